From an optimization exercise on the open Yosys and OpenROAD flow, aimed at small area; shortcuts taken in it are not production practice.
Only simulation tests tie the RTL to the original design; equivalence was not proved.
Runs are listed by start time; runs that overlapped did not see each other's results, and the first one shown may already differ from the original design.
The series may have gaps, and a smaller design here may also do less where the tests do not look.
The clock cells of runs 11 to 17 come from the design's own scripts or RTL, not from TritonCTS.
No driver is modelled on the clock port, so clock power and skew are understated where the tree is cut down; a real chip needs a root buffer or a tree.
Power and IR drop assume default switching activity.

--- run.sh ---
#!/bin/bash
# synth_recipe.tcl (not shown) runs the flow's synth.tcl, then flattens the netlist and writes it again
# the make line also repeats each setting of config.mk as NAME=value (left out here)
make -C /OpenROAD-flow-scripts/flow DESIGN_CONFIG=/design/flow/config.mk WORK_HOME=/design/flow/orfs CLKGATE_MAP_FILE= SYNTH_SCRIPT=/design/flow/synth_recipe.tcl finish
--- config.mk ---
export PLATFORM = sky130hd
export DESIGN_NAME = finalDesign
export DESIGN_NICKNAME = finalDesign
export VERILOG_FILES = /design/flow/design.v
export SDC_FILE = /design/flow/constraint.sdc
export NUM_CORES = 4
export LEC_CHECK = 0
export CAP_MARGIN = 20
export CORE_MARGIN = 2
export CORE_UTILIZATION = 40
export SLEW_MARGIN = 20
--- constraint.sdc ---
create_clock -name core_clock -period 13.0 [get_ports {clk}]
set_input_delay 2.6000 -clock core_clock [delete_from_list [all_inputs] [get_ports {clk}]]
set_output_delay 2.6000 -clock core_clock [all_outputs]
set_load 0.01 [all_outputs]
--- design.v ---
module splittor(
	input clk_in,
	input rst,
	output reg clk_out,
	output tick
);
reg [15:0] counter;
assign tick = (counter >= 1) && !clk_out;
always @(posedge clk_in) begin
	if( rst ) begin
		counter <= 0;
		clk_out <= 0;
	end
	else begin
		counter <= counter + 1'b1;
		if( counter >= 1 ) begin  
			counter <= 0;
			clk_out <= ~clk_out;
		end
	end
end
endmodule
module counter(
	input clk,
	input rst,
	input ce,
	input en,
	input clear,
	output reg [15:0] digits
);
always @(posedge clk) begin
	if( rst ) digits <= 0;
	else if( ce ) begin
		if( en ) digits <= digits + 1'b1;
		else digits <= digits;
		if( clear ) digits <= 0;
	end
end
endmodule
module mapping(
	input clk,
	input rst,
	input wire [15:0] num,
	output reg [6:0] codeout
);
	always@(posedge clk) begin
		if( rst ) codeout <= 7'b0000000;
		else
		case(num)
			4'b0000:codeout<=7'b1111110;
			4'b0001:codeout<=7'b0110000;
			4'b0010:codeout<=7'b1101101;
			4'b0011:codeout<=7'b1111001;
			4'b0100:codeout<=7'b0110011;
			4'b0101:codeout<=7'b1011011;
			4'b0110:codeout<=7'b1011111;
			4'b0111:codeout<=7'b1110000;
			4'b1000:codeout<=7'b1111111;
			4'b1001:codeout<=7'b1111011;
		endcase
	end
endmodule
module display(
	input clk,
	input rst,
	input wire [15:0] count,
	output reg [2:0] seg,
	output reg [6:0] codeout
);
wire [6:0] codeout1;
wire [6:0] codeout2;
wire [6:0] codeout3;
mapping m1(
	.clk (clk),
	.rst (rst),
	.num (count % 10),
	.codeout (codeout1) 
);
mapping m2(
	.clk (clk),
	.rst (rst),
	.num (count/10 % 10),
	.codeout (codeout2) 
);
mapping m3(
	.clk (clk),
	.rst (rst),
	.num (count/100 % 10),
	.codeout (codeout3) 
);
always @(posedge clk) begin
	if( rst ) begin
		seg <= 3'b001;
		codeout <= 7'b0000000;
	end
	else begin
		seg <= 3'b000;
		codeout <= codeout3;
	end
end
endmodule
module finalDesign(
	input clk,
	input rst,
	input start_in,
	input end_in,
	input clear_in,
	input en,
	input wire [2:0] check,
	output wire led,
	output wire [2:0] seg,
	output wire [6:0] digits,
	output reg [1:0] winner
);
wire clk_inner;
wire tick;
wire [15:0] counter_inside;
reg [15:0] counter_storage;
reg [15:0] max;
reg [15:0] min;
reg [15:0] average;
reg [15:0] rand_num;
reg clear_logic;
reg start_flag;
reg en_logic;
reg clear_next;
reg start_next;
reg en_next;
reg start_mid;
assign led = 1'b0;
splittor sp1(
	.clk_in (clk),
	.rst (rst),
	.clk_out (clk_inner),
	.tick (tick)
);
counter c1(
	.clk (clk),
	.rst (rst),
	.ce (tick),
	.en (en_logic),
	.clear (clear_logic),
	.digits (counter_inside)
);
display dp1(
	.clk (clk),
	.rst (rst),
	.count (counter_storage),
	.seg (seg),
	.codeout (digits)
);
always @* begin
	clear_next = clear_logic;
	en_next = en_logic;
	start_next = start_flag;
	if( clear_in ) begin
		en_next = 0;
		clear_next = 1;
	end
	else clear_next = 0;
	if( en && start_in && rand_num == 0 ) begin
		start_next = 1;
		en_next = 1;
	end
	start_mid = start_next;
	if( en && end_in && start_mid ) begin
		start_next = 0;
		en_next = 0;
	end
end
always @(posedge clk) begin
	if( rst ) begin
		counter_storage <= 0;
		rand_num <= 0;
		clear_logic <= 0;
		start_flag <= 0;
		en_logic <= 0;
		max <= 0;
		min <= 999;
		average <= 0;
		winner <= 2'b00;
	end
	else if( tick ) begin
		counter_storage <= counter_inside;
		clear_logic <= clear_next;
		en_logic <= en_next;
		start_flag <= start_next;
		if( rand_num > 0 ) rand_num <= rand_num - 1;
		if( en ) begin
			if( start_in ) begin
				rand_num <= 2000;
			end
			if( end_in ) begin
				if( start_mid ) begin
					if( counter_inside > max ) max <= counter_inside;
					if( counter_inside < min ) min <= counter_inside;
					average <= (max + min)/2;
					if( max > counter_inside ) winner <= 2'b10;
					else winner <= 2'b01;
				end
				else begin
					counter_storage <= 999;
				end
			end
		end
		else begin
			if( check[0] )  counter_storage <= max;
			if( check[1] )  counter_storage <= min;
			if( check[2] )  counter_storage <= average;
		end
	end
end
endmodule
==> results_tabular.tex, run 1 <==
\begin{tabular}{lr}
\hline
Metric & Value \\
\hline
\multicolumn{2}{l}{\textbf{Worst setup path}} \\
Count of buffer and inverter cells on the critical path & 1 \\
Delay of the slowest cell on the worst path & roughly 0.84 ns \\
Required time of the worst setup path & 13.30 ns \\
Type of the worst setup path & register to register \\
CP max-delay cell & a311oi\_4 \\
Arrival @ worst endpoint & 10.82 ns \\
CP Launch Type & register \\
Element type at the critical path end & register \\
Delay-heaviest family, CP & compound AO/OA/AOI/OAI gates \\
Largest fanout on the critical path & 23 \\
\multicolumn{2}{l}{\textbf{Timing}} \\
Number of endpoints failing setup at the final stage & 0 \\
Worst rel slew slack & about 35\% \\
Unrepaired setup endpoints after global routing & false \\
Final hold violations & 0 \\
Transition at the pin with the smallest max-transition slack & about 0.97 ns \\
Max Freq & approximately 95 MHz \\
Fin crit share & 80.9\% \\
Pins Over Slew Limit & 0 \\
Final worst path period need & about 11 ns \\
Total negative slack & 0 ns \\
Clock tree skew after final layout & between 0.008 and 0.009 ns \\
\multicolumn{2}{l}{\textbf{Routing}} \\
\# DRC & 0 \\
Post-Route WL & roughly 30 mm \\
DR vias & about 11000 \\
Number of detailed-routing iterations run before antenna repair & 5 \\
Antenna viol nets, final & 0 \\
Average via count per standard cell & just under 6 \\
Drt first-iter violations & 950 \\
WL/cell & $\sim$17 um \\
\multicolumn{2}{l}{\textbf{Synthesis}} \\
Arithmetic-cell share of the synthesized area counting full adders, half adders and majority gates & approximately 7.3\% \\
Proportion of synthesized area in mux cells & a little over 4\% \\
Combinational family with the most area after synthesis & compound AO/OA/AOI/OAI gates \\
Basic-gate share of the synthesized area counting and, or, nand and nor cells & 23.5\% \\
Cell area after synthesis & roughly 11000 um2 \\
Yosys synthesis warning count & 8 \\
EDFF count, synth & 0 \\
Commonest register cell after synthesis & dfxtp\_1 \\
Compound-gate portion of the synthesized area & 30.3\% \\
Async SR Flop Fraction & 0\% \\
Xor/xnor cell area share of the yosys netlist & around 5\% \\
Mean area per synthesized cell & $\sim$7.6 um2 \\
Portion of the post-synthesis area used by sequential elements & between 20\% and 30\% \\
Proportion of netlist area held by the largest area contributor & 24.2\% \\
Post-synthesis cell type with the largest combined area & dfxtp\_1 \\
Distinct cells, synth & between 100 and 150 \\
Cells taking the most area after synthesis & dfxtp\_1 (24\%), ha\_1 (6.5\%), nor2\_1 (5.8\%) \\
Count of mapped cells out of synthesis & between 1000 and 1500 \\
Flip-flop and latch count after synthesis & 133 \\
\multicolumn{2}{l}{\textbf{Hold path}} \\
Class of the worst hold path & register to register \\
\multicolumn{2}{l}{\textbf{Clocking}} \\
Worst-case clock buffer depth & 2 \\
CTS Hold Buffers Added & 0 \\
TritonCTS clock tree & yes \\
Clock transition time at the flip-flop clock pins of the worst setup and hold paths & 0.06 ns \\
Cell chosen for the clock root & clkbuf\_16 \\
Total number of H-tree levels & 4 \\
Number of buffers added by the clock tree synthesis step & 17 \\
Total clock sinks & roughly 130 \\
Worst-Skew Late Latency & roughly 0.42 ns \\
Post-CTS sizing & 0 \\
Number of setup buffers added after CTS & 0 \\
\multicolumn{2}{l}{\textbf{Placement}} \\
Detailed placement HPWL & around 21 mm \\
Final weighted congestion of routability-driven global placement & $\sim$0.89 \\
Number of buffer cells added on primary ports & 18 \\
Placed cells & about 1700 \\
\multicolumn{2}{l}{\textbf{Floorplan}} \\
Num ports & 22 \\
Chip height & 170 um \\
Initial core utilization & between 40\% and 50\% \\
Cell row count & 60 \\
Die X-Extent & approximately 170 um \\
Core Footprint & between 20000 and 30000 um2 \\
Die Footprint & just under 30000 um2 \\
\multicolumn{2}{l}{\textbf{Flow run}} \\
Maxcap violations & 0 \\
\multicolumn{2}{l}{\textbf{Final layout}} \\
Area taken by flip-flops and latches & roughly 2700 um2 \\
Count of antenna diodes in the layout & 0 \\
Final cell count without fillers & 1776 \\
Net count, final & $\sim$1500 \\
Area of the multi-input gates & 7780 um2 \\
Number of filler instances in the final layout & 2666 \\
Share of final-layout standard cells stronger than drive strength 1 & under 10\% \\
Synthesis-to-layout area growth & 8.74\% \\
\multicolumn{2}{l}{\textbf{Global routing}} \\
Number of global-route vias before repair & 9691 \\
Number of antenna violations at the first check in global routing & 0 \\
Pin count of the biggest net entering global routing & between 80 and 90 \\
Total routing usage reported by global routing & a little over a fifth \\
First-pass GRT wire length & $\sim$50 mm \\
Remaining Overflow, GRT & 0 \\
\multicolumn{2}{l}{\textbf{Run status}} \\
Outcome & finished clean \\
\hline
\end{tabular}
==> layer usage <==
layer / global-route usage (%) / wire (um) / vias to the layer above / share of wire, %
met5: 0 / 0 / - / 0
met4: 7.17 / 665 / 0 / 2.2
met3: 2.75 / 1490 / 54 / 5.0
met2: 34.4 / 13700 / 317 / 46
met1: 28.0 / 13900 / 4913 / 47
li1: - / - / 5257 / -
==> layout make-up <==
class	instances	share of cell area [%]
flip-flops and latches	133	22.3
inverters	66	2.07
clock inverters	14	1.18
multi-input cells	1175	65.1
repair buffers	29	2.16
well taps	341	3.57
clock buffers	18	3.59
==> sequential cells by signal, indices dropped and copies added (netlist names) <==
signal and count:
sp1.counter 16, average 16, dp1.codeout 7, clear_logic 1, dp1.seg 1, c1.digits 16
dp1.m3.codeout 7, en_logic 1, counter_storage 16, start_flag 1, winner 2, rand_num 16
sp1.clk_out 1, max 16, min 16
==> cell families (layout without fill, tap and decap cells) <==
group	Yosys count	after routing
XOR/XNOR	60	60
buffers and inverters	145	127
AND/OR/NAND/NOR	532	532
flip-flops	133	133
multiplexers	41	41
other	1	16
AO/OA/AOI/OAI	461	461
adder cells (fa/ha/maj)	65	65
==> worst register-to-register path, delay by kind of cell (launching register included) <==
kind | cells | cell delay (ns)
compound gates | 14 | 4.86
xor+xnor | 3 | 0.80
fa+ha+maj | 2 | 0.54
buf+inv | 1 | 0.09
flops | 1 | 0.46
mux | 2 | 0.84
simple gates | 12 | 2.81
==> cell usage after synthesis (8+ instances only) <==
| cell type | number |
|---|---|
| nand3_1 | 34 |
| and3_1 | 11 |
| nor4_1 | 21 |
| buf_4 | 8 |
| a22oi_1 | 8 |
| nand4_1 | 17 |
| ha_1 | 57 |
| buf_2 | 10 |
| o31ai_1 | 8 |
| a21oi_1 | 119 |
| xor2_1 | 13 |
| a211oi_1 | 47 |
| xnor2_1 | 43 |
| o21ai_1 | 9 |
| and2_1 | 14 |
| a21o_1 | 18 |
| o221ai_1 | 13 |
| nand2_1 | 133 |
| nor3_1 | 33 |
| a31oi_1 | 15 |
| mux2i_1 | 33 |
| nand2b_1 | 22 |
| o21a_1 | 8 |
| dfxtp_1 | 133 |
| nor2_1 | 169 |
| o21ai_0 | 64 |
| clkbuf_1 | 55 |
| or3_1 | 15 |
| o21bai_1 | 14 |
| o211ai_1 | 12 |
| inv_1 | 58 |
| nor2b_1 | 21 |
==> metrics by stage <==
| stage | worst slack [ns] | utilization [%] | hold slack, ns | area, um2 |
|---|---|---|---|---|
| 2_1_floorplan | 4.66 | - | 0.405 | 11000 |
| 3_3_place_gp | 2.96 | 42.2 | 0.439 | 11400 |
| 3_5_place_dp | 2.63 | 42.2 | 0.448 | 11400 |
| 4_1_cts | 2.59 | 44.3 | 0.456 | 11900 |
| 5_1_grt | 1.76 | 44.3 | 0.469 | 11900 |
| 6_report | 2.49 | 44.3 | 0.454 | 11900 |
==> worst paths after layout <==
| kind | start | to | slack, ns | cells after the start |
|---|---|---|---|---|
| worst max-delay path | counter_storage[12]$_SDFFE_PP0P_ | dp1.m3.codeout[5]$_SDFFE_PP0P_ | 2.49 | 34 |
| worst min-delay path | average[13]$_SDFFE_PP0P_ | average[13]$_SDFFE_PP0P_ | 0.45 | 2 |
| worst max register to register | counter_storage[12]$_SDFFE_PP0P_ | dp1.m3.codeout[5]$_SDFFE_PP0P_ | 2.49 | 34 |
| worst min register to register | average[13]$_SDFFE_PP0P_ | average[13]$_SDFFE_PP0P_ | 0.45 | 2 |
==> cell usage in the layout, fill, tap and decap left out, types with 16 or more instances in the layout <==
cell,synthesis,final
nand4_1,17,17
nor2_1,169,169
nand2b_1,22,22
xnor2_1,43,43
nand3_1,34,34
inv_1,58,58
dfxtp_1,133,133
clkdlybuf4s50_1,0,17
a21oi_1,119,119
mux2i_1,33,33
nor4_1,21,21
nor3_1,33,33
conb_1,1,16
a21o_1,18,18
a211oi_1,47,47
ha_1,57,57
nand2_1,133,133
o21ai_0,64,63
nor2b_1,21,21
clkbuf_16,0,17
Power of run 1 is not shown: the default activity estimate is doubtful for this run.
==> inputs of run 2 (changes only) <==
==> design.v (replaced) <==
module splittor(
	input clk_in,
	input rst,
	output reg c,
	output tick
);
reg o;
assign tick = c & ~o;
always @(posedge clk_in) begin
	if( rst ) begin
		c <= 1'b0;
		o <= 1'b0;
	end
	else begin
		c <= ~c;
		o <= o ^ c;
	end
end
endmodule
module counter(
	input clk,
	input rst,
	input ce,
	input en,
	input clear,
	output reg [6:0] th,
	output reg [3:0] h,
	output reg [6:0] lo
);
wire inc = ce & en & ~clear;
wire wrap = th[6] & th[0] & h[2] & h[0] & lo[5] & lo[1] & lo[0];
wire zero = rst | (ce & clear) | (inc & wrap);
wire c_lo = inc & lo[6] & lo[5] & lo[1] & lo[0];
wire c_h = c_lo & h[3] & h[0];
reg [7:0] k_lo;
reg [4:0] k_h;
reg [7:0] k_th;
integer i;
always @* begin
	k_lo[0] = inc;
	for( i = 0; i < 7; i = i + 1 ) k_lo[i+1] = k_lo[i] & lo[i];
	k_h[0] = c_lo;
	for( i = 0; i < 4; i = i + 1 ) k_h[i+1] = k_h[i] & h[i];
	k_th[0] = c_h;
	for( i = 0; i < 7; i = i + 1 ) k_th[i+1] = k_th[i] & th[i];
end
always @(posedge clk) begin
	lo <= {7{~(zero | c_lo)}} & (lo ^ k_lo[6:0]);
	h <= {4{~(zero | c_h)}} & (h ^ k_h[3:0]);
	th <= {7{~zero}} & (th ^ k_th[6:0]);
end
endmodule
module mapping(
	input wire [3:0] num,
	output wire [6:0] codeout
);
	localparam [111:0] TABLE = {
		7'b0000000, 7'b0000000, 7'b0000000, 7'b0000000, 7'b0000000, 7'b0000000,
		7'b1111011, 7'b1111111, 7'b1110000, 7'b1011111, 7'b1011011,
		7'b0110011, 7'b1111001, 7'b1101101, 7'b0110000, 7'b1111110 };
	assign codeout = TABLE[num*7 +: 7];
endmodule
module display(
	input clk,
	input rst,
	input c,
	input wire [3:0] digit,
	output wire [2:0] seg,
	output wire [6:0] codeout
);
reg [3:0] shown;
reg seg0;
assign seg = {2'b00, seg0};
mapping m1(
	.num (shown),
	.codeout (codeout)
);
always @(posedge clk) begin
	seg0 <= rst;
	if( rst ) shown <= 4'b1111;
	else if( c ) shown <= digit;
end
endmodule
module finalDesign(
	input clk,
	input rst,
	input start_in,
	input end_in,
	input clear_in,
	input en,
	input wire [2:0] check,
	output wire led,
	output wire [2:0] seg,
	output wire [6:0] digits,
	output reg [1:0] winner
);
wire c;
wire tick;
wire [6:0] cnt_th;
wire [3:0] cnt_h;
wire [6:0] cnt_lo;
reg [6:0] max_th;
reg [3:0] max_h;
reg [6:0] max_lo;
reg [3:0] min_h;    
reg [6:0] min_lo;
reg [3:0] avg_h;
reg [3:0] stor_h;
reg clear_logic;
reg start_flag;
reg en_logic;
reg [12:0] lfsr;
reg rnd_zero;
assign led = 1'b0;
splittor sp1(
	.clk_in (clk),
	.rst (rst),
	.c (c),
	.tick (tick)
);
counter c1(
	.clk (clk),
	.rst (rst),
	.ce (tick),
	.en (en_logic),
	.clear (clear_logic),
	.th (cnt_th),
	.h (cnt_h),
	.lo (cnt_lo)
);
display dp1(
	.clk (clk),
	.rst (rst),
	.c (c),
	.digit (stor_h),
	.seg (seg),
	.codeout (digits)
);
wire arm = en & start_in & rnd_zero;
wire start_mid = start_flag | arm;
wire stop = en & end_in & start_mid;
wire en_next = ((en_logic & ~clear_in) | arm) & ~stop;
wire start_next = start_mid & ~stop;
wire [17:0] cnt_all = {cnt_th, cnt_h, cnt_lo};
wire [17:0] max_all = {max_th, max_h, max_lo};
wire [10:0] cnt_low = {cnt_h, cnt_lo};
wire [10:0] min_all = {min_h, min_lo};
reg [18:0] ge;    
reg [11:0] gm;    
reg [7:0] k0;     
reg [7:0] s0;
reg [4:0] k1;
reg [4:0] t;
integer i;
always @* begin
	ge[0] = 1'b1;
	for( i = 0; i < 18; i = i + 1 )
		ge[i+1] = (cnt_all[i] & ~max_all[i]) | ((cnt_all[i] | ~max_all[i]) & ge[i]);
	gm[0] = 1'b1;
	for( i = 0; i < 11; i = i + 1 )
		gm[i+1] = (cnt_low[i] & ~min_all[i]) | ((cnt_low[i] | ~min_all[i]) & gm[i]);
	k0[0] = 1'b0;
	for( i = 0; i < 7; i = i + 1 ) begin
		s0[i] = max_lo[i] ^ min_lo[i] ^ k0[i];
		k0[i+1] = (max_lo[i] & min_lo[i]) | ((max_lo[i] ^ min_lo[i]) & k0[i]);
	end
	s0[7] = k0[7];
	k1[0] = s0[7] | (s0[6] & s0[5] & (s0[4] | s0[3] | s0[2]));    
	for( i = 0; i < 4; i = i + 1 ) begin
		t[i] = max_h[i] ^ min_h[i] ^ k1[i];
		k1[i+1] = (max_h[i] & min_h[i]) | ((max_h[i] ^ min_h[i]) & k1[i]);
	end
	t[4] = k1[4];
end
wire cnt_ge_max = ge[18];
wire cnt_lt_min = (cnt_th == 7'd0) & ~gm[11];
wire [3:0] u = t[4:1];
reg [3:0] avg_next;
always @* begin
	if( !max_th[0] ) avg_next = u;
	else case( u )
		4'd0: avg_next = 4'd5;
		4'd1: avg_next = 4'd6;
		4'd2: avg_next = 4'd7;
		4'd3: avg_next = 4'd8;
		4'd4: avg_next = 4'd9;
		4'd5: avg_next = 4'd0;
		4'd6: avg_next = 4'd1;
		4'd7: avg_next = 4'd2;
		4'd8: avg_next = 4'd3;
		default: avg_next = 4'd4;
	endcase
end
wire load = tick & en & start_in;
wire fb = ~(lfsr[12] ^ lfsr[2]);
wire hit = lfsr[12] & ~|lfsr[10:0];
always @(posedge clk) begin
	lfsr <= {13{~load}} & {lfsr[11:0], fb};
	rnd_zero <= rst | (~load & (rnd_zero | hit));
end
always @(posedge clk) begin
	if( rst ) begin
		stor_h <= 0;
		clear_logic <= 0;
		start_flag <= 0;
		en_logic <= 0;
		max_th <= 0;
		max_h <= 0;
		max_lo <= 0;
		min_h <= 4'd9;
		min_lo <= 7'd99;
		avg_h <= 0;
		winner <= 2'b00;
	end
	else if( tick ) begin
		clear_logic <= clear_in;
		en_logic <= en_next;
		start_flag <= start_next;
		if( !en ) begin
			if( check[2] ) stor_h <= avg_h;
			else if( check[1] ) stor_h <= min_h;
			else if( check[0] ) stor_h <= max_h;
			else stor_h <= cnt_h;
		end
		else if( end_in && !start_mid ) stor_h <= 4'd9;
		else stor_h <= cnt_h;
		if( stop ) begin
			if( cnt_ge_max ) begin
				max_th <= cnt_th;
				max_h <= cnt_h;
				max_lo <= cnt_lo;
			end
			if( cnt_lt_min ) begin
				min_h <= cnt_h;
				min_lo <= cnt_lo;
			end
			avg_h <= avg_next;
			winner <= cnt_ge_max ? 2'b01 : 2'b10;
		end
	end
end
endmodule
--- a/config.mk
+++ b/config.mk
@@ -7,2 +7,3 @@
 export LEC_CHECK = 0
+export ABC_AREA = 1
 export CAP_MARGIN = 20
==> run 2 against run 1 <==
Against the previous run:
- worst setup slack gained 5.5 ns
- sequential share of layout area grew 12 points
- largest cell class unchanged
- non-clock buffer count shrank 9
- synthesized cell count shrank 59%
- first-iteration DRC count shrank 84%
- area after synthesis shrank 61%
- clock-buffer cell count shrank 8
- cell area shrank 60%
- highest routed layer unchanged
- clock skew grew 0.0038 ns
- register-to-register slack gained 5.5 ns
- worst hold slack lost 0.029 ns
==> results_tabular.tex, run 2 <==
\begin{tabular}{lr}
\hline
Metric & Value \\
\hline
\multicolumn{2}{l}{\textbf{Pwr}} \\
Power density over cell area & about 120 nW/um2 \\
Leakage dissipation & around 2.2 nW \\
Max IR drop VDD & roughly 0.048 mV \\
Overall power consumption & approximately 560 uW \\
\multicolumn{2}{l}{\textbf{Clocking}} \\
TritonCTS clock tree & yes \\
Worst-Skew Late Latency & between 0.3 and 0.4 ns \\
Worst-case clock buffer depth & 2 \\
CTS Hold Buffers Added & 0 \\
Total number of H-tree levels & 3 \\
Number of setup buffers added after CTS & 0 \\
Post-CTS sizing & 0 \\
Number of buffers added by the clock tree synthesis step & 9 \\
Cell chosen for the clock root & clkbuf\_8 \\
Clock transition time at the flip-flop clock pins of the worst setup and hold paths & 0.09 ns \\
Total clock sinks & 81 \\
\multicolumn{2}{l}{\textbf{Global routing}} \\
Remaining Overflow, GRT & 0 \\
Number of global-route vias before repair & approximately 3400 \\
Pin count of the biggest net entering global routing & 39 \\
Total routing usage reported by global routing & around 17\% \\
First-pass GRT wire length & about 15 mm \\
Number of antenna violations at the first check in global routing & 0 \\
\multicolumn{2}{l}{\textbf{Floorplan}} \\
Core Footprint & around 10000 um2 \\
Chip height & roughly 110 um \\
Die Footprint & 11600 um2 \\
Die X-Extent & 108 um \\
Num ports & 22 \\
Cell row count & 37 \\
Initial core utilization & between 40\% and 50\% \\
\multicolumn{2}{l}{\textbf{Final layout}} \\
Register containing the most flip-flops in the final layout & lfsr \\
Net count, final & 650 \\
Synthesis-to-layout area growth & 10.8\% \\
Share of final-layout standard cells stronger than drive strength 1 & approximately 5.7\% \\
Most frequent cells in the layout & nand2\_1 (123), inv\_1 (99), dfxtp\_1 (81) \\
Count of antenna diodes in the layout & 0 \\
Max reg flops & 13 \\
Most common cell after layout, fill and taps aside & nand2\_1 \\
\multicolumn{2}{l}{\textbf{Synthesis}} \\
Proportion of netlist area held by the largest area contributor & between 30\% and 40\% \\
Yosys synthesis warning count & 4 \\
Cells taking the most area after synthesis & dfxtp\_1 (38\%), nand2\_1 (11\%), inv\_1 (8.7\%) \\
Commonest register cell after synthesis & dfxtp\_1 \\
Flip-flop and latch count after synthesis & just over 80 \\
Distinct cells, synth & 38 \\
Count of mapped cells out of synthesis & 595 \\
List of most frequent post-synthesis cells & nand2\_1 (123), inv\_1 (99), dfxtp\_1 (81) \\
Async SR Flop Fraction & 0\% \\
Cell area after synthesis & around 4300 um2 \\
Post-synthesis cell type with the largest combined area & dfxtp\_1 \\
Library cell with the highest instance count after synthesis & nand2\_1 \\
Mean area per synthesized cell & 7.21 um2 \\
Portion of the post-synthesis area used by sequential elements & between 30\% and 40\% \\
EDFF count, synth & 0 \\
\multicolumn{2}{l}{\textbf{Timing}} \\
Final hold violations & 0 \\
Number of endpoints failing setup at the final stage & 0 \\
Total negative slack & 0 ns \\
Final worst path period need & 5.00 ns \\
Clock tree skew after final layout & $\sim$0.013 ns \\
Pins Over Slew Limit & 0 \\
Fin crit share & slightly below 40\% \\
Transition at the pin with the smallest max-transition slack & approximately 0.92 ns \\
Unrepaired setup endpoints after global routing & false \\
PnR worst setup slack & 8.00 ns \\
Max Freq & about 200 MHz \\
Worst rel slew slack & about two fifths \\
\multicolumn{2}{l}{\textbf{Routing}} \\
Average via count per standard cell & about 4.8 \\
Post-Route WL & approximately 9 mm \\
DR vias & $\sim$3600 \\
Drt first-iter violations & 154 \\
\# DRC & 0 \\
Antenna viol nets, final & 0 \\
Number of detailed-routing iterations run before antenna repair & 5 \\
WL/cell & about 12 um \\
\multicolumn{2}{l}{\textbf{Worst setup path}} \\
Required time of the worst setup path & between 10 and 15 ns \\
Largest fanout on the critical path & 4 \\
CP Launch Type & register \\
Type of the worst setup path & register to register \\
Element type at the critical path end & register \\
Arrival @ worst endpoint & about 5.3 ns \\
\multicolumn{2}{l}{\textbf{Placement}} \\
Final weighted congestion of routability-driven global placement & 0.903 \\
Worst slack after detailed placement & a little under 8 ns \\
Number of buffer cells added on primary ports & 18 \\
Detailed placement HPWL & around 6.5 mm \\
\multicolumn{2}{l}{\textbf{Run status}} \\
Outcome & finished clean \\
\multicolumn{2}{l}{\textbf{Hold path}} \\
Class of the worst hold path & register to register \\
\multicolumn{2}{l}{\textbf{Flow run}} \\
Maxcap violations & 0 \\
\hline
\end{tabular}
run 2: cell count changes after synthesis, sizes merged, moves of 30 or more:
cell | before | now
nor3 | 35 | 4
dfxtp | 133 | 81
a211oi | 52 | 0
inv | 63 | 102
ha | 57 | 26
clkbuf | 56 | 8
xnor2 | 46 | 3
o21ai | 77 | 47
a21oi | 124 | 49
nor2 | 169 | 58
mux2i | 35 | 0
run 2: logic make-up (layout without fill, tap and decap cells):
kind of cell	after synthesis	in the layout	share of synthesized area, %
adders and majority gates	34	34	11.3
other	1	3	0.0874
buffers and inverters	123	138	11.8
xor gates and xnor gates	4	4	0.816
AOI/OAI and AO/OA	114	114	14.7
and+or+nand+nor	238	238	23.5
DFF	81	81	37.8
run 2: power breakdown:
group | total [mW] | internal (mW) | switching [mW]
Combinational | 0.0793 | 0.0305 | 0.0488
Clock | 0.196 | 0.0966 | 0.0996
Sequential | 0.286 | 0.272 | 0.0139
Total | 0.561 | 0.399 | 0.162
run 2: metal layers:
metal  GRT usage (%)  wire, um
met1            22.1      4510
met2            25.9      3980
met3            3.63       408
met4            7.69       165
met5               0         0
run 2: final cells by class:
cell class | count | area, um2
Inverter | 102 | 385
Fill cell | 1076 | 5610
Clock buffer | 10 | 138
Sequential cell | 81 | 1620
Tap cell | 136 | 170
Timing Repair Buffer | 20 | 195
Multi-Input combinational cell | 393 | 2170
Clock inverter | 6 | 75.1
run 2: path summary, 6_finish.rpt:
kind / startpoint / to / slack, ns / cells after the start
setup / recovery: min_lo[1]$_SDFFE_PP1P_ / avg_h[2]$_SDFFE_PP0P_ / 8.00 / 19
hold / removal: lfsr[11]$_DFF_P_ / lfsr[12]$_DFF_P_ / 0.42 / 2
hold reg to reg: lfsr[11]$_DFF_P_ / lfsr[12]$_DFF_P_ / 0.42 / 2
setup reg to reg: min_lo[1]$_SDFFE_PP1P_ / avg_h[2]$_SDFFE_PP0P_ / 8.00 / 19
run 2: stage by stage:
stage,utilization (%),hold WS [ns],instance area (um2),cells
after floorplan,-,0.390,4300,597
after global placement,43.8,0.396,4540,732
after detailed placement,43.8,0.406,4540,732
after CTS,45.9,0.426,4760,748
after global routing,45.9,0.441,4760,748
final,45.9,0.425,4760,748
run 2: worst max-delay path: stages (launching register included):
cell and delay, ns:
dfxtp_1 0.40, ha_1 0.25, a31o_2 0.26, fa_1 0.38, fa_1 0.36, inv_1 0.07
fa_1 0.19, fa_1 0.17, inv_1 0.05, fa_1 0.48, a31o_2 0.15, a21oi_1 0.09
fa_1 0.40, fa_1 0.40, fa_1 0.51, a31oi_1 0.29, o21ai_0 0.12, o21ai_0 0.10
o21ai_0 0.11, a21oi_1 0.13
==> inputs of run 3 (changes only) <==
==> flow/run.sh (new file) <==
#!/bin/bash
# Own layout flow: the standard synthesis, then its combinational logic re-mapped
# with a stronger ABC script (registers untouched), then the standard ORFS steps
# with buf_1 port buffers and a clock tree without dummy loads.
set -euo pipefail
W=$(pwd)
R=$W/orfs/results/$FLOW_PLATFORM/finalDesign/base
LIB=$FLOW_HOME/platforms/sky130hd/lib/sky130_fd_sc_hd__tt_025C_1v80.lib

bash standard.sh "$R/1_2_yosys.v" > "$W/log_synth.txt" 2>&1
cp "$R/1_2_yosys.v" "$W/standard_synth.v"

sed -e "s#::LIB::#$LIB#g" -e "s#::IN::#$W/standard_synth.v#" \
    -e "s#::SCRIPT::#$W/flow/deep.abc#" -e "s#::OUT::#$W/remapped.v#" \
    flow/remap.ys > "$W/remap_run.ys"
yosys -s "$W/remap_run.ys" > "$W/log_remap.txt" 2>&1
cp "$W/remapped.v" "$R/1_2_yosys.v"
touch "$R/1_2_yosys.v"

export BUFFER_PORTS_ARGS="-buffer_cell sky130_fd_sc_hd__buf_1"
export CTS_ARGS="-sink_clustering_enable -repair_clock_nets -dont_use_dummy_load ${CTS_EXTRA:-}"
bash standard.sh finish > "$W/log_layout.txt" 2>&1
==> flow/deep.abc (new file) <==
strash
&get -n
&deepsyn -T 20
&put
&get -n
&dch -f
&nf -R 1000
&put
==> flow/remap.ys (new file) <==
# Re-map the combinational logic of the standard synthesis; registers are kept as they are.
read_liberty -ignore_miss_func ::LIB::
read_verilog ::IN::
hierarchy -top finalDesign
blackbox sky130_fd_sc_hd__df*
flatten
opt_clean -purge
abc -liberty ::LIB:: -dont_use sky130_fd_sc_hd__lpflow_bleeder_1 -dont_use sky130_fd_sc_hd__lpflow_clkbufkapwr_1 -dont_use sky130_fd_sc_hd__lpflow_clkbufkapwr_16 -dont_use sky130_fd_sc_hd__lpflow_clkbufkapwr_2 -dont_use sky130_fd_sc_hd__lpflow_clkbufkapwr_4 -dont_use sky130_fd_sc_hd__lpflow_clkbufkapwr_8 -dont_use sky130_fd_sc_hd__lpflow_clkinvkapwr_1 -dont_use sky130_fd_sc_hd__lpflow_clkinvkapwr_16 -dont_use sky130_fd_sc_hd__lpflow_clkinvkapwr_2 -dont_use sky130_fd_sc_hd__lpflow_clkinvkapwr_4 -dont_use sky130_fd_sc_hd__lpflow_clkinvkapwr_8 -dont_use sky130_fd_sc_hd__lpflow_decapkapwr_12 -dont_use sky130_fd_sc_hd__lpflow_decapkapwr_3 -dont_use sky130_fd_sc_hd__lpflow_decapkapwr_4 -dont_use sky130_fd_sc_hd__lpflow_decapkapwr_6 -dont_use sky130_fd_sc_hd__lpflow_decapkapwr_8 -dont_use sky130_fd_sc_hd__lpflow_inputiso0n_1 -dont_use sky130_fd_sc_hd__lpflow_inputiso0p_1 -dont_use sky130_fd_sc_hd__lpflow_inputiso1n_1 -dont_use sky130_fd_sc_hd__lpflow_inputiso1p_1 -dont_use sky130_fd_sc_hd__lpflow_inputisolatch_1 -dont_use sky130_fd_sc_hd__lpflow_isobufsrc_1 -dont_use sky130_fd_sc_hd__lpflow_isobufsrc_16 -dont_use sky130_fd_sc_hd__lpflow_isobufsrc_2 -dont_use sky130_fd_sc_hd__lpflow_isobufsrc_4 -dont_use sky130_fd_sc_hd__lpflow_isobufsrc_8 -dont_use sky130_fd_sc_hd__lpflow_isobufsrckapwr_16 -dont_use sky130_fd_sc_hd__lpflow_lsbuf_lh_hl_isowell_tap_1 -dont_use sky130_fd_sc_hd__lpflow_lsbuf_lh_hl_isowell_tap_2 -dont_use sky130_fd_sc_hd__lpflow_lsbuf_lh_hl_isowell_tap_4 -dont_use sky130_fd_sc_hd__lpflow_lsbuf_lh_isowell_4 -dont_use sky130_fd_sc_hd__lpflow_lsbuf_lh_isowell_tap_1 -dont_use sky130_fd_sc_hd__lpflow_lsbuf_lh_isowell_tap_2 -dont_use sky130_fd_sc_hd__lpflow_lsbuf_lh_isowell_tap_4 -dont_use sky130_fd_sc_hd__probe_p_8 -dont_use sky130_fd_sc_hd__probec_p_8  -script ::SCRIPT::
opt_clean -purge
hilomap -singleton -hicell sky130_fd_sc_hd__conb_1 HI -locell sky130_fd_sc_hd__conb_1 LO
splitnets
opt_clean -purge
rename -enumerate -pattern rm_% w:$* c:$*
stat -liberty ::LIB::
write_verilog -noattr -nohex -nodec ::OUT::
==> standard.sh (new file) <==
#!/bin/bash
# synth_recipe.tcl (not shown) runs the flow's synth.tcl, then flattens the netlist and writes it again
# the make line also repeats each setting of config.mk as NAME=value (left out here)
make -C /OpenROAD-flow-scripts/flow DESIGN_CONFIG=/design/flow/config.mk WORK_HOME=/design/flow/orfs CLKGATE_MAP_FILE= SYNTH_SCRIPT=/design/flow/synth_recipe.tcl "${@:-finish}"
removed: run.sh
==> run 3 against run 2 <==
Against the previous run:
- power is 18% lower
- sequential power down 2%
- sequential share of layout area rose by 9.0 points
- flip-flop and latch count is the same
- critical path type is now register to output port
- critical endpoint is now digits[4]
- largest cell class unchanged
- highest routed layer unchanged
==> results_tabular.tex, run 3 <==
\begin{tabular}{lr}
\hline
Metric & Value \\
\hline
\multicolumn{2}{l}{\textbf{Synthesis}} \\
Yosys synthesis warning count & 4 \\
Mean area per synthesized cell & a little under 9 um2 \\
Count of mapped cells out of synthesis & roughly 400 \\
Cell area after synthesis & 3420 um2 \\
\multicolumn{2}{l}{\textbf{Final layout}} \\
Net count, final & roughly 440 \\
Register containing the most flip-flops in the final layout & lfsr \\
Count of antenna diodes in the layout & 0 \\
Max reg flops & 13 \\
Share of final-layout standard cells stronger than drive strength 1 & 2.58\% \\
Most common cell after layout, fill and taps aside & dfxtp\_1 \\
Synthesis-to-layout area growth & 9.94\% \\
Most frequent cells in the layout & dfxtp\_1 (81), nor2\_1 (42), nand2\_1 (40) \\
Share of the core filled with cells in the final layout & a little under half \\
Final cell count without fillers & 531 \\
\multicolumn{2}{l}{\textbf{Floorplan}} \\
Die X-Extent & 96.5 um \\
Cell row count & 33 \\
Die Footprint & roughly 9300 um2 \\
Num ports & 22 \\
Chip height & roughly 97 um \\
Core Footprint & roughly 8300 um2 \\
Initial core utilization & around 41\% \\
\multicolumn{2}{l}{\textbf{Timing}} \\
Total negative slack & 0 ns \\
Final worst path period need & 4.73 ns \\
Unrepaired setup endpoints after global routing & false \\
Clock tree skew after final layout & around 0.017 ns \\
Final hold violations & 0 \\
Fin crit share & a little over a third \\
Number of endpoints failing setup at the final stage & 0 \\
Pins Over Slew Limit & 0 \\
Transition at the pin with the smallest max-transition slack & $\sim$0.84 ns \\
Max Freq & between 200 and 250 MHz \\
Worst rel slew slack & about 44\% \\
\multicolumn{2}{l}{\textbf{Hold path}} \\
Class of the worst hold path & register to register \\
Cell depth of the worst min-delay path & 1 \\
\multicolumn{2}{l}{\textbf{Pwr}} \\
Leakage dissipation & $\sim$1.4 nW \\
Overall power consumption & about 460 uW \\
Power density over cell area & approximately 120 nW/um2 \\
Max IR drop VDD & 0.0589 mV \\
\multicolumn{2}{l}{\textbf{Routing}} \\
WL/cell & approximately 15 um \\
Length of routed wiring on met1 & approximately 3.8 mm \\
\# DRC & 0 \\
Highest Signal Layer & met4 \\
DR vias & just under 3000 \\
Average via count per standard cell & around 5.6 \\
Antenna viol nets, final & 0 \\
Drt first-iter violations & 137 \\
Post-Route WL & a little under 8 mm \\
Wire length on met2 & about 3.4 mm \\
Number of detailed-routing iterations run before antenna repair & 5 \\
Routed met3 length & between 400 and 500 um \\
\multicolumn{2}{l}{\textbf{Global routing}} \\
First-pass GRT wire length & 12.8 mm \\
Number of antenna violations at the first check in global routing & 0 \\
Total routing usage reported by global routing & between 15 and 20\% \\
Remaining Overflow, GRT & 0 \\
Pin count of the biggest net entering global routing & 21 \\
Number of global-route vias before repair & 2678 \\
\multicolumn{2}{l}{\textbf{Placement}} \\
Final weighted congestion of routability-driven global placement & roughly 0.84 \\
Number of buffer cells added on primary ports & 18 \\
Placed cells & roughly 520 \\
Detailed placement HPWL & roughly 5.7 mm \\
\multicolumn{2}{l}{\textbf{Run status}} \\
Outcome & finished clean \\
\multicolumn{2}{l}{\textbf{Worst setup path}} \\
CP Launch Type & register \\
Number of cells on the critical path & 10 \\
Element type at the critical path end & output port \\
Count of buffer and inverter cells on the critical path & 1 \\
Type of the worst setup path & register to output port \\
Critical Path, Cell by Cell & or3\_1, nand2\_1, nor2\_1, nor2\_1, a31oi\_1, nand2\_1, o21ai\_0, and2\_0, or2\_0, buf\_1 \\
Delay-heaviest family, CP & simple AND/OR/NAND/NOR gates \\
Delay of the slowest cell on the worst path & $\sim$0.37 ns \\
Largest fanout on the critical path & 8 \\
R2r worst-path depth & 17 \\
Slack of the worst reg-to-reg path & 9.29 ns \\
Required time of the worst setup path & around 10 ns \\
CP max-delay cell & dfxtp\_1 \\
Arrival @ worst endpoint & roughly 2.1 ns \\
\multicolumn{2}{l}{\textbf{Clocking}} \\
Worst-case clock buffer depth & 2 \\
Number of buffers added by the clock tree synthesis step & 9 \\
TritonCTS clock tree & yes \\
Number of setup buffers added after CTS & 0 \\
Total number of H-tree levels & 3 \\
Clock transition time at the flip-flop clock pins of the worst setup and hold paths & $\sim$0.080 ns \\
CTS Hold Buffers Added & 0 \\
Post-CTS sizing & 0 \\
Cell chosen for the clock root & clkbuf\_8 \\
Total clock sinks & slightly above 80 \\
Worst-Skew Late Latency & between 0.3 and 0.4 ns \\
\multicolumn{2}{l}{\textbf{Flow run}} \\
Maxcap violations & 0 \\
\hline
\end{tabular}
-- run 3: final cells by class --
type | count | area (um2)
Timing Repair Buffer | 19 | 75.1
Clock buffer | 9 | 124
Multi-Input combinational cell | 294 | 1730
Inverter | 23 | 86.3
Fill cell | 837 | 4490
Sequential cell | 81 | 1620
Tap cell | 105 | 131
-- run 3: final timing paths --
check                                 to                      start
setup / recovery               digits[4]  dp1.shown[1]$_SDFFE_PP1P_
hold / removal          lfsr[12]$_DFF_P_           lfsr[11]$_DFF_P_
setup reg to reg  max_th[1]$_SDFFE_PP0P_           c1.lo[0]$_DFF_P_
hold reg to reg         lfsr[12]$_DFF_P_           lfsr[11]$_DFF_P_
-- run 3: report_power, final --
group | switching (mW) | leakage [nW] | internal (mW)
logic | 0.0227 | 0.631 | 0.0176
clock network | 0.0784 | 0.0647 | 0.0620
registers | 0.0118 | 0.660 | 0.270
-- run 3: metal layers --
metal | up-vias | track usage [%]
met5 | - | 0
met4 | 0 | 7.75
met3 | 13 | 3.57
met2 | 83 | 28.4
met1 | 1384 | 24.8
li1 | 1502 | -
-- run 3: metrics by stage --
step                hold slack, ns  worst slack [ns]  cell area [um2]
finish                       0.452              8.27             3760
CTS                          0.457              8.25             3760
global route                 0.486              8.08             3760
global placement             0.420              8.17             3640
detailed placement           0.437              8.11             3640
floorplan                    0.407              8.69             3430
==> inputs of run 4 (changes only) <==
--- a/flow/run.sh
+++ b/flow/run.sh
@@ -20,3 +20,3 @@
 export BUFFER_PORTS_ARGS="-buffer_cell sky130_fd_sc_hd__buf_1"
-export CTS_ARGS="-sink_clustering_enable -repair_clock_nets -dont_use_dummy_load ${CTS_EXTRA:-}"
+export CTS_ARGS="-sink_clustering_enable -repair_clock_nets -dont_use_dummy_load $(cat flow/cts_args.txt 2>/dev/null || true)"
 bash standard.sh finish > "$W/log_layout.txt" 2>&1
==> flow/cts_args.txt (new file) <==
-buf_list sky130_fd_sc_hd__clkbuf_16 -root_buf sky130_fd_sc_hd__clkbuf_16 -sink_clustering_size 100 -sink_clustering_max_diameter 500
==> run 4 against run 3 <==
Against the previous run:
- routed wire length decreased by 0.18%
- critical path depth did not move
- clock skew decreased by 0.0050 ns
- power is 14% higher
- clock power rose by 47%
- cell count unchanged
- cell area up 2.7%
- worst hold slack got worse by 0.0089 ns
- flip-flop and latch count is the same
- highest routed layer unchanged
==> results_tabular.tex, run 4 <==
\begin{tabular}{lr}
\hline
Metric & Value \\
\hline
\multicolumn{2}{l}{\textbf{Final layout}} \\
Max reg flops & 13 \\
Most frequent cells in the layout & dfxtp\_1 (81), nor2\_1 (42), nand2\_1 (40) \\
Most common cell after layout, fill and taps aside & dfxtp\_1 \\
Net count, final & between 400 and 500 \\
Synthesis-to-layout area growth & 12.9\% \\
Number of filler instances in the final layout & around 830 \\
Count of antenna diodes in the layout & 0 \\
Share of final-layout standard cells stronger than drive strength 1 & roughly 2.6\% \\
Register containing the most flip-flops in the final layout & lfsr \\
\multicolumn{2}{l}{\textbf{Timing}} \\
Final hold violations & 0 \\
Worst rel slew slack & approximately 43\% \\
Pins Over Slew Limit & 0 \\
Number of endpoints failing setup at the final stage & 0 \\
Transition at the pin with the smallest max-transition slack & approximately 0.85 ns \\
Total negative slack & 0 ns \\
Worst hold-check slack & between 0.4 and 0.5 ns \\
Max Freq & between 200 and 250 MHz \\
Clock tree skew after final layout & between 0.01 and 0.015 ns \\
Final worst path period need & 4.71 ns \\
Unrepaired setup endpoints after global routing & false \\
Fin crit share & $\sim$36\% \\
\multicolumn{2}{l}{\textbf{Floorplan}} \\
Chip height & 96.5 um \\
Die Footprint & between 9000 and 10000 um2 \\
Die X-Extent & 96.5 um \\
Initial core utilization & 41.5\% \\
Core Footprint & $\sim$8300 um2 \\
Cell row count & 33 \\
Num ports & 22 \\
\multicolumn{2}{l}{\textbf{Global routing}} \\
Met2 usage & between 20\% and 30\% \\
Number of antenna violations at the first check in global routing & 0 \\
Remaining Overflow, GRT & 0 \\
Total routing usage reported by global routing & 18.3\% \\
Routing usage on met3 & between 4 and 5\% \\
First-pass GRT wire length & roughly 13 mm \\
Met1 Resource Use GR & about 25\% \\
Pin count of the biggest net entering global routing & 21 \\
Busiest layer in global routing & met2 \\
Number of global-route vias before repair & 2673 \\
\multicolumn{2}{l}{\textbf{Hold path}} \\
Class of the worst hold path & register to register \\
Endpoint of the worst hold-timing path & lfsr[12]\$\_DFF\_P\_ \\
Startpoint of the tightest hold check path & lfsr[11]\$\_DFF\_P\_ \\
Cell depth of the worst min-delay path & 1 \\
\multicolumn{2}{l}{\textbf{Clocking}} \\
Total number of H-tree levels & 3 \\
Total clock sinks & approximately 80 \\
Cell chosen for the clock root & clkbuf\_16 \\
TritonCTS clock tree & yes \\
Number of buffers added by the clock tree synthesis step & 9 \\
Worst-Skew Late Latency & approximately 0.33 ns \\
Post-CTS sizing & 0 \\
Number of setup buffers added after CTS & 0 \\
Clock transition time at the flip-flop clock pins of the worst setup and hold paths & approximately 0.060 ns \\
CTS Hold Buffers Added & 0 \\
Worst-case clock buffer depth & 2 \\
\multicolumn{2}{l}{\textbf{Worst setup path}} \\
Reg2reg end & max\_th[1]\$\_SDFFE\_PP0P\_ \\
Critical Path, Cell by Cell & or3\_1, nand2\_1, nor2\_1, nor2\_1, a31oi\_1, nand2\_1, o21ai\_0, and2\_0, or2\_0, buf\_1 \\
Delay-heaviest family, CP & simple AND/OR/NAND/NOR gates \\
Delay of the slowest cell on the worst path & between 0.3 and 0.4 ns \\
Largest fanout on the critical path & 8 \\
Arrival @ worst endpoint & about 2.1 ns \\
R2r worst-path depth & 17 \\
Required time of the worst setup path & 10.40 ns \\
Element type at the critical path end & output port \\
Type of the worst setup path & register to output port \\
Count of buffer and inverter cells on the critical path & 1 \\
CP max-delay cell & dfxtp\_1 \\
Slack of the worst reg-to-reg path & 9.32 ns \\
CP Launch Type & register \\
Worst r2r src & c1.lo[0]\$\_DFF\_P\_ \\
\multicolumn{2}{l}{\textbf{Pwr}} \\
Sw Ratio & 22.6\% \\
Internal Power & approximately 410 uW \\
Power density over cell area & 137 nW/um2 \\
Sequential group share of total power & a little over half \\
Overall power consumption & 528 uW \\
Leakage dissipation & around 1.4 nW \\
P\_sw & 119 uW \\
Gate power share & 7.6\% \\
Max IR drop VDD & 0.0631 mV \\
Fraction of power consumed by the clock network & between 30\% and 40\% \\
\multicolumn{2}{l}{\textbf{Routing}} \\
Number of detailed-routing iterations run before antenna repair & 5 \\
Average via count per standard cell & about 5.7 \\
Post-Route WL & about 8 mm \\
\# DRC & 0 \\
DR vias & between 3000 and 4000 \\
WL/cell & roughly 15 um \\
Antenna viol nets, final & 0 \\
Drt first-iter violations & around 160 \\
\multicolumn{2}{l}{\textbf{Synthesis}} \\
Count of mapped cells out of synthesis & 396 \\
Cell area after synthesis & 3420 um2 \\
Mean area per synthesized cell & slightly below 9 um2 \\
Yosys synthesis warning count & 4 \\
\multicolumn{2}{l}{\textbf{Flow run}} \\
Maxcap violations & 0 \\
\multicolumn{2}{l}{\textbf{Placement}} \\
Number of buffer cells added on primary ports & 18 \\
Detailed placement HPWL & between 5 and 6 mm \\
Final weighted congestion of routability-driven global placement & roughly 0.84 \\
\multicolumn{2}{l}{\textbf{Run status}} \\
Outcome & finished clean \\
\hline
\end{tabular}
-- run 4: worst max path at each step --
stage	start	endpoint	slack (ns)	cells past startpoint
after floorplan	dp1.shown[1]$_SDFFE_PP1P_	digits[4]	8.69	9
after global placement	rst	c1.lo[3]$_DFF_P_	8.17	6
after detailed placement	rst	c1.lo[4]$_DFF_P_	8.11	6
after CTS	dp1.shown[1]$_SDFFE_PP1P_	digits[4]	8.28	10
after global routing	dp1.shown[1]$_SDFFE_PP1P_	digits[4]	8.11	10
final	dp1.shown[1]$_SDFFE_PP1P_	digits[4]	8.29	10
-- run 4: metal layers --
layer  vias up  routed length (um)
met4         0                 117
met5         -                   0
met3        10                 416
li1       1504                   -
met1      1407                3810
met2        81                3450
-- run 4: layout make-up --
type | count | area [um2] | area share [%]
timing repair buffer | 19 | 75.1 | 1.94
sequential | 81 | 1620 | 42.0
tap | 105 | 131 | 3.40
inverter | 23 | 86.3 | 2.23
multi-input combinational | 294 | 1730 | 44.6
clock buffer | 9 | 225 | 5.83
-- run 4: power by group through the flow --
stage / clock network (mW) / logic [mW] / registers (mW)
2_1_floorplan: 0 / 0.0295 / 0.284
6_report: 0.206 / 0.0403 / 0.282
4_1_cts: 0.210 / 0.0410 / 0.282
5_1_grt: 0.222 / 0.0460 / 0.285
3_3_place_gp: 0 / 0.0401 / 0.287
3_5_place_dp: 0 / 0.0407 / 0.287
-- run 4: metrics by stage --
stage | area [um2] | instances | util [%] | setup WS [ns]
floorplan | 3430 | 398 | - | 8.69
global placement | 3640 | 522 | 44.0 | 8.17
detailed placement | 3640 | 522 | 44.1 | 8.11
CTS | 3860 | 531 | 46.8 | 8.28
global route | 3860 | 531 | 46.8 | 8.11
finish | 3860 | 531 | 46.8 | 8.29
==> inputs of run 5 (changes only) <==
==> flow/cts_args.txt (replaced) <==
-buf_list sky130_fd_sc_hd__clkbuf_8 -root_buf sky130_fd_sc_hd__clkbuf_8 -sink_clustering_size 40 -sink_clustering_max_diameter 200
==> run 5 against run 4 <==
Against the previous run:
- clock-buffer cell count unchanged
- clock skew increased by 0.0050 ns
- critical path depth unchanged
- combinational power about the same
- critical endpoint unchanged
==> results_tabular.tex, run 5 <==
\begin{tabular}{lr}
\hline
Metric & Value \\
\hline
\multicolumn{2}{l}{\textbf{Worst setup path}} \\
Critical Path, Cell by Cell & or3\_1, nand2\_1, nor2\_1, nor2\_1, a31oi\_1, nand2\_1, o21ai\_0, and2\_0, or2\_0, buf\_1 \\
Count of buffer and inverter cells on the critical path & 1 \\
Delay of the slowest cell on the worst path & $\sim$0.37 ns \\
Delay-heaviest family, CP & simple AND/OR/NAND/NOR gates \\
CP max-delay cell & dfxtp\_1 \\
Largest fanout on the critical path & 8 \\
Arrival @ worst endpoint & between 2 and 2.5 ns \\
Element type at the critical path end & output port \\
Required time of the worst setup path & 10.40 ns \\
Type of the worst setup path & register to output port \\
CP Launch Type & register \\
\multicolumn{2}{l}{\textbf{Final layout}} \\
Most frequent cells in the layout & dfxtp\_1 (81), nor2\_1 (42), nand2\_1 (40) \\
Max reg flops & 13 \\
Count of antenna diodes in the layout & 0 \\
Post-route design area & between 3000 and 4000 um2 \\
Most common cell after layout, fill and taps aside & dfxtp\_1 \\
Number of filler instances in the final layout & between 800 and 900 \\
Area of the multi-input gates & between 1500 and 2000 um2 \\
Net count, final & 437 \\
Final cell count without fillers & between 500 and 600 \\
Share of final-layout standard cells stronger than drive strength 1 & approximately 2.6\% \\
Area taken by flip-flops and latches & around 1600 um2 \\
Register containing the most flip-flops in the final layout & lfsr \\
Synthesis-to-layout area growth & 9.94\% \\
Share of the core filled with cells in the final layout & a little under half \\
\multicolumn{2}{l}{\textbf{Clocking}} \\
CTS Hold Buffers Added & 0 \\
Worst-Skew Late Latency & roughly 0.34 ns \\
Worst-case clock buffer depth & 2 \\
Post-CTS sizing & 0 \\
TritonCTS clock tree & yes \\
Cell chosen for the clock root & clkbuf\_8 \\
Number of setup buffers added after CTS & 0 \\
Number of buffers added by the clock tree synthesis step & 9 \\
Clock transition time at the flip-flop clock pins of the worst setup and hold paths & around 0.08 ns \\
Total clock sinks & a little over 80 \\
Total number of H-tree levels & 3 \\
\multicolumn{2}{l}{\textbf{Routing}} \\
Average via count per standard cell & between 5 and 6 \\
WL/cell & around 15 um \\
Drt first-iter violations & between 100 and 150 \\
Number of detailed-routing iterations run before antenna repair & 5 \\
\# DRC & 0 \\
Post-Route WL & about 7.8 mm \\
DR vias & 2982 \\
Antenna viol nets, final & 0 \\
\multicolumn{2}{l}{\textbf{Pwr}} \\
Power density over cell area & roughly 120 nW/um2 \\
Leakage dissipation & $\sim$1.4 nW \\
Overall power consumption & about 460 uW \\
Max IR drop VDD & slightly below 0.06 mV \\
\multicolumn{2}{l}{\textbf{Placement}} \\
Detailed placement HPWL & 5.72 mm \\
Number of buffer cells added on primary ports & 18 \\
Placed cells & 522 \\
Final weighted congestion of routability-driven global placement & approximately 0.84 \\
Post-placement cell area & 3640 um2 \\
Worst slack after detailed placement & roughly 8.1 ns \\
\multicolumn{2}{l}{\textbf{Floorplan}} \\
Die X-Extent & between 90 and 100 um \\
Die Footprint & a little over 9000 um2 \\
Core Footprint & 8260 um2 \\
Cell row count & 33 \\
Chip height & approximately 97 um \\
Num ports & 22 \\
Initial core utilization & 41.5\% \\
\multicolumn{2}{l}{\textbf{Timing}} \\
Final worst path period need & between 4 and 5 ns \\
Worst rel slew slack & 44.1\% \\
Worst hold-check slack & between 0.4 and 0.5 ns \\
Transition at the pin with the smallest max-transition slack & 0.838 ns \\
Fin crit share & a little over a third \\
Final hold violations & 0 \\
Clock tree skew after final layout & 0.0169 ns \\
Total negative slack & 0 ns \\
PnR worst setup slack & 8.27 ns \\
Max Freq & between 200 and 250 MHz \\
Unrepaired setup endpoints after global routing & false \\
Number of endpoints failing setup at the final stage & 0 \\
Pins Over Slew Limit & 0 \\
\multicolumn{2}{l}{\textbf{Hold path}} \\
Class of the worst hold path & register to register \\
\multicolumn{2}{l}{\textbf{Flow run}} \\
Maxcap violations & 0 \\
\multicolumn{2}{l}{\textbf{Global routing}} \\
Pin count of the biggest net entering global routing & 21 \\
First-pass GRT wire length & 12.8 mm \\
Number of global-route vias before repair & 2678 \\
Remaining Overflow, GRT & 0 \\
Number of antenna violations at the first check in global routing & 0 \\
Total routing usage reported by global routing & between 10\% and 20\% \\
\multicolumn{2}{l}{\textbf{Synthesis}} \\
Cell area after synthesis & roughly 3400 um2 \\
Count of mapped cells out of synthesis & between 300 and 400 \\
Mean area per synthesized cell & between 8 and 9 um2 \\
Yosys synthesis warning count & 4 \\
\multicolumn{2}{l}{\textbf{Run status}} \\
Outcome & finished clean \\
\hline
\end{tabular}
## run 5: area by class of cell
class | count | area share [%]
multi-input combinational | 294 | 45.8
inverter | 23 | 2.29
clock buffer | 9 | 3.29
tap | 105 | 3.49
sequential | 81 | 43.1
timing repair buffer | 19 | 1.99
## run 5: report_power, final
group          switching, mW  total (mW)  internal [mW]  leakage, nW
Sequential            0.0118       0.281          0.270        0.660
Clock                 0.0784       0.140         0.0620       0.0647
Combinational         0.0227      0.0403         0.0176        0.631
## run 5: worst paths after layout
| kind | endpoint | cells after the start | startpoint | slack [ns] |
|---|---|---|---|---|
| min reg2reg | lfsr[12]$_DFF_P_ | 1 | lfsr[11]$_DFF_P_ | 0.45 |
| max | digits[4] | 10 | dp1.shown[1]$_SDFFE_PP1P_ | 8.27 |
| max reg2reg | max_th[1]$_SDFFE_PP0P_ | 17 | c1.lo[0]$_DFF_P_ | 9.29 |
| min | lfsr[12]$_DFF_P_ | 1 | lfsr[11]$_DFF_P_ | 0.45 |
## run 5: layer usage
metal	vias to the layer above	wire length [um]	part of all wire (%)	global-route usage [%]
met5	-	0	0	0
met3	13	401	5.1	3.57
met4	0	153	2.0	7.75
li1	1502	-	-	-
met1	1384	3820	49	24.8
met2	83	3430	44	28.4
## run 5: worst register-to-register path, stage by stage, from the launching register on
cell and delay, ns:
dfxtp_1 0.35, nand2b_1 0.16, maj3_1 0.35, o21ai_0 0.17, a22oi_1 0.09, nor2_1 0.11, a221oi_1 0.06, o21ai_0 0.23
o221ai_1 0.19, a222oi_1 0.27, nor2_1 0.09, a221oi_1 0.24, o221ai_1 0.18, a21oi_1 0.17, a211o_1 0.14, nor2b_1 0.41
buf_4 0.30, a22o_1 0.15
==> inputs of run 6 (changes only) <==
--- a/design.v
+++ b/design.v
@@ -57,3 +57,3 @@
 	localparam [111:0] TABLE = {
-		7'b0000000, 7'b0000000, 7'b0000000, 7'b0000000, 7'b0000000, 7'b0000000,
+		7'b0000000, 7'b0001111, 7'b1011011, 7'b0110011, 7'b0101001, 7'b0101101,
 		7'b1111011, 7'b1111111, 7'b1110000, 7'b1011111, 7'b1011011,
@@ -71,4 +71,3 @@
 reg [3:0] shown;
-reg seg0;
-assign seg = {2'b00, seg0};
+assign seg = {2'b00, (shown == 4'b1111) & ~c};
 mapping m1(
@@ -78,3 +77,2 @@
 always @(posedge clk) begin
-	seg0 <= rst;
 	if( rst ) shown <= 4'b1111;
@@ -194,6 +192,5 @@
 wire load = tick & en & start_in;
-wire fb = ~(lfsr[12] ^ lfsr[2]);
-wire hit = lfsr[12] & ~|lfsr[10:0];
-always @(posedge clk) begin
-	lfsr <= {13{~load}} & {lfsr[11:0], fb};
+wire hit = (lfsr == 13'h0800);
+always @(posedge clk) begin
+	lfsr <= ~({13{load}} | {lfsr[11:0], lfsr[12] ^ lfsr[2]});
 	rnd_zero <= rst | (~load & (rnd_zero | hit));
==> flow/run.sh (replaced) <==
#!/bin/bash
# Own layout flow: the standard synthesis, then its combinational logic re-mapped
# with a stronger ABC script (registers untouched; several random seeds, the
# smallest result kept), then the standard ORFS steps with buf_1 port buffers.
set -euo pipefail
W=$(pwd)
R=$W/orfs/results/$FLOW_PLATFORM/finalDesign/base
LIB=$FLOW_HOME/platforms/sky130hd/lib/sky130_fd_sc_hd__tt_025C_1v80.lib

bash standard.sh "$R/1_2_yosys.v" > "$W/log_synth.txt" 2>&1
cp "$R/1_2_yosys.v" "$W/standard_synth.v"

for S in 1 2 3 4; do
  sed -e "s/-S 0/-S $S/" flow/deep.abc > "$W/deep_$S.abc"
  sed -e "s#::LIB::#$LIB#g" -e "s#::IN::#$W/standard_synth.v#" \
      -e "s#::SCRIPT::#$W/deep_$S.abc#" -e "s#::OUT::#$W/remapped_$S.v#" \
      flow/remap.ys > "$W/remap_$S.ys"
  yosys -s "$W/remap_$S.ys" > "$W/log_remap_$S.txt" 2>&1 &
done
wait
best=""; bestarea=""
for S in 1 2 3 4; do
  a=$(grep "Chip area" "$W/log_remap_$S.txt" | tail -1 | awk '{print $NF}')
  [[ -n "$a" && -s "$W/remapped_$S.v" ]] || continue
  if [[ -z "$best" ]] || awk "BEGIN{exit !($a < $bestarea)}"; then best=$S; bestarea=$a; fi
done
echo "remap seed $best area $bestarea" > "$W/log_remap_choice.txt"
cp "$W/remapped_$best.v" "$R/1_2_yosys.v"
touch "$R/1_2_yosys.v"

export BUFFER_PORTS_ARGS="-buffer_cell sky130_fd_sc_hd__buf_1"
export CTS_ARGS="-sink_clustering_enable -repair_clock_nets -dont_use_dummy_load $(cat flow/cts_args.txt 2>/dev/null || true)"
bash standard.sh finish > "$W/log_layout.txt" 2>&1
==> flow/cts_args.txt (replaced) <==
-buf_list {sky130_fd_sc_hd__clkbuf_4 sky130_fd_sc_hd__clkbuf_8} -root_buf sky130_fd_sc_hd__clkbuf_8
==> flow/deep.abc (replaced) <==
strash
&get -n
&deepsyn -T 20 -S 0
&put
&get -n
&dch -f
&nf -R 1000
&put
==> run 6 against run 5 <==
Against the previous run:
- still clean on timing, DRC and antenna
- global-route usage about the same
- register-to-register slack improved by 0.40 ns
- routed wire length decreased by 1.6%
- utilization decreased by 0.23 points
- die area decreased by 1.9%
- critical path type unchanged
- highest routed layer unchanged
==> results_tabular.tex, run 6 <==
\begin{tabular}{lr}
\hline
Metric & Value \\
\hline
\multicolumn{2}{l}{\textbf{Worst setup path}} \\
CP Launch Type & register \\
CP max-delay cell & dfxtp\_1 \\
Arrival @ worst endpoint & 1.70 ns \\
Delay-heaviest family, CP & flip-flops \\
Critical Path, Cell by Cell & o21ai\_0, nand2\_1, nor2\_1, a31oi\_1, maj3\_1, buf\_1 \\
Element type at the critical path end & output port \\
Type of the worst setup path & register to output port \\
Largest fanout on the critical path & 10 \\
Delay of the slowest cell on the worst path & 0.39 ns \\
Count of buffer and inverter cells on the critical path & 1 \\
Required time of the worst setup path & 10.40 ns \\
\multicolumn{2}{l}{\textbf{Floorplan}} \\
Die Footprint & 9130 um2 \\
Num ports & 22 \\
Initial core utilization & between 40\% and 50\% \\
Cell row count & 33 \\
Die X-Extent & about 96 um \\
Chip height & 95.6 um \\
Core Footprint & 8180 um2 \\
\multicolumn{2}{l}{\textbf{Placement}} \\
Post-placement cell area & between 3000 and 4000 um2 \\
Worst slack after detailed placement & 8.67 ns \\
Final weighted congestion of routability-driven global placement & around 0.83 \\
Number of buffer cells added on primary ports & 18 \\
Detailed placement HPWL & between 5 and 6 mm \\
\multicolumn{2}{l}{\textbf{Clocking}} \\
TritonCTS clock tree & yes \\
CTS Hold Buffers Added & 0 \\
Total number of H-tree levels & 3 \\
Number of setup buffers added after CTS & 0 \\
Post-CTS sizing & 0 \\
Total clock sinks & 80 \\
Worst-case clock buffer depth & 2 \\
Number of buffers added by the clock tree synthesis step & 9 \\
Worst-Skew Late Latency & approximately 0.35 ns \\
Cell chosen for the clock root & clkbuf\_8 \\
Clock transition time at the flip-flop clock pins of the worst setup and hold paths & around 0.08 ns \\
\multicolumn{2}{l}{\textbf{Routing}} \\
\# DRC & 0 \\
Number of detailed-routing iterations run before antenna repair & 5 \\
Average via count per standard cell & approximately 5.7 \\
Antenna viol nets, final & 0 \\
WL/cell & 14.5 um \\
Post-Route WL & between 7 and 8 mm \\
DR vias & between 2000 and 3000 \\
Drt first-iter violations & about 180 \\
\multicolumn{2}{l}{\textbf{Global routing}} \\
Number of global-route vias before repair & roughly 2700 \\
Remaining Overflow, GRT & 0 \\
Pin count of the biggest net entering global routing & 19 \\
Total routing usage reported by global routing & a little under a fifth \\
First-pass GRT wire length & approximately 13 mm \\
Number of antenna violations at the first check in global routing & 0 \\
\multicolumn{2}{l}{\textbf{Timing}} \\
Unrepaired setup endpoints after global routing & false \\
Max Freq & roughly 230 MHz \\
Total negative slack & 0 ns \\
PnR worst setup slack & between 8 and 9 ns \\
Clock tree skew after final layout & approximately 0.019 ns \\
Transition at the pin with the smallest max-transition slack & 0.894 ns \\
Worst rel slew slack & roughly 40\% \\
Pins Over Slew Limit & 0 \\
Number of endpoints failing setup at the final stage & 0 \\
Final worst path period need & between 4 and 5 ns \\
Final hold violations & 0 \\
Fin crit share & 33.1\% \\
\multicolumn{2}{l}{\textbf{Final layout}} \\
Most common cell after layout, fill and taps aside & dfxtp\_1 \\
Post-route design area & 3710 um2 \\
Most frequent cells in the layout & dfxtp\_1 (80), nor2\_1 (49), nand2\_1 (33) \\
Count of antenna diodes in the layout & 0 \\
Net count, final & between 400 and 500 \\
Share of final-layout standard cells stronger than drive strength 1 & between 2 and 3\% \\
Register containing the most flip-flops in the final layout & lfsr \\
Number of filler instances in the final layout & 808 \\
Synthesis-to-layout area growth & 10.5\% \\
Max reg flops & 13 \\
\multicolumn{2}{l}{\textbf{Synthesis}} \\
Mean area per synthesized cell & roughly 8.5 um2 \\
Yosys synthesis warning count & 4 \\
Cell area after synthesis & approximately 3400 um2 \\
Count of mapped cells out of synthesis & just under 400 \\
\multicolumn{2}{l}{\textbf{Pwr}} \\
Power density over cell area & roughly 120 nW/um2 \\
Leakage dissipation & 1.32 nW \\
Max IR drop VDD & about 0.07 mV \\
\multicolumn{2}{l}{\textbf{Flow run}} \\
Maxcap violations & 0 \\
\multicolumn{2}{l}{\textbf{Run status}} \\
Outcome & finished clean \\
\multicolumn{2}{l}{\textbf{Hold path}} \\
Class of the worst hold path & register to register \\
\hline
\end{tabular}
==> run 6: stage by stage <==
step | hold slack (ns) | utilization (%) | total power, mW | instances
global route | 0.416 | 45.3 | 0.484 | 530
detailed placement | 0.395 | 43.8 | 0.326 | 521
CTS | 0.404 | 45.3 | 0.465 | 530
global placement | 0.396 | 43.8 | 0.325 | 521
finish | 0.400 | 45.3 | 0.458 | 530
floorplan | 0.384 | - | 0.311 | 395
==> run 6: area by class of cell <==
class                      instances  area, um2  share of cell area [%]
multi-input combinational        285       1650                    44.4
sequential                        80       1600                    43.2
tap                              105        131                    3.54
clock buffer                       9        124                    3.34
inverter                          30        113                    3.04
timing repair buffer              21       90.1                    2.43
==> run 6: where the power goes <==
| group | switching [mW] | internal (mW) |
|---|---|---|
| sequential | 0.0135 | 0.267 |
| combinational | 0.0233 | 0.0164 |
| clock | 0.0752 | 0.0619 |
==> run 6: worst paths after layout <==
kind                                   from  depth (start not counted)                endpoint  slack [ns]
hold reg to reg             lfsr[4]$_DFF_P_                          1         lfsr[5]$_DFF_P_        0.40
hold / removal              lfsr[4]$_DFF_P_                          1         lfsr[5]$_DFF_P_        0.40
setup reg to reg           c1.lo[2]$_DFF_P_                         15  max_lo[0]$_SDFFE_PP0P_        9.69
setup / recovery  dp1.shown[2]$_SDFFE_PP1P_                          6               digits[1]        8.70
==> run 6: routing by layer <==
| layer | vias up | part of all wire [%] | global-route usage, % | routed length [um] |
|---|---|---|---|---|
| met4 | 0 | 1.4 | 5.83 | 106 |
| li1 | 1507 | - | - | - |
| met5 | - | 0 | 0 | 0 |
| met3 | 8 | 5.7 | 4.90 | 440 |
| met1 | 1395 | 49 | 25.4 | 3780 |
| met2 | 87 | 44 | 27.4 | 3360 |
==> inputs of run 7 (changes only) <==
==> flow/cts_args.txt (replaced) <==
-buf_list sky130_fd_sc_hd__clkbuf_4 -root_buf sky130_fd_sc_hd__clkbuf_8 -sink_clustering_size 10 -sink_clustering_max_diameter 40
==> run 7 against run 6 <==
Against the previous run:
- worst setup slack unchanged
- largest power group unchanged
- synthesized cell count is the same
- critical path depth is the same
- sequential share of layout area is the same
- die area is the same
- clock skew did not move
- clock power barely moved
- combinational power barely moved
==> results_tabular.tex, run 7 <==
\begin{tabular}{lr}
\hline
Metric & Value \\
\hline
\multicolumn{2}{l}{\textbf{Pwr}} \\
Leakage dissipation & around 1.3 nW \\
Sw Ratio & about a quarter \\
Fraction of power consumed by the clock network & 30.0\% \\
Max IR drop VDD & 0.0696 mV \\
Overall power consumption & between 400 and 500 uW \\
Internal Power & 346 uW \\
Gate power share & a little under 9\% \\
Power density over cell area & $\sim$120 nW/um2 \\
P\_sw & 112 uW \\
Sequential group share of total power & about three fifths \\
\multicolumn{2}{l}{\textbf{Routing}} \\
Antenna viol nets, final & 0 \\
WL/cell & approximately 15 um \\
Average via count per standard cell & $\sim$5.7 \\
Drt first-iter violations & 184 \\
\# DRC & 0 \\
Number of detailed-routing iterations run before antenna repair & 5 \\
DR vias & around 3000 \\
Post-Route WL & 7.69 mm \\
\multicolumn{2}{l}{\textbf{Timing}} \\
Max Freq & $\sim$230 MHz \\
Number of endpoints failing setup at the final stage & 0 \\
Clock tree skew after final layout & around 0.019 ns \\
Transition at the pin with the smallest max-transition slack & between 0.8 and 0.9 ns \\
Total negative slack & 0 ns \\
Final worst path period need & roughly 4.3 ns \\
Unrepaired setup endpoints after global routing & false \\
Worst rel slew slack & approximately two fifths \\
Final hold violations & 0 \\
Fin crit share & about 33\% \\
Pins Over Slew Limit & 0 \\
\multicolumn{2}{l}{\textbf{Final layout}} \\
Synthesis-to-layout area growth & 10.5\% \\
Most common cell after layout, fill and taps aside & dfxtp\_1 \\
Number of filler instances in the final layout & 808 \\
Final cell count without fillers & 530 \\
Most frequent cells in the layout & dfxtp\_1 (80), nor2\_1 (49), nand2\_1 (33) \\
Net count, final & roughly 440 \\
Count of antenna diodes in the layout & 0 \\
Register containing the most flip-flops in the final layout & lfsr \\
Post-route design area & about 3700 um2 \\
Max reg flops & 13 \\
Share of final-layout standard cells stronger than drive strength 1 & 2.82\% \\
\multicolumn{2}{l}{\textbf{Floorplan}} \\
Die X-Extent & about 96 um \\
Initial core utilization & between 40\% and 50\% \\
Die Footprint & roughly 9000 um2 \\
Core Footprint & slightly above 8000 um2 \\
Cell row count & 33 \\
Num ports & 22 \\
Chip height & 95.6 um \\
\multicolumn{2}{l}{\textbf{Global routing}} \\
Busiest layer in global routing & met2 \\
Met2 usage & a little over a quarter \\
Pin count of the biggest net entering global routing & 19 \\
First-pass GRT wire length & 12.8 mm \\
Remaining Overflow, GRT & 0 \\
Number of global-route vias before repair & between 2000 and 3000 \\
Met1 Resource Use GR & 25.4\% \\
Total routing usage reported by global routing & 18.2\% \\
Number of antenna violations at the first check in global routing & 0 \\
Routing usage on met3 & approximately 4.9\% \\
\multicolumn{2}{l}{\textbf{Flow run}} \\
Maxcap violations & 0 \\
\multicolumn{2}{l}{\textbf{Clocking}} \\
Number of buffers added by the clock tree synthesis step & 9 \\
Worst-Skew Late Latency & $\sim$0.35 ns \\
Post-CTS sizing & 0 \\
Cell chosen for the clock root & clkbuf\_8 \\
Number of setup buffers added after CTS & 0 \\
CTS Hold Buffers Added & 0 \\
Total number of H-tree levels & 3 \\
Clock transition time at the flip-flop clock pins of the worst setup and hold paths & roughly 0.080 ns \\
Total clock sinks & 80 \\
TritonCTS clock tree & yes \\
Worst-case clock buffer depth & 2 \\
\multicolumn{2}{l}{\textbf{Worst setup path}} \\
Worst r2r src & c1.lo[2]\$\_DFF\_P\_ \\
Largest fanout on the critical path & 10 \\
CP Launch Type & register \\
Critical Path, Cell by Cell & o21ai\_0, nand2\_1, nor2\_1, a31oi\_1, maj3\_1, buf\_1 \\
Worst setup startpoint & dp1.shown[2]\$\_SDFFE\_PP1P\_ \\
CP max-delay cell & dfxtp\_1 \\
Arrival @ worst endpoint & around 1.7 ns \\
Delay of the slowest cell on the worst path & 0.39 ns \\
Required time of the worst setup path & roughly 10 ns \\
Element type at the critical path end & output port \\
Type of the worst setup path & register to output port \\
\multicolumn{2}{l}{\textbf{Hold path}} \\
Class of the worst hold path & register to register \\
Startpoint of the tightest hold check path & lfsr[4]\$\_DFF\_P\_ \\
\multicolumn{2}{l}{\textbf{Placement}} \\
Detailed placement HPWL & around 5.7 mm \\
Final weighted congestion of routability-driven global placement & between 0.8 and 0.9 \\
Placed cells & approximately 520 \\
Number of buffer cells added on primary ports & 18 \\
Post-placement cell area & about 3600 um2 \\
\multicolumn{2}{l}{\textbf{Synthesis}} \\
Yosys synthesis warning count & 4 \\
Mean area per synthesized cell & 8.54 um2 \\
Cell area after synthesis & 3350 um2 \\
Count of mapped cells out of synthesis & 393 \\
\multicolumn{2}{l}{\textbf{Run status}} \\
Outcome & finished clean \\
\hline
\end{tabular}
==> run 7: cell counts in the layout (fill, tap and decap cells not counted) <==
No cell type changed its count.
==> run 7: area by class of cell <==
| type | count | area, um2 | area share, % |
|---|---|---|---|
| Tap cell | 105 | 131 | 3.54 |
| Inverter | 30 | 113 | 3.04 |
| Timing Repair Buffer | 21 | 90.1 | 2.43 |
| Multi-Input combinational cell | 285 | 1650 | 44.4 |
| Sequential cell | 80 | 1600 | 43.2 |
| Clock buffer | 9 | 124 | 3.34 |
==> run 7: final timing paths <==
| path | to | slack (ns) | cells past startpoint |
|---|---|---|---|
| worst max-delay path | digits[1] | 8.70 | 6 |
| worst min-delay path | lfsr[5]$_DFF_P_ | 0.40 | 1 |
| worst max register to register | max_lo[0]$_SDFFE_PP0P_ | 9.69 | 15 |
| worst min register to register | lfsr[5]$_DFF_P_ | 0.40 | 1 |
==> run 7: worst max-delay path, delay by kind of cell, from the launching register on <==
kind                       cells  cell delay (ns)
AOI/OAI and AO/OA              2             0.27
adders and majority gates      1             0.36
buffers and inverters          1             0.13
DFF                            1             0.39
and+or+nand+nor                2             0.20
==> run 7: power groups by stage <==
stage	sequential (mW)	clock (mW)	combinational, mW
floorplan	0.283	0	0.0276
global placement	0.286	0	0.0386
detailed placement	0.287	0	0.0398
CTS	0.281	0.144	0.0398
global route	0.284	0.155	0.0455
finish	0.281	0.137	0.0396
==> run 7: metal layers <==
| layer | routed length (um) | vias to the layer above |
|---|---|---|
| met5 | 0 | - |
| met4 | 106 | 0 |
| met3 | 440 | 8 |
| met2 | 3360 | 87 |
| met1 | 3780 | 1395 |
| li1 | - | 1507 |
==> run 7: stage by stage <==
step / hold slack, ns / utilization [%] / setup slack [ns]
after floorplan: 0.384 / - / 8.92
after global placement: 0.396 / 43.8 / 8.74
after detailed placement: 0.395 / 43.8 / 8.67
after CTS: 0.404 / 45.3 / 8.68
after global routing: 0.416 / 45.3 / 8.56
final: 0.400 / 45.3 / 8.70
==> inputs of run 8 (changes only) <==
--- a/flow/remap.ys
+++ b/flow/remap.ys
@@ -6,2 +6,3 @@
 flatten
+rename -hide w:_*_.*
 opt_clean -purge
--- a/config.mk
+++ b/config.mk
@@ -10,3 +10,3 @@
 export CORE_MARGIN = 2
-export CORE_UTILIZATION = 40
+export CORE_UTILIZATION = 65
 export SLEW_MARGIN = 20
removed: flow/cts_args.txt
==> run 8 against run 7 <==
Against the previous run:
- cell count down 6.6%
- via count up 2.2%
- register-to-register slack worse by 0.02 ns
- critical path depth unchanged
- synthesized cell count unchanged
- largest cell class unchanged
- critical path type unchanged
- still clean on timing, DRC and antenna
- clock power about the same
- die area down 37%
- clock-buffer cell count unchanged
- clock skew up 0.0038 ns
- critical endpoint unchanged
==> results_tabular.tex, run 8 <==
\begin{tabular}{lr}
\hline
Metric & Value \\
\hline
\multicolumn{2}{l}{\textbf{Run status}} \\
Outcome & finished clean \\
\multicolumn{2}{l}{\textbf{Floorplan}} \\
Core Footprint & approximately 5000 um2 \\
Chip height & between 70 and 80 um \\
Cell row count & 26 \\
Initial core utilization & approximately 67\% \\
Die X-Extent & approximately 76 um \\
Num ports & 22 \\
Die Footprint & 5750 um2 \\
\multicolumn{2}{l}{\textbf{Global routing}} \\
Pin count of the biggest net entering global routing & 19 \\
Number of antenna violations at the first check in global routing & 0 \\
Number of global-route vias before repair & 2775 \\
First-pass GRT wire length & $\sim$13 mm \\
Remaining Overflow, GRT & 0 \\
Total routing usage reported by global routing & 29.2\% \\
\multicolumn{2}{l}{\textbf{Worst setup path}} \\
Element type at the critical path end & output port \\
R2r worst-path depth & 12 \\
Largest fanout on the critical path & 10 \\
CP Launch Type & register \\
Type of the worst setup path & register to output port \\
Worst r2r src & sp1.c\$\_SDFF\_PP0\_ \\
Arrival @ worst endpoint & approximately 1.7 ns \\
Required time of the worst setup path & about 10 ns \\
CP max-delay cell & dfxtp\_1 \\
Critical Path, Cell by Cell & o21ai\_0, nand2\_1, nor2\_1, a31oi\_1, maj3\_1, buf\_1 \\
Reg2reg end & c1.th[6]\$\_DFF\_P\_ \\
Slack of the worst reg-to-reg path & between 9 and 10 ns \\
Delay of the slowest cell on the worst path & about 0.4 ns \\
\multicolumn{2}{l}{\textbf{Clocking}} \\
Total clock sinks & 80 \\
Cell chosen for the clock root & clkbuf\_8 \\
Clock transition time at the flip-flop clock pins of the worst setup and hold paths & roughly 0.080 ns \\
TritonCTS clock tree & yes \\
Post-CTS sizing & 0 \\
Worst-Skew Late Latency & roughly 0.35 ns \\
Total number of H-tree levels & 3 \\
Number of setup buffers added after CTS & 0 \\
CTS Hold Buffers Added & 0 \\
Worst-case clock buffer depth & 2 \\
Number of buffers added by the clock tree synthesis step & 9 \\
\multicolumn{2}{l}{\textbf{Timing}} \\
Unrepaired setup endpoints after global routing & false \\
Number of endpoints failing setup at the final stage & 0 \\
Final worst path period need & between 4 and 5 ns \\
Final hold violations & 0 \\
Max Freq & approximately 230 MHz \\
Fin crit share & between 30\% and 40\% \\
Transition at the pin with the smallest max-transition slack & $\sim$0.95 ns \\
PnR worst setup slack & 8.71 ns \\
Total negative slack & 0 ns \\
Pins Over Slew Limit & 0 \\
Worst rel slew slack & 36.0\% \\
Clock tree skew after final layout & approximately 0.023 ns \\
\multicolumn{2}{l}{\textbf{Routing}} \\
Routed met3 length & roughly 500 um \\
WL/cell & roughly 16 um \\
Length of routed wiring on met1 & 3.41 mm \\
\# DRC & 0 \\
Post-Route WL & 7.94 mm \\
Average via count per standard cell & 6.19 \\
Highest Signal Layer & met4 \\
DR vias & roughly 3100 \\
Drt first-iter violations & 270 \\
Number of detailed-routing iterations run before antenna repair & 7 \\
Wire length on met2 & between 3 and 4 mm \\
Antenna viol nets, final & 0 \\
\multicolumn{2}{l}{\textbf{Hold path}} \\
Cell depth of the worst min-delay path & 1 \\
Class of the worst hold path & register to register \\
Startpoint of the tightest hold check path & lfsr[3]\$\_DFF\_P\_ \\
Endpoint of the worst hold-timing path & lfsr[4]\$\_DFF\_P\_ \\
\multicolumn{2}{l}{\textbf{Final layout}} \\
Synthesis-to-layout area growth & 9.21\% \\
Count of antenna diodes in the layout & 0 \\
Net count, final & 436 \\
Most common cell after layout, fill and taps aside & dfxtp\_1 \\
Most frequent cells in the layout & dfxtp\_1 (80), nor2\_1 (49), nand2\_1 (33) \\
Register containing the most flip-flops in the final layout & lfsr \\
Max reg flops & 13 \\
Share of final-layout standard cells stronger than drive strength 1 & $\sim$2.8\% \\
\multicolumn{2}{l}{\textbf{Synthesis}} \\
Yosys synthesis warning count & 4 \\
Mean area per synthesized cell & $\sim$8.5 um2 \\
Count of mapped cells out of synthesis & between 300 and 400 \\
Cell area after synthesis & around 3400 um2 \\
\multicolumn{2}{l}{\textbf{Placement}} \\
Detailed placement HPWL & 5.75 mm \\
Final weighted congestion of routability-driven global placement & 0.866 \\
Number of buffer cells added on primary ports & 18 \\
Worst slack after detailed placement & a little under 9 ns \\
\multicolumn{2}{l}{\textbf{Pwr}} \\
Power density over cell area & around 120 nW/um2 \\
P\_sw & $\sim$110 uW \\
Overall power consumption & about 460 uW \\
Fraction of power consumed by the clock network & between 20 and 30\% \\
Sequential group share of total power & roughly three fifths \\
Sw Ratio & between 20\% and 30\% \\
Gate power share & 8.6\% \\
Max IR drop VDD & around 0.10 mV \\
Leakage dissipation & around 1.3 nW \\
Internal Power & 346 uW \\
\multicolumn{2}{l}{\textbf{Flow run}} \\
Maxcap violations & 0 \\
\hline
\end{tabular}
run 8: stage by stage:
| stage | hold WS [ns] | cells | instance area [um2] | utilization [%] |
|---|---|---|---|---|
| after floorplan | 0.384 | 395 | 3360 | - |
| after global placement | 0.400 | 486 | 3540 | 70.2 |
| after detailed placement | 0.403 | 486 | 3540 | 70.2 |
| after CTS | 0.397 | 495 | 3660 | 72.7 |
| after global routing | 0.399 | 495 | 3660 | 72.7 |
| final | 0.394 | 495 | 3660 | 72.7 |
run 8: critical path, delay by kind of cell, from the launching register on:
family | cells | cell delay, ns
AOI/OAI and AO/OA | 2 | 0.26
adders and majority gates | 1 | 0.38
DFF | 1 | 0.39
buffers and inverters | 1 | 0.14
and+or+nand+nor | 2 | 0.20
run 8: per-layer routing:
layer / vias up / GRT usage [%]
met5: - / 0
met4: 0 / 14.6
met3: 23 / 5.03
met2: 123 / 47.7
met1: 1407 / 37.1
li1: 1511 / -
run 8: worst max-delay path by stage:
stage | slack, ns | end | cells past startpoint | startpoint
global route | 8.54 | digits[1] | 6 | dp1.shown[1]$_SDFFE_PP1P_
floorplan | 8.92 | max_h[0]$_SDFFE_PP0P_ | 4 | start_in
CTS | 8.72 | digits[1] | 6 | dp1.shown[2]$_SDFFE_PP1P_
finish | 8.71 | digits[1] | 6 | dp1.shown[2]$_SDFFE_PP1P_
detailed placement | 8.77 | max_th[2]$_SDFFE_PP0P_ | 4 | en
global placement | 8.85 | max_th[2]$_SDFFE_PP0P_ | 4 | en
run 8: power by group through the flow:
stage                     Sequential [mW]  Clock [mW]  Combinational [mW]
after floorplan                     0.283           0              0.0276
after global placement              0.287           0              0.0376
after detailed placement            0.287           0              0.0391
after CTS                           0.281       0.140              0.0393
after global routing                0.284       0.147              0.0461
final                               0.281       0.137              0.0392
run 8: cell type report:
class,instances,area (um2)
inverters,30,113
well taps,70,87.6
repair buffers,21,90.1
clock buffers,9,124
fillers,414,1380
multi-input cells,285,1650
flip-flops and latches,80,1600
==> inputs of run 9 (changes only) <==
--- a/config.mk
+++ b/config.mk
@@ -10,3 +10,3 @@
 export CORE_MARGIN = 2
-export CORE_UTILIZATION = 65
+export CORE_UTILIZATION = 40
 export SLEW_MARGIN = 20
==> run 9 against run 8 <==
Against the previous run:
- utilization shrank 27 points
- register-to-register slack better by 0.02 ns
- largest power group unchanged
- largest cell class unchanged
- clock-buffer cell count did not move
- highest routed layer unchanged
- non-clock buffer count unchanged
==> results_tabular.tex, run 9 <==
\begin{tabular}{lr}
\hline
Metric & Value \\
\hline
\multicolumn{2}{l}{\textbf{Placement}} \\
Final weighted congestion of routability-driven global placement & around 0.83 \\
Number of buffer cells added on primary ports & 18 \\
Detailed placement HPWL & about 5.7 mm \\
\multicolumn{2}{l}{\textbf{Clocking}} \\
CTS Hold Buffers Added & 0 \\
Number of setup buffers added after CTS & 0 \\
Number of buffers added by the clock tree synthesis step & 9 \\
Worst-case clock buffer depth & 2 \\
Post-CTS sizing & 0 \\
Worst-Skew Late Latency & roughly 0.34 ns \\
Total clock sinks & 80 \\
TritonCTS clock tree & yes \\
Total number of H-tree levels & 3 \\
Cell chosen for the clock root & clkbuf\_8 \\
Clock transition time at the flip-flop clock pins of the worst setup and hold paths & $\sim$0.070 ns \\
\multicolumn{2}{l}{\textbf{Worst setup path}} \\
Slack of the worst reg-to-reg path & between 9 and 10 ns \\
Arrival @ worst endpoint & between 1.5 and 2 ns \\
CP Launch Type & register \\
Element type at the critical path end & output port \\
R2r worst-path depth & 15 \\
Reg2reg end & max\_lo[5]\$\_SDFFE\_PP0P\_ \\
Required time of the worst setup path & around 10 ns \\
Worst setup startpoint & dp1.shown[2]\$\_SDFFE\_PP1P\_ \\
Largest fanout on the critical path & 10 \\
Critical path capture point & digits[1] \\
Type of the worst setup path & register to output port \\
Worst r2r src & c1.lo[2]\$\_DFF\_P\_ \\
\multicolumn{2}{l}{\textbf{Global routing}} \\
Pin count of the biggest net entering global routing & 19 \\
Total routing usage reported by global routing & approximately 18\% \\
Met1 Resource Use GR & around a quarter \\
Number of antenna violations at the first check in global routing & 0 \\
Busiest layer in global routing & met2 \\
Met2 usage & a little over a quarter \\
First-pass GRT wire length & around 12 mm \\
Remaining Overflow, GRT & 0 \\
Routing usage on met3 & under 10\% \\
Number of global-route vias before repair & 2541 \\
\multicolumn{2}{l}{\textbf{Timing}} \\
Clock tree skew after final layout & around 0.016 ns \\
Fin crit share & about 33\% \\
Pins Over Slew Limit & 0 \\
Transition at the pin with the smallest max-transition slack & just under 0.9 ns \\
Final worst path period need & about 4.3 ns \\
Max Freq & approximately 230 MHz \\
Unrepaired setup endpoints after global routing & false \\
Worst rel slew slack & 41.0\% \\
Number of endpoints failing setup at the final stage & 0 \\
Final hold violations & 0 \\
Total negative slack & 0 ns \\
\multicolumn{2}{l}{\textbf{Final layout}} \\
Count of antenna diodes in the layout & 0 \\
Most frequent cells in the layout & dfxtp\_1 (80), nor2\_1 (49), nand2\_1 (33) \\
Synthesis-to-layout area growth & 10.5\% \\
Share of final-layout standard cells stronger than drive strength 1 & 2.82\% \\
Share of the core filled with cells in the final layout & between 40\% and 50\% \\
Net count, final & between 400 and 500 \\
Max reg flops & 13 \\
Area taken by flip-flops and latches & roughly 1600 um2 \\
Number of filler instances in the final layout & 842 \\
Register containing the most flip-flops in the final layout & lfsr \\
Area of the multi-input gates & about 1600 um2 \\
Most common cell after layout, fill and taps aside & dfxtp\_1 \\
\multicolumn{2}{l}{\textbf{Hold path}} \\
Class of the worst hold path & register to register \\
\multicolumn{2}{l}{\textbf{Floorplan}} \\
Chip height & between 90 and 100 um \\
Core Footprint & 8180 um2 \\
Cell row count & 33 \\
Die X-Extent & around 96 um \\
Die Footprint & around 9100 um2 \\
Initial core utilization & roughly two fifths \\
Num ports & 22 \\
\multicolumn{2}{l}{\textbf{Routing}} \\
DR vias & $\sim$3000 \\
Antenna viol nets, final & 0 \\
Number of detailed-routing iterations run before antenna repair & 5 \\
Average via count per standard cell & between 5 and 6 \\
Post-Route WL & between 7 and 8 mm \\
Drt first-iter violations & 229 \\
WL/cell & between 10 and 15 um \\
\# DRC & 0 \\
\multicolumn{2}{l}{\textbf{Synthesis}} \\
Cell area after synthesis & 3350 um2 \\
Yosys synthesis warning count & 4 \\
Count of mapped cells out of synthesis & between 300 and 400 \\
Mean area per synthesized cell & $\sim$8.5 um2 \\
\multicolumn{2}{l}{\textbf{Pwr}} \\
Leakage dissipation & 1.32 nW \\
Power density over cell area & 124 nW/um2 \\
Max IR drop VDD & approximately 0.09 mV \\
\multicolumn{2}{l}{\textbf{Flow run}} \\
Maxcap violations & 0 \\
\multicolumn{2}{l}{\textbf{Run status}} \\
Outcome & finished clean \\
\hline
\end{tabular}
==> run 9: how the worst min path moves through the flow <==
stage | startpoint | endpoint | depth (start not counted)
finish | lfsr[11]$_DFF_P_ | lfsr[12]$_DFF_P_ | 1
global route | lfsr[4]$_DFF_P_ | lfsr[5]$_DFF_P_ | 1
CTS | lfsr[11]$_DFF_P_ | lfsr[12]$_DFF_P_ | 1
detailed placement | lfsr[11]$_DFF_P_ | lfsr[12]$_DFF_P_ | 1
global placement | lfsr[11]$_DFF_P_ | lfsr[12]$_DFF_P_ | 1
floorplan | lfsr[11]$_DFF_P_ | lfsr[12]$_DFF_P_ | 1
==> run 9: metrics by stage <==
stage	instances	hold WS (ns)	power [mW]	instance area, um2	worst slack, ns
after floorplan	395	0.384	0.311	3360	8.92
after detailed placement	521	0.400	0.327	3580	8.67
final	530	0.406	0.459	3710	8.74
after CTS	530	0.411	0.465	3710	8.71
after global placement	521	0.397	0.325	3580	8.74
after global routing	530	0.427	0.482	3710	8.58
==> run 9: report_power, final <==
part | total (mW) | internal [mW] | switching, mW
clock | 0.138 | 0.0619 | 0.0758
sequential | 0.281 | 0.267 | 0.0138
combinational | 0.0397 | 0.0164 | 0.0234
==> run 9: final cells by class <==
class / instances / share of cell area (%)
timing repair buffer: 21 / 2.43
tap: 105 / 3.54
clock buffer: 9 / 3.34
inverter: 30 / 3.04
sequential: 80 / 43.2
multi-input combinational: 285 / 44.4
==> run 9: layer usage <==
metal | up-vias | share of wire [%]
li1 | 1508 | -
met4 | 0 | 1.5
met2 | 82 | 43
met5 | - | 0
met3 | 10 | 5.4
met1 | 1403 | 50
==> run 9: critical path, stage by stage (launching register included) <==
cell	delay [ns]
dfxtp_1	0.39
o21ai_0	0.19
nand2_1	0.07
nor2_1	0.12
a31oi_1	0.08
maj3_1	0.36
buf_1	0.13
==> inputs of run 10 (changes only) <==
--- a/config.mk
+++ b/config.mk
@@ -11,2 +11,3 @@
 export CORE_UTILIZATION = 40
+export GPL_TIMING_DRIVEN = 0
 export SLEW_MARGIN = 20
==> run 10 against run 9 <==
Against the previous run:
- still clean on timing, DRC and antenna
- worst setup slack worse by 0.035 ns
- flip-flop and latch count unchanged
- cell count decreased by 0.38%
- area after synthesis unchanged
- via count decreased by 0.70%
- worst hold slack improved by 0.0019 ns
- register-to-register slack worse by 0.17 ns
- power up 0.12%
- routed wire length shrank 0.25%
- largest cell class unchanged
- highest routed layer unchanged
==> results_tabular.tex, run 10 <==
\begin{tabular}{lr}
\hline
Metric & Value \\
\hline
\multicolumn{2}{l}{\textbf{Run status}} \\
Outcome & finished clean \\
\multicolumn{2}{l}{\textbf{Clocking}} \\
Total clock sinks & 80 \\
Worst-case clock buffer depth & 2 \\
Post-CTS sizing & 0 \\
Cell chosen for the clock root & clkbuf\_8 \\
TritonCTS clock tree & yes \\
Number of buffers added by the clock tree synthesis step & 9 \\
Number of setup buffers added after CTS & 0 \\
Worst-Skew Late Latency & approximately 0.35 ns \\
Total number of H-tree levels & 3 \\
CTS Hold Buffers Added & 0 \\
Clock transition time at the flip-flop clock pins of the worst setup and hold paths & about 0.08 ns \\
\multicolumn{2}{l}{\textbf{Routing}} \\
\# DRC & 0 \\
DR vias & 2982 \\
Drt first-iter violations & 131 \\
WL/cell & 14.5 um \\
Average via count per standard cell & approximately 5.6 \\
Number of detailed-routing iterations run before antenna repair & 4 \\
Post-Route WL & between 7 and 8 mm \\
Antenna viol nets, final & 0 \\
\multicolumn{2}{l}{\textbf{Placement}} \\
Final weighted congestion of routability-driven global placement & 0.866 \\
Number of buffer cells added on primary ports & 18 \\
Detailed placement HPWL & 5.61 mm \\
Worst slack after detailed placement & around 8.5 ns \\
\multicolumn{2}{l}{\textbf{Final layout}} \\
Most frequent cells in the layout & dfxtp\_1 (80), nor2\_1 (49), nand2\_1 (33) \\
Most common cell after layout, fill and taps aside & dfxtp\_1 \\
Area taken by flip-flops and latches & 1600 um2 \\
Net count, final & $\sim$430 \\
Synthesis-to-layout area growth & 10.4\% \\
Area of the multi-input gates & approximately 1700 um2 \\
Count of antenna diodes in the layout & 0 \\
Max reg flops & 13 \\
Share of the core filled with cells in the final layout & a little under half \\
Share of final-layout standard cells stronger than drive strength 1 & 2.60\% \\
Register containing the most flip-flops in the final layout & lfsr \\
Number of filler instances in the final layout & just over 800 \\
\multicolumn{2}{l}{\textbf{Floorplan}} \\
Core Footprint & 8180 um2 \\
Die X-Extent & 95.6 um \\
Chip height & $\sim$96 um \\
Initial core utilization & roughly two fifths \\
Num ports & 22 \\
Die Footprint & about 9100 um2 \\
Cell row count & 33 \\
\multicolumn{2}{l}{\textbf{Timing}} \\
Clock tree skew after final layout & about 0.019 ns \\
Final worst path period need & $\sim$4.3 ns \\
Final hold violations & 0 \\
Max Freq & 233 MHz \\
PnR worst setup slack & just under 9 ns \\
Worst hold-check slack & 0.408 ns \\
Worst rel slew slack & a little over two fifths \\
Transition at the pin with the smallest max-transition slack & 0.858 ns \\
Pins Over Slew Limit & 0 \\
Fin crit share & 33.1\% \\
Total negative slack & 0 ns \\
Number of endpoints failing setup at the final stage & 0 \\
Unrepaired setup endpoints after global routing & false \\
\multicolumn{2}{l}{\textbf{Hold path}} \\
Cell depth of the worst min-delay path & 1 \\
Endpoint of the worst hold-timing path & lfsr[1]\$\_DFF\_P\_ \\
Class of the worst hold path & register to register \\
Startpoint of the tightest hold check path & lfsr[0]\$\_DFF\_P\_ \\
\multicolumn{2}{l}{\textbf{Worst setup path}} \\
Reg2reg end & c1.th[6]\$\_DFF\_P\_ \\
Delay of the slowest cell on the worst path & approximately 0.4 ns \\
CP max-delay cell & dfxtp\_1 \\
Worst setup startpoint & dp1.shown[2]\$\_SDFFE\_PP1P\_ \\
Largest fanout on the critical path & 10 \\
Critical Path, Cell by Cell & o21ai\_0, nand2\_1, nor2\_1, a31oi\_1, maj3\_1, buf\_1 \\
Slack of the worst reg-to-reg path & 9.52 ns \\
R2r worst-path depth & 11 \\
Required time of the worst setup path & 10.40 ns \\
Worst r2r src & sp1.c\$\_SDFF\_PP0\_ \\
Element type at the critical path end & output port \\
Type of the worst setup path & register to output port \\
Arrival @ worst endpoint & roughly 1.7 ns \\
CP Launch Type & register \\
\multicolumn{2}{l}{\textbf{Pwr}} \\
Leakage dissipation & about 1.3 nW \\
Overall power consumption & approximately 460 uW \\
Power density over cell area & around 120 nW/um2 \\
Max IR drop VDD & a little over 0.07 mV \\
\multicolumn{2}{l}{\textbf{Global routing}} \\
Number of global-route vias before repair & around 2700 \\
Remaining Overflow, GRT & 0 \\
Total routing usage reported by global routing & about 18\% \\
First-pass GRT wire length & roughly 12 mm \\
Number of antenna violations at the first check in global routing & 0 \\
Pin count of the biggest net entering global routing & 19 \\
\multicolumn{2}{l}{\textbf{Synthesis}} \\
Mean area per synthesized cell & 8.54 um2 \\
Count of mapped cells out of synthesis & between 300 and 400 \\
Cell area after synthesis & 3350 um2 \\
Yosys synthesis warning count & 4 \\
\multicolumn{2}{l}{\textbf{Flow run}} \\
Maxcap violations & 0 \\
\hline
\end{tabular}
==> run 10: metrics by stage <==
step | instances | area [um2]
global placement | 518 | 3560
CTS | 528 | 3700
finish | 528 | 3700
floorplan | 395 | 3360
global route | 528 | 3700
detailed placement | 519 | 3580
==> run 10: where the power goes <==
group	internal, mW	switching (mW)	total, mW	leakage, nW
sequential	0.267	0.0136	0.281	0.652
combinational	0.0160	0.0234	0.0394	0.592
clock	0.0619	0.0769	0.139	0.0647
==> run 10: final cells by class <==
| type | count | share of cell area, % |
|---|---|---|
| flip-flops and latches | 80 | 43.3 |
| multi-input cells | 285 | 44.7 |
| well taps | 105 | 3.55 |
| repair buffers | 19 | 2.13 |
| clock buffers | 9 | 3.35 |
| inverters | 30 | 3.04 |
==> run 10: per-layer routing <==
| metal | wire (um) | global-route usage, % |
|---|---|---|
| met5 | 0 | 0 |
| met4 | 116 | 6.79 |
| met3 | 351 | 3.32 |
| met2 | 3510 | 29.6 |
| met1 | 3670 | 23.0 |
==> run 10: worst max-delay path by stage <==
stage | to | slack (ns) | cells past startpoint
2_1_floorplan | max_h[0]$_SDFFE_PP0P_ | 8.92 | 4
3_3_place_gp | max_lo[1]$_SDFFE_PP0P_ | 8.19 | 5
3_5_place_dp | max_lo[4]$_SDFFE_PP0P_ | 8.51 | 4
4_1_cts | digits[1] | 8.69 | 6
5_1_grt | digits[1] | 8.56 | 6
6_report | digits[1] | 8.70 | 6
==> run 10: worst max-delay path, delay by kind of cell, from the launching register on <==
kind                     cells  cell delay, ns
flip-flops                   1            0.40
AO/OA/AOI/OAI                2            0.27
adder cells (fa/ha/maj)      1            0.36
AND/OR/NAND/NOR              2            0.20
buffers and inverters        1            0.13
==> inputs of run 11 (changes only) <==
--- a/flow/run.sh
+++ b/flow/run.sh
@@ -3,3 +3,4 @@
 # with a stronger ABC script (registers untouched; several random seeds, the
-# smallest result kept), then the standard ORFS steps with buf_1 port buffers.
+# smallest result kept), then the standard ORFS steps with buf_1 port buffers and a
+# one-level clock distribution of our own (flow/cts.tcl).
 set -euo pipefail
@@ -31,3 +32,10 @@
 export BUFFER_PORTS_ARGS="-buffer_cell sky130_fd_sc_hd__buf_1"
-export CTS_ARGS="-sink_clustering_enable -repair_clock_nets -dont_use_dummy_load $(cat flow/cts_args.txt 2>/dev/null || true)"
+bash standard.sh place > "$W/log_place.txt" 2>&1
+
+# own clock distribution instead of ORFS's CTS step
+export R LIB
+export CLK_CELL=$(sed -n 1p flow/clk.txt) CLK_LEAVES=$(sed -n 2p flow/clk.txt)
+openroad -no_init -exit flow/cts.tcl > "$W/log_cts.txt" 2>&1
+touch "$R/4_1_cts.odb" "$R/4_cts.sdc"
+
 bash standard.sh finish > "$W/log_layout.txt" 2>&1
==> flow/clk.txt (new file) <==
sky130_fd_sc_hd__clkbuf_16
4
==> flow/cts.tcl (new file) <==
# Clock distribution in place of ORFS's CTS step: the clock port drives
# $::env(CLK_LEAVES) clock buffers ($::env(CLK_CELL)), each driving one
# k-means cluster of the register clock pins from its cluster's centre.
set R $::env(R)
read_db $R/3_place.odb
read_liberty $::env(LIB)
read_sdc $R/3_place.sdc
source $::env(FLOW_HOME)/platforms/sky130hd/setRC.tcl

set block [ord::get_db_block]
set master [[ord::get_db] findMaster $::env(CLK_CELL)]
set clknet [$block findNet clk]
set k $::env(CLK_LEAVES)
set pts {}
foreach it [$clknet getITerms] {
  set bb [[$it getInst] getBBox]
  lappend pts [list $it [expr {([$bb xMin] + [$bb xMax]) / 2.0}] [expr {([$bb yMin] + [$bb yMax]) / 2.0}]]
}
set n [llength $pts]
# initial centres: points spread along the sorted x order
set sorted [lsort -real -index 1 $pts]
for {set g 0} {$g < $k} {incr g} {
  set p [lindex $sorted [expr {int(($g + 0.5) * $n / $k)}]]
  set cx($g) [lindex $p 1]; set cy($g) [lindex $p 2]
}
for {set iter 0} {$iter < 50} {incr iter} {
  for {set g 0} {$g < $k} {incr g} { set sx($g) 0.0; set sy($g) 0.0; set cnt($g) 0 }
  set assign {}
  foreach p $pts {
    lassign $p it x y
    set best 0; set bd 1e30
    for {set g 0} {$g < $k} {incr g} {
      set d [expr {abs($x - $cx($g)) + abs($y - $cy($g))}]
      if {$d < $bd} { set bd $d; set best $g }
    }
    lappend assign $best
    set sx($best) [expr {$sx($best) + $x}]; set sy($best) [expr {$sy($best) + $y}]; incr cnt($best)
  }
  for {set g 0} {$g < $k} {incr g} {
    if {$cnt($g) > 0} { set cx($g) [expr {$sx($g) / $cnt($g)}]; set cy($g) [expr {$sy($g) / $cnt($g)}] }
  }
}
for {set g 0} {$g < $k} {incr g} {
  set net($g) [odb::dbNet_create $block clknet_leaf_$g]
  $net($g) setSigType CLOCK
}
foreach p $pts g $assign {
  set it [lindex $p 0]
  $it disconnect
  $it connect $net($g)
}
for {set g 0} {$g < $k} {incr g} {
  set inst [odb::dbInst_create $block $master clkbuf_leaf_$g]
  [$inst findITerm A] connect $clknet
  [$inst findITerm X] connect $net($g)
  $inst setLocation [expr {int($cx($g))}] [expr {int($cy($g))}]
  $inst setPlacementStatus PLACED
  puts "clock buffer $g drives $cnt($g) pins"
}
$clknet setSigType CLOCK
detailed_placement
check_placement -verbose
set_propagated_clock [all_clocks]
estimate_parasitics -placement
set worst 0
foreach pin [all_registers -clock_pins] {
  foreach e {rise fall} {
    set s [sta::time_sta_ui [get_property $pin slew_max_$e]]
    if {$s > $worst} { set worst $s }
  }
}
puts "worst register clock pin slew (placement estimate): $worst"
report_checks -path_delay min_max
write_db $R/4_1_cts.odb
write_sdc -no_timestamp $R/4_cts.sdc
==> run 11 against run 10 <==
Against the previous run:
- flip-flop and latch count is the same
- first-iteration DRC count grew 16%
- largest cell class unchanged
- critical endpoint is now max_h[0]$_SDFFE_PP0P_
- worst setup slack worse by 0.0035 ns
- cell area is 0.64% lower
- utilization shrank 0.29 points
- global-route usage decreased by 1.1 points
- still clean on timing, DRC and antenna
==> results_tabular.tex, run 11 <==
\begin{tabular}{lr}
\hline
Metric & Value \\
\hline
\multicolumn{2}{l}{\textbf{Timing}} \\
Unrepaired setup endpoints after global routing & false \\
Worst hold-check slack & a little over 0.4 ns \\
Number of endpoints failing setup at the final stage & 0 \\
Clock tree skew after final layout & 0.0111 ns \\
Worst rel slew slack & a little over two fifths \\
Fin crit share & 33.1\% \\
Pins Over Slew Limit & 0 \\
Final hold violations & 0 \\
Total negative slack & 0 ns \\
PnR worst setup slack & slightly below 9 ns \\
Max Freq & $\sim$230 MHz \\
Transition at the pin with the smallest max-transition slack & 0.858 ns \\
Final worst path period need & 4.30 ns \\
\multicolumn{2}{l}{\textbf{Routing}} \\
Post-Route WL & around 7.5 mm \\
Number of detailed-routing iterations run before antenna repair & 4 \\
DR vias & slightly below 3000 \\
Antenna viol nets, final & 0 \\
\# DRC & 0 \\
Average via count per standard cell & 5.63 \\
WL/cell & about 14 um \\
Drt first-iter violations & approximately 150 \\
\multicolumn{2}{l}{\textbf{Placement}} \\
Post-placement cell area & about 3600 um2 \\
Final weighted congestion of routability-driven global placement & approximately 0.87 \\
Number of buffer cells added on primary ports & 18 \\
Detailed placement HPWL & approximately 5.6 mm \\
Placed cells & just over 500 \\
Worst slack after detailed placement & 8.51 ns \\
\multicolumn{2}{l}{\textbf{Clocking}} \\
Worst-Skew Late Latency & approximately 0.15 ns \\
Clock transition time at the flip-flop clock pins of the worst setup and hold paths & 0.08 ns \\
\multicolumn{2}{l}{\textbf{Floorplan}} \\
Cell row count & 33 \\
Chip height & between 90 and 100 um \\
Die X-Extent & roughly 96 um \\
Initial core utilization & 41.0\% \\
Die Footprint & between 9000 and 10000 um2 \\
Core Footprint & 8180 um2 \\
Num ports & 22 \\
\multicolumn{2}{l}{\textbf{Final layout}} \\
Synthesis-to-layout area growth & 9.66\% \\
Register containing the most flip-flops in the final layout & lfsr \\
Net count, final & 429 \\
Final cell count without fillers & 523 \\
Max reg flops & 13 \\
Post-route design area & 3680 um2 \\
Most frequent cells in the layout & dfxtp\_1 (80), nor2\_1 (49), nand2\_1 (33) \\
Count of antenna diodes in the layout & 0 \\
Share of final-layout standard cells stronger than drive strength 1 & around 1.4\% \\
Share of the core filled with cells in the final layout & about 45\% \\
Most common cell after layout, fill and taps aside & dfxtp\_1 \\
\multicolumn{2}{l}{\textbf{Pwr}} \\
Leakage dissipation & between 1 and 1.5 nW \\
Power density over cell area & around 120 nW/um2 \\
Overall power consumption & roughly 440 uW \\
Max IR drop VDD & $\sim$0.078 mV \\
\multicolumn{2}{l}{\textbf{Synthesis}} \\
Mean area per synthesized cell & 8.54 um2 \\
Yosys synthesis warning count & 4 \\
Cell area after synthesis & between 3000 and 4000 um2 \\
Count of mapped cells out of synthesis & between 300 and 400 \\
\multicolumn{2}{l}{\textbf{Hold path}} \\
Class of the worst hold path & register to register \\
\multicolumn{2}{l}{\textbf{Worst setup path}} \\
Largest fanout on the critical path & 18 \\
Critical Path, Cell by Cell & buf\_1, and4b\_1, and4b\_1, a22o\_1 \\
Arrival @ worst endpoint & 4.39 ns \\
Element type at the critical path end & register \\
Required time of the worst setup path & between 10 and 15 ns \\
CP max-delay cell & and4b\_1 \\
Dominant cell type by count on the critical path & and4b\_1 \\
CP Launch Type & input pin \\
Delay of the slowest cell on the worst path & 0.77 ns \\
Type of the worst setup path & input pin to register \\
\multicolumn{2}{l}{\textbf{Global routing}} \\
Number of antenna violations at the first check in global routing & 0 \\
Pin count of the biggest net entering global routing & 24 \\
Total routing usage reported by global routing & 16.8\% \\
First-pass GRT wire length & 12.5 mm \\
Number of global-route vias before repair & 2669 \\
Remaining Overflow, GRT & 0 \\
\multicolumn{2}{l}{\textbf{Flow run}} \\
Maxcap violations & 0 \\
\multicolumn{2}{l}{\textbf{Run status}} \\
Outcome & finished clean \\
\hline
\end{tabular}
## run 11: cell count changes in the layout (fill, tap and decap cells not counted)
cell / change
clkbuf_8: -9
clkbuf_16: +4
## run 11: power breakdown
part	leakage (nW)	switching [mW]	internal, mW
Combinational	0.592	0.0232	0.0160
Sequential	0.652	0.0135	0.267
Clock	0.0493	0.0613	0.0559
## run 11: layer usage
metal  track usage (%)  up-vias  wire length, um
met3              1.26        7              362
met2              29.8       49             3470
met1              23.0     1390             3580
met5                 0        -                0
met4              1.90        0              105
li1                  -     1501                -
## run 11: path summary, 6_finish.rpt
check	start	endpoint	slack, ns	cells past startpoint
max	en	max_h[0]$_SDFFE_PP0P_	8.70	4
min	lfsr[0]$_DFF_P_	lfsr[1]$_DFF_P_	0.41	1
max reg2reg	sp1.c$_SDFF_PP0_	c1.th[6]$_DFF_P_	9.53	11
min reg2reg	lfsr[0]$_DFF_P_	lfsr[1]$_DFF_P_	0.41	1
## run 11: final cells by class
cell class	instances	area, um2
multi-input cells	285	1650
inverters	30	113
plain buffers	4	100
well taps	105	131
repair buffers	19	78.8
fillers	807	4500
flip-flops and latches	80	1600
## run 11: critical path: cells and delay by family
family / cells / cell delay (ns)
buffers and inverters: 1 / 0.29
AO/OA/AOI/OAI: 1 / 0.23
AND/OR/NAND/NOR: 2 / 1.27
==> inputs of run 12 (changes only) <==
==> flow/clk.txt (replaced) <==
sky130_fd_sc_hd__buf_12
4
--- a/flow/cts.tcl
+++ b/flow/cts.tcl
@@ -2,3 +2,3 @@
 # $::env(CLK_LEAVES) clock buffers ($::env(CLK_CELL)), each driving one
-# k-means cluster of the register clock pins from its cluster's centre.
+# balanced k-means cluster of the register clock pins from its cluster's centre.
 set R $::env(R)
@@ -25,14 +25,22 @@
 }
-for {set iter 0} {$iter < 50} {incr iter} {
+# k-means with balanced clusters: pairs (pin, centre) are taken in order of
+# distance, each centre taking at most ceil(n / k) pins
+set cap [expr {($n + $k - 1) / $k}]
+for {set iter 0} {$iter < 30} {incr iter} {
+  set pairs {}
+  for {set i 0} {$i < $n} {incr i} {
+    lassign [lindex $pts $i] it x y
+    for {set g 0} {$g < $k} {incr g} {
+      lappend pairs [list [expr {abs($x - $cx($g)) + abs($y - $cy($g))}] $i $g]
+    }
+  }
+  set pairs [lsort -real -index 0 $pairs]
   for {set g 0} {$g < $k} {incr g} { set sx($g) 0.0; set sy($g) 0.0; set cnt($g) 0 }
-  set assign {}
-  foreach p $pts {
-    lassign $p it x y
-    set best 0; set bd 1e30
-    for {set g 0} {$g < $k} {incr g} {
-      set d [expr {abs($x - $cx($g)) + abs($y - $cy($g))}]
-      if {$d < $bd} { set bd $d; set best $g }
-    }
-    lappend assign $best
-    set sx($best) [expr {$sx($best) + $x}]; set sy($best) [expr {$sy($best) + $y}]; incr cnt($best)
+  array unset of
+  foreach pr $pairs {
+    lassign $pr d i g
+    if {[info exists of($i)] || $cnt($g) >= $cap} { continue }
+    set of($i) $g
+    lassign [lindex $pts $i] it x y
+    set sx($g) [expr {$sx($g) + $x}]; set sy($g) [expr {$sy($g) + $y}]; incr cnt($g)
   }
@@ -42,2 +50,4 @@
 }
+set assign {}
+for {set i 0} {$i < $n} {incr i} { lappend assign $of($i) }
 for {set g 0} {$g < $k} {incr g} {
==> run 12 against run 11 <==
Against the previous run:
- first-iteration DRC count down 7.2%
- register-to-register slack worse by 0.04 ns
- maximum frequency decreased by 1.3%
- area after synthesis unchanged
- sequential share of layout area increased by 0.24 points
- cell area shrank 0.54%
- synthesized cell count unchanged
- worst hold slack got worse by 0.0080 ns
- largest cell class unchanged
==> results_tabular.tex, run 12 <==
\begin{tabular}{lr}
\hline
Metric & Value \\
\hline
\multicolumn{2}{l}{\textbf{Timing}} \\
Final worst path period need & roughly 4.4 ns \\
Total negative slack & 0 ns \\
PnR worst setup slack & between 8 and 9 ns \\
Number of endpoints failing setup at the final stage & 0 \\
Worst rel slew slack & 39.2\% \\
Fin crit share & around 34\% \\
Clock tree skew after final layout & roughly 0.015 ns \\
Pins Over Slew Limit & 0 \\
Unrepaired setup endpoints after global routing & false \\
Max Freq & 230 MHz \\
Transition at the pin with the smallest max-transition slack & between 0.9 and 1 ns \\
Final hold violations & 0 \\
\multicolumn{2}{l}{\textbf{Routing}} \\
\# DRC & 0 \\
Drt first-iter violations & between 100 and 150 \\
Antenna viol nets, final & 0 \\
Number of detailed-routing iterations run before antenna repair & 4 \\
Average via count per standard cell & about 5.6 \\
DR vias & 2950 \\
Post-Route WL & roughly 7.6 mm \\
WL/cell & between 10 and 15 um \\
\multicolumn{2}{l}{\textbf{Worst setup path}} \\
Type of the worst setup path & input pin to register \\
Dominant cell type by count on the critical path & and4b\_1 \\
Delay of the slowest cell on the worst path & $\sim$0.78 ns \\
Critical Path, Cell by Cell & buf\_1, and4b\_1, and4b\_1, a22o\_1 \\
CP max-delay cell & and4b\_1 \\
Required time of the worst setup path & $\sim$13 ns \\
Element type at the critical path end & register \\
CP Launch Type & input pin \\
Largest fanout on the critical path & 18 \\
Arrival @ worst endpoint & roughly 4.4 ns \\
\multicolumn{2}{l}{\textbf{Placement}} \\
Detailed placement HPWL & about 5.6 mm \\
Number of buffer cells added on primary ports & 18 \\
Placed cells & around 520 \\
Final weighted congestion of routability-driven global placement & about 0.87 \\
Worst slack after detailed placement & 8.51 ns \\
\multicolumn{2}{l}{\textbf{Run status}} \\
Outcome & finished clean \\
\multicolumn{2}{l}{\textbf{Final layout}} \\
Most frequent cells in the layout & dfxtp\_1 (80), nor2\_1 (49), nand2\_1 (33) \\
Share of final-layout standard cells stronger than drive strength 1 & roughly 1.4\% \\
Share of the core filled with cells in the final layout & between 40\% and 50\% \\
Register containing the most flip-flops in the final layout & lfsr \\
Count of antenna diodes in the layout & 0 \\
Net count, final & 429 \\
Synthesis-to-layout area growth & 9.06\% \\
Number of filler instances in the final layout & between 800 and 900 \\
Max reg flops & 13 \\
Area taken by flip-flops and latches & roughly 1600 um2 \\
Final cell count without fillers & around 520 \\
Most common cell after layout, fill and taps aside & dfxtp\_1 \\
Area of the multi-input gates & approximately 1700 um2 \\
\multicolumn{2}{l}{\textbf{Global routing}} \\
Remaining Overflow, GRT & 0 \\
First-pass GRT wire length & between 10 and 15 mm \\
Pin count of the biggest net entering global routing & 21 \\
Number of global-route vias before repair & 2678 \\
Number of antenna violations at the first check in global routing & 0 \\
Total routing usage reported by global routing & approximately 17\% \\
\multicolumn{2}{l}{\textbf{Pwr}} \\
Leakage dissipation & 1.28 nW \\
Overall power consumption & about 430 uW \\
Power density over cell area & between 100 and 150 nW/um2 \\
Max IR drop VDD & approximately 0.063 mV \\
\multicolumn{2}{l}{\textbf{Synthesis}} \\
Yosys synthesis warning count & 4 \\
Mean area per synthesized cell & roughly 8.5 um2 \\
Cell area after synthesis & 3350 um2 \\
Count of mapped cells out of synthesis & 393 \\
\multicolumn{2}{l}{\textbf{Floorplan}} \\
Num ports & 22 \\
Core Footprint & slightly above 8000 um2 \\
Cell row count & 33 \\
Die Footprint & between 9000 and 10000 um2 \\
Chip height & 95.6 um \\
Initial core utilization & just over 40\% \\
Die X-Extent & between 90 and 100 um \\
\multicolumn{2}{l}{\textbf{Hold path}} \\
Class of the worst hold path & register to register \\
\multicolumn{2}{l}{\textbf{Flow run}} \\
Maxcap violations & 0 \\
\multicolumn{2}{l}{\textbf{Clocking}} \\
Clock transition time at the flip-flop clock pins of the worst setup and hold paths & approximately 0.090 ns \\
Worst-Skew Late Latency & 0.13 ns \\
\hline
\end{tabular}
==> run 12: final cells by class <==
type                       instances  area share (%)
multi-input combinational        285            45.2
sequential                        80            43.8
tap                              105            3.59
inverter                          30            3.08
buffer                             4            2.19
timing repair buffer              19            2.15
==> run 12: routing by layer <==
layer | up-vias | global-route usage [%] | wire [um]
met5 | - | 0 | 0
met1 | 1373 | 22.8 | 3460
met2 | 66 | 30.7 | 3520
met3 | 7 | 1.11 | 457
li1 | 1504 | - | -
met4 | 0 | 1.55 | 123
==> run 12: where the power goes <==
group / switching [mW] / leakage (nW) / internal [mW]
clock network: 0.0629 / 0.0376 / 0.0500
logic: 0.0233 / 0.592 / 0.0160
registers: 0.0136 / 0.652 / 0.268
==> run 12: through the flow <==
| stage | hold WS, ns | area (um2) |
|---|---|---|
| finish | 0.402 | 3660 |
| global route | 0.430 | 3660 |
| detailed placement | 0.400 | 3580 |
| global placement | 0.397 | 3560 |
| floorplan | 0.384 | 3360 |
==> run 12: final timing paths <==
| path | start | to | slack (ns) | depth (start not counted) |
|---|---|---|---|---|
| setup reg to reg | sp1.c$_SDFF_PP0_ | c1.th[6]$_DFF_P_ | 9.49 | 11 |
| hold / removal | lfsr[3]$_DFF_P_ | lfsr[4]$_DFF_P_ | 0.40 | 1 |
| setup / recovery | en | max_lo[1]$_SDFFE_PP0P_ | 8.64 | 4 |
| hold reg to reg | lfsr[3]$_DFF_P_ | lfsr[4]$_DFF_P_ | 0.40 | 1 |
==> run 12: critical path: cells and delay by family <==
family / cells / cell delay, ns
buffers and inverters: 1 / 0.30
and+or+nand+nor: 2 / 1.27
AOI/OAI and AO/OA: 1 / 0.24
==> inputs of run 13 (changes only) <==
==> flow/clk.txt (replaced) <==
sky130_fd_sc_hd__clkbuf_8
4
--- a/config.mk
+++ b/config.mk
@@ -10,3 +10,3 @@
 export CORE_MARGIN = 2
-export CORE_UTILIZATION = 40
+export CORE_UTILIZATION = 65
 export GPL_TIMING_DRIVEN = 0
==> run 13 against run 12 <==
Against the previous run:
- highest routed layer unchanged
- cell count down 6.7%
- first-iteration DRC count increased by 57%
- clock skew fell by 0.0075 ns
- sequential share of layout area rose by 0.84 points
- worst setup slack better by 0.051 ns
- combinational power down 2%
- flip-flop and latch count did not move
- largest power group unchanged
- utilization rose by 26 points
- register-to-register slack lost 0.12 ns
==> results_tabular.tex, run 13 <==
\begin{tabular}{lr}
\hline
Metric & Value \\
\hline
\multicolumn{2}{l}{\textbf{Pwr}} \\
Sw Ratio & a little under a quarter \\
Max IR drop VDD & about 0.11 mV \\
Overall power consumption & around 410 uW \\
Leakage dissipation & $\sim$1.3 nW \\
Power density over cell area & 114 nW/um2 \\
Internal Power & approximately 310 uW \\
Gate power share & about a tenth \\
Fraction of power consumed by the clock network & 21.7\% \\
P\_sw & 95.9 uW \\
Sequential group share of total power & between 60 and 70\% \\
\multicolumn{2}{l}{\textbf{Placement}} \\
Detailed placement HPWL & approximately 5.4 mm \\
Post-placement cell area & around 3500 um2 \\
Number of buffer cells added on primary ports & 18 \\
Final weighted congestion of routability-driven global placement & 0.869 \\
\multicolumn{2}{l}{\textbf{Floorplan}} \\
Initial core utilization & 66.5\% \\
Num ports & 22 \\
Die Footprint & around 5800 um2 \\
Core Footprint & about 5000 um2 \\
Cell row count & 26 \\
Die X-Extent & about 76 um \\
Chip height & between 70 and 80 um \\
\multicolumn{2}{l}{\textbf{Worst setup path}} \\
CP Launch Type & input pin \\
Dominant cell type by count on the critical path & and4b\_1 \\
Arrival @ worst endpoint & 4.42 ns \\
Required time of the worst setup path & between 10 and 15 ns \\
Critical Path, Cell by Cell & buf\_1, and4b\_1, and4b\_1, a22o\_1 \\
CP max-delay cell & and4b\_1 \\
Type of the worst setup path & input pin to register \\
Delay of the slowest cell on the worst path & $\sim$0.8 ns \\
Largest fanout on the critical path & 18 \\
Element type at the critical path end & register \\
\multicolumn{2}{l}{\textbf{Timing}} \\
Transition at the pin with the smallest max-transition slack & 0.849 ns \\
Final hold violations & 0 \\
Total negative slack & 0 ns \\
Max Freq & $\sim$230 MHz \\
Unrepaired setup endpoints after global routing & false \\
Fin crit share & 33.1\% \\
Clock tree skew after final layout & between 0.007 and 0.008 ns \\
Pins Over Slew Limit & 0 \\
Final worst path period need & $\sim$4.3 ns \\
Number of endpoints failing setup at the final stage & 0 \\
Worst rel slew slack & a little over two fifths \\
\multicolumn{2}{l}{\textbf{Final layout}} \\
Most common cell after layout, fill and taps aside & dfxtp\_1 \\
Share of final-layout standard cells stronger than drive strength 1 & around 1.4\% \\
Area taken by flip-flops and latches & 1600 um2 \\
Number of filler instances in the final layout & between 400 and 500 \\
Register containing the most flip-flops in the final layout & lfsr \\
Count of antenna diodes in the layout & 0 \\
Most frequent cells in the layout & dfxtp\_1 (80), nor2\_1 (49), nand2\_1 (33) \\
Area of the multi-input gates & between 1500 and 2000 um2 \\
Max reg flops & 13 \\
Synthesis-to-layout area growth & 7.01\% \\
Post-route design area & approximately 3600 um2 \\
Net count, final & 429 \\
\multicolumn{2}{l}{\textbf{Synthesis}} \\
Mean area per synthesized cell & 8.54 um2 \\
Cell area after synthesis & 3350 um2 \\
Yosys synthesis warning count & 4 \\
Count of mapped cells out of synthesis & between 300 and 400 \\
\multicolumn{2}{l}{\textbf{Routing}} \\
WL/cell & around 15 um \\
Average via count per standard cell & around 6.0 \\
Antenna viol nets, final & 0 \\
Number of detailed-routing iterations run before antenna repair & 5 \\
DR vias & slightly below 3000 \\
Drt first-iter violations & about 220 \\
\# DRC & 0 \\
Post-Route WL & approximately 7.3 mm \\
\multicolumn{2}{l}{\textbf{Global routing}} \\
Pin count of the biggest net entering global routing & 21 \\
Total routing usage reported by global routing & about a quarter \\
Number of global-route vias before repair & 2465 \\
Remaining Overflow, GRT & 0 \\
Number of antenna violations at the first check in global routing & 0 \\
First-pass GRT wire length & 11.4 mm \\
\multicolumn{2}{l}{\textbf{Clocking}} \\
Worst-Skew Late Latency & around 0.17 ns \\
Clock transition time at the flip-flop clock pins of the worst setup and hold paths & roughly 0.11 ns \\
\multicolumn{2}{l}{\textbf{Hold path}} \\
Class of the worst hold path & register to register \\
\multicolumn{2}{l}{\textbf{Flow run}} \\
Maxcap violations & 0 \\
\multicolumn{2}{l}{\textbf{Run status}} \\
Outcome & finished clean \\
\hline
\end{tabular}
run 13: worst paths after layout:
path / startpoint / endpoint / slack [ns] / cells after the start
min reg2reg: lfsr[11]$_DFF_P_ / lfsr[12]$_DFF_P_ / 0.41 / 1
max reg2reg: sp1.c$_SDFF_PP0_ / c1.th[6]$_DFF_P_ / 9.37 / 11
max: en / max_th[5]$_SDFFE_PP0P_ / 8.69 / 4
min: lfsr[11]$_DFF_P_ / lfsr[12]$_DFF_P_ / 0.41 / 1
run 13: metrics by stage:
stage	hold slack [ns]	utilization [%]	instances	worst slack (ns)
after global placement	0.393	69.8	483	8.18
after detailed placement	0.396	70.1	484	8.52
final	0.411	71.2	488	8.69
after floorplan	0.384	-	395	8.92
after global routing	0.439	71.2	488	8.53
run 13: critical path: cells and delay by family:
kind	cells	cell delay (ns)
AOI/OAI and AO/OA	1	0.22
and+or+nand+nor	2	1.32
buffers and inverters	1	0.27
run 13: layout make-up:
| class | count | area share (%) |
|---|---|---|
| buffer | 4 | 1.53 |
| tap | 70 | 2.44 |
| timing repair buffer | 19 | 2.20 |
| inverter | 30 | 3.14 |
| multi-input combinational | 285 | 46.1 |
| sequential | 80 | 44.6 |
run 13: layer usage:
metal | share of wire [%] | vias to the layer above | track usage, %
li1 | - | 1501 | -
met5 | 0 | - | 0
met2 | 48 | 59 | 44.9
met1 | 47 | 1378 | 34.0
met3 | 3.8 | 10 | 1.72
met4 | 1.6 | 0 | 4.29
run 13: power by group through the flow:
stage               Clock, mW  Combinational, mW  Sequential (mW)
floorplan                   0             0.0276            0.283
global placement            0             0.0366            0.286
detailed placement          0             0.0390            0.287
global route           0.0983             0.0448            0.285
finish                 0.0884             0.0386            0.281
==> inputs of run 14 (changes only) <==
--- a/design.v
+++ b/design.v
@@ -175,18 +175,8 @@
 wire [3:0] u = t[4:1];
-reg [3:0] avg_next;
-always @* begin
-	if( !max_th[0] ) avg_next = u;
-	else case( u )
-		4'd0: avg_next = 4'd5;
-		4'd1: avg_next = 4'd6;
-		4'd2: avg_next = 4'd7;
-		4'd3: avg_next = 4'd8;
-		4'd4: avg_next = 4'd9;
-		4'd5: avg_next = 4'd0;
-		4'd6: avg_next = 4'd1;
-		4'd7: avg_next = 4'd2;
-		4'd8: avg_next = 4'd3;
-		default: avg_next = 4'd4;
-	endcase
-end
+localparam [127:0] ADD5 = {
+	4'd2, 4'd3, 4'd0, 4'd11, 4'd8, 4'd3, 4'd4, 4'd3,
+	4'd2, 4'd1, 4'd0, 4'd9, 4'd8, 4'd7, 4'd6, 4'd5,
+	4'd15, 4'd14, 4'd13, 4'd12, 4'd11, 4'd10, 4'd9, 4'd8,
+	4'd7, 4'd6, 4'd5, 4'd4, 4'd3, 4'd2, 4'd1, 4'd0 };
+wire [3:0] avg_next = ADD5[{max_th[0], u}*4 +: 4];
 wire load = tick & en & start_in;
@@ -197,5 +187,15 @@
 end
+wire false_start = en & end_in & ~start_mid;
+wire sel_avg = tick & ~en & check[2];
+wire sel_min = tick & ~en & ~check[2] & check[1];
+wire sel_max = tick & ~en & ~check[2] & ~check[1] & check[0];
+wire sel_cnt = tick & (en ? ~end_in | start_mid : ~|check);
+wire sel_9 = tick & false_start;
+wire sel_hold = ~tick;
+wire [3:0] stor_next = ({4{sel_avg}} & avg_h) | ({4{sel_min}} & min_h) |
+	({4{sel_max}} & max_h) | ({4{sel_cnt}} & cnt_h) | ({4{sel_9}} & 4'd9) |
+	({4{sel_hold}} & stor_h);
+always @(posedge clk) stor_h <= {4{~rst}} & stor_next;
 always @(posedge clk) begin
 	if( rst ) begin
-		stor_h <= 0;
 		clear_logic <= 0;
@@ -215,10 +215,2 @@
 		start_flag <= start_next;
-		if( !en ) begin
-			if( check[2] ) stor_h <= avg_h;
-			else if( check[1] ) stor_h <= min_h;
-			else if( check[0] ) stor_h <= max_h;
-			else stor_h <= cnt_h;
-		end
-		else if( end_in && !start_mid ) stor_h <= 4'd9;
-		else stor_h <= cnt_h;
 		if( stop ) begin
==> run 14 against run 13 <==
Against the previous run:
- register-to-register slack worse by 0.21 ns
- utilization is 1.9 points higher
- area after synthesis is 1.5% lower
- power is 0.48% lower
- routed wire length is 3.2% lower
- critical path type unchanged
- still clean
- worst setup slack worse by 0.60 ns
- highest routed layer unchanged
- maximum frequency is 12% lower
==> results_tabular.tex, run 14 <==
\begin{tabular}{lr}
\hline
Metric & Value \\
\hline
\multicolumn{2}{l}{\textbf{Run status}} \\
Outcome & finished clean \\
\multicolumn{2}{l}{\textbf{Routing}} \\
\# DRC & 0 \\
Post-Route WL & 7.06 mm \\
Antenna viol nets, final & 0 \\
WL/cell & 15.1 um \\
DR vias & between 2000 and 3000 \\
Number of detailed-routing iterations run before antenna repair & 5 \\
Average via count per standard cell & 6.25 \\
Drt first-iter violations & 259 \\
\multicolumn{2}{l}{\textbf{Worst setup path}} \\
Element type at the critical path end & register \\
R2r worst-path depth & 17 \\
Critical Path, Cell by Cell & buf\_1, nand2\_1, nor3\_1, o221a\_1, and2\_0, a22o\_1 \\
Arrival @ worst endpoint & between 5 and 6 ns \\
Largest fanout on the critical path & 18 \\
Reg2reg end & max\_h[1]\$\_SDFFE\_PP0P\_ \\
CP Launch Type & input pin \\
Worst r2r src & c1.lo[0]\$\_DFF\_P\_ \\
CP max-delay cell & and2\_0 \\
Type of the worst setup path & input pin to register \\
Worst setup startpoint & en \\
Delay of the slowest cell on the worst path & $\sim$0.84 ns \\
Slack of the worst reg-to-reg path & 9.16 ns \\
Required time of the worst setup path & about 13 ns \\
\multicolumn{2}{l}{\textbf{Timing}} \\
Worst rel slew slack & a little under 30\% \\
Pins Over Slew Limit & 0 \\
Final hold violations & 0 \\
Worst hold-check slack & between 0.4 and 0.5 ns \\
Max Freq & $\sim$200 MHz \\
Unrepaired setup endpoints after global routing & false \\
Total negative slack & 0 ns \\
PnR worst setup slack & around 8.1 ns \\
Clock tree skew after final layout & 0.00736 ns \\
Fin crit share & $\sim$38\% \\
Final worst path period need & slightly below 5 ns \\
Number of endpoints failing setup at the final stage & 0 \\
Transition at the pin with the smallest max-transition slack & 1.06 ns \\
\multicolumn{2}{l}{\textbf{Pwr}} \\
Sequential group share of total power & between 60\% and 70\% \\
Max IR drop VDD & between 0.08 and 0.09 mV \\
Gate power share & about 8.9\% \\
Internal Power & between 300 and 400 uW \\
P\_sw & between 90 and 100 uW \\
Leakage dissipation & approximately 1.2 nW \\
Sw Ratio & between 20\% and 30\% \\
Overall power consumption & 406 uW \\
Power density over cell area & $\sim$120 nW/um2 \\
Fraction of power consumed by the clock network & between 20 and 25\% \\
\multicolumn{2}{l}{\textbf{Final layout}} \\
Share of final-layout standard cells stronger than drive strength 1 & 1.24\% \\
Most common cell after layout, fill and taps aside & dfxtp\_1 \\
Synthesis-to-layout area growth & 6.55\% \\
Register containing the most flip-flops in the final layout & lfsr \\
Most frequent cells in the layout & dfxtp\_1 (80), nor2\_1 (44), nand2\_1 (33) \\
Share of the core filled with cells in the final layout & between 70\% and 80\% \\
Net count, final & $\sim$410 \\
Number of filler instances in the final layout & 392 \\
Max reg flops & 13 \\
Area of the multi-input gates & about 1600 um2 \\
Area taken by flip-flops and latches & between 1500 and 2000 um2 \\
Count of antenna diodes in the layout & 0 \\
\multicolumn{2}{l}{\textbf{Synthesis}} \\
Mean area per synthesized cell & 8.75 um2 \\
Cell area after synthesis & approximately 3300 um2 \\
Yosys synthesis warning count & 4 \\
Count of mapped cells out of synthesis & around 380 \\
\multicolumn{2}{l}{\textbf{Global routing}} \\
Pin count of the biggest net entering global routing & 21 \\
First-pass GRT wire length & about 11 mm \\
Total routing usage reported by global routing & between 20\% and 30\% \\
Number of antenna violations at the first check in global routing & 0 \\
Remaining Overflow, GRT & 0 \\
Number of global-route vias before repair & approximately 2500 \\
\multicolumn{2}{l}{\textbf{Hold path}} \\
Startpoint of the tightest hold check path & lfsr[11]\$\_DFF\_P\_ \\
Class of the worst hold path & register to register \\
Endpoint of the worst hold-timing path & lfsr[12]\$\_DFF\_P\_ \\
Cell depth of the worst min-delay path & 1 \\
\multicolumn{2}{l}{\textbf{Clocking}} \\
Clock transition time at the flip-flop clock pins of the worst setup and hold paths & 0.12 ns \\
Worst-Skew Late Latency & 0.17 ns \\
\multicolumn{2}{l}{\textbf{Placement}} \\
Detailed placement HPWL & 5.13 mm \\
Number of buffer cells added on primary ports & 18 \\
Worst slack after detailed placement & approximately 8 ns \\
Final weighted congestion of routability-driven global placement & slightly below 0.9 \\
\multicolumn{2}{l}{\textbf{Floorplan}} \\
Die X-Extent & 75.3 um \\
Core Footprint & around 4800 um2 \\
Chip height & 75.3 um \\
Initial core utilization & about two thirds \\
Num ports & 22 \\
Die Footprint & 5670 um2 \\
Cell row count & 25 \\
\multicolumn{2}{l}{\textbf{Flow run}} \\
Maxcap violations & 0 \\
\hline
\end{tabular}
==> run 14: cell type report <==
class                           count  share of cell area, %
Sequential cell                    80                   45.5
Tap cell                           67                   2.38
Multi-Input combinational cell    271                   45.6
Buffer                              4                   1.56
Inverter                           29                   3.09
Timing Repair Buffer               18                   1.92
==> run 14: worst max path at each step <==
| stage | endpoint | slack (ns) |
|---|---|---|
| 2_1_floorplan | max_h[0]$_SDFFE_PP0P_ | 8.75 |
| 3_3_place_gp | max_lo[3]$_SDFFE_PP0P_ | 7.99 |
| 3_5_place_dp | max_th[5]$_SDFFE_PP0P_ | 7.93 |
| 5_1_grt | max_lo[1]$_SDFFE_PP0P_ | 7.94 |
| 6_report | max_h[1]$_SDFFE_PP0P_ | 8.10 |
==> run 14: through the flow <==
stage	cell area, um2	cells
floorplan	3310	380
global placement	3460	465
detailed placement	3470	465
global route	3520	469
finish	3520	469
==> run 14: per-layer routing <==
metal,GRT usage (%),up-vias,routed length [um]
li1,-,1475,-
met1,35.1,1353,3280
met2,43.3,99,3220
met3,1.72,5,510
met4,2.34,0,48
met5,0,-,0
==> run 14: critical path, delay by kind of cell <==
kind | cells | cell delay, ns
simple gates | 3 | 1.65
buf+inv | 1 | 0.17
compound gates | 2 | 0.59
==> run 14: power by group through the flow <==
stage          Clock [mW]  Combinational [mW]  Sequential (mW)
6_report           0.0888              0.0360            0.281
5_1_grt            0.0974              0.0412            0.284
3_5_place_dp            0              0.0359            0.287
3_3_place_gp            0              0.0340            0.286
2_1_floorplan           0              0.0260            0.283
==> inputs of run 15 (changes only) <==
==> flow/clk.txt (replaced) <==
sky130_fd_sc_hd__buf_12
4
==> run 15 against run 14 <==
Against the previous run:
- still clean on timing, DRC and antenna
- first-iteration DRC count is 37% lower
- via count is 0.14% lower
- clock skew is 0.0027 ns higher
- sequential share of layout area is 0.75 points lower
- area after synthesis is 0.83% higher
- register-to-register slack worse by 0.17 ns
- cell area is 1.7% higher
- worst setup slack better by 0.019 ns
- utilization is 2.1 points lower
- combinational power is 5% higher
- largest power group unchanged
==> results_tabular.tex, run 15 <==
\begin{tabular}{lr}
\hline
Metric & Value \\
\hline
\multicolumn{2}{l}{\textbf{Run status}} \\
Outcome & finished clean \\
\multicolumn{2}{l}{\textbf{Floorplan}} \\
Die Footprint & about 5700 um2 \\
Num ports & 22 \\
Core Footprint & $\sim$5000 um2 \\
Initial core utilization & between 60\% and 70\% \\
Chip height & about 76 um \\
Die X-Extent & about 76 um \\
Cell row count & 26 \\
\multicolumn{2}{l}{\textbf{Global routing}} \\
Pin count of the biggest net entering global routing & 22 \\
First-pass GRT wire length & approximately 12 mm \\
Number of antenna violations at the first check in global routing & 0 \\
Total routing usage reported by global routing & between 20\% and 30\% \\
Number of global-route vias before repair & about 2600 \\
Remaining Overflow, GRT & 0 \\
\multicolumn{2}{l}{\textbf{Final layout}} \\
Most common cell after layout, fill and taps aside & dfxtp\_1 \\
Count of antenna diodes in the layout & 0 \\
Most frequent cells in the layout & dfxtp\_1 (80), nor2\_1 (49), a21oi\_1 (32) \\
Number of filler instances in the final layout & 443 \\
Area of the multi-input gates & 1640 um2 \\
Net count, final & 415 \\
Share of final-layout standard cells stronger than drive strength 1 & $\sim$1.5\% \\
Register containing the most flip-flops in the final layout & lfsr \\
Max reg flops & 13 \\
Final cell count without fillers & 474 \\
Synthesis-to-layout area growth & 7.43\% \\
Area taken by flip-flops and latches & $\sim$1600 um2 \\
\multicolumn{2}{l}{\textbf{Timing}} \\
Pins Over Slew Limit & 0 \\
Worst rel slew slack & approximately two fifths \\
Final hold violations & 0 \\
Clock tree skew after final layout & $\sim$0.010 ns \\
Total negative slack & 0 ns \\
Final worst path period need & 4.89 ns \\
PnR worst setup slack & slightly above 8 ns \\
Unrepaired setup endpoints after global routing & false \\
Max Freq & 205 MHz \\
Fin crit share & 37.6\% \\
Number of endpoints failing setup at the final stage & 0 \\
Transition at the pin with the smallest max-transition slack & $\sim$0.91 ns \\
Worst hold-check slack & roughly 0.42 ns \\
\multicolumn{2}{l}{\textbf{Worst setup path}} \\
R2r worst-path depth & 17 \\
Required time of the worst setup path & 13.06 ns \\
Largest fanout on the critical path & 18 \\
Type of the worst setup path & input pin to register \\
Slack of the worst reg-to-reg path & 8.99 ns \\
Arrival @ worst endpoint & just under 5 ns \\
Worst r2r src & c1.lo[1]\$\_DFF\_P\_ \\
CP Launch Type & input pin \\
Element type at the critical path end & register \\
Reg2reg end & max\_lo[0]\$\_SDFFE\_PP0P\_ \\
\multicolumn{2}{l}{\textbf{Synthesis}} \\
Yosys synthesis warning count & 4 \\
Cell area after synthesis & roughly 3300 um2 \\
Mean area per synthesized cell & between 8 and 9 um2 \\
Count of mapped cells out of synthesis & 380 \\
\multicolumn{2}{l}{\textbf{Hold path}} \\
Class of the worst hold path & register to register \\
Endpoint of the worst hold-timing path & lfsr[10]\$\_DFF\_P\_ \\
Cell depth of the worst min-delay path & 1 \\
Startpoint of the tightest hold check path & lfsr[9]\$\_DFF\_P\_ \\
\multicolumn{2}{l}{\textbf{Routing}} \\
DR vias & 2928 \\
Number of detailed-routing iterations run before antenna repair & 7 \\
Average via count per standard cell & between 6 and 7 \\
Post-Route WL & approximately 7.3 mm \\
Drt first-iter violations & about 160 \\
WL/cell & between 15 and 20 um \\
\# DRC & 0 \\
Antenna viol nets, final & 0 \\
\multicolumn{2}{l}{\textbf{Placement}} \\
Final weighted congestion of routability-driven global placement & 0.860 \\
Worst slack after detailed placement & between 8 and 9 ns \\
Detailed placement HPWL & roughly 5.1 mm \\
Number of buffer cells added on primary ports & 18 \\
Placed cells & between 400 and 500 \\
\multicolumn{2}{l}{\textbf{Clocking}} \\
Worst-Skew Late Latency & 0.13 ns \\
Clock transition time at the flip-flop clock pins of the worst setup and hold paths & 0.08 ns \\
\multicolumn{2}{l}{\textbf{Pwr}} \\
Max IR drop VDD & around 0.099 mV \\
Leakage dissipation & approximately 1.3 nW \\
Overall power consumption & around 430 uW \\
Power density over cell area & around 120 nW/um2 \\
\multicolumn{2}{l}{\textbf{Flow run}} \\
Maxcap violations & 0 \\
\hline
\end{tabular}
## run 15: layer usage
layer,up-vias,wire length [um],part of all wire (%),GRT usage (%)
met1,1388,3530,48,36.9
met4,0,119,1.6,4.09
met2,58,3400,47,43.0
met3,10,259,3.5,1.72
li1,1472,-,-,-
met5,-,0,0,0
## run 15: final cells by class
type	count	area share (%)
repair buffers	18	1.89
flip-flops and latches	80	44.7
well taps	70	2.45
plain buffers	4	2.24
inverters	28	2.94
multi-input cells	274	45.8
## run 15: worst max path at each step
stage | startpoint | endpoint | slack (ns) | depth (start not counted)
global route | en | max_lo[5]$_SDFFE_PP0P_ | 7.98 | 6
global placement | en | max_lo[4]$_SDFFE_PP0P_ | 7.72 | 6
floorplan | en | max_h[0]$_SDFFE_PP0P_ | 8.82 | 5
finish | en | max_lo[0]$_SDFFE_PP0P_ | 8.11 | 6
detailed placement | en | max_lo[0]$_SDFFE_PP0P_ | 8.01 | 6
## run 15: stage by stage
step | area [um2] | utilization (%)
after global placement | 3500 | 69.3
after detailed placement | 3500 | 69.4
after floorplan | 3340 | -
after global routing | 3580 | 71.0
final | 3580 | 71.0
## run 15: critical path, cell delays in order
cell and delay (ns):
buf_1 0.17, nand3_1 0.17, nor2_1 0.71, o221ai_1 0.32, nor2_2 0.71, a22o_1 0.25
## run 15: power by group
group / internal (mW) / switching, mW / total (mW)
Sequential: 0.267 / 0.0150 / 0.282
Combinational: 0.0156 / 0.0223 / 0.0379
Clock: 0.0500 / 0.0619 / 0.112
Total: 0.333 / 0.0992 / 0.432
==> inputs of run 16 (changes only) <==
--- a/design.v
+++ b/design.v
@@ -109,3 +109,3 @@
 reg en_logic;
-reg [12:0] lfsr;
+reg [10:0] lfsr;
 reg rnd_zero;
@@ -182,5 +182,5 @@
 wire load = tick & en & start_in;
-wire hit = (lfsr == 13'h0800);
-always @(posedge clk) begin
-	lfsr <= ~({13{load}} | {lfsr[11:0], lfsr[12] ^ lfsr[2]});
+wire hit = tick & (lfsr == 11'h4be);
+always @(posedge clk) begin
+	lfsr <= ~({11{load}} | {lfsr[9:0], lfsr[10] ^ lfsr[8]});
 	rnd_zero <= rst | (~load & (rnd_zero | hit));
--- a/flow/run.sh
+++ b/flow/run.sh
@@ -13,3 +13,3 @@
 
-for S in 1 2 3 4; do
+for S in 1 2 3 4 5 6 7 8; do
   sed -e "s/-S 0/-S $S/" flow/deep.abc > "$W/deep_$S.abc"
@@ -19,6 +19,6 @@
   yosys -s "$W/remap_$S.ys" > "$W/log_remap_$S.txt" 2>&1 &
+  if (( S % 4 == 0 )); then wait; fi
 done
-wait
 best=""; bestarea=""
-for S in 1 2 3 4; do
+for S in 1 2 3 4 5 6 7 8; do
   a=$(grep "Chip area" "$W/log_remap_$S.txt" | tail -1 | awk '{print $NF}')
@@ -38,2 +38,7 @@
 openroad -no_init -exit flow/cts.tcl > "$W/log_cts.txt" 2>&1
+slew=$(grep "worst register clock pin slew" "$W/log_cts.txt" | awk '{print $NF}')
+if awk "BEGIN{exit !($slew > 126)}"; then
+  export CLK_CELL=sky130_fd_sc_hd__buf_12
+  openroad -no_init -exit flow/cts.tcl > "$W/log_cts_retry.txt" 2>&1
+fi
 touch "$R/4_1_cts.odb" "$R/4_cts.sdc"
==> flow/clk.txt (replaced) <==
sky130_fd_sc_hd__clkbuf_8
4
--- a/flow/cts.tcl
+++ b/flow/cts.tcl
@@ -81,3 +81,4 @@
 }
-puts "worst register clock pin slew (placement estimate): $worst"
+# time_sta_ui of the property value comes out in units of 1e-6 ps here
+puts "worst register clock pin slew (placement estimate, ps): [expr {$worst / 1e6}]"
 report_checks -path_delay min_max
==> run 16 against run 15 <==
Against the previous run:
- still clean on timing, DRC and antenna
- cell area is 1.8% lower
- global-route usage is 0.70 points lower
- flip-flop and latch count is 2 lower
- clock power is 22% lower
- critical path depth stayed put
- first-iteration DRC count is 23% higher
- cell count is 1.1% lower
- sequential share of layout area is 0.31 points lower
- synthesized cell count is 0.79% lower
- via count is 0.17% lower
- combinational power is 1% lower
==> results_tabular.tex, run 16 <==
\begin{tabular}{lr}
\hline
Metric & Value \\
\hline
\multicolumn{2}{l}{\textbf{Global routing}} \\
Pin count of the biggest net entering global routing & 24 \\
Remaining Overflow, GRT & 0 \\
Number of antenna violations at the first check in global routing & 0 \\
Number of global-route vias before repair & between 2000 and 2500 \\
First-pass GRT wire length & $\sim$11 mm \\
Total routing usage reported by global routing & approximately 25\% \\
\multicolumn{2}{l}{\textbf{Worst setup path}} \\
Reg2reg end & max\_th[3]\$\_SDFFE\_PP0P\_ \\
Largest fanout on the critical path & 23 \\
Required time of the worst setup path & $\sim$13 ns \\
R2r worst-path depth & 17 \\
Critical path capture point & max\_th[3]\$\_SDFFE\_PP0P\_ \\
Worst r2r src & c1.lo[3]\$\_DFF\_P\_ \\
Element type at the critical path end & register \\
Arrival @ worst endpoint & 4.66 ns \\
Slack of the worst reg-to-reg path & between 9 and 10 ns \\
CP Launch Type & input pin \\
Type of the worst setup path & input pin to register \\
Worst setup startpoint & rst \\
\multicolumn{2}{l}{\textbf{Routing}} \\
Drt first-iter violations & 202 \\
Antenna viol nets, final & 0 \\
Number of detailed-routing iterations run before antenna repair & 5 \\
DR vias & between 2000 and 3000 \\
\# DRC & 0 \\
WL/cell & around 15 um \\
Average via count per standard cell & 6.23 \\
Post-Route WL & just under 7 mm \\
\multicolumn{2}{l}{\textbf{Synthesis}} \\
Cell area after synthesis & 3280 um2 \\
Mean area per synthesized cell & a little under 9 um2 \\
Count of mapped cells out of synthesis & roughly 380 \\
Yosys synthesis warning count & 4 \\
\multicolumn{2}{l}{\textbf{Final layout}} \\
Count of antenna diodes in the layout & 0 \\
Net count, final & roughly 410 \\
Max reg flops & 11 \\
Synthesis-to-layout area growth & 7.05\% \\
Most frequent cells in the layout & dfxtp\_1 (78), nor2\_1 (49), a21oi\_1 (29) \\
Most common cell after layout, fill and taps aside & dfxtp\_1 \\
Final cell count without fillers & 469 \\
Share of final-layout standard cells stronger than drive strength 1 & under 10\% \\
Register containing the most flip-flops in the final layout & lfsr \\
\multicolumn{2}{l}{\textbf{Run status}} \\
Outcome & finished clean \\
\multicolumn{2}{l}{\textbf{Timing}} \\
Final worst path period need & around 4.5 ns \\
Unrepaired setup endpoints after global routing & false \\
Fin crit share & roughly a third \\
Total negative slack & 0 ns \\
Transition at the pin with the smallest max-transition slack & 1.00 ns \\
Pins Over Slew Limit & 0 \\
Worst rel slew slack & approximately 33\% \\
Final hold violations & 0 \\
Number of endpoints failing setup at the final stage & 0 \\
Max Freq & roughly 220 MHz \\
Clock tree skew after final layout & around 0.0073 ns \\
\multicolumn{2}{l}{\textbf{Floorplan}} \\
Num ports & 22 \\
Core Footprint & 4790 um2 \\
Die Footprint & between 5000 and 6000 um2 \\
Chip height & approximately 75 um \\
Initial core utilization & roughly two thirds \\
Die X-Extent & between 70 and 80 um \\
Cell row count & 25 \\
\multicolumn{2}{l}{\textbf{Clocking}} \\
Worst-Skew Late Latency & about 0.17 ns \\
Clock transition time at the flip-flop clock pins of the worst setup and hold paths & around 0.12 ns \\
\multicolumn{2}{l}{\textbf{Hold path}} \\
Startpoint of the tightest hold check path & lfsr[7]\$\_DFF\_P\_ \\
Class of the worst hold path & register to register \\
\multicolumn{2}{l}{\textbf{Placement}} \\
Number of buffer cells added on primary ports & 18 \\
Final weighted congestion of routability-driven global placement & roughly 0.86 \\
Placed cells & between 400 and 500 \\
Detailed placement HPWL & between 5 and 6 mm \\
\multicolumn{2}{l}{\textbf{Pwr}} \\
Power density over cell area & between 100 and 150 nW/um2 \\
Max IR drop VDD & between 0.07 and 0.08 mV \\
Leakage dissipation & around 1.2 nW \\
\multicolumn{2}{l}{\textbf{Flow run}} \\
Maxcap violations & 0 \\
\hline
\end{tabular}
==> run 16: cell count changes in the layout (fill, tap and decap cells not counted), sizes merged, moves of 3 or more <==
cell / delta
nor3: -3
a31oi: +4
clkbuf: +4
nand2b: +3
and3: -3
nand2: +4
buf: -3
o22ai: -3
maj3: -3
==> run 16: cell type report <==
type / instances / area [um2]
Inverter: 27 / 101
Timing Repair Buffer: 19 / 78.8
Buffer: 4 / 55.1
Multi-Input combinational cell: 274 / 1640
Sequential cell: 78 / 1560
Fill cell: 392 / 1270
Tap cell: 67 / 83.8
==> run 16: metrics by stage <==
stage	util (%)	hold WS [ns]	area (um2)	setup WS [ns]	power (mW)
floorplan	-	0.383	3290	8.23	0.300
global placement	71.9	0.395	3440	7.05	0.312
detailed placement	72.3	0.407	3460	8.32	0.315
global route	73.5	0.439	3520	8.28	0.413
finish	73.5	0.424	3520	8.45	0.397
==> run 16: power breakdown <==
part	leakage (nW)	switching [mW]	internal [mW]
Clock	0.0288	0.0583	0.0288
Sequential	0.636	0.0133	0.259
Combinational	0.542	0.0222	0.0153
Total	1.21	0.0937	0.303
==> run 16: worst min path at each step <==
stage / end / slack [ns] / depth (start not counted)
floorplan: lfsr[3]$_DFF_P_ / 0.38 / 1
global placement: lfsr[5]$_DFF_P_ / 0.40 / 1
detailed placement: lfsr[6]$_DFF_P_ / 0.41 / 1
global route: lfsr[6]$_DFF_P_ / 0.44 / 1
finish: lfsr[8]$_DFF_P_ / 0.42 / 1
==> run 16: routing by layer <==
metal,GRT usage (%),part of all wire (%),wire [um]
met5,0,0,0
met4,3.57,1.1,78
met3,0.937,5.1,351
met2,42.4,46,3170
met1,36.0,48,3330
==> run 16: worst max-delay path, stage by stage <==
cell and delay, ns:
buf_1 0.71, nor2_1 0.18, o21ai_0 0.15, a21oi_2 0.09, nor2_2 0.66, a22o_1 0.24
==> inputs of run 17 (changes only) <==
--- a/config.mk
+++ b/config.mk
@@ -8,3 +8,3 @@
 export ABC_AREA = 1
-export CAP_MARGIN = 20
+export CAP_MARGIN = 0
 export CORE_MARGIN = 2
@@ -12,2 +12,2 @@
 export GPL_TIMING_DRIVEN = 0
-export SLEW_MARGIN = 20
+export SLEW_MARGIN = 0
==> run 17 against run 16 <==
Against the previous run:
- global-route usage grew 0.74 points
- first-iteration DRC count increased by 41%
- maximum frequency is 20% lower
- utilization shrank 0.39 points
- critical path depth rose by 2
- clock skew about the same
- combinational power decreased by 9.3%
- flip-flop and latch count is the same
- register-to-register slack worse by 1.1 ns
- critical path type unchanged
- largest cell class unchanged
==> results_tabular.tex, run 17 <==
\begin{tabular}{lr}
\hline
Metric & Value \\
\hline
\multicolumn{2}{l}{\textbf{Routing}} \\
Drt first-iter violations & between 200 and 300 \\
Post-Route WL & approximately 7 mm \\
\# DRC & 0 \\
WL/cell & $\sim$15 um \\
DR vias & between 2000 and 3000 \\
Average via count per standard cell & 6.15 \\
Antenna viol nets, final & 0 \\
Number of detailed-routing iterations run before antenna repair & 5 \\
\multicolumn{2}{l}{\textbf{Floorplan}} \\
Core Footprint & around 4800 um2 \\
Cell row count & 25 \\
Chip height & between 70 and 80 um \\
Die X-Extent & 75.0 um \\
Die Footprint & $\sim$5600 um2 \\
Num ports & 22 \\
Initial core utilization & 68.4\% \\
\multicolumn{2}{l}{\textbf{Worst setup path}} \\
Largest fanout on the critical path & 19 \\
Critical path capture point & max\_lo[1]\$\_SDFFE\_PP0P\_ \\
Arrival @ worst endpoint & 5.74 ns \\
Worst setup startpoint & en \\
R2r worst-path depth & 20 \\
Worst r2r src & c1.lo[2]\$\_DFF\_P\_ \\
CP Launch Type & input pin \\
Slack of the worst reg-to-reg path & 8.48 ns \\
Reg2reg end & max\_lo[1]\$\_SDFFE\_PP0P\_ \\
Required time of the worst setup path & 13.07 ns \\
Type of the worst setup path & input pin to register \\
Element type at the critical path end & register \\
\multicolumn{2}{l}{\textbf{Synthesis}} \\
Count of mapped cells out of synthesis & between 300 and 400 \\
Mean area per synthesized cell & between 8 and 9 um2 \\
Yosys synthesis warning count & 4 \\
Cell area after synthesis & 3270 um2 \\
\multicolumn{2}{l}{\textbf{Timing}} \\
Pins Over Slew Limit & 0 \\
Final worst path period need & $\sim$5.7 ns \\
Worst hold-check slack & around 0.42 ns \\
Final hold violations & 0 \\
Max Freq & roughly 180 MHz \\
Transition at the pin with the smallest max-transition slack & 1.26 ns \\
Number of endpoints failing setup at the final stage & 0 \\
Clock tree skew after final layout & just under 0.008 ns \\
Worst rel slew slack & approximately 15\% \\
Unrepaired setup endpoints after global routing & false \\
Fin crit share & 43.6\% \\
Total negative slack & 0 ns \\
\multicolumn{2}{l}{\textbf{Global routing}} \\
Remaining Overflow, GRT & 0 \\
Number of antenna violations at the first check in global routing & 0 \\
First-pass GRT wire length & $\sim$12 mm \\
Met2 usage & between 40\% and 50\% \\
Pin count of the biggest net entering global routing & 21 \\
Routing usage on met3 & roughly 2.1\% \\
Total routing usage reported by global routing & 25.6\% \\
Number of global-route vias before repair & $\sim$2600 \\
Busiest layer in global routing & met2 \\
Met1 Resource Use GR & 36.5\% \\
\multicolumn{2}{l}{\textbf{Placement}} \\
Placed cells & $\sim$470 \\
Final weighted congestion of routability-driven global placement & 0.924 \\
Detailed placement HPWL & 5.12 mm \\
Number of buffer cells added on primary ports & 18 \\
Post-placement cell area & 3440 um2 \\
\multicolumn{2}{l}{\textbf{Final layout}} \\
Most frequent cells in the layout & dfxtp\_1 (78), nor2\_1 (45), a21oi\_1 (29) \\
Most common cell after layout, fill and taps aside & dfxtp\_1 \\
Number of filler instances in the final layout & $\sim$400 \\
Final cell count without fillers & 470 \\
Register containing the most flip-flops in the final layout & lfsr \\
Net count, final & approximately 410 \\
Post-route design area & 3500 um2 \\
Area of the multi-input gates & 1620 um2 \\
Synthesis-to-layout area growth & 6.80\% \\
Area taken by flip-flops and latches & approximately 1600 um2 \\
Count of antenna diodes in the layout & 0 \\
Max reg flops & 11 \\
Share of final-layout standard cells stronger than drive strength 1 & under 10\% \\
\multicolumn{2}{l}{\textbf{Pwr}} \\
Power density over cell area & about 110 nW/um2 \\
Gate power share & approximately 8.7\% \\
Fraction of power consumed by the clock network & 22.4\% \\
P\_sw & just over 90 uW \\
Sequential group share of total power & 68.9\% \\
Internal Power & 301 uW \\
Sw Ratio & between 20\% and 30\% \\
Max IR drop VDD & 0.0867 mV \\
Leakage dissipation & 1.22 nW \\
\multicolumn{2}{l}{\textbf{Hold path}} \\
Class of the worst hold path & register to register \\
\multicolumn{2}{l}{\textbf{Run status}} \\
Outcome & finished clean \\
\multicolumn{2}{l}{\textbf{Clocking}} \\
Worst-Skew Late Latency & between 0.15 and 0.2 ns \\
Clock transition time at the flip-flop clock pins of the worst setup and hold paths & about 0.11 ns \\
\multicolumn{2}{l}{\textbf{Flow run}} \\
Maxcap violations & 0 \\
\hline
\end{tabular}
## run 17: power groups by stage
stage                     Combinational (mW)  Clock, mW  Sequential [mW]
final                                 0.0340     0.0877            0.270
after global routing                  0.0390     0.0972            0.273
after detailed placement              0.0340          0            0.276
after global placement                0.0324          0            0.275
after floorplan                       0.0245          0            0.273
## run 17: worst max-delay path, stage by stage
cell and delay, ns:
buf_1 0.17, and3_1 0.47, a21oi_1 0.25, nor3_1 0.62, o221ai_1 0.27, o22ai_2 0.73
nor2_2 0.36, a22o_1 0.27
## run 17: worst min path at each step
stage / start / endpoint / depth (start not counted)
after floorplan: lfsr[2]$_DFF_P_ / lfsr[3]$_DFF_P_ / 1
after global placement: lfsr[4]$_DFF_P_ / lfsr[5]$_DFF_P_ / 1
after detailed placement: lfsr[2]$_DFF_P_ / lfsr[3]$_DFF_P_ / 1
after global routing: lfsr[4]$_DFF_P_ / lfsr[5]$_DFF_P_ / 1
final: lfsr[7]$_DFF_P_ / lfsr[8]$_DFF_P_ / 1
## run 17: per-stage QoR
stage                     util [%]  setup WS [ns]  total power [mW]
after floorplan                  -           7.73             0.297
after global placement        71.7           6.38             0.308
final                         73.1           7.33             0.392
after detailed placement      71.9           7.05             0.310
after global routing          73.1           7.07             0.409
## run 17: cell type report
cell class              instances  share of cell area (%)
well taps                      67                    2.40
plain buffers                   4                    1.57
multi-input cells             275                    46.4
repair buffers                 18                    1.93
inverters                      28                    3.01
flip-flops and latches         78                    44.7
## run 17: layer usage
layer / vias up / share of wire, %
li1: 1455 / -
met1: 1355 / 48
met2: 74 / 45
met3: 8 / 4.7
met4: 0 / 1.4
met5: - / 0

## what the ideal ports hide
How much do the figures lean on ideal ports? The routed layouts below were timed once more, with nothing changed but the port constraints. Step 1 assumes that a clkbuf_16 drives the clock port and a buf_2 every other input. Step 2 adds t to the input delays and takes it off the output delays; t is the mean of the earliest and latest rising clock arrival at the registers after step 1. Input paths then give back, and output paths get back, about the clock's delay inside the block. Three values: ideal, step 1, step 2; two values: the first two.
run | shift t [ns] | setup WS [ns] | pins driven straight from the clock port
run 1 | 0.455 | 2.487 / 2.487 / 2.487 | 1
run 2 | 0.394 | 8.005 / 8.005 / 7.753 | 1
run 3 | 0.366 | 8.270 / 8.239 / 8.182 | 1
run 4 | 0.356 | 8.294 / 8.260 / 8.194 | 1
run 5 | 0.366 | 8.270 / 8.239 / 8.182 | 1
run 6 | 0.369 | 8.696 / 8.664 / 8.614 | 1
run 7 | 0.369 | 8.696 / 8.664 / 8.614 | 1
run 8 | 0.370 | 8.708 / 8.678 / 8.689 | 1
run 9 | 0.366 | 8.736 / 8.705 / 8.592 | 1
run 10 | 0.370 | 8.701 / 8.669 / 8.487 | 1
run 11 | 0.226 | 8.698 / 8.756 / 8.530 | 4
run 12 | 0.203 | 8.643 / 8.703 / 8.501 | 4
run 13 | 0.228 | 8.694 / 8.729 / 8.501 | 4
run 14 | 0.225 | 8.095 / 8.131 / 7.906 | 4
run 15 | 0.202 | 8.114 / 8.169 / 7.967 | 4
run 16 | 0.224 | 8.454 / 8.482 / 8.258 | 4
run 17 | 0.224 | 7.326 / 7.362 / 7.138 | 4
After both steps setup and hold are still met in every run listed. For run 2, which loses most, drivers alone change the setup slack by 0.000 ns; drivers and shift together by -0.252 ns.
